Source: an optimization exercise on an open RTL-to-GDS flow (aim: small area and a short achievable clock period). Production flows keep margins and buffers that such runs may drop. Only simulation tests tie the RTL to the original design; equivalence was not proved. Order is by start time. A run may have started before the one above it ended, and the first run may already hold edits. Not every run is shown, and edits may drop behaviour that the tests do not exercise. Power figures rest on the tool's default switching activity, not on a simulated workload.

==> design.v <==
module FullAdder( a, b, cin, sum, cout ) ;
  input a, b, cin ;
  output sum, cout ;
  assign sum =  a ^ b ^ cin ;
  assign cout = a & b | a & cin | b & cin ;
endmodule 
module Mux5( addout, subout, sltout, andout, orout, s, y ) ;
  input addout, subout, sltout, andout, orout ;
  input [2:0] s ;
  output y ;
  parameter AND = 3'b000;
  parameter OR  = 3'b001;
  parameter ADD = 3'b010;
  parameter SUB = 3'b110;
  parameter SLT = 3'b111;
  wire  a,b,c,d,e ;
  assign a = s == AND ? 1 : 0 ;
  assign b = s == OR ? 1 : 0 ;
  assign c = s == ADD ? 1 : 0 ;
  assign d = s == SUB ? 1 : 0 ;
  assign e = s == SLT ? 1 : 0 ;
  assign y = a ? andout : b ? orout : c ? addout : d ? subout : e ? sltout : 1'b0 ;
endmodule 
module ALUbit( ai, bi, ci, Signal, bitOut, cout, less, set );
input less ;
input ai, bi, ci ;
input [2:0] Signal ;
output bitOut, cout ;
output set ;
parameter AND = 3'b000;
parameter OR  = 3'b001;
parameter ADD = 3'b010;
parameter SUB = 3'b110;
parameter SLT = 3'b111;
wire addsubout, andout, orout, sltout ;
wire temp ;
assign sltout = less ;
assign andout = ai & bi ;
assign orout = ai | bi ;
assign set = addsubout ;
wire binvert = Signal == ADD ? 0 : 1 ;
wire binvertB = bi ^ binvert ;
FullAdder a1( ai, binvertB, ci, addsubout, cout ) ;
Mux5 m5( addsubout, addsubout, sltout, andout, orout, Signal, temp ) ;
assign bitOut = temp ;
endmodule
module alu(ctl, a, b, result, zero) ;
input [31:0] a ;
input [31:0] b ;
input [2:0] ctl ;
output [31:0] result ;
output zero ;
wire [31:0] temp ;
parameter AND = 3'b000;
parameter OR  = 3'b001;
parameter ADD = 3'b010;
parameter SUB = 3'b110;
parameter SLT = 3'b111;
wire [31:0] c ;  
assign c[0] = ctl == ADD ? 1'b0 : 1'b1 ; 
wire cout ;      
wire set  ;      
ALUbit f0( a[0], b[0],  c[0], ctl, temp[0], c[1], set, ) ;
ALUbit f1( a[1], b[1],  c[1], ctl, temp[1], c[2], 1'b0, ) ;
ALUbit f2( a[2], b[2],  c[2], ctl, temp[2], c[3], 1'b0, ) ;
ALUbit f3( a[3], b[3],  c[3], ctl, temp[3], c[4], 1'b0, ) ;
ALUbit f4( a[4], b[4],  c[4], ctl, temp[4], c[5], 1'b0, ) ;
ALUbit f5( a[5], b[5],  c[5], ctl, temp[5], c[6], 1'b0, ) ;
ALUbit f6( a[6], b[6],  c[6], ctl, temp[6], c[7], 1'b0, ) ;
ALUbit f7( a[7], b[7],  c[7], ctl, temp[7], c[8], 1'b0, ) ;
ALUbit f8( a[8], b[8],  c[8], ctl, temp[8], c[9], 1'b0, ) ;
ALUbit f9( a[9], b[9],  c[9], ctl, temp[9], c[10], 1'b0, ) ;
ALUbit f10( a[10], b[10],  c[10], ctl, temp[10], c[11], 1'b0, ) ;
ALUbit f11( a[11], b[11],  c[11], ctl, temp[11], c[12], 1'b0, ) ;
ALUbit f12( a[12], b[12],  c[12], ctl, temp[12], c[13], 1'b0, ) ;
ALUbit f13( a[13], b[13],  c[13], ctl, temp[13], c[14], 1'b0, ) ;
ALUbit f14( a[14], b[14],  c[14], ctl, temp[14], c[15], 1'b0, ) ;
ALUbit f15( a[15], b[15],  c[15], ctl, temp[15], c[16], 1'b0, ) ;
ALUbit f16( a[16], b[16],  c[16], ctl, temp[16], c[17], 1'b0, ) ;
ALUbit f17( a[17], b[17],  c[17], ctl, temp[17], c[18], 1'b0, ) ;
ALUbit f18( a[18], b[18],  c[18], ctl, temp[18], c[19], 1'b0, ) ;
ALUbit f19( a[19], b[19],  c[19], ctl, temp[19], c[20], 1'b0, ) ;
ALUbit f20( a[20], b[20],  c[20], ctl, temp[20], c[21], 1'b0, ) ;
ALUbit f21( a[21], b[21],  c[21], ctl, temp[21], c[22], 1'b0, ) ;
ALUbit f22( a[22], b[22],  c[22], ctl, temp[22], c[23], 1'b0, ) ;
ALUbit f23( a[23], b[23],  c[23], ctl, temp[23], c[24], 1'b0, ) ;
ALUbit f24( a[24], b[24],  c[24], ctl, temp[24], c[25], 1'b0, ) ;
ALUbit f25( a[25], b[25],  c[25], ctl, temp[25], c[26], 1'b0, ) ;
ALUbit f26( a[26], b[26],  c[26], ctl, temp[26], c[27], 1'b0, ) ;
ALUbit f27( a[27], b[27],  c[27], ctl, temp[27], c[28], 1'b0, ) ;
ALUbit f28( a[28], b[28],  c[28], ctl, temp[28], c[29], 1'b0, ) ;
ALUbit f29( a[29], b[29],  c[29], ctl, temp[29], c[30], 1'b0, ) ;
ALUbit f30( a[30], b[30],  c[30], ctl, temp[30], c[31], 1'b0, ) ;
ALUbit f31( a[31], b[31],  c[31], ctl, temp[31], cout, 1'b0, set ) ;
assign zero = ctl == SUB ? ( temp == 32'd0 ? 1'b1 : 1'b0 ) : 1'b0 ;  
assign result = ctl == SLT ? ( temp[0] ? 32'd1 : 32'd0 ) : temp ;
endmodule
module alu_ctl( ALUOp, Funct, ALUOperation, sllMuxDst );
    input [1:0] ALUOp;
    input [5:0] Funct;
    output [2:0] ALUOperation;
    reg    [2:0] ALUOperation;
	output sllMuxDst ;
    parameter F_add = 6'd32;
    parameter F_sub = 6'd34;
    parameter F_and = 6'd36;
    parameter F_or  = 6'd37;
    parameter F_slt = 6'd42;
    parameter F_sll = 6'd00 ;
    parameter ALU_add = 3'b010;
    parameter ALU_sub = 3'b110;
    parameter ALU_and = 3'b000;
    parameter ALU_or  = 3'b001;
    parameter ALU_slt = 3'b111;
    always @(ALUOp or Funct)
    begin
        case (ALUOp)
            2'b00 : ALUOperation = ALU_add;
            2'b01 : ALUOperation = ALU_sub;
			2'b11 : ALUOperation = ALU_or;   
            2'b10 : case (Funct)
                        F_add : ALUOperation = ALU_add;
                        F_sub : ALUOperation = ALU_sub;
                        F_and : ALUOperation = ALU_and;
                        F_or  : ALUOperation = ALU_or;
                        F_slt : ALUOperation = ALU_slt;
                        default ALUOperation = ALU_and;
                    endcase
            default ALUOperation = ALU_and;
        endcase
    end
	assign sllMuxDst = ( ALUOp == 2'b10 && Funct == F_sll ) ? 1'b1 : 1'b0 ;
endmodule
module control_single( opcode, RegDst, ALUSrc, MemtoReg, RegWrite,
					   MemRead, MemWrite, Branch, Jump, ALUOp, BneDst, ExtndDst);
    input[5:0] opcode;
    output RegDst, ALUSrc, MemtoReg, RegWrite, MemRead, MemWrite, Branch, Jump, BneDst, ExtndDst;
   output[1:0] ALUOp;
    reg RegDst, ALUSrc, MemtoReg, RegWrite, MemRead, MemWrite, Branch, Jump, BneDst, ExtndDst;
    reg[1:0] ALUOp;
    parameter R_FORMAT = 6'd0;
    parameter LW = 6'd35;
    parameter SW = 6'd43;
    parameter BEQ = 6'd4;
	parameter J = 6'd2;
    parameter BNE = 6'd5 ;
	parameter ORI = 6'd13 ;
    always @( opcode ) begin
        case ( opcode )
          R_FORMAT :
          begin
				RegDst = 1'b1; ALUSrc = 1'b0; MemtoReg = 1'b0; RegWrite = 1'b1; MemRead = 1'b0;
				MemWrite = 1'b0; Branch = 1'b0; Jump = 1'b0; ALUOp = 2'b10; BneDst = 1'b0 ; ExtndDst = 1'b0 ;
          end
          LW :
          begin
				RegDst = 1'b0; ALUSrc = 1'b1; MemtoReg = 1'b1; RegWrite = 1'b1; MemRead = 1'b1;
				MemWrite = 1'b0; Branch = 1'b0; Jump = 1'b0; ALUOp = 2'b00; BneDst = 1'b0 ; ExtndDst = 1'b0 ;
          end
          SW :
          begin
				RegDst = 1'b0; ALUSrc = 1'b1; MemtoReg = 1'b0; RegWrite = 1'b0; MemRead = 1'b0;
				MemWrite = 1'b1; Branch = 1'b0; Jump = 1'b0; ALUOp = 2'b00; BneDst = 1'b0 ; ExtndDst = 1'b0 ;
          end
          BEQ :
          begin
				RegDst = 1'b0; ALUSrc = 1'b0; MemtoReg = 1'b0; RegWrite = 1'b0; MemRead = 1'b0;
				MemWrite = 1'b0; Branch = 1'b1; Jump = 1'b0; ALUOp = 2'b01; BneDst = 1'b0 ; ExtndDst = 1'b0 ;
          end
		  J :
		  begin
				RegDst = 1'b0; ALUSrc = 1'b0; MemtoReg = 1'b0; RegWrite = 1'b0; MemRead = 1'b0;
				MemWrite = 1'b0; Branch = 1'b1; Jump = 1'b1; ALUOp = 2'b01; BneDst = 1'b0 ; ExtndDst = 1'b0 ;
		  end
		  BNE :
		  begin
				RegDst = 1'b0; ALUSrc = 1'b0; MemtoReg = 1'b0; RegWrite = 1'b0; MemRead = 1'b0;
				MemWrite = 1'b0; Branch = 1'b1; Jump = 1'b0; ALUOp = 2'b01; BneDst = 1'b1 ; ExtndDst = 1'b0 ;
		  end
		  ORI :
		  begin
				RegDst = 1'b0; ALUSrc = 1'b1; MemtoReg = 1'b0; RegWrite = 1'b1; MemRead = 1'b0;
				MemWrite = 1'b0; Branch = 1'b0; Jump = 1'b0; ALUOp = 2'b11 ; BneDst = 1'b0 ; ExtndDst = 1'b1 ;
		  end
          default
          begin
				RegDst=1'b0; ALUSrc=1'b0; MemtoReg=1'b0; RegWrite=1'b0; MemRead=1'b0;
				MemWrite=1'b0; Branch=1'b0; Jump = 1'b0; ALUOp = 2'b00; BneDst = 1'b0 ; ExtndDst = 1'b0 ;
          end
        endcase
    end
endmodule
module Shifter( in, shamt, Signal, out, reset );
input reset ;
input [31:0] in ;
input [31:0] shamt ;
input [5:0] Signal ;
output [31:0] out ;
wire [31:0] outLeft ;
wire [31:0] temp ;
parameter SLL = 6'b000000;
wire s0, s1, s2, s3, s4, s5 ;
wire [25:0] s6 ;
wire [31:0] tempOutLeft0, tempOutLeft1, tempOutLeft2, tempOutLeft3, tempOutLeft4 ;
assign s0 = shamt[0] ;
assign s1 = shamt[1] ;
assign s2 = shamt[2] ;
assign s3 = shamt[3] ;
assign s4 = shamt[4] ;
assign s5 = shamt[5] ;
assign tempOutLeft0 = s0 ? { in[30:0], 1'b0 } : in;
assign tempOutLeft1 = s1 ? { tempOutLeft0[29:0], 2'b0 } : tempOutLeft0 ;
assign tempOutLeft2 = s2 ? { tempOutLeft1[27:0], 4'b0 } : tempOutLeft1 ;
assign tempOutLeft3 = s3 ? { tempOutLeft2[23:0], 8'b0 } : tempOutLeft2 ;
assign tempOutLeft4 = s4 ? { tempOutLeft3[15:0], 16'b0 } : tempOutLeft3 ;
assign outLeft = s5 ? 32'b0 : tempOutLeft4 ;
assign temp = ( Signal == SLL ) ? outLeft : 32'b0 ;
assign out = temp ;
endmodule
module add32(a, b, result);
  input [31:0] a, b;
  output [31:0] result;
  assign result = a + b;
endmodule
module mux2( sel, a, b, y );
    parameter bitwidth=32;
    input sel;
    input  [bitwidth-1:0] a, b;
    output [bitwidth-1:0] y;
    assign y = sel ? b : a;
endmodule
module reg32 ( clk, rst, en_reg, d_in, d_out );
    input clk, rst, en_reg;
    input[31:0]	d_in;
    output[31:0] d_out;
    reg [31:0] d_out;
    always @( posedge clk ) begin
        if ( rst )
			d_out <= 32'b0;
        else if ( en_reg )
			d_out <= d_in;
    end
endmodule
module sign_extend( immed_in, ext_immed_out, extndDecide );
	input[15:0] immed_in;
	input extndDecide ;  
	output[31:0] ext_immed_out;
	assign ext_immed_out = extndDecide ? { {16{1'b0}}, immed_in } : { {16{immed_in[15]}}, immed_in };
endmodule
module reg_file( clk, RegWrite, RN1, RN2, WN, WD, RD1, RD2 );
	input clk;
	input RegWrite;
	input[4:0] RN1, RN2, WN;
	input[31:0] WD;
	output[31:0] RD1, RD2;
	reg[31:0] RD1, RD2;
	reg[31:0] file_array[31:1];
	always @( RN1 or file_array[RN1] ) begin
		if ( RN1 == 0 )
			RD1 = 32'd0;
		else
			RD1 = file_array[RN1];
	end
	always @( RN2 or file_array[RN2] ) begin
		if ( RN2 == 0 )
			RD2 = 32'd0;
		else
			RD2 = file_array[RN2];
	end
	always @( posedge clk ) begin
		if ( RegWrite && (WN != 0) ) begin
			file_array[WN] <= WD;
		end
	end
endmodule
module if_id (  clk, rst, en_reg, add32_in, add32_out, insmem_in, insmem_out, jmpaddr_in, jmpaddr_out );
    input clk, rst, en_reg;
    input[31:0]	insmem_in, add32_in;
	input[25:0] jmpaddr_in ;
	output[25:0] jmpaddr_out ;
	reg[25:0] jmpaddr_out ;
    output[31:0] insmem_out, add32_out;
    reg [31:0] insmem_out, add32_out;
    always @( posedge clk ) begin
        if ( rst )
			jmpaddr_out <= 26'b0;
        else if ( en_reg )
			jmpaddr_out <= jmpaddr_in;
    end
    always @( posedge clk ) begin
        if ( rst )
			insmem_out <= 32'b0;
        else if ( en_reg )
			insmem_out <= insmem_in;
    end
    always @( posedge clk ) begin
        if ( rst )
			add32_out <= 32'b0;
	else if ( en_reg )
			add32_out <= add32_in;
    end
endmodule 
module id_ex (  clk, rst, en_reg, add32_tin, add32_tout, rfrd_out1, rfrd_out2, rfrd_in1, rfrd_in2, 
			    extnd_out, extnd_in, rt_in, rd_in, rt_out, rd_out,
				RegDst_in, ALUSrc_in, MemtoReg_in, RegWrite_in,
				MemRead_in, MemWrite_in, Branch_in, BneDst_in, ALUOp_in, funct_in,
				RegDst_out, ALUSrc_out, MemtoReg_out, RegWrite_out, MemRead_out, MemWrite_out,
				Branch_out, BneDst_out, ALUOp_out, funct_out, Jump_in, Jump_out, jmpaddr_in, jmpaddr_out, shamt_32bits_in, shamt_32bits_out );
    input clk, rst, en_reg ;
    input[31:0]	 add32_tin ;
    output[31:0]  add32_tout ;
    output[31:0] rfrd_out1, rfrd_out2, extnd_out;
    reg [31:0] rfrd_out1, rfrd_out2, add32_tout, extnd_out;
	input[1:0] ALUOp_in;
    input RegDst_in, ALUSrc_in, MemtoReg_in, RegWrite_in, MemRead_in, MemWrite_in, Branch_in, BneDst_in, Jump_in ;
	input [5:0]funct_in;
	output[1:0] ALUOp_out;
	output RegDst_out, ALUSrc_out, MemtoReg_out, RegWrite_out, MemRead_out, MemWrite_out, Branch_out, BneDst_out, Jump_out;
    input [31:0] rfrd_in1, rfrd_in2, extnd_in;
	input [4:0] rt_in, rd_in ;
	output[4:0] rt_out, rd_out ;
	output [5:0]funct_out;
	reg[4:0] rt_out, rd_out ;
	reg RegDst_out, ALUSrc_out, MemtoReg_out, RegWrite_out, MemRead_out, MemWrite_out, Branch_out, BneDst_out, Jump_out ;
	reg[1:0] ALUOp_out;
	reg[5:0]funct_out;
	input[31:0] jmpaddr_in ;
	output[31:0] jmpaddr_out ;
	reg[31:0] jmpaddr_out ;
	input[31:0] shamt_32bits_in ;
	output[31:0] shamt_32bits_out ;
	reg[31:0] shamt_32bits_out ;
	always @( posedge clk ) begin
        if ( rst )
			shamt_32bits_out <= 31'd0;
        else if ( en_reg )
			shamt_32bits_out <= shamt_32bits_in;
    end
    always @( posedge clk ) begin
        if ( rst )
			jmpaddr_out <= 31'd0;
        else if ( en_reg )
			jmpaddr_out <= jmpaddr_in;
    end
   always @( posedge clk ) begin
        if ( rst )
			rt_out <= 32'b0;
        else if ( en_reg )
			rt_out <= rt_in;
    end
	always @( posedge clk ) begin
        if ( rst )
			rd_out <= 32'b0;
        else if ( en_reg )
			rd_out <= rd_in;
    end
    always @( posedge clk ) begin
        if ( rst )
			rfrd_out1 <= 32'b0;
        else if ( en_reg )
			rfrd_out1 <= rfrd_in1;
    end
    always @( posedge clk ) begin
        if ( rst )
			rfrd_out2 <= 32'b0;
        else if ( en_reg )
			rfrd_out2 <= rfrd_in2;
    end
    always @( posedge clk ) begin
        if ( rst )
			add32_tout <= 32'b0;
	else if ( en_reg )
			add32_tout <= add32_tin;
    end
    always @( posedge clk ) begin
        if ( rst )
			extnd_out <= 32'b0;
	else if ( en_reg )
			extnd_out <= extnd_in;
    end	
    always @( posedge clk ) begin
        if ( rst )
		    RegDst_out <= 1'd0;
		else if ( en_reg )
			RegDst_out <= RegDst_in;
    end
	always @( posedge clk ) begin
        if ( rst )
		    ALUSrc_out <= 1'd0;
		else if ( en_reg )
			ALUSrc_out <= ALUSrc_in;
    end
	always @( posedge clk ) begin
        if ( rst )
		    MemtoReg_out <= 1'd0;
		else if ( en_reg )
			MemtoReg_out <= MemtoReg_in;
    end
	always @( posedge clk ) begin
        if ( rst )
		    RegWrite_out <= 1'd0;
		else if ( en_reg )
			RegWrite_out <= RegWrite_in;
    end
	always @( posedge clk ) begin
        if ( rst )
		    MemRead_out <= 1'd0;
		else if ( en_reg )
			MemRead_out <= MemRead_in;
    end
	always @( posedge clk ) begin
        if ( rst )
		    MemWrite_out <= 1'd0;
		else if ( en_reg )
			MemWrite_out <= MemWrite_in;
    end
	always @( posedge clk ) begin
        if ( rst )
		    Branch_out <= 1'd0;
		else if ( en_reg )
			Branch_out <= Branch_in;
    end 
	always @( posedge clk ) begin
        if ( rst )
		    BneDst_out <= 1'd0;
		else if ( en_reg )
			BneDst_out <= BneDst_in;
    end
	always @( posedge clk ) begin
        if ( rst )
		    ALUOp_out <= 2'd0;
		else if ( en_reg )
			ALUOp_out <= ALUOp_in;
    end
	always @( posedge clk ) begin
        if ( rst )
		    funct_out <= 5'd0;
		else if ( en_reg )
			funct_out <= funct_in;
    end
	always @( posedge clk ) begin
        if ( rst )
		    Jump_out <= 1'd0;
		else if ( en_reg )
			Jump_out <= Jump_in;
    end
endmodule  
module ex_mem (  clk, rst, en_reg, add32three_in, add32three_out, zero_in, zero_out, alu_in, alu_out,EMrd_out2, EMrd_in2, rfile_wn_in, rfile_wn_out, 
                 in_shiftCtl, out_shiftCtl, 
                 in_wb_regwrite, in_wb_memtoreg, in_m_branch, in_m_memread, in_m_mem,
                 out_wb_regwrite, out_wb_memtoreg, out_m_branch, Jump_in, Jump_out, out_m_memread, out_m_mem, jmpaddr_in, jmpaddr_out,
                 shifter_dataout_in, shifter_dataout_out );
    input clk, rst, en_reg, zero_in;
	input[4:0] rfile_wn_in ;
    input[31:0] add32three_in, alu_in, EMrd_in2;
    output[31:0] alu_out, add32three_out , EMrd_out2;
	output[4:0]  rfile_wn_out ;
	output zero_out ;
    reg [31:0] alu_out, add32three_out, EMrd_out2;
    reg[4:0]  rfile_wn_out ;
	reg zero_out ;
	input[31:0] jmpaddr_in ;
	output[31:0] jmpaddr_out ;
	reg[31:0] jmpaddr_out ;
	input[31:0] shifter_dataout_in ;
	output[31:0] shifter_dataout_out ;
	reg[31:0] shifter_dataout_out ;
	input in_wb_regwrite, in_wb_memtoreg, in_m_branch, in_m_memread, in_m_mem, Jump_in, in_shiftCtl ;
	output out_wb_regwrite, out_wb_memtoreg, out_m_branch, out_m_memread, out_m_mem, Jump_out, out_shiftCtl;
	reg out_wb_regwrite, out_wb_memtoreg, out_m_branch, out_m_memread, out_m_mem, Jump_out, out_shiftCtl ;
	always @( posedge clk ) begin
        if ( rst )
			shifter_dataout_out <= 32'b0;
        else if ( en_reg )
			shifter_dataout_out <= shifter_dataout_in;
    end
	always @( posedge clk ) begin
        if ( rst )
			jmpaddr_out <= 31'b0;
        else if ( en_reg )
			jmpaddr_out <= jmpaddr_in;
    end
    always @( posedge clk ) begin
        if ( rst )
			zero_out <= 32'b0;
        else if ( en_reg )
			zero_out <= zero_in;
    end
	always @( posedge clk ) begin
        if ( rst )
			rfile_wn_out <= 32'b0;
        else if ( en_reg )
			rfile_wn_out <= rfile_wn_in;
    end
    always @( posedge clk ) begin
        if ( rst )
			alu_out <= 32'b0;
        else if ( en_reg )
			alu_out <= alu_in;
    end
    always @( posedge clk ) begin
        if ( rst )
			add32three_out <= 32'b0;
	else if ( en_reg )
			add32three_out <= add32three_in;
    end
    always @( posedge clk ) begin
        if ( rst )
			EMrd_out2 <= 32'b0;
        else if ( en_reg )
			EMrd_out2 <= EMrd_in2;
    end
	always @( posedge clk ) begin
        if ( rst )
			out_wb_regwrite <= 1'b0;
        else if ( en_reg )
			out_wb_regwrite <= in_wb_regwrite;
    end
	always @( posedge clk ) begin
        if ( rst )
			out_wb_memtoreg <= 1'b0;
        else if ( en_reg )
			out_wb_memtoreg <= in_wb_memtoreg;
    end
	always @( posedge clk ) begin
        if ( rst )
			out_m_branch <= 1'b0;
        else if ( en_reg )
			out_m_branch <= in_m_branch;
    end
	always @( posedge clk ) begin
        if ( rst )
			out_m_memread <= 1'b0;
        else if ( en_reg )
			out_m_memread <= in_m_memread;
    end
	always @( posedge clk ) begin
        if ( rst )
			out_m_mem <= 1'b0;
        else if ( en_reg )
			out_m_mem <= in_m_mem;
    end	
	always @( posedge clk ) begin
        if ( rst )
			Jump_out <= 1'b0;
        else if ( en_reg )
			Jump_out <= Jump_in;
    end	
	always @( posedge clk ) begin
        if ( rst )
			out_shiftCtl <= 1'b0;
        else if ( en_reg )
			out_shiftCtl <= in_shiftCtl;
    end	
endmodule  
module mem_wb (  clk, rst, en_reg, alutwo_in, alutwo_out,DataMemoryRd_out, DataMemoryRd_in, rfile_wn_in, rfile_wn_out, in_shiftCtl, out_shiftCtl, 
                 MW_MemtoReg_in, MW_RegWrite_in, MW_MemtoReg_out, MW_RegWrite_out, shifter_dataout_in, shifter_dataout_out );
    input clk, rst, en_reg;
	input[4:0] rfile_wn_in ;
    input[31:0]	alutwo_in, DataMemoryRd_in;
    output[31:0] alutwo_out, DataMemoryRd_out;
	output[4:0]  rfile_wn_out ;
    reg [31:0] alutwo_out, DataMemoryRd_out;
	reg[4:0]  rfile_wn_out ;
    input MW_MemtoReg_in, MW_RegWrite_in, in_shiftCtl;
	output MW_MemtoReg_out, MW_RegWrite_out, out_shiftCtl;
	reg MW_MemtoReg_out, MW_RegWrite_out, out_shiftCtl;
	input[31:0] shifter_dataout_in ;
	output[31:0] shifter_dataout_out ;
	reg[31:0] shifter_dataout_out ;
	always @( posedge clk ) begin
        if ( rst )
			shifter_dataout_out <= 32'b0;
        else if ( en_reg )
			shifter_dataout_out <= shifter_dataout_in;
    end
    always @( posedge clk ) begin
        if ( rst )
			rfile_wn_out <= 32'b0;
        else if ( en_reg )
			rfile_wn_out <= rfile_wn_in;
    end
    always @( posedge clk ) begin
        if ( rst )
			alutwo_out <= 32'b0;
        else if ( en_reg )
			alutwo_out <= alutwo_in;
    end
    always @( posedge clk ) begin
        if ( rst )
			DataMemoryRd_out <= 32'b0;
        else if ( en_reg )
			DataMemoryRd_out <= DataMemoryRd_in;
    end
	always @( posedge clk ) begin
        if ( rst )
		    MW_MemtoReg_out <= 1'd0;
		else if ( en_reg )
		    MW_MemtoReg_out <= MW_MemtoReg_in;
    end
	always @( posedge clk ) begin
        if ( rst )
		    MW_RegWrite_out <= 1'd0;
		else if ( en_reg )
			MW_RegWrite_out <= MW_RegWrite_in;
    end
	always @( posedge clk ) begin
        if ( rst )
		    out_shiftCtl <= 1'd0;
		else if ( en_reg )
			out_shiftCtl <= in_shiftCtl;
    end
endmodule  
module mips_single( clk, rst, imem_addr, imem_rdata, dmem_addr, dmem_wdata, dmem_re, dmem_we, dmem_rdata,
                    rf_we, rf_waddr, rf_wdata );
	input clk, rst;
	output [31:0] imem_addr;
	input  [31:0] imem_rdata;
	output [31:0] dmem_addr, dmem_wdata;
	output dmem_re, dmem_we;
	input  [31:0] dmem_rdata;
	output rf_we;
	output [4:0] rf_waddr;
	output [31:0] rf_wdata;
	wire[31:0] right_instr_from_IFID_to_IDEX, right_instr_from_IFID_to_IDEX_to_IFID;
	wire [5:0] opcode, funct;
    wire [4:0] rs, rt, rt_from_IDEX_to_EXMEM, rd, rd_from_IDEX_to_EXMEM, shamt;
    wire [15:0] immed;
    wire [31:0] extend_immed, extend_immed_from_IDEX_to_EXMEM, b_offset;
    wire [25:0] jumpoffset, jumpoffset_to_IFID;
    wire [4:0] rfile_wn, rfile_wn_from_EXMEM_to_MEMWB, rfile_wn_from_MEMWB ;
    wire [31:0] rfile_rd1, rfile_rd1_from_IDEX_to_EXMEM, rfile_rd2, rfile_rd2_from_IDEX_to_EXMEM, rfile_rd2_from_EXMEM_to_MEMWB, WRMUX_out, rfile_wd, alu_b, alu_out, alu_out_from_EXMEM_to_MEMWB, alu_out_from_MEMWB, b_tgt, b_tgt_from_EXMEM_to_MEMWB, pc_next,
                pc, pc_incr_to_IFID, pc_incr_form_IFID_to_IDEX, pc_incr_form_IDEX_to_EXMEM, dmem_rdata_from_MEMWB, jump_addr, jump_addr_from_IDEX_to_EXMEM, jump_addr_from_EXMEM_to_MEMWB, branch_addr;
    wire RegWrite, Branch, PCSrc, RegDst, MemtoReg, MemRead, MemWrite, ALUSrc, Zero, zero_from_EXMEM_to_MEMWB, Jump;
    wire [1:0] ALUOp;
    wire [2:0] Operation;
	wire ControlToIDEX_RegWrite, ControlToIDEX_MemtoReg, ControlToIDEX_MemRead, ControlToIDEX_MemWrite, ControlToIDEX_Branch, ControlToIDEX_Jump ;
    wire ControlToIDEX_RegDst  ;
    wire [1:0]ControlToIDEX_ALUOp;
	wire ControlToIDEX_ALUSrc, ControlToIDEX_BneDst ;
    wire IDEXtoEXMEM_RegWrite, 	IDEXtoEXMEM_MemtoReg, IDEXtoEXMEM_MemRead, IDEXtoEXMEM_MemWrite, IDEXtoEXMEM_Branch;
	wire IDEXtoEXMEM_Jump ;
	wire EXMEMtoMEMWB_RegWrite, EXMEMtoMEMWB_MemtoReg ;
	wire [31:0] shamt_32bits, shamt_32bits_from_IDEX_to_EXMEM , shifter_dataout, shifter_dataout_from_EXMEM_to_MEMWB, shifter_dataout_from_MEMWB ;
	wire srlDst_toEXMEM, EXMEMtoMEMWB_srlDst, shiftDst ;
	wire ExtndDst, BneDst, ZeroSrc ;
    assign opcode = right_instr_from_IFID_to_IDEX[31:26];
    assign rs = right_instr_from_IFID_to_IDEX[25:21];
    assign rt = right_instr_from_IFID_to_IDEX[20:16];
    assign rd = right_instr_from_IFID_to_IDEX[15:11];
    assign shamt = right_instr_from_IFID_to_IDEX[10:6];
	assign shamt_32bits = { 27'b000_0000_0000_0000_0000_0000_0000, shamt } ;
    assign immed = right_instr_from_IFID_to_IDEX[15:0];
    assign jumpoffset = right_instr_from_IFID_to_IDEX_to_IFID[25:0];
    assign b_offset = extend_immed_from_IDEX_to_EXMEM << 2;
	assign jump_addr = { pc_incr_form_IFID_to_IDEX[31:28], jumpoffset_to_IFID, 2'b00 };
	assign imem_addr = pc;
	assign right_instr_from_IFID_to_IDEX_to_IFID = imem_rdata;
	assign dmem_addr = alu_out_from_EXMEM_to_MEMWB;
	assign dmem_wdata = rfile_rd2_from_EXMEM_to_MEMWB;
	assign dmem_re = MemRead;
	assign dmem_we = MemWrite;
	assign rf_we = RegWrite && ( rfile_wn_from_MEMWB != 5'd0 );
	assign rf_waddr = rfile_wn_from_MEMWB;
	assign rf_wdata = rfile_wd;
	reg32 PC( .clk(clk), .rst(rst), .en_reg(1'b1), .d_in(pc_next), .d_out(pc) );
	sign_extend SignExt( .immed_in(immed), .ext_immed_out(extend_immed), .extndDecide(ExtndDst)  );
	add32 PCADD( .a(pc), .b(32'd4), .result(pc_incr_to_IFID) );
	if_id if_id_complement(  .clk(clk), .rst(rst), .en_reg(1'b1), .add32_in(pc_incr_to_IFID), .add32_out(pc_incr_form_IFID_to_IDEX),
	                         .insmem_in(right_instr_from_IFID_to_IDEX_to_IFID), .insmem_out(right_instr_from_IFID_to_IDEX) , .jmpaddr_in(jumpoffset), .jmpaddr_out(jumpoffset_to_IFID));
	id_ex id_ex_complement(  .clk(clk), .rst(rst), .en_reg(1'b1), .add32_tin(pc_incr_form_IFID_to_IDEX), .add32_tout(pc_incr_form_IDEX_to_EXMEM),
	                         .rfrd_out1( rfile_rd1_from_IDEX_to_EXMEM ), .rfrd_out2( rfile_rd2_from_IDEX_to_EXMEM ), .rfrd_in1(rfile_rd1),
							 .rfrd_in2(rfile_rd2), .extnd_out( extend_immed_from_IDEX_to_EXMEM ), .extnd_in(extend_immed), .rt_in(rt), .rd_in(rd),
							 .rt_out(rt_from_IDEX_to_EXMEM), .rd_out(rd_from_IDEX_to_EXMEM ),
							 .RegDst_in(ControlToIDEX_RegDst), .ALUSrc_in(ControlToIDEX_ALUSrc), .MemtoReg_in(ControlToIDEX_MemtoReg),
							 .RegWrite_in(ControlToIDEX_RegWrite), .MemRead_in(ControlToIDEX_MemRead), .MemWrite_in(ControlToIDEX_MemWrite),
							 .Branch_in(ControlToIDEX_Branch), .BneDst_in(ControlToIDEX_BneDst), .ALUOp_in(ControlToIDEX_ALUOp), .funct_in(right_instr_from_IFID_to_IDEX[5:0]),
							 .RegDst_out(RegDst), .ALUSrc_out(ALUSrc), .MemtoReg_out(IDEXtoEXMEM_MemtoReg),
							 .RegWrite_out(IDEXtoEXMEM_RegWrite), .MemRead_out(IDEXtoEXMEM_MemRead), .MemWrite_out(IDEXtoEXMEM_MemWrite),
							 .Branch_out(IDEXtoEXMEM_Branch), .BneDst_out(BneDst), .ALUOp_out(ALUOp), .funct_out(funct), .Jump_in(ControlToIDEX_Jump), .Jump_out( IDEXtoEXMEM_Jump ),
							 .jmpaddr_in(jump_addr), .jmpaddr_out(jump_addr_from_IDEX_to_EXMEM) , .shamt_32bits_in(shamt_32bits), .shamt_32bits_out(shamt_32bits_from_IDEX_to_EXMEM) );
	ex_mem ex_mem_complement(  .clk(clk), .rst(rst), .en_reg(1'b1), .add32three_in(b_tgt), .add32three_out( b_tgt_from_EXMEM_to_MEMWB ),
							   .zero_in(ZeroSrc), .zero_out(zero_from_EXMEM_to_MEMWB), .alu_in(alu_out),
							   .alu_out( alu_out_from_EXMEM_to_MEMWB ), .EMrd_out2( rfile_rd2_from_EXMEM_to_MEMWB ),
							   .EMrd_in2( rfile_rd2_from_IDEX_to_EXMEM ), .rfile_wn_in( rfile_wn), .rfile_wn_out( rfile_wn_from_EXMEM_to_MEMWB),
							   .in_shiftCtl(srlDst_toEXMEM), .out_shiftCtl(EXMEMtoMEMWB_srlDst),
							   .in_wb_regwrite(IDEXtoEXMEM_RegWrite), .in_wb_memtoreg(IDEXtoEXMEM_MemtoReg), .in_m_branch(IDEXtoEXMEM_Branch),
							   .in_m_memread(IDEXtoEXMEM_MemRead), .in_m_mem(IDEXtoEXMEM_MemWrite),
							   .out_wb_regwrite(EXMEMtoMEMWB_RegWrite), .out_wb_memtoreg(EXMEMtoMEMWB_MemtoReg), .out_m_branch(Branch), .Jump_in( IDEXtoEXMEM_Jump ), .Jump_out( Jump ),
							   .out_m_memread(MemRead), .out_m_mem(MemWrite), .jmpaddr_in(jump_addr_from_IDEX_to_EXMEM), .jmpaddr_out(jump_addr_from_EXMEM_to_MEMWB),
                               .shifter_dataout_in(shifter_dataout), .shifter_dataout_out(shifter_dataout_from_EXMEM_to_MEMWB)  );
	mem_wb mem_wb_complement(  .clk(clk), .rst(rst), .en_reg(1'b1), .alutwo_in( alu_out_from_EXMEM_to_MEMWB ),
							  .alutwo_out( alu_out_from_MEMWB ) , .DataMemoryRd_out( dmem_rdata_from_MEMWB ),
							  .DataMemoryRd_in( dmem_rdata ),.rfile_wn_in( rfile_wn_from_EXMEM_to_MEMWB),
							  .rfile_wn_out( rfile_wn_from_MEMWB ) ,
                              .in_shiftCtl(EXMEMtoMEMWB_srlDst), .out_shiftCtl(shiftDst),
							  .MW_MemtoReg_in(EXMEMtoMEMWB_MemtoReg), .MW_RegWrite_in(EXMEMtoMEMWB_RegWrite),
	                          .MW_MemtoReg_out(MemtoReg), .MW_RegWrite_out(RegWrite), .shifter_dataout_in(shifter_dataout_from_EXMEM_to_MEMWB), .shifter_dataout_out(shifter_dataout_from_MEMWB) );
    add32 BRADD( .a(pc_incr_form_IDEX_to_EXMEM), .b(b_offset), .result(b_tgt) );
    alu ALU( .ctl(Operation), .a(rfile_rd1_from_IDEX_to_EXMEM), .b(alu_b), .result(alu_out), .zero(Zero) );
    and BR_AND(PCSrc, Branch, zero_from_EXMEM_to_MEMWB);
    mux2 #(32) SHIFTER_MUX( .sel(shiftDst), .a(WRMUX_out), .b(shifter_dataout_from_MEMWB), .y(rfile_wd) ) ;
	mux2 #(1) BENMUX( .sel(BneDst), .a(Zero), .b(~Zero), .y(ZeroSrc) ) ;
    mux2 #(5) RFMUX( .sel(RegDst), .a(rt_from_IDEX_to_EXMEM), .b(rd_from_IDEX_to_EXMEM), .y(rfile_wn) );
    mux2 #(32) PCMUX( .sel(PCSrc), .a(pc_incr_to_IFID), .b(b_tgt_from_EXMEM_to_MEMWB), .y(branch_addr) );
	mux2 #(32) JMUX( .sel(Jump), .a(branch_addr), .b(jump_addr_from_EXMEM_to_MEMWB), .y(pc_next) );
    mux2 #(32) ALUMUX( .sel(ALUSrc), .a(rfile_rd2_from_IDEX_to_EXMEM), .b(extend_immed_from_IDEX_to_EXMEM), .y(alu_b) );
    mux2 #(32) WRMUX( .sel(MemtoReg), .a(alu_out_from_MEMWB), .b(dmem_rdata_from_MEMWB), .y(WRMUX_out) );
    control_single CTL(.opcode(opcode), .RegDst(ControlToIDEX_RegDst), .ALUSrc(ControlToIDEX_ALUSrc), .MemtoReg(ControlToIDEX_MemtoReg),
                       .RegWrite(ControlToIDEX_RegWrite), .MemRead(ControlToIDEX_MemRead), .MemWrite(ControlToIDEX_MemWrite), .Branch(ControlToIDEX_Branch),
                       .Jump(ControlToIDEX_Jump), .ALUOp(ControlToIDEX_ALUOp), .BneDst(ControlToIDEX_BneDst), .ExtndDst(ExtndDst) );
    alu_ctl ALUCTL( .ALUOp(ALUOp), .Funct(funct), .ALUOperation(Operation), .sllMuxDst(srlDst_toEXMEM));
	reg_file RegFile( .clk(clk), .RegWrite(RegWrite), .RN1(rs), .RN2(rt), .WN(rfile_wn_from_MEMWB),
					  .WD(rfile_wd), .RD1(rfile_rd1), .RD2(rfile_rd2) );
    Shifter shifter_complement( .in(rfile_rd2_from_IDEX_to_EXMEM), .shamt(shamt_32bits_from_IDEX_to_EXMEM), .Signal(funct), .out(shifter_dataout), .reset(rst) ) ;
endmodule
==> run.sh <==
#!/bin/bash
# synth_recipe.tcl (not shown) runs the flow's synth.tcl, then flattens the netlist and writes it again
# the make line also repeats each setting of config.mk as NAME=value (left out here)
make -C /OpenROAD-flow-scripts/flow DESIGN_CONFIG=/design/flow/config.mk WORK_HOME=/design/flow/orfs CLKGATE_MAP_FILE= SYNTH_SCRIPT=/design/flow/synth_recipe.tcl finish
==> config.mk <==
export PLATFORM = sky130hd
export DESIGN_NAME = mips_single
export DESIGN_NICKNAME = mips_single
export VERILOG_FILES = /design/flow/design.v
export SDC_FILE = /design/flow/constraint.sdc
export NUM_CORES = 4
export LEC_CHECK = 0
export CAP_MARGIN = 20
export CORE_MARGIN = 2
export CORE_UTILIZATION = 40
export PLACE_DENSITY = 0.6
export SLEW_MARGIN = 20
==> constraint.sdc <==
create_clock -name core_clock -period 15.0 [get_ports {clk}]
set_input_delay 3.0000 -clock core_clock [delete_from_list [all_inputs] [get_ports {clk}]]
set_output_delay 3.0000 -clock core_clock [all_outputs]
set_load 0.01 [all_outputs]
==> results of run 1 <==
-- synthesized netlist by cell type, types with 30 or more instances --
library cell                 n
sky130_fd_sc_hd__dfxtp_1   503
sky130_fd_sc_hd__edfxtp_1  992
sky130_fd_sc_hd__o21ai_0   143
sky130_fd_sc_hd__mux2i_1   396
sky130_fd_sc_hd__buf_1      79
sky130_fd_sc_hd__ha_1       30
sky130_fd_sc_hd__a22oi_1    64
sky130_fd_sc_hd__a221oi_1   64
sky130_fd_sc_hd__nor2b_1   287
sky130_fd_sc_hd__a21oi_1   307
sky130_fd_sc_hd__mux4_2    403
sky130_fd_sc_hd__nor2_1    421
sky130_fd_sc_hd__xor2_1     58
sky130_fd_sc_hd__o211ai_1   70
sky130_fd_sc_hd__nand2_1   286
sky130_fd_sc_hd__fa_1       31
sky130_fd_sc_hd__a211oi_1   35
sky130_fd_sc_hd__clkbuf_1  236
-- power groups by stage --
| stage | clock [mW] | combinational [mW] | sequential, mW |
|---|---|---|---|
| after global placement | 0 | 0.990 | 4.68 |
| after detailed placement | 0 | 1.00 | 4.68 |
| after floorplan | 0 | 0.613 | 4.64 |
| after CTS | 3.96 | 1.01 | 4.60 |
| after global routing | 4.11 | 1.09 | 4.60 |
| final | 3.90 | 1.02 | 4.60 |
-- cell families (layout without fill, tap and decap cells) --
kind of cell | Yosys count | count (layout)
adder cells (fa/ha/maj) | 61 | 61
multiplexers | 807 | 807
AO/OA/AOI/OAI | 771 | 771
buffers and inverters | 350 | 655
AND/OR/NAND/NOR | 1124 | 1124
XOR/XNOR | 76 | 76
flip-flops | 1495 | 1495
-- stage by stage --
step                      setup TNS [ns]  utilization (%)  worst slack (ns)
after global routing                   0             46.5            0.0443
after CTS                              0             46.4            0.0271
after global placement            -0.178             43.2            -0.178
final                                  0             46.5             0.402
after detailed placement          -0.272             43.3            -0.272
after floorplan                        0                -           0.00805
-- final cells by class --
class	count	area, µm²	area share [%]
clock buffer	209	4400	5.75
clock inverter	82	774	1.01
inverter	22	82.6	0.108
multi-input combinational	2839	25400	33.2
sequential	1495	39900	52.2
tap	2189	2740	3.59
timing repair buffer	342	3110	4.07
-- state kept, by name, summed over array words and instances (netlist names), 2 cells and up, named ones only --
name and cells:
PC.d_out 30, RegFile.file_array 992, ex_mem_complement.EMrd_out2 32, ex_mem_complement.add32three_out 32, ex_mem_complement.alu_out 32, ex_mem_complement.jmpaddr_out 30
ex_mem_complement.rfile_wn_out 5, ex_mem_complement.shifter_dataout_out 32, id_ex_complement.ALUOp_out 2, id_ex_complement.add32_tout 28, id_ex_complement.jmpaddr_out 26, id_ex_complement.rfrd_out1 32
id_ex_complement.rfrd_out2 32, id_ex_complement.shamt_32bits_out 4, if_id_complement.add32_out 32, if_id_complement.insmem_out 7, if_id_complement.jmpaddr_out 25, mem_wb_complement.DataMemoryRd_out 32
mem_wb_complement.alutwo_out 32, mem_wb_complement.rfile_wn_out 5, mem_wb_complement.shifter_dataout_out 32
-- repair_timing --
item,in CTS,in global routing
setup endpoints to repair,1,1
buffers inserted,0,0
gates resized for setup,7,10
pin swaps,3,3
-- worst min-delay path by stage --
stage / to / slack [ns] / depth (start not counted) / startpoint
after global placement: mem_wb_complement.out_shiftCtl / 0.42 / 1 / ex_mem_complement.out_shiftCtl
after CTS: id_ex_complement.add32_tout[2] / 0.44 / 1 / if_id_complement.add32_out[2]
final: ex_mem_complement.jmpaddr_out[25] / 0.43 / 1 / id_ex_complement.jmpaddr_out[25]
after global routing: mem_wb_complement.shifter_dataout_out[27] / 0.45 / 1 / ex_mem_complement.shifter_dataout_out[27]
after detailed placement: mem_wb_complement.out_shiftCtl / 0.42 / 1 / ex_mem_complement.out_shiftCtl
after floorplan: ex_mem_complement.Jump_out / 0.41 / 1 / id_ex_complement.Jump_out
-- metal layers --
layer  wire length (µm)  share of wire [%]
met2              95900                 47
met3              16800                8.3
met5                 41              0.020
met1              82100                 41
met4               7580                3.7
-- cells in the final DEF (no fill, tap or decap), types with 20 or more instances in the layout --
| master | n |
|---|---|
| sky130_fd_sc_hd__and3_1 | 28 |
| sky130_fd_sc_hd__o211ai_1 | 70 |
| sky130_fd_sc_hd__o21ai_0 | 106 |
| sky130_fd_sc_hd__clkinv_1 | 32 |
| sky130_fd_sc_hd__mux2i_1 | 396 |
| sky130_fd_sc_hd__clkbuf_16 | 166 |
| sky130_fd_sc_hd__clkbuf_1 | 35 |
| sky130_fd_sc_hd__o21ai_2 | 31 |
| sky130_fd_sc_hd__a21o_1 | 20 |
| sky130_fd_sc_hd__a211oi_1 | 35 |
| sky130_fd_sc_hd__nand2_1 | 284 |
| sky130_fd_sc_hd__nand3_1 | 22 |
| sky130_fd_sc_hd__nor3_1 | 24 |
| sky130_fd_sc_hd__buf_4 | 138 |
| sky130_fd_sc_hd__clkdlybuf4s50_1 | 200 |
| sky130_fd_sc_hd__clkinv_2 | 26 |
| sky130_fd_sc_hd__edfxtp_1 | 992 |
| sky130_fd_sc_hd__a21oi_1 | 306 |
| sky130_fd_sc_hd__nor2b_1 | 284 |
| sky130_fd_sc_hd__mux4_2 | 403 |
| sky130_fd_sc_hd__nor2_4 | 33 |
| sky130_fd_sc_hd__inv_1 | 21 |
| sky130_fd_sc_hd__dfxtp_1 | 489 |
| sky130_fd_sc_hd__ha_1 | 30 |
| sky130_fd_sc_hd__fa_2 | 28 |
| sky130_fd_sc_hd__nor2_1 | 388 |
| sky130_fd_sc_hd__a221oi_1 | 64 |
| sky130_fd_sc_hd__xor2_1 | 58 |
| sky130_fd_sc_hd__a22oi_1 | 64 |
==> results.json, run 1 <==
{
  "crit_type": "flip-flop to flip-flop",
  "r2r-end": "ex_mem_complement.zero_out",
  "ctsHoldBuffers": 0,
  "dp_cells": 6886,
  "yosysSeqAreaShare_pct": 60.4,
  "comb_power_share_pct": 10.7,
  "finish.cell_count_without_fillers": 7178,
  "cap_viol_max_count": 0,
  "worst_skew_pair.late_latency_ns": 0.80,
  "use_met1_pct": 31.7,
  "start_kind": "flip-flop",
  "drt-vias-per-instance": 5.88,
  "cts_buffers": 159,
  "route.antenna.remaining_nets": 0,
  "synthSimpleGateAreaFrac_pct": 7.98,
  "remaining_drc_errors": 0,
  "multiplexer_share_of_the_synthesized_area_pct": 19.9,
  "timing_hold_violations_final": 0,
  "critPathRequiredTime_ns": 15.68,
  "r2r_worst_path_depth": 39,
  "floorplan.initialDensity_pct": 40.2,
  "hold_slack_ns": 0.434,
  "timing.critical_path.mode_cell": "sky130_fd_sc_hd__fa_2",
  "gp_routability_congestion": 0.922,
  "path_buf_inv": 0,
  "nNetsFinal": 4986,
  "min_period_ns": 14.60,
  "groute.layer.met2.usage_pct": 38.4,
  "drive_above_1_share_pct": 18.1,
  "ff2ff_setup_slack_ns": 0.40,
  "largest_stage_delay_worst_path_ns": 0.55,
  "timing.clock.skew_ns": 0.0311,
  "net-switching-power_mw": 2.38,
  "synth_top_area_share_pct": 45.1,
  "ys_dominant_reg_cell": "sky130_fd_sc_hd__edfxtp_1",
  "report.final.setup_viol": 0,
  "status": "finished clean",
  "adder_cell_share_of_the_synthesized_area_pct": 1.51,
  "syn_to_final_growth_pct": 15.7,
  "grt_pass1_wl_um": 292000,
  "xor_xnor_cell_area_share_of_the_yosys_netlist_pct": 1.01,
  "critical_path.startpoint": "id_ex_complement.jmpaddr_out[2]",
  "yosys.cell_types.count": 70,
  "grt_pass1_vias": 42200,
  "synth_enable_flop_cells": 992,
  "ys_warn_count": 8,
  "cts_max_level": 4,
  "synth_area_mm2": 0.0660,
  "layout.cell_area.non_filler_mm2": 0.0764,
  "internal_power_mw": 7.14,
  "timing.critical_path.depth": 39,
  "antenna_cells": 0,
  "total_power_mw": 9.52,
  "top_level_ports": 202,
  "die_area_mm2": 0.168,
  "clk_transition_reported_paths_ns": 0.06,
  "timing.rr.start": "id_ex_complement.jmpaddr_out[2]",
  "crit_fanout": 3,
  "tritoncts": "done",
  "p_seq_share_pct": 48.3,
  "post-dp-hpwl_um": 122000,
  "routed_wire_length_per_instance_um": 28.2,
  "synth-seq-cells": 1495,
  "timing.critical_path.arrival_ns": 15.28,
  "critical-path-slowest-cell": "sky130_fd_sc_hd__or4b_4",
  "maximum_number_of_pins_on_one_net_before_global_route_repair": 123,
  "postPlaceCellArea_mm2": 0.0711,
  "portBuffers": 201,
  "maxClockFrequency_mhz": 68.5,
  "antenna_found_initial": 12,
  "clock_path_buffers": 3,
  "die-height_um": 410,
  "drt-total-wl_um": 202000,
  "irDropWorstVdd_mv": 0.0976,
  "pwr_density_cell_mw_per_mm2": 125,
  "slew_at_the_pin_closest_to_its_max_slew_limit_ns": 1.33,
  "p_clk_share_pct": 41.0,
  "crit_family": "adder cells",
  "cts_root_buf": "sky130_fd_sc_hd__clkbuf_16",
  "grt_use_met3_pct": 4.66,
  "max_slew_margin_pct": 10.1,
  "postSynthCellCount": 4684,
  "leakagePower_nw": 25.4,
  "numClockSinks": 1495,
  "hp-class": "flip-flop to flip-flop",
  "grt_overflow_total": 0,
  "detail_route.first_pass.iterations": 7,
  "report.final.slew_viol_count": 0,
  "die_w_um": 410,
  "setup.worst_path.end_class": "flip-flop",
  "rsz0062_at_grt": "no",
  "synth_area_leaders": "sky130_fd_sc_hd__edfxtp_1 45%, sky130_fd_sc_hd__dfxtp_1 15%, sky130_fd_sc_hd__mux4_2 14%",
  "share_of_the_synthesized_area_in_compound_gates_ao_oa_aoi_oai_pct": 7.23,
  "main_combinational_cell_family_by_area_after_synthesis": "multiplexers",
  "drtIter0Drc": 4733,
  "filler_cell_count": 14300,
  "dr_total_vias": 42200,
  "async_flop_share_pct": 0,
  "switching_power_as_a_share_of_total_power_pct": 25.0,
  "coreArea_mm2": 0.164,
  "postSynthAreaPerCell_um2": 14.1,
  "period_share_pct": 97.3,
  "yosysTopAreaCell": "sky130_fd_sc_hd__edfxtp_1",
  "core.rowCount": 149,
  "track_usage_pct": 23.8,
  "setup.worst_path.end": "ex_mem_complement.zero_out",
  "global_route.peak_usage_layer": "met2"
}
==> run 2: changes to the inputs <==
==> design.v (replaced) <==
module rf_2r1w( clk, we, wn, wd, rn1, rn2, rd1, rd2 );
	input clk, we;
	input [4:0] wn, rn1, rn2;
	input [31:0] wd;
	output [31:0] rd1, rd2;
	reg [31:0] r [31:1];
	always @( posedge clk ) begin
		if ( we )
			r[wn] <= wd;
	end
	reg [31:0] a1, a2;
	integer i;
	always @* begin
		a1 = 32'd0;
		a2 = 32'd0;
		for ( i = 1; i < 32; i = i + 1 ) begin
			a1 = a1 | ( r[i] & {32{rn1 == i}} );
			a2 = a2 | ( r[i] & {32{rn2 == i}} );
		end
	end
	assign rd1 = a1;
	assign rd2 = a2;
endmodule
module mips_single( clk, rst, imem_addr, imem_rdata, dmem_addr, dmem_wdata, dmem_re, dmem_we, dmem_rdata,
                    rf_we, rf_waddr, rf_wdata );
	input clk, rst;
	output [31:0] imem_addr;
	input  [31:0] imem_rdata;
	output [31:0] dmem_addr, dmem_wdata;
	output dmem_re, dmem_we;
	input  [31:0] dmem_rdata;
	output rf_we;
	output [4:0] rf_waddr;
	output [31:0] rf_wdata;
	reg  [31:2] pc;
	wire [31:2] pc4 = pc + 30'd1;
	wire        m_taken;
	reg  [31:2] m_target;
	always @( posedge clk ) begin
		if ( rst )
			pc <= 30'd0;
		else
			pc <= m_taken ? m_target : pc4;
	end
	assign imem_addr = { pc, 2'b00 };
	reg [31:0] d_ins;
	reg [31:2] d_pc4;
	reg        d_v;
	always @( posedge clk ) begin
		d_ins <= imem_rdata;
		d_pc4 <= pc4;
		d_v   <= ~rst;
	end
	wire [5:0]  op  = d_ins[31:26];
	wire [4:0]  rs  = d_ins[25:21];
	wire [4:0]  rt  = d_ins[20:16];
	wire [4:0]  rd  = d_ins[15:11];
	wire [15:0] imm = d_ins[15:0];
	wire [5:0]  fn  = d_ins[5:0];
	wire i_r   = ~( op[5] | op[3] | op[2] | op[1] );   
	wire i_lw  = op[5] & ~op[3];                       
	wire i_sw  = op[5] &  op[3];                       
	wire i_ori = op[3] & ~op[5];                       
	wire i_br  = op[2] & ~op[3];                       
	wire i_j   = op[1] & ~op[5];                       
	wire [4:0] wn   = i_r ? rd : rt;
	wire       wr   = d_v & ( i_r | i_ori | i_lw ) & ( wn != 5'd0 );
	wire c_sll = i_r & ~fn[5];
	wire c_log = ( i_r & fn[2] ) | i_ori;
	wire c_or  = fn[0] | i_ori;
	wire c_slt = i_r & fn[3];
	wire c_sub = ( i_r & fn[1] ) | i_br;
	wire c_imm = i_ori | op[5];
	wire c_ext = imm[15] & ~i_ori;
	wire k1 = d_v & i_br;
	wire k0 = d_v & ( i_j | ( i_br & op[0] ) );
	wire [31:2] b_tgt  = d_pc4 + { {14{imm[15]}}, imm };
	wire [31:2] target = i_j ? { d_pc4[31:28], d_ins[25:0] } : b_tgt;
	wire [31:0] rd1, rd2;
	reg         w_we;
	reg  [4:0]  w_n;
	reg  [31:0] w_data;
	rf_2r1w RF( .clk(clk), .we(w_we), .wn(w_n), .wd(w_data), .rn1(rs), .rn2(rt), .rd1(rd1), .rd2(rd2) );
	reg [31:0] e_a, e_b;
	reg [15:0] e_imm;
	reg        e_ext, e_sll, e_log, e_or, e_slt, e_sub, e_imsel;
	reg [31:2] e_target;
	reg [4:0]  e_wn;
	reg        e_we, e_lw, e_sw, e_k1, e_k0;
	always @( posedge clk ) begin
		e_a <= rd1;
		e_b <= rd2;
		e_imm <= imm;
		e_ext <= c_ext;
		e_sll <= c_sll;
		e_log <= c_log;
		e_or  <= c_or;
		e_slt <= c_slt;
		e_sub <= c_sub;
		e_imsel <= c_imm;
		e_target <= target;
		e_wn <= wn;
		if ( rst ) begin
			e_we <= 1'b0; e_lw <= 1'b0; e_sw <= 1'b0; e_k1 <= 1'b0; e_k0 <= 1'b0;
		end else begin
			e_we <= wr; e_lw <= d_v & i_lw; e_sw <= d_v & i_sw; e_k1 <= k1; e_k0 <= k0;
		end
	end
	wire [31:0] bop  = e_imsel ? { {16{e_ext}}, e_imm } : e_b;
	wire [31:0] sum  = e_sub ? ( e_a - bop ) : ( e_a + bop );
	wire [31:0] shl  = e_b << e_imm[10:6];
	wire [31:0] logv = e_or ? ( e_a | bop ) : ( e_a & bop );
	wire [31:0] res  = e_sll ? shl : e_log ? logv : e_slt ? { 31'd0, sum[31] } : sum;
	reg [31:0] m_alu, m_sd;
	reg [4:0]  m_wn;
	reg        m_we, m_lw, m_sw, m_k1, m_k0;
	always @( posedge clk ) begin
		m_alu <= res;
		m_sd  <= e_b;
		m_target <= e_target;
		m_wn <= e_wn;
		if ( rst ) begin
			m_we <= 1'b0; m_lw <= 1'b0; m_sw <= 1'b0; m_k1 <= 1'b0; m_k0 <= 1'b0;
		end else begin
			m_we <= e_we; m_lw <= e_lw; m_sw <= e_sw; m_k1 <= e_k1; m_k0 <= e_k0;
		end
	end
	assign dmem_addr  = m_alu;
	assign dmem_wdata = m_sd;
	assign dmem_re    = m_lw;
	assign dmem_we    = m_sw;
	wire m_zero = ( m_alu == 32'd0 );
	assign m_taken = m_k1 ? ( m_k0 ^ m_zero ) : m_k0;
	always @( posedge clk ) begin
		w_data <= m_lw ? dmem_rdata : m_alu;
		w_n <= m_wn;
		if ( rst )
			w_we <= 1'b0;
		else
			w_we <= m_we;
	end
	assign rf_we    = w_we;
	assign rf_waddr = w_n;
	assign rf_wdata = w_data;
endmodule
==> results.json, run 2 <==
{
  "timing.clock.skew_ns": 0.0356,
  "core.rowCount": 138,
  "largest_stage_delay_worst_path_ns": 0.72,
  "p_seq_share_pct": 50.3,
  "track_usage_pct": 33.9,
  "period_share_pct": 44.4,
  "post-dp-hpwl_um": 132000,
  "maximum_number_of_pins_on_one_net_before_global_route_repair": 79,
  "async_flop_share_pct": 0,
  "portBuffers": 198,
  "postSynthCellCount": 4197,
  "pwr_density_cell_mw_per_mm2": 149,
  "ctsHoldBuffers": 0,
  "die_area_mm2": 0.145,
  "die_w_um": 381,
  "maxClockFrequency_mhz": 150,
  "timing.critical_path.arrival_ns": 7.29,
  "rsz0062_at_grt": "no",
  "min_from": "e_target[18]",
  "tritoncts": "done",
  "synth_area_mm2": 0.0567,
  "max_flop_register": "RF.r",
  "route.antenna.remaining_nets": 0,
  "synth.top_cells.by_count": "992 x sky130_fd_sc_hd__edfxtp_1, 569 x sky130_fd_sc_hd__a22oi_1, 361 x sky130_fd_sc_hd__dfxtp_1, 236 x sky130_fd_sc_hd__clkbuf_1, 232 x sky130_fd_sc_hd__nor2_1",
  "gp_routability_congestion": 0.923,
  "grt_pass1_wl_um": 343000,
  "dr_total_vias": 45900,
  "drt-vias-per-instance": 7.15,
  "start_kind": "flip-flop",
  "drtIter0Drc": 8708,
  "status": "finished clean",
  "max_slew_margin_pct": 22.8,
  "r2r_worst_path_depth": 18,
  "leakagePower_nw": 22.3,
  "coreArea_mm2": 0.141,
  "hold_end": "m_target[18]",
  "use_met1_pct": 41.2,
  "drive_above_1_share_pct": 12.0,
  "comb_power_share_pct": 13.7,
  "cp_cell_sequence": "buf_4 > mux2i_1 > ha_1 > o221ai_1 > nor4_1 > and3_1 > nor3_1 > o21ai_1 > o21a_1 > ha_1 > a21oi_1 > nor2_1 > a2111o_1 > nor3b_1 > a2bb2oi_1 > a31o_1 > xnor2_1 > o21ai_1",
  "report.final.setup_viol": 0,
  "antenna_found_initial": 20,
  "synth_most_common_cell": "sky130_fd_sc_hd__edfxtp_1",
  "ff2ff_setup_slack_ns": 8.34,
  "timing_hold_violations_final": 0,
  "switching_power_as_a_share_of_total_power_pct": 28.1,
  "cts_setup_buffers": 0,
  "grt_overflow_total": 0,
  "crit_fanout": 78,
  "timing.rr.start": "e_imsel",
  "cap_viol_max_count": 0,
  "detail_route.first_pass.iterations": 9,
  "crit_family": "compound AO/OA/AOI/OAI gates",
  "grt_use_met3_pct": 14.8,
  "report.final.slew_viol_count": 0,
  "routed_wire_length_per_instance_um": 39.7,
  "min_period_ns": 6.66,
  "yosys.cell_types.count": 88,
  "timing.setup.tns_ns": 0,
  "synth_area_leaders": "sky130_fd_sc_hd__edfxtp_1 53%, sky130_fd_sc_hd__dfxtp_1 13%, sky130_fd_sc_hd__a22oi_1 7.5%",
  "commonest_non_fill_non_tap_cells_in_the_layout": "992 x sky130_fd_sc_hd__edfxtp_1, 569 x sky130_fd_sc_hd__a22oi_1, 350 x sky130_fd_sc_hd__dfxtp_1",
  "cts_buffers": 138,
  "postSynthAreaPerCell_um2": 13.5,
  "nNetsFinal": 4520,
  "global_route.peak_usage_layer": "met2",
  "clk_transition_reported_paths_ns": 0.06,
  "syn_to_final_growth_pct": 17.0,
  "postCtsResizedCells": 0,
  "critical-path-slowest-cell": "sky130_fd_sc_hd__nor4_1",
  "synth_top_area_share_pct": 52.5,
  "total_power_mw": 9.86,
  "cts_max_level": 4,
  "crit_type": "flip-flop to flip-flop",
  "die-height_um": 381,
  "drt-total-wl_um": 255000,
  "path_buf_inv": 1,
  "floorplan.initialDensity_pct": 40.2,
  "largest_reg_flops": 992,
  "clock_path_buffers": 3,
  "internal_power_mw": 7.09,
  "worstHoldPathCells": 0,
  "worst_skew_pair.late_latency_ns": 0.81,
  "net-switching-power_mw": 2.78,
  "synth-seq-cells": 1353,
  "irDropWorstVdd_mv": 0.119,
  "synth_enable_flop_cells": 992,
  "ys_dominant_reg_cell": "sky130_fd_sc_hd__edfxtp_1",
  "numClockSinks": 1353,
  "hp-class": "flip-flop to flip-flop",
  "p_clk_share_pct": 36.1,
  "cts_root_buf": "sky130_fd_sc_hd__clkbuf_16",
  "setup.worst_path.end_class": "flip-flop",
  "slew_at_the_pin_closest_to_its_max_slew_limit_ns": 1.16,
  "grt_pass1_vias": 42500,
  "remaining_drc_errors": 0,
  "yosysSeqAreaShare_pct": 65.3,
  "yosysTopAreaCell": "sky130_fd_sc_hd__edfxtp_1",
  "layout.cells.most_common": "sky130_fd_sc_hd__edfxtp_1",
  "r2r-end": "m_alu[0]",
  "top_level_ports": 202,
  "ys_warn_count": 2,
  "critPathRequiredTime_ns": 15.63,
  "groute.layer.met2.usage_pct": 49.4
}
==> run 2: cell types whose count changed after synthesis, moves of 142 or more <==
cell	before	now
sky130_fd_sc_hd__a21oi_1	307	104
sky130_fd_sc_hd__a22o_1	1	171
sky130_fd_sc_hd__a22oi_1	64	569
sky130_fd_sc_hd__dfxtp_1	503	361
sky130_fd_sc_hd__mux2i_1	396	81
sky130_fd_sc_hd__mux4_2	403	24
sky130_fd_sc_hd__nand2_1	286	95
sky130_fd_sc_hd__nor2_1	421	232
sky130_fd_sc_hd__nor2b_1	287	28
==> run 2: final cells by class <==
| cell class | instances | area, µm² |
|---|---|---|
| fill | 12300 | 74700 |
| sequential | 1353 | 37000 |
| multi-input combinational | 2526 | 19200 |
| clock buffer | 190 | 3890 |
| timing repair buffer | 323 | 2920 |
| tap | 1890 | 2360 |
| clock inverter | 67 | 758 |
| inverter | 46 | 173 |
| antenna | 19 | 47.5 |
==> run 2: worst max-delay path by stage <==
| stage | startpoint | to | slack (ns) | depth (start not counted) |
|---|---|---|---|---|
| after floorplan | e_imsel | m_alu[27] | 9.53 | 24 |
| final | e_imsel | m_alu[0] | 8.34 | 18 |
| after detailed placement | e_imsel | m_alu[0] | 8.50 | 18 |
| after global placement | e_imsel | m_alu[0] | 8.57 | 18 |
| after CTS | e_imsel | m_alu[0] | 8.47 | 18 |
| after global routing | e_imsel | m_alu[0] | 8.14 | 18 |
==> run 2: power groups by stage <==
stage	combinational [mW]	clock, mW	sequential [mW]
2_1_floorplan	0.527	0	4.95
3_3_place_gp	1.29	0	5.03
3_5_place_dp	1.29	0	5.04
4_1_cts	1.29	3.57	4.96
5_1_grt	1.40	3.71	4.99
6_report	1.35	3.56	4.96
==> run 2: per-layer routing <==
metal	wire, µm	vias up
li1	-	17600
met3	42200	1400
met2	106000	4741
met4	20500	26
met5	360	-
met1	85800	22100
==> run 2: kinds of logic after synthesis <==
family                   Yosys count  share of synthesized area (%)
adder cells (fa/ha/maj)           81                           1.75
XOR/XNOR                          96                           1.48
AO/OA/AOI/OAI                   1341                           18.0
flip-flops                      1353                           65.3
AND/OR/NAND/NOR                  850                           7.88
buffers and inverters            319                           2.18
other                              1                        0.00661
multiplexers                     156                           3.40
==> run 2: worst register-to-register path, delay by kind of cell (launching register included) <==
family          cells  cell delay, ns
compound gates      8            2.46
simple gates        5            1.56
buf+inv             1            0.64
fa+ha+maj           2            0.55
xor+xnor            1            0.55
mux                 1            0.44
flops               1            0.33
==> run 2: per-stage QoR <==
stage / hold WS (ns) / setup slack [ns] / std cells / utilization, % / area, µm²
final: 0.315 / 8.34 / 6414 / 47.0 / 66400
after global routing: 0.319 / 8.14 / 6396 / 47.0 / 66300
after CTS: 0.307 / 8.47 / 6395 / 47.0 / 66300
after detailed placement: 0.312 / 8.50 / 6138 / 43.7 / 61600
after global placement: 0.310 / 8.57 / 6138 / 43.7 / 61600
after floorplan: 0.310 / 9.53 / 4198 / - / 56700
==> run 3: changes to the inputs <==
--- a/design.v
+++ b/design.v
@@ -81,23 +81,24 @@
 	reg  [4:0]  w_n;
 	reg  [31:0] w_data;
 	rf_2r1w RF( .clk(clk), .we(w_we), .wn(w_n), .wd(w_data), .rn1(rs), .rn2(rt), .rd1(rd1), .rd2(rd2) );
-	reg [31:0] e_a, e_b;
-	reg [15:0] e_imm;
-	reg        e_ext, e_sll, e_log, e_or, e_slt, e_sub, e_imsel;
+	wire [31:0] bsel = c_imm ? { {16{c_ext}}, imm } : rd2;
+	wire [31:0] bop  = bsel ^ {32{c_sub}};
+	reg [31:0] e_a, e_b, e_bop;
+	reg [4:0]  e_sh;
+	reg        e_cin, e_sll, e_or, e_arith, e_slt;
 	reg [31:2] e_target;
 	reg [4:0]  e_wn;
 	reg        e_we, e_lw, e_sw, e_k1, e_k0;
 	always @( posedge clk ) begin
 		e_a <= rd1;
 		e_b <= rd2;
-		e_imm <= imm;
-		e_ext <= c_ext;
+		e_bop <= bop;
+		e_sh <= imm[10:6];
+		e_cin <= c_sub;
 		e_sll <= c_sll;
-		e_log <= c_log;
 		e_or  <= c_or;
+		e_arith <= ~( c_sll | c_log | c_slt );
 		e_slt <= c_slt;
-		e_sub <= c_sub;
-		e_imsel <= c_imm;
 		e_target <= target;
 		e_wn <= wn;
 		if ( rst ) begin
@@ -106,11 +107,12 @@
 			e_we <= wr; e_lw <= d_v & i_lw; e_sw <= d_v & i_sw; e_k1 <= k1; e_k0 <= k0;
 		end
 	end
-	wire [31:0] bop  = e_imsel ? { {16{e_ext}}, e_imm } : e_b;
-	wire [31:0] sum  = e_sub ? ( e_a - bop ) : ( e_a + bop );
-	wire [31:0] shl  = e_b << e_imm[10:6];
-	wire [31:0] logv = e_or ? ( e_a | bop ) : ( e_a & bop );
-	wire [31:0] res  = e_sll ? shl : e_log ? logv : e_slt ? { 31'd0, sum[31] } : sum;
+	wire [32:0] sum33 = { e_a, 1'b1 } + { e_bop, e_cin };
+	wire [31:0] sum   = sum33[32:1];
+	wire [31:0] shl   = e_b << e_sh;
+	wire [31:0] logv  = e_or ? ( e_a | e_bop ) : ( e_a & e_bop );
+	wire [31:0] other = e_sll ? shl : e_slt ? 32'd0 : logv;
+	wire [31:0] res   = e_arith ? sum : { other[31:1], other[0] | ( e_slt & sum[31] ) };
 	reg [31:0] m_alu, m_sd;
 	reg [4:0]  m_wn;
 	reg        m_we, m_lw, m_sw, m_k1, m_k0;
==> results.json, run 3 <==
{
  "status": "finished clean",
  "setup_ws_ns": 9.29,
  "hp-class": "flip-flop to flip-flop",
  "worstHoldPathCells": 0,
  "internal_power_mw": 7.19,
  "maximum_number_of_pins_on_one_net_before_global_route_repair": 68,
  "critical-path-slowest-cell": "sky130_fd_sc_hd__dfxtp_1",
  "cts_buffers": 140,
  "synth_enable_flop_cells": 992,
  "cts_setup_buffers": 0,
  "yosys.cell_types.count": 71,
  "r2r-end": "e_bop[8]",
  "crit_family": "flip-flops",
  "grt_pass1_vias": 42600,
  "gp_routability_congestion": 0.942,
  "comb_power_share_pct": 12.6,
  "core.rowCount": 138,
  "synth_most_common_cell": "sky130_fd_sc_hd__edfxtp_1",
  "dr_total_vias": 45300,
  "report.final.slew_viol_count": 0,
  "top_level_ports": 202,
  "synth_area_leaders": "sky130_fd_sc_hd__edfxtp_1 53%, sky130_fd_sc_hd__dfxtp_1 13%, sky130_fd_sc_hd__a22oi_1 8.1%",
  "postSynthAreaPerCell_um2": 13.5,
  "irDropWorstVdd_mv": 0.105,
  "setup.worst_path.end_class": "output pin",
  "min_from": "e_target[7]",
  "path_buf_inv": 1,
  "timing.setup.tns_ns": 0,
  "period_share_pct": 38.1,
  "nNetsFinal": 4573,
  "antenna_found_initial": 7,
  "numClockSinks": 1372,
  "crit_fanout": 32,
  "max_flop_register": "RF.r",
  "floorplan.initialDensity_pct": 40.2,
  "leakagePower_nw": 22.6,
  "detail_route.first_pass.iterations": 10,
  "largest_stage_delay_worst_path_ns": 1.03,
  "p_seq_share_pct": 50.4,
  "routed_wire_length_per_instance_um": 39.0,
  "tritoncts": "done",
  "min_period_ns": 5.71,
  "die_area_mm2": 0.145,
  "crit_type": "flip-flop to output pin",
  "synth.top_cells.by_count": "992 x sky130_fd_sc_hd__edfxtp_1, 614 x sky130_fd_sc_hd__a22oi_1, 380 x sky130_fd_sc_hd__dfxtp_1, 222 x sky130_fd_sc_hd__nor2_1, 207 x sky130_fd_sc_hd__clkbuf_1",
  "preCtsSetupSlack_ns": 10.12,
  "hold_end": "m_target[7]",
  "ys_dominant_reg_cell": "sky130_fd_sc_hd__edfxtp_1",
  "r2r_worst_path_depth": 9,
  "synth_area_mm2": 0.0567,
  "ctsHoldBuffers": 0,
  "timing.critical_path.arrival_ns": 2.71,
  "coreArea_mm2": 0.141,
  "postSynthCellCount": 4213,
  "rsz0062_at_grt": "no",
  "cts_root_buf": "sky130_fd_sc_hd__clkbuf_16",
  "net-switching-power_mw": 2.70,
  "yosysSeqAreaShare_pct": 65.9,
  "cts_max_level": 4,
  "drive_above_1_share_pct": 11.7,
  "start_kind": "flip-flop",
  "maxClockFrequency_mhz": 175,
  "portBuffers": 198,
  "drtIter0Drc": 8656,
  "p_clk_share_pct": 37.0,
  "pwr_density_cell_mw_per_mm2": 149,
  "grt_pass1_wl_um": 339000,
  "drt-total-wl_um": 250000,
  "timing.critical_path.depth": 1,
  "route.antenna.remaining_nets": 0,
  "drt-vias-per-instance": 7.05,
  "cap_viol_max_count": 0,
  "commonest_non_fill_non_tap_cells_in_the_layout": "992 x sky130_fd_sc_hd__edfxtp_1, 614 x sky130_fd_sc_hd__a22oi_1, 367 x sky130_fd_sc_hd__dfxtp_1",
  "ys_warn_count": 2,
  "timing_hold_violations_final": 0,
  "largest_reg_flops": 992,
  "timing.rr.start": "d_ins[17]",
  "die-height_um": 381,
  "slew_at_the_pin_closest_to_its_max_slew_limit_ns": 1.23,
  "clk_transition_reported_paths_ns": 0.06,
  "layout.cells.most_common": "sky130_fd_sc_hd__edfxtp_1",
  "critPathRequiredTime_ns": 12.00,
  "timing.clock.skew_ns": 0.0330,
  "yosysTopAreaCell": "sky130_fd_sc_hd__edfxtp_1",
  "synth-seq-cells": 1372,
  "switching_power_as_a_share_of_total_power_pct": 27.3,
  "cp_cell_sequence": "clkdlybuf4s50_1",
  "die_w_um": 381,
  "ff2ff_setup_slack_ns": 10.83,
  "synth_top_area_share_pct": 52.5,
  "postCtsResizedCells": 0,
  "report.final.setup_viol": 0,
  "syn_to_final_growth_pct": 17.2,
  "track_usage_pct": 33.5,
  "max_slew_margin_pct": 17.6,
  "remaining_drc_errors": 0,
  "async_flop_share_pct": 0,
  "grt_overflow_total": 0,
  "post-dp-hpwl_um": 131000,
  "clock_path_buffers": 3,
  "worst_skew_pair.late_latency_ns": 0.81
}
==> run 3: changes by cell type in the layout (fill, tap and decap cells not counted), moves of 24 or more <==
| cell | before | now |
|---|---|---|
| sky130_fd_sc_hd__nand3_1 | 160 | 206 |
| sky130_fd_sc_hd__a22oi_1 | 569 | 614 |
| sky130_fd_sc_hd__inv_1 | 45 | 90 |
| sky130_fd_sc_hd__a21oi_1 | 104 | 146 |
| sky130_fd_sc_hd__ha_1 | 64 | 94 |
| sky130_fd_sc_hd__a22o_1 | 171 | 142 |
| sky130_fd_sc_hd__nand4_1 | 106 | 82 |
==> run 3: how the worst max path moves through the flow <==
stage | startpoint | endpoint | slack [ns]
after detailed placement | w_data[11] | rf_wdata[11] | 10.12
after CTS | w_data[11] | rf_wdata[11] | 9.31
final | w_data[6] | rf_wdata[6] | 9.29
after global routing | w_data[11] | rf_wdata[11] | 9.19
after global placement | w_data[11] | rf_wdata[11] | 10.18
after floorplan | rst | pc[10] | 11.27
==> run 3: final cells by class <==
| type | count | area (µm²) |
|---|---|---|
| Fill cell | 12400 | 74700 |
| Clock buffer | 196 | 4050 |
| Tap cell | 1890 | 2360 |
| Inverter | 94 | 353 |
| Timing Repair Buffer | 323 | 2920 |
| Multi-Input combinational cell | 2480 | 18700 |
| Sequential cell | 1372 | 37400 |
| Antenna cell | 13 | 32.5 |
| Clock inverter | 58 | 718 |
==> run 3: metrics by stage <==
stage	util, %	instances	instance area, µm²	hold WS (ns)	power, mW
finish	47.1	6426	66500	0.325	9.89
global route	47.1	6414	66500	0.329	10.1
CTS	47.1	6413	66500	0.317	9.85
detailed placement	43.7	6159	61700	0.312	6.26
global placement	43.7	6159	61700	0.310	6.24
floorplan	-	4214	56700	0.310	5.48
==> run 3: kinds of logic (layout without fill, tap and decap cells) <==
| kind of cell | Yosys count | count (layout) | synth area share [%] |
|---|---|---|---|
| buf+inv | 362 | 671 | 2.47 |
| flops | 1372 | 1372 | 65.9 |
| fa+ha+maj | 96 | 96 | 2.14 |
| mux | 138 | 138 | 2.97 |
| other cells | 1 | 15 | 0.00661 |
| simple gates | 814 | 814 | 7.23 |
| compound gates | 1317 | 1317 | 17.5 |
| xor+xnor | 113 | 113 | 1.74 |
==> run 3: metal layers <==
layer  up-vias  share of wire, %  GRT usage (%)
met2      4527                41           48.6
met3      1392                17           16.2
li1      17400                 -              -
met1     21900                34           40.3
met4        14               7.8           19.7
met5         -             0.063          0.331
==> run 3: power by group through the flow <==
| stage | logic [mW] | clock network (mW) | registers [mW] |
|---|---|---|---|
| 5_1_grt | 1.31 | 3.81 | 5.02 |
| 6_report | 1.24 | 3.66 | 4.98 |
| 3_3_place_gp | 1.20 | 0 | 5.04 |
| 2_1_floorplan | 0.492 | 0 | 4.99 |
| 4_1_cts | 1.21 | 3.66 | 4.98 |
| 3_5_place_dp | 1.20 | 0 | 5.06 |
==> run 4: changes to the inputs <==
==> flow/run.sh (new file) <==
#!/bin/bash
# Standard ORFS layout (standard.sh, synthesis unchanged), with:
#  - timing repair aimed below the 15 ns clock (setup margin), so the achieved
#    period is pushed towards what the design's IO paths allow;
#  - port buffers made from buf_2 cells instead of the default choice.
# Each make step's full output is in orfs/logs; the make output is in flow_make.log.
set -euo pipefail
bash standard.sh \
  SETUP_SLACK_MARGIN=10.7 \
  "BUFFER_PORTS_ARGS=-buffer_cell sky130_fd_sc_hd__buf_2" \
  finish > flow_make.log 2>&1
==> standard.sh (new file) <==
#!/bin/bash
# synth_recipe.tcl (not shown) runs the flow's synth.tcl, then flattens the netlist and writes it again
# the make line also repeats each setting of config.mk as NAME=value (left out here)
make -C /OpenROAD-flow-scripts/flow DESIGN_CONFIG=/design/flow/config.mk WORK_HOME=/design/flow/orfs CLKGATE_MAP_FILE= SYNTH_SCRIPT=/design/flow/synth_recipe.tcl "${@:-finish}"
removed: run.sh
==> results.json, run 4 <==
{
  "finish.cell_count_without_fillers": 6552,
  "remaining_drc_errors": 0,
  "dr_total_vias": 46300,
  "drtIter0Drc": 9467,
  "yosysSeqAreaShare_pct": 65.9,
  "pwr_density_cell_mw_per_mm2": 153,
  "coreArea_mm2": 0.141,
  "synth-seq-cells": 1372,
  "tritoncts": "done",
  "yosys.cell_types.count": 71,
  "portBuffers": 198,
  "route.antenna.remaining_nets": 0,
  "routed_wire_length_per_instance_um": 39.3,
  "rsz0062_at_grt": "yes",
  "grt_overflow_total": 0,
  "leakagePower_nw": 23.7,
  "cp_cell_sequence": "buf_12 > buf_8",
  "dp_cells": 6158,
  "antenna_found_initial": 16,
  "die-height_um": 381,
  "start_kind": "flip-flop",
  "synth_area_mm2": 0.0567,
  "critical-path-slowest-cell": "sky130_fd_sc_hd__dfxtp_4",
  "max_slew_margin_pct": 9.67,
  "max_flop_register": "RF.r",
  "period_share_pct": 29.6,
  "largest_stage_delay_worst_path_ns": 0.35,
  "drive_above_1_share_pct": 20.5,
  "timing.setup.tns_ns": 0,
  "drt-vias-per-instance": 7.06,
  "synth_enable_flop_cells": 992,
  "min_period_ns": 4.43,
  "seqCellArea_mm2": 0.0377,
  "grt_pass1_wl_um": 348000,
  "crit_type": "flip-flop to output pin",
  "synth_area_leaders": "sky130_fd_sc_hd__edfxtp_1 53%, sky130_fd_sc_hd__dfxtp_1 13%, sky130_fd_sc_hd__a22oi_1 8.1%",
  "syn_to_final_growth_pct": 19.3,
  "core.rowCount": 138,
  "worst_skew_pair.late_latency_ns": 0.82,
  "postSynthAreaPerCell_um2": 13.5,
  "timing.clock.skew_ns": 0.0378,
  "hp-class": "flip-flop to flip-flop",
  "critPathRequiredTime_ns": 12.00,
  "numClockSinks": 1372,
  "crit_family": "flip-flops",
  "async_flop_share_pct": 0,
  "slew_at_the_pin_closest_to_its_max_slew_limit_ns": 1.35,
  "path_buf_inv": 2,
  "filler_cell_count": 12200,
  "ys_warn_count": 2,
  "die_area_mm2": 0.145,
  "yosysTopAreaCell": "sky130_fd_sc_hd__edfxtp_1",
  "detail_route.first_pass.iterations": 11,
  "cts_root_buf": "sky130_fd_sc_hd__clkbuf_16",
  "grt_pass1_vias": 43300,
  "clock_path_buffers": 3,
  "cap_viol_max_count": 0,
  "report.final.setup_viol": 0,
  "timing_hold_violations_final": 0,
  "combined_area_of_the_multi_input_logic_cells_mm2": 0.0187,
  "cts_buffers": 139,
  "status": "finished clean",
  "ff2ff_setup_slack_ns": 10.95,
  "cts_max_level": 4,
  "report.final.slew_viol_count": 0,
  "postSynthCellCount": 4213,
  "gp_routability_congestion": 0.929,
  "synth_top_area_share_pct": 52.5,
  "floorplan.initialDensity_pct": 40.2,
  "maxClockFrequency_mhz": 226,
  "nNetsFinal": 4700,
  "layout.cells.most_common": "sky130_fd_sc_hd__edfxtp_1",
  "synth.top_cells.by_count": "992 x sky130_fd_sc_hd__edfxtp_1, 614 x sky130_fd_sc_hd__a22oi_1, 380 x sky130_fd_sc_hd__dfxtp_1, 222 x sky130_fd_sc_hd__nor2_1, 207 x sky130_fd_sc_hd__clkbuf_1",
  "largest_reg_flops": 992,
  "timing.critical_path.arrival_ns": 1.43,
  "synth_most_common_cell": "sky130_fd_sc_hd__edfxtp_1",
  "crit_fanout": 5,
  "irDropWorstVdd_mv": 0.129,
  "drt-total-wl_um": 258000,
  "clk_transition_reported_paths_ns": 0.07,
  "post-dp-hpwl_um": 130000,
  "top_level_ports": 202,
  "die_w_um": 381,
  "track_usage_pct": 34.4,
  "commonest_non_fill_non_tap_cells_in_the_layout": "992 x sky130_fd_sc_hd__edfxtp_1, 614 x sky130_fd_sc_hd__a22oi_1, 276 x sky130_fd_sc_hd__dfxtp_1",
  "ys_dominant_reg_cell": "sky130_fd_sc_hd__edfxtp_1",
  "setup.worst_path.end_class": "output pin",
  "maximum_number_of_pins_on_one_net_before_global_route_repair": 68
}
-- run 4: cell counts after synthesis --
No cell type changed its count.
-- run 4: path summary, 6_finish.rpt --
check / startpoint / to / cells past startpoint
setup / recovery: w_data[14] / rf_wdata[14] / 2
hold / removal: e_target[18] / m_target[18] / 0
setup reg to reg: d_ins[16] / e_bop[29] / 9
hold reg to reg: e_target[18] / m_target[18] / 0
-- run 4: repair_timing --
action                     4_1_cts  5_1_grt
hold buffers                     0        0
gates resized for setup        297        9
setup buffers                  113        2
setup endpoints to repair       99       36
cloned                          14        0
-- run 4: area by class of cell --
class / instances / share of cell area [%]
Sequential cell: 1372 / 55.7
Multi-Input combinational cell: 2480 / 27.5
Timing Repair Buffer: 451 / 5.76
Clock buffer: 177 / 5.70
Tap cell: 1890 / 3.49
Clock inverter: 77 / 1.26
Inverter: 94 / 0.521
Antenna cell: 11 / 0.0407
-- run 4: cells by family (layout without fill, tap and decap cells) --
group / after synthesis / count (layout) / synth area share (%)
AO/OA/AOI/OAI: 1317 / 1317 / 17.5
multiplexers: 138 / 138 / 2.97
buffers and inverters: 362 / 799 / 2.47
flip-flops: 1372 / 1372 / 65.9
adder cells (fa/ha/maj): 96 / 96 / 2.14
other: 1 / 13 / 0.00661
AND/OR/NAND/NOR: 814 / 814 / 7.23
XOR/XNOR: 113 / 113 / 1.74
-- run 4: stage by stage --
stage | area, µm² | utilization, % | hold slack (ns) | worst slack [ns] | power, mW
floorplan | 56700 | - | 0.310 | 11.27 | 5.48
global placement | 60700 | 43.0 | 0.310 | 10.65 | 6.14
detailed placement | 60700 | 43.0 | 0.312 | 10.58 | 6.15
CTS | 67600 | 47.9 | 0.321 | 10.54 | 10.3
global route | 67700 | 47.9 | 0.323 | 10.55 | 10.6
finish | 67700 | 47.9 | 0.323 | 10.57 | 10.4
-- run 4: worst register-to-register path: stages (launching register included) --
cell and delay, ns:
sky130_fd_sc_hd__dfxtp_1 0.36, sky130_fd_sc_hd__nand2b_1 0.58, sky130_fd_sc_hd__nor2_4 1.23, sky130_fd_sc_hd__buf_4 0.59, sky130_fd_sc_hd__a22o_1 0.20, sky130_fd_sc_hd__a221oi_1 0.05, sky130_fd_sc_hd__nand3_1 0.15, sky130_fd_sc_hd__or4_1 0.40
sky130_fd_sc_hd__a21oi_1 0.15, sky130_fd_sc_hd__xnor2_1 0.18
-- run 4: metal layers --
layer | wire length, µm | track usage (%) | share of wire (%)
met5 | 432 | 1.55 | 0.17
met4 | 20700 | 21.2 | 8.0
met3 | 45200 | 16.7 | 18
met2 | 106000 | 49.8 | 41
met1 | 85100 | 40.9 | 33
-- run 4: power by group --
part | internal [mW] | total [mW] | switching (mW)
Sequential | 4.64 | 4.82 | 0.184
Combinational | 0.771 | 1.92 | 1.15
Clock | 2.06 | 3.62 | 1.56
==> run 5: changes to the inputs <==
--- a/design.v
+++ b/design.v
@@ -1,3 +1,21 @@
+module rf_aoi3( a1, a2, b1, b2, c1, c2, y );
+	input a1, a2, b1, b2, c1, c2;
+	output y;
+	assign y = ~( ( a1 & a2 ) | ( b1 & b2 ) | ( c1 & c2 ) );
+endmodule
+module rf_rdbit( d, s, y );
+	input [31:1] d, s;
+	output y;
+	wire [10:0] t;
+	genvar k;
+	generate
+		for ( k = 0; k < 10; k = k + 1 ) begin : g
+			rf_aoi3 u( .a1(d[3*k+1]), .a2(s[3*k+1]), .b1(d[3*k+2]), .b2(s[3*k+2]), .c1(d[3*k+3]), .c2(s[3*k+3]), .y(t[k]) );
+		end
+	endgenerate
+	assign t[10] = ~( d[31] & s[31] );
+	assign y = ~&t;
+endmodule
 module rf_2r1w( clk, we, wn, wd, rn1, rn2, rd1, rd2 );
 	input clk, we;
 	input [4:0] wn, rn1, rn2;
@@ -8,18 +26,25 @@
 		if ( we )
 			r[wn] <= wd;
 	end
-	reg [31:0] a1, a2;
+	reg [31:1] s1, s2;
 	integer i;
 	always @* begin
-		a1 = 32'd0;
-		a2 = 32'd0;
 		for ( i = 1; i < 32; i = i + 1 ) begin
-			a1 = a1 | ( r[i] & {32{rn1 == i}} );
-			a2 = a2 | ( r[i] & {32{rn2 == i}} );
+			s1[i] = ( rn1 == i );
+			s2[i] = ( rn2 == i );
 		end
 	end
-	assign rd1 = a1;
-	assign rd2 = a2;
+	genvar b, j;
+	generate
+		for ( b = 0; b < 32; b = b + 1 ) begin : gb
+			wire [31:1] col;
+			for ( j = 1; j < 32; j = j + 1 ) begin : c
+				assign col[j] = r[j][b];
+			end
+			rf_rdbit p1( .d(col), .s(s1), .y(rd1[b]) );
+			rf_rdbit p2( .d(col), .s(s2), .y(rd2[b]) );
+		end
+	endgenerate
 endmodule
 module mips_single( clk, rst, imem_addr, imem_rdata, dmem_addr, dmem_wdata, dmem_re, dmem_we, dmem_rdata,
                     rf_we, rf_waddr, rf_wdata );
@@ -34,13 +59,13 @@
 	output [31:0] rf_wdata;
 	reg  [31:2] pc;
 	wire [31:2] pc4 = pc + 30'd1;
-	wire        m_taken;
-	reg  [31:2] m_target;
+	reg         m_taken;
+	reg  [31:0] m_alu;
 	always @( posedge clk ) begin
 		if ( rst )
 			pc <= 30'd0;
 		else
-			pc <= m_taken ? m_target : pc4;
+			pc <= m_taken ? m_alu[31:2] : pc4;
 	end
 	assign imem_addr = { pc, 2'b00 };
 	reg [31:0] d_ins;
@@ -72,8 +97,7 @@
 	wire c_sub = ( i_r & fn[1] ) | i_br;
 	wire c_imm = i_ori | op[5];
 	wire c_ext = imm[15] & ~i_ori;
-	wire k1 = d_v & i_br;
-	wire k0 = d_v & ( i_j | ( i_br & op[0] ) );
+	wire c_jb  = i_br | i_j;
 	wire [31:2] b_tgt  = d_pc4 + { {14{imm[15]}}, imm };
 	wire [31:2] target = i_j ? { d_pc4[31:28], d_ins[25:0] } : b_tgt;
 	wire [31:0] rd1, rd2;
@@ -85,10 +109,10 @@
 	wire [31:0] bop  = bsel ^ {32{c_sub}};
 	reg [31:0] e_a, e_b, e_bop;
 	reg [4:0]  e_sh;
-	reg        e_cin, e_sll, e_or, e_arith, e_slt;
+	reg        e_cin, e_sll, e_or, e_arith, e_slt, e_jb, e_bne;
 	reg [31:2] e_target;
 	reg [4:0]  e_wn;
-	reg        e_we, e_lw, e_sw, e_k1, e_k0;
+	reg        e_we, e_lw, e_sw, e_br, e_j;
 	always @( posedge clk ) begin
 		e_a <= rd1;
 		e_b <= rd2;
@@ -97,42 +121,43 @@
 		e_cin <= c_sub;
 		e_sll <= c_sll;
 		e_or  <= c_or;
-		e_arith <= ~( c_sll | c_log | c_slt );
+		e_arith <= ~( c_sll | c_log | c_slt | c_jb );
 		e_slt <= c_slt;
+		e_jb  <= c_jb;
+		e_bne <= op[0];
 		e_target <= target;
 		e_wn <= wn;
 		if ( rst ) begin
-			e_we <= 1'b0; e_lw <= 1'b0; e_sw <= 1'b0; e_k1 <= 1'b0; e_k0 <= 1'b0;
+			e_we <= 1'b0; e_lw <= 1'b0; e_sw <= 1'b0; e_br <= 1'b0; e_j <= 1'b0;
 		end else begin
-			e_we <= wr; e_lw <= d_v & i_lw; e_sw <= d_v & i_sw; e_k1 <= k1; e_k0 <= k0;
+			e_we <= wr; e_lw <= d_v & i_lw; e_sw <= d_v & i_sw; e_br <= d_v & i_br; e_j <= d_v & i_j;
 		end
 	end
 	wire [32:0] sum33 = { e_a, 1'b1 } + { e_bop, e_cin };
 	wire [31:0] sum   = sum33[32:1];
 	wire [31:0] shl   = e_b << e_sh;
 	wire [31:0] logv  = e_or ? ( e_a | e_bop ) : ( e_a & e_bop );
-	wire [31:0] other = e_sll ? shl : e_slt ? 32'd0 : logv;
+	wire [31:0] other = e_jb ? { e_target, 2'b00 } : e_sll ? shl : e_slt ? 32'd0 : logv;
+	wire        eq    = &( e_a ^ e_bop );
+	wire        taken = e_j | ( e_br & ( eq ^ e_bne ) );
 	wire [31:0] res   = e_arith ? sum : { other[31:1], other[0] | ( e_slt & sum[31] ) };
-	reg [31:0] m_alu, m_sd;
+	reg [31:0] m_sd;
 	reg [4:0]  m_wn;
-	reg        m_we, m_lw, m_sw, m_k1, m_k0;
+	reg        m_we, m_lw, m_sw;
 	always @( posedge clk ) begin
 		m_alu <= res;
 		m_sd  <= e_b;
-		m_target <= e_target;
 		m_wn <= e_wn;
 		if ( rst ) begin
-			m_we <= 1'b0; m_lw <= 1'b0; m_sw <= 1'b0; m_k1 <= 1'b0; m_k0 <= 1'b0;
+			m_we <= 1'b0; m_lw <= 1'b0; m_sw <= 1'b0; m_taken <= 1'b0;
 		end else begin
-			m_we <= e_we; m_lw <= e_lw; m_sw <= e_sw; m_k1 <= e_k1; m_k0 <= e_k0;
+			m_we <= e_we; m_lw <= e_lw; m_sw <= e_sw; m_taken <= taken;
 		end
 	end
 	assign dmem_addr  = m_alu;
 	assign dmem_wdata = m_sd;
 	assign dmem_re    = m_lw;
 	assign dmem_we    = m_sw;
-	wire m_zero = ( m_alu == 32'd0 );
-	assign m_taken = m_k1 ? ( m_k0 ^ m_zero ) : m_k0;
 	always @( posedge clk ) begin
 		w_data <= m_lw ? dmem_rdata : m_alu;
 		w_n <= m_wn;
--- a/flow/run.sh
+++ b/flow/run.sh
@@ -6,6 +6,6 @@
 # Each make step's full output is in orfs/logs; the make output is in flow_make.log.
 set -euo pipefail
 bash standard.sh \
-  SETUP_SLACK_MARGIN=10.7 \
+  SETUP_SLACK_MARGIN=10.85 \
   "BUFFER_PORTS_ARGS=-buffer_cell sky130_fd_sc_hd__buf_2" \
   finish > flow_make.log 2>&1
--- a/config.mk
+++ b/config.mk
@@ -7,6 +7,10 @@
 export LEC_CHECK = 0
 export CAP_MARGIN = 20
 export CORE_MARGIN = 2
-export CORE_UTILIZATION = 40
+export CORE_UTILIZATION = 50
+export CTS_CLUSTER_DIAMETER = 80
+export CTS_CLUSTER_SIZE = 20
 export PLACE_DENSITY = 0.6
 export SLEW_MARGIN = 20
+export SYNTH_HIERARCHICAL = 1
+export SYNTH_MINIMUM_KEEP_SIZE = 0
==> results.json, run 5 <==
{
  "portBuffers": 198,
  "cts_max_level": 3,
  "net-switching-power_mw": 2.49,
  "grt_overflow_total": 0,
  "ys_dominant_reg_cell": "sky130_fd_sc_hd__edfxtp_1",
  "max_flop_register": "RF.r",
  "setup.worst_path.end_class": "output pin",
  "track_usage_pct": 38.5,
  "tritoncts": "done",
  "cts_buffers": 80,
  "postPlaceCellArea_mm2": 0.0586,
  "comb_power_share_pct": 21.3,
  "dp_cells": 5358,
  "die-height_um": 335,
  "final_util_pct": 59.1,
  "detail_route.first_pass.iterations": 14,
  "ys_warn_count": 8,
  "report.final.slew_viol_count": 0,
  "leakagePower_nw": 22.6,
  "critical-path-slowest-cell": "sky130_fd_sc_hd__dfxtp_4",
  "postSynthCellCount": 3706,
  "die_area_mm2": 0.112,
  "max_slew_margin_pct": 28.2,
  "p_clk_share_pct": 26.4,
  "synth_area_mm2": 0.0547,
  "synth.top_cells.by_count": "992 x sky130_fd_sc_hd__edfxtp_1, 640 x sky130_fd_sc_hd__a222oi_1, 351 x sky130_fd_sc_hd__dfxtp_1, 220 x sky130_fd_sc_hd__nor2_1, 191 x sky130_fd_sc_hd__nand2_1",
  "largest_reg_flops": 992,
  "post-dp-hpwl_um": 128000,
  "yosys.cell_types.count": 79,
  "dr_total_vias": 41800,
  "min_period_ns": 4.34,
  "internal_power_mw": 6.17,
  "critical_path.startpoint": "w_data[23]",
  "remaining_drc_errors": 0,
  "worst_skew_pair.late_latency_ns": 0.71,
  "hp-class": "flip-flop to flip-flop",
  "status": "finished clean",
  "report.final.setup_viol": 0,
  "maxClockFrequency_mhz": 230,
  "synth_top_area_share_pct": 54.5,
  "start_kind": "flip-flop",
  "core.rowCount": 121,
  "syn_to_final_growth_pct": 17.5,
  "rsz0062_at_grt": "yes",
  "path_buf_inv": 2,
  "finish.cell_count_without_fillers": 5661,
  "nNetsFinal": 4352,
  "layout.cells.most_common": "sky130_fd_sc_hd__edfxtp_1",
  "total_power_mw": 8.67,
  "maximum_number_of_pins_on_one_net_before_global_route_repair": 61,
  "p_seq_share_pct": 52.3,
  "largest_stage_delay_worst_path_ns": 0.36,
  "pwr_density_cell_mw_per_mm2": 135,
  "yosysTopAreaCell": "sky130_fd_sc_hd__edfxtp_1",
  "floorplan.initialDensity_pct": 50.3,
  "r2r_worst_path_depth": 8,
  "grt_pass1_vias": 39400,
  "antenna_found_initial": 17,
  "drt-vias-per-instance": 7.39,
  "cap_viol_max_count": 0,
  "synth_enable_flop_cells": 992,
  "clock_path_buffers": 3,
  "async_flop_share_pct": 0,
  "crit_type": "flip-flop to output pin",
  "coreArea_mm2": 0.109,
  "timing.clock.skew_ns": 0.0324,
  "route.antenna.remaining_nets": 0,
  "grt_pass1_wl_um": 301000,
  "die_w_um": 335,
  "clk_transition_reported_paths_ns": 0.09,
  "synth_area_leaders": "sky130_fd_sc_hd__edfxtp_1 54%, sky130_fd_sc_hd__dfxtp_1 13%, sky130_fd_sc_hd__a222oi_1 12%",
  "yosysSeqAreaShare_pct": 67.3,
  "crit_fanout": 2,
  "slew_at_the_pin_closest_to_its_max_slew_limit_ns": 1.07,
  "drt-total-wl_um": 220000,
  "switching_power_as_a_share_of_total_power_pct": 28.8,
  "synth_most_common_cell": "sky130_fd_sc_hd__edfxtp_1",
  "irDropWorstVdd_mv": 0.111,
  "gp_routability_congestion": 0.955,
  "ctsHoldBuffers": 0,
  "timing_hold_violations_final": 0,
  "layout.cell_area.non_filler_mm2": 0.0643,
  "timing.critical_path.depth": 2,
  "met1_length_um": 75200,
  "timing.setup.tns_ns": 0,
  "timing.critical_path.arrival_ns": 1.34,
  "drtIter0Drc": 8749,
  "drive_above_1_share_pct": 21.6,
  "commonest_non_fill_non_tap_cells_in_the_layout": "992 x sky130_fd_sc_hd__edfxtp_1, 640 x sky130_fd_sc_hd__a222oi_1, 240 x sky130_fd_sc_hd__buf_4",
  "wl_met2_um": 97900,
  "crit_family": "flip-flops",
  "r2r-end": "e_bop[8]",
  "synth-seq-cells": 1343,
  "ff2ff_setup_slack_ns": 11.28,
  "routed_wire_length_per_instance_um": 38.9,
  "critPathRequiredTime_ns": 12.00,
  "numClockSinks": 1343,
  "cp_cell_sequence": "buf_12 > buf_6",
  "postSynthAreaPerCell_um2": 14.8,
  "maxUsedRoutingLayer": "met5",
  "timing.rr.start": "d_ins[17]",
  "wl_met3_um": 30600,
  "cts_root_buf": "sky130_fd_sc_hd__clkbuf_16",
  "top_level_ports": 202,
  "setup.worst_path.end": "rf_wdata[23]",
  "period_share_pct": 29.0,
  "filler_cell_count": 8546
}
[run 5: per-stage QoR]
step / setup WS (ns) / hold WS (ns)
2_1_floorplan: 11.26 / 0.310
6_report: 10.66 / 0.328
3_5_place_dp: 10.59 / 0.313
5_1_grt: 10.64 / 0.333
4_1_cts: 10.65 / 0.332
3_3_place_gp: 10.62 / 0.313
[run 5: repair_timing]
item,4_1_cts,5_1_grt
gates resized for setup,387,11
cloned,25,0
buffers inserted,128,10
setup endpoints to repair,119,124
pin swaps,0,0
[run 5: worst min-delay path by stage]
stage / to / cells after the start / start
after floorplan: e_bne / 0 / d_ins[26]
after global placement: w_n[4] / 0 / m_wn[4]
after detailed placement: w_n[4] / 0 / m_wn[4]
after CTS: w_n[0] / 0 / m_wn[0]
after global routing: w_n[0] / 0 / m_wn[0]
final: w_n[0] / 0 / m_wn[0]
[run 5: cell families after synthesis]
family | after synthesis | share of synthesized area, %
XOR/XNOR | 108 | 1.73
flip-flops | 1343 | 67.3
multiplexers | 144 | 3.36
other | 1 | 0.00686
adder cells (fa/ha/maj) | 96 | 2.22
AND/OR/NAND/NOR | 745 | 6.68
AO/OA/AOI/OAI | 1074 | 17.3
buffers and inverters | 195 | 1.37
[run 5: final cells by class]
cell class / instances / area, µm² / area share [%]
Sequential cell: 1343 / 37200 / 57.8
Inverter: 102 / 383 / 0.596
Antenna cell: 9 / 22.5 / 0.0350
Clock buffer: 118 / 2230 / 3.47
Tap cell: 1414 / 1770 / 2.75
Multi-Input combinational cell: 2169 / 17600 / 27.5
Timing Repair Buffer: 494 / 4940 / 7.68
Clock inverter: 12 / 124 / 0.193
[run 5: modules after synthesis (local to each module, per instance)]
module / times used / cell area (µm²) / cells inside
rf_aoi3: 640 / 10.0 / 1
mips_single: 1 / 16100 / 1680
rf_rdbit: 64 / 27.5 / 4
rf_2r1w: 1 / 30400 / 1130
[run 5: layer usage]
| layer | global-route usage, % | up-vias |
|---|---|---|
| met4 | 24.0 | 18 |
| met1 | 47.6 | 20800 |
| met2 | 58.9 | 3294 |
| met5 | 0 | - |
| met3 | 12.3 | 723 |
| li1 | - | 17000 |
[run 5: power groups by stage]
stage | logic, mW | registers, mW | clock network, mW
finish | 1.85 | 4.53 | 2.29
global route | 1.89 | 4.54 | 2.43
CTS | 1.78 | 4.53 | 2.29
detailed placement | 1.20 | 4.65 | 0
global placement | 1.20 | 4.64 | 0
floorplan | 0.507 | 4.66 | 0
==> run 6: changes to the inputs <==
==> flow/run.sh (replaced) <==
#!/bin/bash
# Standard ORFS layout (standard.sh, synthesis unchanged), with:
#  - timing repair aimed below the 15 ns clock (setup margin), so the achieved
#    period is pushed towards what the design's IO paths allow;
#  - port buffers made from buf_2 cells instead of the default choice;
#  - clock tree with larger sink clusters and no dummy balancing loads.
# Each make step's full output is in orfs/logs; the make output is in flow_make.log.
set -euo pipefail
bash standard.sh \
  SETUP_SLACK_MARGIN=10.85 \
  "BUFFER_PORTS_ARGS=-buffer_cell sky130_fd_sc_hd__buf_2" \
  "CTS_ARGS=-sink_clustering_enable -repair_clock_nets -sink_clustering_size 20 -sink_clustering_max_diameter 80 -dont_use_dummy_load" \
  finish > flow_make.log 2>&1
--- a/config.mk
+++ b/config.mk
@@ -7,10 +7,8 @@
 export LEC_CHECK = 0
 export CAP_MARGIN = 20
 export CORE_MARGIN = 2
-export CORE_UTILIZATION = 50
-export CTS_CLUSTER_DIAMETER = 80
-export CTS_CLUSTER_SIZE = 20
-export PLACE_DENSITY = 0.6
+export CORE_UTILIZATION = 60
+export PLACE_DENSITY = 0.65
 export SLEW_MARGIN = 20
 export SYNTH_HIERARCHICAL = 1
 export SYNTH_MINIMUM_KEEP_SIZE = 0
==> results.json, run 6 <==
{
  "grt_overflow_total": 0,
  "synth_enable_flop_cells": 992,
  "layout.cell_area.non_filler_mm2": 0.0629,
  "combined_area_of_the_multi_input_logic_cells_mm2": 0.0175,
  "status": "finished clean",
  "maxClockFrequency_mhz": 231,
  "max_slew_margin_pct": 11.7,
  "rsz0062_at_grt": "yes",
  "leakagePower_nw": 22.2,
  "die-height_um": 306,
  "report.final.slew_viol_count": 0,
  "synth_area_mm2": 0.0547,
  "setup.worst_path.end": "rf_wdata[26]",
  "filler_cell_count": 6035,
  "groute.layer.met2.usage_pct": 69.1,
  "die_area_mm2": 0.0936,
  "cts_max_level": 3,
  "timing_hold_violations_final": 0,
  "net-switching-power_mw": 2.41,
  "seqCellArea_mm2": 0.0371,
  "r2r-end": "m_alu[6]",
  "tritoncts": "done",
  "async_flop_share_pct": 0,
  "yosys.cell_types.count": 79,
  "timing.setup.tns_ns": 0,
  "postSynthCellCount": 3706,
  "ys_warn_count": 8,
  "route.antenna.remaining_nets": 0,
  "slew_at_the_pin_closest_to_its_max_slew_limit_ns": 1.31,
  "grt_pass1_vias": 40600,
  "p_clk_share_pct": 24.9,
  "internal_power_mw": 6.00,
  "max_flop_register": "RF.r",
  "layout.cells.most_common": "sky130_fd_sc_hd__edfxtp_1",
  "timing.clock.skew_ns": 0.0988,
  "gp_routability_congestion": 0.955,
  "setup.worst_path.end_class": "output pin",
  "track_usage_pct": 45.3,
  "detail_route.first_pass.iterations": 17,
  "coreArea_mm2": 0.0901,
  "worst_skew_pair.late_latency_ns": 0.71,
  "min_period_ns": 4.32,
  "start_kind": "flip-flop",
  "core.rowCount": 110,
  "crit_fanout": 2,
  "report.final.setup_viol": 0,
  "die_w_um": 306,
  "yosysSeqAreaShare_pct": 67.3,
  "drt-vias-per-instance": 8.02,
  "r2r_worst_path_depth": 6,
  "cts_buffers": 79,
  "ff2ff_setup_slack_ns": 11.11,
  "ys_dominant_reg_cell": "sky130_fd_sc_hd__edfxtp_1",
  "largest_reg_flops": 992,
  "antenna_found_initial": 27,
  "post-dp-hpwl_um": 126000,
  "synth_area_leaders": "sky130_fd_sc_hd__edfxtp_1 54%, sky130_fd_sc_hd__dfxtp_1 13%, sky130_fd_sc_hd__a222oi_1 12%",
  "critical_path.startpoint": "w_data[26]",
  "pwr_density_cell_mw_per_mm2": 134,
  "crit_type": "flip-flop to output pin",
  "synth-seq-cells": 1343,
  "maximum_number_of_pins_on_one_net_before_global_route_repair": 61,
  "postPlaceCellArea_mm2": 0.0581,
  "yosysTopAreaCell": "sky130_fd_sc_hd__edfxtp_1",
  "comb_power_share_pct": 21.1,
  "global_route.peak_usage_layer": "met2",
  "use_met1_pct": 53.8,
  "grt_use_met3_pct": 17.6,
  "drtIter0Drc": 11100,
  "nNetsFinal": 4329,
  "critPathRequiredTime_ns": 12.00,
  "timing.rr.start": "e_sh[1]",
  "timing.critical_path.arrival_ns": 1.32,
  "clk_transition_reported_paths_ns": 0.08,
  "top_level_ports": 202,
  "commonest_non_fill_non_tap_cells_in_the_layout": "992 x sky130_fd_sc_hd__edfxtp_1, 640 x sky130_fd_sc_hd__a222oi_1, 244 x sky130_fd_sc_hd__dfxtp_1",
  "grt_pass1_wl_um": 298000,
  "drt-total-wl_um": 217000,
  "numClockSinks": 1343,
  "dr_total_vias": 42900,
  "period_share_pct": 28.8,
  "p_seq_share_pct": 54.0,
  "switching_power_as_a_share_of_total_power_pct": 28.6,
  "synth_most_common_cell": "sky130_fd_sc_hd__edfxtp_1",
  "clock_path_buffers": 3,
  "synth_top_area_share_pct": 54.5,
  "routed_wire_length_per_instance_um": 40.6,
  "syn_to_final_growth_pct": 15.0,
  "cts_root_buf": "sky130_fd_sc_hd__clkbuf_16",
  "irDropWorstVdd_mv": 0.105,
  "remaining_drc_errors": 0,
  "postSynthAreaPerCell_um2": 14.8,
  "cap_viol_max_count": 0,
  "drive_above_1_share_pct": 20.6,
  "synth.top_cells.by_count": "992 x sky130_fd_sc_hd__edfxtp_1, 640 x sky130_fd_sc_hd__a222oi_1, 351 x sky130_fd_sc_hd__dfxtp_1, 220 x sky130_fd_sc_hd__nor2_1, 191 x sky130_fd_sc_hd__nand2_1",
  "hp-class": "flip-flop to flip-flop",
  "portBuffers": 198,
  "floorplan.initialDensity_pct": 60.7
}
## run 6: cell count changes in the layout (fill, tap and decap cells not counted), sizes merged
cell	before	now
clkbuf	118	79
buf	469	452
inv	108	102
bufbuf	25	20
diode	9	8
clkinv	6	0
## run 6: stage by stage
stage | hold WS (ns) | worst slack (ns) | total power, mW | util, % | instances
6_report | 0.329 | 10.68 | 8.41 | 69.7 | 5349
5_1_grt | 0.336 | 10.66 | 8.56 | 69.7 | 5341
4_1_cts | 0.330 | 10.62 | 8.28 | 69.5 | 5332
3_5_place_dp | 0.313 | 10.54 | 5.82 | 64.5 | 5112
3_3_place_gp | 0.314 | 10.59 | 5.79 | 64.5 | 5112
2_1_floorplan | 0.310 | 11.26 | 5.17 | - | 3707
## run 6: logic make-up (layout without fill, tap and decap cells)
family	count (synthesis)	count (layout)	share of synthesized area, %
adders and majority gates	96	96	2.22
and+or+nand+nor	745	745	6.68
muxes	144	144	3.36
DFF	1343	1343	67.3
AOI/OAI and AO/OA	1074	1074	17.3
other	1	10	0.00686
xor gates and xnor gates	108	108	1.73
buffers and inverters	195	653	1.37
## run 6: how the worst min path moves through the flow
stage	slack, ns	end	cells past startpoint	from
final	0.33	w_n[0]	0	m_wn[0]
after global routing	0.34	w_n[0]	0	m_wn[0]
after CTS	0.33	w_n[0]	0	m_wn[0]
after detailed placement	0.31	m_wn[0]	0	e_wn[0]
after global placement	0.31	w_n[1]	0	m_wn[1]
after floorplan	0.31	e_bne	0	d_ins[26]
## run 6: per-module statistics from Yosys (local to each module, per instance)
| module | cells | cell area [µm²] | times used |
|---|---|---|---|
| rf_rdbit | 4 | 27.5 | 64 |
| mips_single | 1680 | 16100 | 1 |
| rf_2r1w | 1130 | 30400 | 1 |
| rf_aoi3 | 1 | 10.0 | 640 |
## run 6: area by class of cell
cell class / count / area share, %
antenna: 8 / 0.0318
clock buffer: 79 / 3.15
inverter: 102 / 0.609
multi-input combinational: 2169 / 27.9
sequential: 1343 / 59.0
tap: 1176 / 2.34
timing repair buffer: 472 / 6.96
## run 6: critical path, cell delays in order (launching register included)
cell	delay, ns
sky130_fd_sc_hd__dfxtp_4	0.37
sky130_fd_sc_hd__buf_12	0.13
sky130_fd_sc_hd__buf_6	0.11
## run 6: power groups by stage
stage	clock network (mW)	logic (mW)	registers, mW
2_1_floorplan	0	0.507	4.66
3_3_place_gp	0	1.12	4.67
3_5_place_dp	0	1.14	4.68
4_1_cts	2.08	1.67	4.53
5_1_grt	2.21	1.81	4.55
6_report	2.09	1.77	4.54
## run 6: layer usage
metal	vias up	wire, µm
li1	16900	-
met1	20600	66300
met2	4313	95300
met3	1029	36300
met4	24	19100
met5	-	272
## run 6: what timing repair did
| item | 4_1_cts | 5_1_grt |
|---|---|---|
| setup endpoints to repair | 98 | 82 |
| resized for setup | 296 | 22 |
| hold buffers | 0 | 0 |
| cloned | 20 | 0 |
| buffers inserted | 121 | 8 |
==> run 7: changes to the inputs <==
--- a/design.v
+++ b/design.v
@@ -1,3 +1,9 @@
+module rf_cell( clk, d, s, h, q );
+	input clk, d, s, h;
+	output reg q;
+	always @( posedge clk )
+		q <= ( d & s ) | ( q & h );
+endmodule
 module rf_aoi3( a1, a2, b1, b2, c1, c2, y );
 	input a1, a2, b1, b2, c1, c2;
 	output y;
@@ -21,15 +27,12 @@
 	input [4:0] wn, rn1, rn2;
 	input [31:0] wd;
 	output [31:0] rd1, rd2;
-	reg [31:0] r [31:1];
-	always @( posedge clk ) begin
-		if ( we )
-			r[wn] <= wd;
-	end
-	reg [31:1] s1, s2;
+	reg [31:1] ws, wh, s1, s2;
 	integer i;
 	always @* begin
 		for ( i = 1; i < 32; i = i + 1 ) begin
+			ws[i] = we & ( wn == i );
+			wh[i] = ~ws[i];
 			s1[i] = ( rn1 == i );
 			s2[i] = ( rn2 == i );
 		end
@@ -38,8 +41,8 @@
 	generate
 		for ( b = 0; b < 32; b = b + 1 ) begin : gb
 			wire [31:1] col;
-			for ( j = 1; j < 32; j = j + 1 ) begin : c
-				assign col[j] = r[j][b];
+			for ( j = 1; j < 32; j = j + 1 ) begin : r
+				rf_cell u( .clk(clk), .d(wd[b]), .s(ws[j]), .h(wh[j]), .q(col[j]) );
 			end
 			rf_rdbit p1( .d(col), .s(s1), .y(rd1[b]) );
 			rf_rdbit p2( .d(col), .s(s2), .y(rd2[b]) );
@@ -94,38 +97,38 @@
 	wire c_log = ( i_r & fn[2] ) | i_ori;
 	wire c_or  = fn[0] | i_ori;
 	wire c_slt = i_r & fn[3];
-	wire c_sub = ( i_r & fn[1] ) | i_br;
-	wire c_imm = i_ori | op[5];
+	wire c_sub = i_r & fn[1];
+	wire c_imm = i_ori | op[5] | i_br | i_j;
 	wire c_ext = imm[15] & ~i_ori;
 	wire c_jb  = i_br | i_j;
-	wire [31:2] b_tgt  = d_pc4 + { {14{imm[15]}}, imm };
-	wire [31:2] target = i_j ? { d_pc4[31:28], d_ins[25:0] } : b_tgt;
+	wire [31:0] a_pc = { d_pc4[31:28], i_j ? 26'd0 : d_pc4[27:2], 2'b00 };
+	wire [31:0] immv = i_j ? { 4'd0, d_ins[25:0], 2'b00 } :
+	                   i_br ? { {14{imm[15]}}, imm, 2'b00 } : { {16{c_ext}}, imm };
 	wire [31:0] rd1, rd2;
 	reg         w_we;
 	reg  [4:0]  w_n;
-	reg  [31:0] w_data;
-	rf_2r1w RF( .clk(clk), .we(w_we), .wn(w_n), .wd(w_data), .rn1(rs), .rn2(rt), .rd1(rd1), .rd2(rd2) );
-	wire [31:0] bsel = c_imm ? { {16{c_ext}}, imm } : rd2;
+	reg  [31:0] w_data, rw_data_n;
+	rf_2r1w RF( .clk(clk), .we(w_we), .wn(w_n), .wd(~rw_data_n), .rn1(rs), .rn2(rt), .rd1(rd1), .rd2(rd2) );
+	wire [31:0] bsel = c_imm ? immv : rd2;
+	wire        eq   = ( rd1 == rd2 );
 	wire [31:0] bop  = bsel ^ {32{c_sub}};
 	reg [31:0] e_a, e_b, e_bop;
 	reg [4:0]  e_sh;
-	reg        e_cin, e_sll, e_or, e_arith, e_slt, e_jb, e_bne;
-	reg [31:2] e_target;
+	reg        e_cin, e_sll, e_or, e_arith, e_slt, e_eq, e_bne;
 	reg [4:0]  e_wn;
 	reg        e_we, e_lw, e_sw, e_br, e_j;
 	always @( posedge clk ) begin
-		e_a <= rd1;
+		e_a <= c_jb ? a_pc : rd1;
 		e_b <= rd2;
 		e_bop <= bop;
 		e_sh <= imm[10:6];
 		e_cin <= c_sub;
 		e_sll <= c_sll;
 		e_or  <= c_or;
-		e_arith <= ~( c_sll | c_log | c_slt | c_jb );
+		e_arith <= ~( c_sll | c_log | c_slt );
 		e_slt <= c_slt;
-		e_jb  <= c_jb;
+		e_eq  <= eq;
 		e_bne <= op[0];
-		e_target <= target;
 		e_wn <= wn;
 		if ( rst ) begin
 			e_we <= 1'b0; e_lw <= 1'b0; e_sw <= 1'b0; e_br <= 1'b0; e_j <= 1'b0;
@@ -137,29 +140,32 @@
 	wire [31:0] sum   = sum33[32:1];
 	wire [31:0] shl   = e_b << e_sh;
 	wire [31:0] logv  = e_or ? ( e_a | e_bop ) : ( e_a & e_bop );
-	wire [31:0] other = e_jb ? { e_target, 2'b00 } : e_sll ? shl : e_slt ? 32'd0 : logv;
-	wire        eq    = &( e_a ^ e_bop );
-	wire        taken = e_j | ( e_br & ( eq ^ e_bne ) );
+	wire [31:0] other = e_sll ? shl : e_slt ? 32'd0 : logv;
+	wire        taken = e_j | ( e_br & ( e_eq ^ e_bne ) );
 	wire [31:0] res   = e_arith ? sum : { other[31:1], other[0] | ( e_slt & sum[31] ) };
 	reg [31:0] m_sd;
 	reg [4:0]  m_wn;
 	reg        m_we, m_lw, m_sw;
+	reg        m_ld_n;   
+	wire       m_ld = ~m_ld_n;
 	always @( posedge clk ) begin
 		m_alu <= res;
 		m_sd  <= e_b;
 		m_wn <= e_wn;
 		if ( rst ) begin
-			m_we <= 1'b0; m_lw <= 1'b0; m_sw <= 1'b0; m_taken <= 1'b0;
+			m_we <= 1'b0; m_lw <= 1'b0; m_sw <= 1'b0; m_taken <= 1'b0; m_ld_n <= 1'b1;
 		end else begin
-			m_we <= e_we; m_lw <= e_lw; m_sw <= e_sw; m_taken <= taken;
+			m_we <= e_we; m_lw <= e_lw; m_sw <= e_sw; m_taken <= taken; m_ld_n <= ~e_lw;
 		end
 	end
 	assign dmem_addr  = m_alu;
 	assign dmem_wdata = m_sd;
 	assign dmem_re    = m_lw;
 	assign dmem_we    = m_sw;
+	wire [31:0] wdata = m_ld ? dmem_rdata : m_alu;
 	always @( posedge clk ) begin
-		w_data <= m_lw ? dmem_rdata : m_alu;
+		w_data <= wdata;
+		rw_data_n <= ~wdata;
 		w_n <= m_wn;
 		if ( rst )
 			w_we <= 1'b0;
==> flow/run.sh (replaced) <==
#!/bin/bash
# Standard ORFS layout (standard.sh, synthesis unchanged), with:
#  - timing repair aimed below the 15 ns clock (setup margin), so the achieved
#    period is pushed towards what the design's IO paths allow;
#  - port buffers made from buf_2 cells instead of the default choice.
# Each make step's full output is in orfs/logs; the make output is in flow_make.log.
set -euo pipefail
bash standard.sh \
  SETUP_SLACK_MARGIN=10.7 \
  "BUFFER_PORTS_ARGS=-buffer_cell sky130_fd_sc_hd__buf_2" \
  finish > flow_make.log 2>&1
--- a/config.mk
+++ b/config.mk
@@ -7,8 +7,10 @@
 export LEC_CHECK = 0
 export CAP_MARGIN = 20
 export CORE_MARGIN = 2
-export CORE_UTILIZATION = 60
-export PLACE_DENSITY = 0.65
+export CORE_UTILIZATION = 50
+export CTS_CLUSTER_DIAMETER = 80
+export CTS_CLUSTER_SIZE = 20
+export PLACE_DENSITY = 0.6
 export SLEW_MARGIN = 20
 export SYNTH_HIERARCHICAL = 1
 export SYNTH_MINIMUM_KEEP_SIZE = 0
==> results.json, run 7 <==
{
  "crit_type": "flip-flop to flip-flop",
  "hp-class": "flip-flop to flip-flop",
  "synth_most_common_cell": "sky130_fd_sc_hd__dfxtp_1",
  "routed_wire_length_per_instance_um": 37.0,
  "detail_route.first_pass.iterations": 14,
  "postSynthCellCount": 4753,
  "drt-vias-per-instance": 7.64,
  "p_seq_share_pct": 57.0,
  "grt_overflow_total": 0,
  "finish.cell_count_without_fillers": 6496,
  "ctsHoldBuffers": 0,
  "total_power_mw": 6.86,
  "die-height_um": 330,
  "grt_pass1_wl_um": 337000,
  "largest_reg_flops": 992,
  "postSynthAreaPerCell_um2": 11.2,
  "cts_buffers": 77,
  "rsz0062_at_grt": "yes",
  "maxClockFrequency_mhz": 219,
  "drtIter0Drc": 9970,
  "top_level_ports": 202,
  "groute.layer.met2.usage_pct": 60.1,
  "antenna_found_initial": 18,
  "period_share_pct": 30.4,
  "remaining_drc_errors": 0,
  "critical_path.startpoint": "d_ins[22]",
  "dp_cells": 6389,
  "ys_warn_count": 9,
  "start_kind": "flip-flop",
  "hold_slack_ns": 0.327,
  "yosysSeqAreaShare_pct": 50.8,
  "timing.rr.start": "d_ins[22]",
  "yosys.cell_types.count": 74,
  "synth_area_mm2": 0.0530,
  "setup.worst_path.end_class": "flip-flop",
  "cp_cell_sequence": "nand2b_4 > nor2_2 > buf_4 > a222oi_1 > nand4_1 > a2111o_1 > xor2_1 > nor4_1 > nand4_1 > nor2_1",
  "filler_cell_count": 9094,
  "clock_path_buffers": 3,
  "switching_power_as_a_share_of_total_power_pct": 28.0,
  "tritoncts": "done",
  "max_slew_margin_pct": 9.92,
  "ys_dominant_reg_cell": "sky130_fd_sc_hd__dfxtp_1",
  "min_period_ns": 4.57,
  "global_route.peak_usage_layer": "met2",
  "report.final.setup_viol": 0,
  "die_w_um": 330,
  "async_flop_share_pct": 0,
  "largest_stage_delay_worst_path_ns": 0.74,
  "drive_above_1_share_pct": 12.7,
  "post-dp-hpwl_um": 143000,
  "path_buf_inv": 1,
  "internal_power_mw": 4.94,
  "worst_skew_pair.late_latency_ns": 0.71,
  "ff2ff_setup_slack_ns": 10.43,
  "dr_total_vias": 49600,
  "synth.top_cells.by_count": "1,346 x sky130_fd_sc_hd__dfxtp_1, 992 x sky130_fd_sc_hd__a22o_1, 640 x sky130_fd_sc_hd__a222oi_1, 280 x sky130_fd_sc_hd__nand2_1, 224 x sky130_fd_sc_hd__nor2_1",
  "irDropWorstVdd_mv": 0.142,
  "commonest_non_fill_non_tap_cells_in_the_layout": "1,302 x sky130_fd_sc_hd__dfxtp_1, 992 x sky130_fd_sc_hd__a22o_1, 640 x sky130_fd_sc_hd__a222oi_1",
  "slew_at_the_pin_closest_to_its_max_slew_limit_ns": 1.35,
  "min_from": "m_wn[3]",
  "grt_pass1_vias": 45900,
  "report.final.slew_viol_count": 0,
  "synth-seq-cells": 1346,
  "p_clk_share_pct": 32.1,
  "track_usage_pct": 42.5,
  "route.antenna.remaining_nets": 0,
  "net-switching-power_mw": 1.92,
  "syn_to_final_growth_pct": 12.3,
  "yosysTopAreaCell": "sky130_fd_sc_hd__dfxtp_1",
  "cap_viol_max_count": 0,
  "portBuffers": 198,
  "pwr_density_cell_mw_per_mm2": 115,
  "cts_root_buf": "sky130_fd_sc_hd__clkbuf_16",
  "numClockSinks": 1346,
  "timing.critical_path.arrival_ns": 5.14,
  "timing.clock.skew_ns": 0.0412,
  "cts_max_level": 3,
  "core.rowCount": 119,
  "status": "finished clean",
  "critical-path-slowest-cell": "sky130_fd_sc_hd__a2111o_1",
  "leakagePower_nw": 23.5,
  "synth_top_area_share_pct": 50.8,
  "timing_hold_violations_final": 0,
  "floorplan.initialDensity_pct": 50.4,
  "timing.setup.tns_ns": 0,
  "crit_family": "simple AND/OR/NAND/NOR gates",
  "comb_power_share_pct": 10.9,
  "nNetsFinal": 5225,
  "synth_area_leaders": "sky130_fd_sc_hd__dfxtp_1 51%, sky130_fd_sc_hd__a22o_1 16%, sky130_fd_sc_hd__a222oi_1 12%",
  "max_flop_register": "RF.gb.r.u.q",
  "timing.critical_path.mode_cell": "sky130_fd_sc_hd__nand4_1",
  "gp_routability_congestion": 0.983,
  "layout.cells.most_common": "sky130_fd_sc_hd__dfxtp_1",
  "grt_use_met3_pct": 15.2,
  "clk_transition_reported_paths_ns": 0.09,
  "use_met1_pct": 55.3,
  "crit_fanout": 32,
  "maximum_number_of_pins_on_one_net_before_global_route_repair": 68,
  "drt-total-wl_um": 240000,
  "die_area_mm2": 0.109,
  "critPathRequiredTime_ns": 15.57,
  "synth_enable_flop_cells": 0,
  "coreArea_mm2": 0.105
}
==> run 7: timing repair <==
action,CTS,global route
gates cloned,5,0
pin swaps,6,5
setup endpoints to repair,22,10
gates resized for setup,40,20
setup buffers,4,0
==> run 7: final cells by class <==
type / instances / area [µm²] / area share [%]
multi-input combinational: 3153 / 25700 / 43.2
tap: 1391 / 1740 / 2.92
clock buffer: 82 / 2010 / 3.37
clock inverter: 5 / 66.3 / 0.111
timing repair buffer: 363 / 2420 / 4.07
sequential: 1346 / 27000 / 45.4
inverter: 152 / 571 / 0.958
antenna: 4 / 10.0 / 0.0168
==> run 7: cells by family after synthesis <==
kind of cell / after synthesis / synth area share (%)
compound gates: 2049 / 34.0
other cells: 1 / 0.00707
fa+ha+maj: 66 / 1.57
flops: 1346 / 50.8
buf+inv: 260 / 1.91
xor+xnor: 119 / 1.97
mux: 115 / 2.52
simple gates: 797 / 7.17
==> run 7: stage by stage <==
step | setup slack, ns | area, µm² | util [%]
finish | 10.43 | 59500 | 56.6
detailed placement | 10.46 | 57100 | 54.2
CTS | 10.70 | 59300 | 56.3
floorplan | 11.23 | 53000 | -
global route | 10.69 | 59500 | 56.6
global placement | 10.38 | 57000 | 54.1
==> run 7: Yosys stat by module, one instance, submodules excluded <==
module / times used / cells inside / area (µm²) / flops+latches
mips_single: 1 / 1685 / 15400 / 354
rf_2r1w: 1 / 188 / 912 / 0
rf_aoi3: 640 / 1 / 10.0 / 0
rf_cell: 992 / 2 / 28.8 / 1
rf_rdbit: 64 / 4 / 27.5 / 0
==> run 7: power groups by stage <==
stage / registers, mW / clock network, mW / logic (mW)
after floorplan: 3.94 / 0 / 0.387
after global placement: 3.98 / 0 / 0.701
after detailed placement: 3.98 / 0 / 0.706
after CTS: 3.90 / 2.21 / 0.715
after global routing: 3.93 / 2.32 / 0.776
final: 3.91 / 2.20 / 0.747
==> run 7: worst paths after layout <==
kind | endpoint | cells past startpoint
max | e_eq | 10
min | w_n[3] | 0
max reg2reg | e_eq | 10
min reg2reg | w_n[3] | 0
==> run 7: routing by layer <==
| metal | up-vias | routed length [µm] |
|---|---|---|
| met5 | - | 135 |
| met4 | 18 | 17000 |
| met2 | 3918 | 97600 |
| met3 | 827 | 34700 |
| li1 | 20700 | - |
| met1 | 24200 | 90700 |
==> run 8: changes to the inputs <==
==> flow/run.sh (replaced) <==
#!/bin/bash
# Standard ORFS layout (standard.sh, synthesis unchanged), with:
#  - timing repair aimed below the 15 ns clock (setup margin), so the achieved
#    period is pushed towards what the design's IO paths allow;
#  - port buffers made from buf_1 cells instead of the default choice;
#  - clock tree with larger sink clusters and no dummy balancing loads.
# Each make step's full output is in orfs/logs; the make output is in flow_make.log.
set -euo pipefail
bash standard.sh \
  SETUP_SLACK_MARGIN=10.7 \
  "BUFFER_PORTS_ARGS=-buffer_cell sky130_fd_sc_hd__buf_1" \
  "CTS_ARGS=-sink_clustering_enable -repair_clock_nets -sink_clustering_size 20 -sink_clustering_max_diameter 80 -dont_use_dummy_load" \
  finish > flow_make.log 2>&1
--- a/config.mk
+++ b/config.mk
@@ -7,10 +7,8 @@
 export LEC_CHECK = 0
 export CAP_MARGIN = 20
 export CORE_MARGIN = 2
-export CORE_UTILIZATION = 50
-export CTS_CLUSTER_DIAMETER = 80
-export CTS_CLUSTER_SIZE = 20
-export PLACE_DENSITY = 0.6
+export CORE_UTILIZATION = 60
+export PLACE_DENSITY = 0.65
 export SLEW_MARGIN = 20
 export SYNTH_HIERARCHICAL = 1
 export SYNTH_MINIMUM_KEEP_SIZE = 0
==> results.json, run 8 <==
{
  "status": "finished clean",
  "commonest_non_fill_non_tap_cells_in_the_layout": "1,321 x sky130_fd_sc_hd__dfxtp_1, 992 x sky130_fd_sc_hd__a22o_1, 640 x sky130_fd_sc_hd__a222oi_1",
  "synth-seq-cells": 1346,
  "postSynthAreaPerCell_um2": 11.2,
  "worstHoldPathCells": 0,
  "worst_skew_pair.late_latency_ns": 0.68,
  "timing.clock.skew_ns": 0.0495,
  "ys_warn_count": 9,
  "max_flop_register": "RF.gb.r.u.q",
  "cts_root_buf": "sky130_fd_sc_hd__clkbuf_16",
  "synth.top_cells.by_count": "1,346 x sky130_fd_sc_hd__dfxtp_1, 992 x sky130_fd_sc_hd__a22o_1, 640 x sky130_fd_sc_hd__a222oi_1, 280 x sky130_fd_sc_hd__nand2_1, 224 x sky130_fd_sc_hd__nor2_1",
  "setup_ws_ns": 10.52,
  "gp_routability_congestion": 0.987,
  "crit_type": "flip-flop to flip-flop",
  "report.final.setup_viol": 0,
  "grt_pass1_vias": 46100,
  "async_flop_share_pct": 0,
  "nNetsFinal": 5225,
  "core.rowCount": 109,
  "die-height_um": 301,
  "hold_slack_ns": 0.331,
  "timing.setup.tns_ns": 0,
  "postSynthCellCount": 4753,
  "synth_area_leaders": "sky130_fd_sc_hd__dfxtp_1 51%, sky130_fd_sc_hd__a22o_1 16%, sky130_fd_sc_hd__a222oi_1 12%",
  "drtIter0Drc": 11400,
  "period_share_pct": 29.9,
  "syn_to_final_growth_pct": 10.9,
  "preCtsSetupSlack_ns": 10.65,
  "synth_top_area_share_pct": 50.8,
  "antenna_found_initial": 17,
  "detail_route.first_pass.iterations": 14,
  "yosys.cell_types.count": 74,
  "maxClockFrequency_mhz": 223,
  "leakagePower_nw": 22.8,
  "track_usage_pct": 47.8,
  "grt_pass1_wl_um": 321000,
  "numClockSinks": 1346,
  "timing.critical_path.arrival_ns": 5.04,
  "yosysTopAreaCell": "sky130_fd_sc_hd__dfxtp_1",
  "top_level_ports": 202,
  "dr_total_vias": 50200,
  "yosysSeqAreaShare_pct": 50.8,
  "maximum_number_of_pins_on_one_net_before_global_route_repair": 68,
  "grt_overflow_total": 0,
  "portBuffers": 198,
  "tritoncts": "done",
  "setup.worst_path.end_class": "flip-flop",
  "hp-class": "flip-flop to flip-flop",
  "report.final.slew_viol_count": 0,
  "drt-total-wl_um": 227000,
  "coreArea_mm2": 0.0880,
  "irDropWorstVdd_mv": 0.119,
  "largest_reg_flops": 992,
  "die_area_mm2": 0.0908,
  "floorplan.initialDensity_pct": 60.3,
  "ff2ff_setup_slack_ns": 10.52,
  "route.antenna.remaining_nets": 0,
  "critPathRequiredTime_ns": 15.56,
  "post-dp-hpwl_um": 137000,
  "drt-vias-per-instance": 8.02,
  "routed_wire_length_per_instance_um": 36.3,
  "crit_fanout": 32,
  "ys_dominant_reg_cell": "sky130_fd_sc_hd__dfxtp_1",
  "cts_max_level": 3,
  "cap_viol_max_count": 0,
  "clock_path_buffers": 3,
  "synth_most_common_cell": "sky130_fd_sc_hd__dfxtp_1",
  "layout.cells.most_common": "sky130_fd_sc_hd__dfxtp_1",
  "cts_buffers": 77,
  "max_slew_margin_pct": 16.2,
  "remaining_drc_errors": 0,
  "synth_area_mm2": 0.0530,
  "start_kind": "flip-flop",
  "synth_enable_flop_cells": 0,
  "min_period_ns": 4.48,
  "timing_hold_violations_final": 0,
  "rsz0062_at_grt": "yes",
  "r2r_worst_path_depth": 10,
  "die_w_um": 301,
  "slew_at_the_pin_closest_to_its_max_slew_limit_ns": 1.25,
  "pwr_density_cell_mw_per_mm2": 115,
  "drive_above_1_share_pct": 8.43,
  "clk_transition_reported_paths_ns": 0.08
}
==> run 8: cell families after synthesis <==
kind of cell	after synthesis	synth area share, %
flip-flops	1346	50.8
other	1	0.00707
multiplexers	115	2.52
AND/OR/NAND/NOR	797	7.17
adder cells (fa/ha/maj)	66	1.57
AO/OA/AOI/OAI	2049	34.0
buffers and inverters	260	1.91
XOR/XNOR	119	1.97
==> run 8: through the flow <==
stage	area, µm²	util [%]	power, mW	cells
final	58800	66.8	6.74	6262
after detailed placement	56500	64.2	4.66	6160
after floorplan	53000	-	4.33	4754
after CTS	58500	66.5	6.67	6240
after global routing	58800	66.8	6.89	6258
after global placement	56400	64.1	4.65	6157
==> run 8: layout make-up <==
| cell class | instances | area (µm²) |
|---|---|---|
| fillers | 7014 | 29200 |
| flip-flops and latches | 1346 | 27000 |
| multi-input cells | 3148 | 25600 |
| repair buffers | 368 | 2250 |
| clock buffers | 77 | 1930 |
| well taps | 1165 | 1460 |
| inverters | 152 | 571 |
| diodes | 6 | 15.0 |
==> run 8: Yosys stat by module (local to each module, per instance) <==
module | cells | copies in the design
rf_cell | 2 | 992
rf_2r1w | 188 | 1
rf_aoi3 | 1 | 640
rf_rdbit | 4 | 64
mips_single | 1685 | 1
==> run 8: critical path, cell delays in order, from the launching register on <==
cell	delay, ns
sky130_fd_sc_hd__dfxtp_1	0.70
sky130_fd_sc_hd__or3b_1	0.40
sky130_fd_sc_hd__nor2_4	0.04
sky130_fd_sc_hd__buf_4	0.33
sky130_fd_sc_hd__a222oi_1	0.56
sky130_fd_sc_hd__nand4_1	0.49
sky130_fd_sc_hd__a2111o_1	0.61
sky130_fd_sc_hd__xor2_1	0.28
sky130_fd_sc_hd__nor4_1	0.51
sky130_fd_sc_hd__nand4_1	0.15
sky130_fd_sc_hd__nor2_1	0.27
==> run 8: what timing repair did <==
action                                  in CTS  in global routing
pin swaps                                    0                  6
hold buffers                                 0                  0
gates resized for setup                     28                 14
endpoints found under the setup margin      12                  7
buffers inserted                             3                  5
==> run 8: final timing paths <==
| check | from | to |
|---|---|---|
| worst max-delay path | d_ins[23] | e_eq |
| worst min-delay path | e_wn[2] | m_wn[2] |
| worst max register to register | d_ins[23] | e_eq |
| worst min register to register | e_wn[2] | m_wn[2] |
==> run 8: routing by layer <==
layer	vias up	GRT usage [%]	share of wire [%]	routed length (µm)
met5	-	1.38	0.091	207
met3	1001	18.7	17	38100
met2	4506	67.0	40	91400
met1	24000	61.5	35	80300
met4	24	29.1	7.6	17400
li1	20700	-	-	-
==> run 8: report_power, final <==
part	internal [mW]	leakage, nW	switching [mW]	total, mW
clock	0.916	0.949	1.19	2.11
combinational	0.215	10.9	0.515	0.730
sequential	3.75	10.9	0.152	3.90
total	4.88	22.8	1.86	6.74
==> run 9: changes to the inputs <==
--- a/design.v
+++ b/design.v
@@ -1,3 +1,23 @@
+module add32_sk( a, b, cin, sum );
+	input  [31:0] a, b;
+	input         cin;
+	output [31:0] sum;
+	reg [31:0] g, p, c;
+	integer l, i;
+	always @* begin
+		g = a & b;
+		p = a ^ b;
+		g[0] = g[0] | ( p[0] & cin );
+		for ( l = 1; l < 32; l = l * 2 )
+			for ( i = 0; i < 32; i = i + 1 )
+				if ( ( i / l ) % 2 == 1 ) begin
+					g[i] = g[i] | ( p[i] & g[( i / l ) * l - 1] );
+					p[i] = p[i] & p[( i / l ) * l - 1];
+				end
+		c = { g[30:0], cin };
+	end
+	assign sum = a ^ b ^ c;
+endmodule
 module rf_cell( clk, d, s, h, q );
 	input clk, d, s, h;
 	output reg q;
@@ -110,11 +130,17 @@
 	reg  [31:0] w_data, rw_data_n;
 	rf_2r1w RF( .clk(clk), .we(w_we), .wn(w_n), .wd(~rw_data_n), .rn1(rs), .rn2(rt), .rd1(rd1), .rd2(rd2) );
 	wire [31:0] bsel = c_imm ? immv : rd2;
-	wire        eq   = ( rd1 == rd2 );
+	reg  [7:0]  eqp;
+	integer q;
+	always @* begin
+		for ( q = 0; q < 8; q = q + 1 )
+			eqp[q] = ( rd1[4*q +: 4] == rd2[4*q +: 4] );
+	end
 	wire [31:0] bop  = bsel ^ {32{c_sub}};
 	reg [31:0] e_a, e_b, e_bop;
 	reg [4:0]  e_sh;
-	reg        e_cin, e_sll, e_or, e_arith, e_slt, e_eq, e_bne;
+	reg        e_cin, e_sll, e_or, e_arith, e_slt, e_bne;
+	reg [7:0]  e_eqp;
 	reg [4:0]  e_wn;
 	reg        e_we, e_lw, e_sw, e_br, e_j;
 	always @( posedge clk ) begin
@@ -127,7 +153,7 @@
 		e_or  <= c_or;
 		e_arith <= ~( c_sll | c_log | c_slt );
 		e_slt <= c_slt;
-		e_eq  <= eq;
+		e_eqp <= eqp;
 		e_bne <= op[0];
 		e_wn <= wn;
 		if ( rst ) begin
@@ -136,12 +162,12 @@
 			e_we <= wr; e_lw <= d_v & i_lw; e_sw <= d_v & i_sw; e_br <= d_v & i_br; e_j <= d_v & i_j;
 		end
 	end
-	wire [32:0] sum33 = { e_a, 1'b1 } + { e_bop, e_cin };
-	wire [31:0] sum   = sum33[32:1];
+	wire [31:0] sum;
+	add32_sk ADD( .a(e_a), .b(e_bop), .cin(e_cin), .sum(sum) );
 	wire [31:0] shl   = e_b << e_sh;
 	wire [31:0] logv  = e_or ? ( e_a | e_bop ) : ( e_a & e_bop );
 	wire [31:0] other = e_sll ? shl : e_slt ? 32'd0 : logv;
-	wire        taken = e_j | ( e_br & ( e_eq ^ e_bne ) );
+	wire        taken = e_j | ( e_br & ( ( &e_eqp ) ^ e_bne ) );
 	wire [31:0] res   = e_arith ? sum : { other[31:1], other[0] | ( e_slt & sum[31] ) };
 	reg [31:0] m_sd;
 	reg [4:0]  m_wn;
--- a/flow/run.sh
+++ b/flow/run.sh
@@ -7,7 +7,7 @@
 # Each make step's full output is in orfs/logs; the make output is in flow_make.log.
 set -euo pipefail
 bash standard.sh \
-  SETUP_SLACK_MARGIN=10.7 \
+  SETUP_SLACK_MARGIN=10.8 \
   "BUFFER_PORTS_ARGS=-buffer_cell sky130_fd_sc_hd__buf_1" \
   "CTS_ARGS=-sink_clustering_enable -repair_clock_nets -sink_clustering_size 20 -sink_clustering_max_diameter 80 -dont_use_dummy_load" \
   finish > flow_make.log 2>&1
==> results.json, run 9 <==
{
  "crit_family": "simple AND/OR/NAND/NOR gates",
  "die_w_um": 299,
  "setup.worst_path.end_class": "flip-flop",
  "synth_area_mm2": 0.0521,
  "detail_route.first_pass.iterations": 15,
  "maximum_number_of_pins_on_one_net_before_global_route_repair": 61,
  "timing.setup.tns_ns": 0,
  "period_share_pct": 29.1,
  "start_kind": "flip-flop",
  "crit_type": "flip-flop to flip-flop",
  "coreArea_mm2": 0.0863,
  "hold_end": "e_bne",
  "timing.rr.start": "d_ins[20]",
  "drt-total-wl_um": 221000,
  "max_slew_margin_pct": 16.8,
  "rsz0062_at_grt": "yes",
  "synth_enable_flop_cells": 0,
  "clk_transition_reported_paths_ns": 0.08,
  "tritoncts": "done",
  "cts_max_level": 3,
  "groute.layer.met2.usage_pct": 67.4,
  "report.final.slew_viol_count": 0,
  "grt_overflow_total": 0,
  "antenna_found_initial": 15,
  "async_flop_share_pct": 0,
  "critPathRequiredTime_ns": 15.50,
  "route.antenna.remaining_nets": 0,
  "die_area_mm2": 0.0891,
  "synth_area_leaders": "sky130_fd_sc_hd__dfxtp_1 52%, sky130_fd_sc_hd__a22o_1 17%, sky130_fd_sc_hd__a222oi_1 12%",
  "largest_stage_delay_worst_path_ns": 0.83,
  "grt_pass1_wl_um": 314000,
  "ys_warn_count": 10,
  "path_buf_inv": 1,
  "postSynthCellCount": 4485,
  "clock_path_buffers": 3,
  "maxClockFrequency_mhz": 229,
  "filler_cell_count": 6710,
  "grt_use_met3_pct": 18.3,
  "yosysTopAreaCell": "sky130_fd_sc_hd__dfxtp_1",
  "numClockSinks": 1353,
  "drt-vias-per-instance": 8.07,
  "top_level_ports": 202,
  "grt_pass1_vias": 45700,
  "yosys.cell_types.count": 83,
  "drive_above_1_share_pct": 11.1,
  "track_usage_pct": 47.4,
  "hp-class": "flip-flop to flip-flop",
  "portBuffers": 198,
  "dr_total_vias": 48500,
  "global_route.peak_usage_layer": "met2",
  "ys_dominant_reg_cell": "sky130_fd_sc_hd__dfxtp_1",
  "post-dp-hpwl_um": 132000,
  "max_flop_register": "RF.gb.r.u.q",
  "report.final.setup_viol": 0,
  "cts_root_buf": "sky130_fd_sc_hd__clkbuf_16",
  "irDropWorstVdd_mv": 0.116,
  "floorplan.initialDensity_pct": 60.3,
  "min_period_ns": 4.37,
  "critical-path-slowest-cell": "sky130_fd_sc_hd__dfxtp_1",
  "timing.clock.skew_ns": 0.0603,
  "postSynthAreaPerCell_um2": 11.6,
  "syn_to_final_growth_pct": 11.5,
  "yosysSeqAreaShare_pct": 52.0,
  "cp_cell_sequence": "nand2b_1 > nor2_2 > buf_4 > a222oi_1 > nand4_1 > a2111o_1 > xor2_1 > nor4_1",
  "cap_viol_max_count": 0,
  "hold_slack_ns": 0.335,
  "pwr_density_cell_mw_per_mm2": 115,
  "status": "finished clean",
  "leakagePower_nw": 22.6,
  "slew_at_the_pin_closest_to_its_max_slew_limit_ns": 1.25,
  "timing_hold_violations_final": 0,
  "min_from": "d_ins[26]",
  "ff2ff_setup_slack_ns": 10.63,
  "r2r-end": "e_eqp[3]",
  "commonest_non_fill_non_tap_cells_in_the_layout": "1,293 x sky130_fd_sc_hd__dfxtp_1, 993 x sky130_fd_sc_hd__a22o_1, 641 x sky130_fd_sc_hd__a222oi_1",
  "layout.cells.most_common": "sky130_fd_sc_hd__dfxtp_1",
  "crit_fanout": 32,
  "r2r_worst_path_depth": 8,
  "largest_reg_flops": 992,
  "remaining_drc_errors": 0,
  "timing.critical_path.arrival_ns": 4.86,
  "gp_routability_congestion": 0.999,
  "drtIter0Drc": 10100,
  "cts_buffers": 77,
  "die-height_um": 299,
  "synth_most_common_cell": "sky130_fd_sc_hd__dfxtp_1",
  "synth-seq-cells": 1353,
  "synth_top_area_share_pct": 52.0,
  "synth.top_cells.by_count": "1,353 x sky130_fd_sc_hd__dfxtp_1, 993 x sky130_fd_sc_hd__a22o_1, 641 x sky130_fd_sc_hd__a222oi_1, 265 x sky130_fd_sc_hd__nand2_1, 146 x sky130_fd_sc_hd__nor2_1",
  "nNetsFinal": 4953,
  "worstHoldPathCells": 0,
  "core.rowCount": 108,
  "worst_skew_pair.late_latency_ns": 0.68,
  "use_met1_pct": 59.9,
  "routed_wire_length_per_instance_um": 36.8
}
[run 9: cell count changes in the layout (fill, tap and decap cells not counted), sizes merged, moves of 18 or more]
cell,previous run,this run
maj3,0,32
o21a,11,36
o21ai,43,19
clkbuf,78,96
nor2,224,146
inv,152,106
mux2i,86,47
ha,65,30
a21oi,158,97
[run 9: cells by family after synthesis]
logic type | after synthesis | synth area share [%]
compound gates | 1959 | 33.9
flops | 1353 | 52.0
simple gates | 701 | 6.63
buf+inv | 197 | 1.52
xor+xnor | 116 | 1.95
mux | 90 | 2.44
fa+ha+maj | 68 | 1.57
other cells | 1 | 0.00720
[run 9: final cells by class]
class	instances	area [µm²]	area share (%)
Antenna cell	5	12.5	0.0216
Clock buffer	77	1930	3.32
Inverter	108	407	0.701
Multi-Input combinational cell	2936	24600	42.4
Sequential cell	1353	27200	46.9
Tap cell	1155	1450	2.49
Timing Repair Buffer	375	2400	4.14
[run 9: per-layer routing]
| metal | share of wire (%) | vias up | routed length (µm) |
|---|---|---|---|
| met3 | 16 | 978 | 35300 |
| met2 | 41 | 4197 | 91000 |
| li1 | - | 19900 | - |
| met4 | 7.4 | 22 | 16400 |
| met5 | 0.14 | - | 317 |
| met1 | 35 | 23400 | 78100 |
[run 9: where the power goes]
group	switching [mW]	internal (mW)
sequential	0.149	3.77
combinational	0.469	0.207
clock	1.19	0.916
[run 9: worst max path at each step]
stage	cells past startpoint	from	end
after global placement	3	rst	e_sw
after CTS	1	w_n[3]	rf_waddr[3]
after floorplan	4	rst	pc[18]
after global routing	1	w_n[3]	rf_waddr[3]
final	8	d_ins[20]	e_eqp[3]
after detailed placement	3	rst	e_sw
[run 9: worst reg2reg max path, delay by kind of cell (launching register included)]
family / cells / cell delay, ns
flip-flops: 1 / 0.83
XOR/XNOR: 1 / 0.19
AO/OA/AOI/OAI: 2 / 1.10
buffers and inverters: 1 / 0.33
AND/OR/NAND/NOR: 4 / 1.76
[run 9: Yosys stat by module, one instance, submodules excluded]
module       cells inside  flip-flops and latches  times used  area (µm²)
rf_aoi3                 1                       0         640        10.0
add32_sk              155                       0           1        1280
rf_2r1w               188                       0           1         912
rf_cell                 2                       1         992        28.8
mips_single          1262                     361           1       13200
rf_rdbit                4                       0          64        27.5
[run 9: repair_timing]
item,4_1_cts,5_1_grt
pin swaps,0,1
gates cloned,0,0
buffers inserted,6,8
setup endpoints to repair,82,45
gates resized for setup,91,46
hold buffers,0,0
[run 9: per-stage QoR]
| step | instance area, µm² | total power [mW] | setup slack, ns | cells | util [%] |
|---|---|---|---|---|---|
| 2_1_floorplan | 52100 | 4.31 | 11.33 | 4486 | - |
| 3_3_place_gp | 55400 | 4.61 | 9.87 | 5899 | 64.2 |
| 3_5_place_dp | 55500 | 4.62 | 9.81 | 5903 | 64.3 |
| 4_1_cts | 57600 | 6.64 | 10.52 | 5986 | 66.7 |
| 5_1_grt | 58000 | 6.84 | 10.79 | 6004 | 67.2 |
| 6_report | 58000 | 6.70 | 10.63 | 6009 | 67.2 |
==> run 10: changes to the inputs <==
--- a/design.v
+++ b/design.v
@@ -125,10 +125,10 @@
 	wire [31:0] immv = i_j ? { 4'd0, d_ins[25:0], 2'b00 } :
 	                   i_br ? { {14{imm[15]}}, imm, 2'b00 } : { {16{c_ext}}, imm };
 	wire [31:0] rd1, rd2;
-	reg         w_we;
-	reg  [4:0]  w_n;
+	reg         w_we, rw_we_n;
+	reg  [4:0]  w_n, rw_n_n;
 	reg  [31:0] w_data, rw_data_n;
-	rf_2r1w RF( .clk(clk), .we(w_we), .wn(w_n), .wd(~rw_data_n), .rn1(rs), .rn2(rt), .rd1(rd1), .rd2(rd2) );
+	rf_2r1w RF( .clk(clk), .we(~rw_we_n), .wn(~rw_n_n), .wd(~rw_data_n), .rn1(rs), .rn2(rt), .rd1(rd1), .rd2(rd2) );
 	wire [31:0] bsel = c_imm ? immv : rd2;
 	reg  [7:0]  eqp;
 	integer q;
@@ -193,10 +193,14 @@
 		w_data <= wdata;
 		rw_data_n <= ~wdata;
 		w_n <= m_wn;
-		if ( rst )
+		rw_n_n <= ~m_wn;
+		if ( rst ) begin
 			w_we <= 1'b0;
-		else
+			rw_we_n <= 1'b1;
+		end else begin
 			w_we <= m_we;
+			rw_we_n <= ~m_we;
+		end
 	end
 	assign rf_we    = w_we;
 	assign rf_waddr = w_n;
==> results.json, run 10 <==
{
  "crit_type": "flip-flop to flip-flop",
  "ys_warn_count": 10,
  "setup_ws_ns": 10.79,
  "yosysSeqAreaShare_pct": 51.9,
  "remaining_drc_errors": 0,
  "status": "finished clean",
  "drtIter0Drc": 10800,
  "min_period_ns": 4.21,
  "gp_routability_congestion": 0.973,
  "layout.cells.most_common": "sky130_fd_sc_hd__dfxtp_1",
  "use_met1_pct": 60.8,
  "critPathRequiredTime_ns": 15.54,
  "crit_fanout": 32,
  "drt-total-wl_um": 225000,
  "synth-seq-cells": 1359,
  "postSynthCellCount": 4540,
  "die_w_um": 300,
  "grt_use_met3_pct": 19.0,
  "grt_overflow_total": 0,
  "numClockSinks": 1359,
  "min_from": "d_ins[26]",
  "dr_total_vias": 49300,
  "max_flop_register": "RF.gb.r.u.q",
  "clk_transition_reported_paths_ns": 0.08,
  "groute.layer.met2.usage_pct": 68.1,
  "global_route.peak_usage_layer": "met2",
  "coreArea_mm2": 0.0868,
  "synth_top_area_share_pct": 51.9,
  "postSynthAreaPerCell_um2": 11.6,
  "report.final.slew_viol_count": 0,
  "maximum_number_of_pins_on_one_net_before_global_route_repair": 59,
  "setup.worst_path.end_class": "flip-flop",
  "drive_above_1_share_pct": 11.0,
  "max_slew_margin_pct": 15.6,
  "core.rowCount": 108,
  "report.final.setup_viol": 0,
  "largest_reg_flops": 992,
  "drt-vias-per-instance": 8.14,
  "die-height_um": 300,
  "hold_slack_ns": 0.331,
  "pwr_density_cell_mw_per_mm2": 116,
  "cts_root_buf": "sky130_fd_sc_hd__clkbuf_16",
  "ys_dominant_reg_cell": "sky130_fd_sc_hd__dfxtp_1",
  "period_share_pct": 28.0,
  "slew_at_the_pin_closest_to_its_max_slew_limit_ns": 1.26,
  "synth_most_common_cell": "sky130_fd_sc_hd__dfxtp_1",
  "routed_wire_length_per_instance_um": 37.2,
  "leakagePower_nw": 22.8,
  "irDropWorstVdd_mv": 0.111,
  "die_area_mm2": 0.0898,
  "synth.top_cells.by_count": "1,359 x sky130_fd_sc_hd__dfxtp_1, 992 x sky130_fd_sc_hd__a22o_1, 641 x sky130_fd_sc_hd__a222oi_1, 254 x sky130_fd_sc_hd__nand2_1, 164 x sky130_fd_sc_hd__nor2_1",
  "total_power_mw": 6.75,
  "post-dp-hpwl_um": 131000,
  "worstHoldPathCells": 0,
  "clock_path_buffers": 3,
  "cts_buffers": 78,
  "floorplan.initialDensity_pct": 60.5,
  "cap_viol_max_count": 0,
  "nNetsFinal": 5001,
  "syn_to_final_growth_pct": 11.2,
  "grt_pass1_vias": 45900,
  "yosysTopAreaCell": "sky130_fd_sc_hd__dfxtp_1",
  "rsz0062_at_grt": "yes",
  "synth_enable_flop_cells": 0,
  "critical_path.startpoint": "d_ins[17]",
  "maxClockFrequency_mhz": 238,
  "top_level_ports": 202,
  "track_usage_pct": 48.0,
  "grt_pass1_wl_um": 319000,
  "async_flop_share_pct": 0,
  "portBuffers": 198,
  "timing.rr.start": "d_ins[17]",
  "timing.critical_path.arrival_ns": 4.75,
  "synth_area_leaders": "sky130_fd_sc_hd__dfxtp_1 52%, sky130_fd_sc_hd__a22o_1 17%, sky130_fd_sc_hd__a222oi_1 12%",
  "commonest_non_fill_non_tap_cells_in_the_layout": "1,300 x sky130_fd_sc_hd__dfxtp_1, 992 x sky130_fd_sc_hd__a22o_1, 641 x sky130_fd_sc_hd__a222oi_1",
  "synth_area_mm2": 0.0524,
  "worst_skew_pair.late_latency_ns": 0.69,
  "start_kind": "flip-flop",
  "finish.cell_count_without_fillers": 6056,
  "yosys.cell_types.count": 83,
  "tritoncts": "done",
  "r2r_worst_path_depth": 8,
  "cts_max_level": 3,
  "route.antenna.remaining_nets": 0,
  "hp-class": "flip-flop to flip-flop",
  "detail_route.first_pass.iterations": 13,
  "timing.clock.skew_ns": 0.0670,
  "timing_hold_violations_final": 0,
  "preCtsSetupSlack_ns": 9.82,
  "antenna_found_initial": 16,
  "timing.setup.tns_ns": 0,
  "dp_cells": 5953
}
## run 10: worst paths after layout
kind                                  to  slack (ns)
worst max register to register  e_eqp[3]       10.79
worst min-delay path               e_bne        0.33
worst max-delay path            e_eqp[3]       10.79
worst min register to register     e_bne        0.33
## run 10: area by class of cell
type | instances | area, µm²
clock buffer | 78 | 1950
antenna | 4 | 10.0
timing repair buffer | 370 | 2330
inverter | 118 | 445
sequential | 1359 | 27300
fill | 6800 | 28400
tap | 1155 | 1450
multi-input combinational | 2972 | 24800
## run 10: per-layer routing
metal | vias up | share of wire (%) | routed length [µm]
met1 | 23600 | 35 | 78900
met3 | 1113 | 16 | 36600
met4 | 24 | 8.0 | 18000
met5 | - | 0.13 | 299
met2 | 4537 | 41 | 91600
li1 | 20000 | - | -
## run 10: repair_timing
action                     in CTS  in global routing
setup endpoints to repair      88                 35
resized for setup             121                 29
hold buffers                    0                  0
buffers inserted               11                  6
pin swaps                       0                  0
## run 10: cells by family after synthesis
group / after synthesis / synth area share, %
muxes: 107 / 2.75
buffers and inverters: 210 / 1.62
and+or+nand+nor: 708 / 6.66
adders and majority gates: 67 / 1.54
AOI/OAI and AO/OA: 1972 / 33.6
xor gates and xnor gates: 116 / 1.94
other: 1 / 0.00715
DFF: 1359 / 51.9
## run 10: power by group
part / internal, mW / switching, mW
clock: 0.927 / 1.19
combinational: 0.218 / 0.478
sequential: 3.79 / 0.147
total: 4.93 / 1.82
## run 10: modules after synthesis (local to each module, per instance)
module / cell area, µm² / cells inside
rf_aoi3: 10.0 / 1
add32_sk: 1280 / 155
mips_single: 13500 / 1317
rf_cell: 28.8 / 2
rf_rdbit: 27.5 / 4
rf_2r1w: 912 / 188
## run 10: stage by stage
stage	utilization (%)	cell area (µm²)
3_3_place_gp	64.3	55800
5_1_grt	67.2	58300
3_5_place_dp	64.4	55900
6_report	67.2	58300
2_1_floorplan	-	52500
4_1_cts	67.0	58100
## run 10: worst max-delay path: stages (launching register included)
cell	delay, ns
sky130_fd_sc_hd__dfxtp_1	0.69
sky130_fd_sc_hd__nand2b_1	0.60
sky130_fd_sc_hd__nor2_2	0.05
sky130_fd_sc_hd__buf_4	0.32
sky130_fd_sc_hd__a222oi_1	0.61
sky130_fd_sc_hd__nand4_1	0.58
sky130_fd_sc_hd__a2111o_1	0.59
sky130_fd_sc_hd__xor2_1	0.18
sky130_fd_sc_hd__nor4_1	0.39
==> run 11: changes to the inputs <==
--- a/flow/run.sh
+++ b/flow/run.sh
@@ -7,7 +7,7 @@
 # Each make step's full output is in orfs/logs; the make output is in flow_make.log.
 set -euo pipefail
 bash standard.sh \
-  SETUP_SLACK_MARGIN=10.8 \
+  SETUP_SLACK_MARGIN=11.05 \
   "BUFFER_PORTS_ARGS=-buffer_cell sky130_fd_sc_hd__buf_1" \
   "CTS_ARGS=-sink_clustering_enable -repair_clock_nets -sink_clustering_size 20 -sink_clustering_max_diameter 80 -dont_use_dummy_load" \
   finish > flow_make.log 2>&1
==> results.json, run 11 <==
{
  "nNetsFinal": 5045,
  "drt-total-wl_um": 227000,
  "die_area_mm2": 0.0898,
  "ys_dominant_reg_cell": "sky130_fd_sc_hd__dfxtp_1",
  "cp_cell_sequence": "buf_6",
  "setup_ws_ns": 10.80,
  "finish.cell_count_without_fillers": 6102,
  "drtIter0Drc": 10900,
  "synth_most_common_cell": "sky130_fd_sc_hd__dfxtp_1",
  "setup.worst_path.end_class": "output pin",
  "cts_buffers": 78,
  "crit_type": "flip-flop to output pin",
  "seqCellArea_mm2": 0.0274,
  "commonest_non_fill_non_tap_cells_in_the_layout": "1,269 x sky130_fd_sc_hd__dfxtp_1, 992 x sky130_fd_sc_hd__a22o_1, 641 x sky130_fd_sc_hd__a222oi_1",
  "r2r-end": "e_eqp[3]",
  "combined_area_of_the_multi_input_logic_cells_mm2": 0.0248,
  "r2r_worst_path_depth": 8,
  "report.final.slew_viol_count": 0,
  "critPathRequiredTime_ns": 12.00,
  "yosysTopAreaCell": "sky130_fd_sc_hd__dfxtp_1",
  "dp_cells": 5953,
  "period_share_pct": 28.0,
  "clk_transition_reported_paths_ns": 0.09,
  "timing.clock.skew_ns": 0.0721,
  "grt_pass1_wl_um": 321000,
  "synth_enable_flop_cells": 0,
  "pwr_density_cell_mw_per_mm2": 115,
  "numClockSinks": 1359,
  "synth_area_mm2": 0.0524,
  "die_w_um": 300,
  "max_slew_margin_pct": 16.0,
  "ff2ff_setup_slack_ns": 10.93,
  "postSynthAreaPerCell_um2": 11.6,
  "timing_hold_violations_final": 0,
  "synth_area_leaders": "sky130_fd_sc_hd__dfxtp_1 52%, sky130_fd_sc_hd__a22o_1 17%, sky130_fd_sc_hd__a222oi_1 12%",
  "dr_total_vias": 49600,
  "irDropWorstVdd_mv": 0.111,
  "crit_fanout": 3,
  "syn_to_final_growth_pct": 13.0,
  "largest_reg_flops": 992,
  "grt_pass1_vias": 46300,
  "yosys.cell_types.count": 83,
  "status": "finished clean",
  "path_buf_inv": 1,
  "cts_max_level": 3,
  "hold_end": "e_bne",
  "route.antenna.remaining_nets": 0,
  "filler_cell_count": 6602,
  "max_flop_register": "RF.gb.r.u.q",
  "timing.critical_path.arrival_ns": 1.20,
  "layout.cells.most_common": "sky130_fd_sc_hd__dfxtp_1",
  "gp_routability_congestion": 0.973,
  "main_combinational_cell_family_by_area_after_synthesis": "compound AO/OA/AOI/OAI gates",
  "async_flop_share_pct": 0,
  "multiplexer_share_of_the_synthesized_area_pct": 2.75,
  "timing.setup.tns_ns": 0,
  "track_usage_pct": 48.4,
  "floorplan.initialDensity_pct": 60.5,
  "leakagePower_nw": 23.3,
  "total_power_mw": 6.80,
  "adder_cell_share_of_the_synthesized_area_pct": 1.54,
  "worstHoldPathCells": 0,
  "slew_at_the_pin_closest_to_its_max_slew_limit_ns": 1.26,
  "synth_top_area_share_pct": 51.9,
  "synth-seq-cells": 1359,
  "top_level_ports": 202,
  "antenna_found_initial": 17,
  "synth.top_cells.by_count": "1,359 x sky130_fd_sc_hd__dfxtp_1, 992 x sky130_fd_sc_hd__a22o_1, 641 x sky130_fd_sc_hd__a222oi_1, 254 x sky130_fd_sc_hd__nand2_1, 164 x sky130_fd_sc_hd__nor2_1",
  "drt-vias-per-instance": 8.12,
  "remaining_drc_errors": 0,
  "post-dp-hpwl_um": 131000,
  "timing.rr.start": "d_ins[17]",
  "preCtsSetupSlack_ns": 9.82,
  "start_kind": "flip-flop",
  "xor_xnor_cell_area_share_of_the_yosys_netlist_pct": 1.94,
  "rsz0062_at_grt": "yes",
  "report.final.setup_viol": 0,
  "detail_route.first_pass.iterations": 15,
  "maximum_number_of_pins_on_one_net_before_global_route_repair": 59,
  "share_of_the_synthesized_area_in_compound_gates_ao_oa_aoi_oai_pct": 33.6,
  "min_period_ns": 4.20,
  "worst_skew_pair.late_latency_ns": 0.70,
  "die-height_um": 300,
  "synthSimpleGateAreaFrac_pct": 6.66,
  "yosysSeqAreaShare_pct": 51.9,
  "critical-path-slowest-cell": "sky130_fd_sc_hd__dfxtp_4",
  "core.rowCount": 108,
  "routed_wire_length_per_instance_um": 37.3,
  "tritoncts": "done",
  "grt_overflow_total": 0,
  "cap_viol_max_count": 0,
  "portBuffers": 198,
  "postSynthCellCount": 4540,
  "drive_above_1_share_pct": 13.9,
  "hp-class": "flip-flop to flip-flop",
  "min_from": "d_ins[26]",
  "largest_stage_delay_worst_path_ns": 0.39,
  "ys_warn_count": 10,
  "cts_root_buf": "sky130_fd_sc_hd__clkbuf_16",
  "maxClockFrequency_mhz": 238,
  "coreArea_mm2": 0.0868,
  "crit_family": "flip-flops",
  "clock_path_buffers": 3
}
run 11: cell count changes in the layout (fill, tap and decap cells not counted), moves of 3 or more:
cell,change
sky130_fd_sc_hd__nand2b_2,+3
sky130_fd_sc_hd__clkbuf_2,-10
sky130_fd_sc_hd__buf_4,+43
sky130_fd_sc_hd__dfxtp_2,+26
sky130_fd_sc_hd__dfxtp_4,+5
sky130_fd_sc_hd__nand2b_1,-3
sky130_fd_sc_hd__buf_2,+10
sky130_fd_sc_hd__buf_6,+73
sky130_fd_sc_hd__buf_1,-72
sky130_fd_sc_hd__dfxtp_1,-31
run 11: report_power, final:
group	switching, mW	total [mW]	internal (mW)
clock network	1.19	2.12	0.927
registers	0.147	3.93	3.79
logic	0.491	0.745	0.254
run 11: routing by layer:
layer	vias to the layer above	share of wire [%]	global-route usage [%]
li1	20100	-	-
met1	23700	35	61.4
met2	4622	41	68.8
met3	1128	16	18.6
met4	26	7.9	30.4
met5	-	0.15	1.32
run 11: cell families (layout without fill, tap and decap cells):
| family | count (synthesis) | count (layout) |
|---|---|---|
| AO/OA/AOI/OAI | 1972 | 1972 |
| flip-flops | 1359 | 1359 |
| AND/OR/NAND/NOR | 708 | 708 |
| buffers and inverters | 210 | 610 |
| XOR/XNOR | 116 | 116 |
| multiplexers | 107 | 107 |
| adder cells (fa/ha/maj) | 67 | 67 |
| other | 1 | 8 |
run 11: timing repair:
item / CTS / global route
setup buffers: 52 / 9
hold buffers: 0 / 0
endpoints found under the setup margin: 164 / 161
pin swaps: 0 / 1
gates resized for setup: 307 / 29
run 11: cell type report:
class | count | area share, %
sequential | 1359 | 46.2
multi-input combinational | 2972 | 41.9
timing repair buffer | 414 | 5.41
clock buffer | 78 | 3.29
tap | 1155 | 2.44
inverter | 118 | 0.756
antenna | 6 | 0.0253
run 11: through the flow:
step                      util [%]  hold WS (ns)  cell area (µm²)
final                         68.3         0.331            59300
after global routing          68.3         0.336            59300
after CTS                     68.0         0.330            59000
after detailed placement      64.4         0.313            55900
after global placement        64.3         0.312            55800
after floorplan                  -         0.310            52500
run 11: how the worst max path moves through the flow:
stage          startpoint      endpoint  depth (start not counted)
6_report         m_alu[4]  dmem_addr[4]                          1
5_1_grt          m_alu[4]  dmem_addr[4]                          1
4_1_cts          m_alu[4]  dmem_addr[4]                          1
3_3_place_gp          rst          e_sw                          3
3_5_place_dp          rst          e_sw                          3
2_1_floorplan         rst        pc[17]                          4
run 11: modules after synthesis (local to each module, per instance):
module / area (µm²) / flip-flops and latches / cells / copies in the design
mips_single: 13500 / 367 / 1317 / 1
rf_2r1w: 912 / 0 / 188 / 1
rf_cell: 28.8 / 1 / 2 / 992
rf_rdbit: 27.5 / 0 / 4 / 64
rf_aoi3: 10.0 / 0 / 1 / 640
add32_sk: 1280 / 0 / 155 / 1
==> run 12: changes to the inputs <==
--- a/design.v
+++ b/design.v
@@ -42,9 +42,11 @@
 	assign t[10] = ~( d[31] & s[31] );
 	assign y = ~&t;
 endmodule
-module rf_2r1w( clk, we, wn, wd, rn1, rn2, rd1, rd2 );
+module rf_2r1w( clk, we, wn, wd, rs_l, rs_h, rt_l, rt_h, rd1, rd2 );
 	input clk, we;
-	input [4:0] wn, rn1, rn2;
+	input [4:0] wn;
+	input [3:0] rs_l, rt_l;    
+	input [7:0] rs_h, rt_h;    
 	input [31:0] wd;
 	output [31:0] rd1, rd2;
 	reg [31:1] ws, wh, s1, s2;
@@ -53,8 +55,8 @@
 		for ( i = 1; i < 32; i = i + 1 ) begin
 			ws[i] = we & ( wn == i );
 			wh[i] = ~ws[i];
-			s1[i] = ( rn1 == i );
-			s2[i] = ( rn2 == i );
+			s1[i] = rs_l[i%4] & rs_h[i/4];
+			s2[i] = rt_l[i%4] & rt_h[i/4];
 		end
 	end
 	genvar b, j;
@@ -91,17 +93,28 @@
 			pc <= m_taken ? m_alu[31:2] : pc4;
 	end
 	assign imem_addr = { pc, 2'b00 };
-	reg [31:0] d_ins;
+	reg [31:26] d_op;
+	reg [15:0]  d_lo;
+	reg [3:0]   d_rs_l, d_rt_l;
+	reg [7:0]   d_rs_h, d_rt_h;
 	reg [31:2] d_pc4;
 	reg        d_v;
 	always @( posedge clk ) begin
-		d_ins <= imem_rdata;
+		d_op <= imem_rdata[31:26];
+		d_lo <= imem_rdata[15:0];
+		d_rs_l <= 4'd1 << imem_rdata[22:21];
+		d_rs_h <= 8'd1 << imem_rdata[25:23];
+		d_rt_l <= 4'd1 << imem_rdata[17:16];
+		d_rt_h <= 8'd1 << imem_rdata[20:18];
 		d_pc4 <= pc4;
 		d_v   <= ~rst;
 	end
+	wire [4:0]  rs  = { d_rs_h[4] | d_rs_h[5] | d_rs_h[6] | d_rs_h[7], d_rs_h[2] | d_rs_h[3] | d_rs_h[6] | d_rs_h[7],
+	                    d_rs_h[1] | d_rs_h[3] | d_rs_h[5] | d_rs_h[7], d_rs_l[2] | d_rs_l[3], d_rs_l[1] | d_rs_l[3] };
+	wire [4:0]  rt  = { d_rt_h[4] | d_rt_h[5] | d_rt_h[6] | d_rt_h[7], d_rt_h[2] | d_rt_h[3] | d_rt_h[6] | d_rt_h[7],
+	                    d_rt_h[1] | d_rt_h[3] | d_rt_h[5] | d_rt_h[7], d_rt_l[2] | d_rt_l[3], d_rt_l[1] | d_rt_l[3] };
+	wire [31:0] d_ins = { d_op, rs, rt, d_lo };
 	wire [5:0]  op  = d_ins[31:26];
-	wire [4:0]  rs  = d_ins[25:21];
-	wire [4:0]  rt  = d_ins[20:16];
 	wire [4:0]  rd  = d_ins[15:11];
 	wire [15:0] imm = d_ins[15:0];
 	wire [5:0]  fn  = d_ins[5:0];
@@ -128,7 +141,7 @@
 	reg         w_we, rw_we_n;
 	reg  [4:0]  w_n, rw_n_n;
 	reg  [31:0] w_data, rw_data_n;
-	rf_2r1w RF( .clk(clk), .we(~rw_we_n), .wn(~rw_n_n), .wd(~rw_data_n), .rn1(rs), .rn2(rt), .rd1(rd1), .rd2(rd2) );
+	rf_2r1w RF( .clk(clk), .we(~rw_we_n), .wn(~rw_n_n), .wd(~rw_data_n), .rs_l(d_rs_l), .rs_h(d_rs_h), .rt_l(d_rt_l), .rt_h(d_rt_h), .rd1(rd1), .rd2(rd2) );
 	wire [31:0] bsel = c_imm ? immv : rd2;
 	reg  [7:0]  eqp;
 	integer q;
--- a/flow/run.sh
+++ b/flow/run.sh
@@ -7,7 +7,7 @@
 # Each make step's full output is in orfs/logs; the make output is in flow_make.log.
 set -euo pipefail
 bash standard.sh \
-  SETUP_SLACK_MARGIN=11.05 \
+  SETUP_SLACK_MARGIN=10.8 \
   "BUFFER_PORTS_ARGS=-buffer_cell sky130_fd_sc_hd__buf_1" \
   "CTS_ARGS=-sink_clustering_enable -repair_clock_nets -sink_clustering_size 20 -sink_clustering_max_diameter 80 -dont_use_dummy_load" \
   finish > flow_make.log 2>&1
--- a/config.mk
+++ b/config.mk
@@ -7,8 +7,8 @@
 export LEC_CHECK = 0
 export CAP_MARGIN = 20
 export CORE_MARGIN = 2
-export CORE_UTILIZATION = 60
-export PLACE_DENSITY = 0.65
+export CORE_UTILIZATION = 65
+export PLACE_DENSITY = 0.7
 export SLEW_MARGIN = 20
 export SYNTH_HIERARCHICAL = 1
 export SYNTH_MINIMUM_KEEP_SIZE = 0
==> results.json, run 12 <==
{
  "drive_above_1_share_pct": 9.62,
  "drtIter0Drc": 11300,
  "top_level_ports": 202,
  "tritoncts": "done",
  "postSynthCellCount": 4511,
  "track_usage_pct": 50.1,
  "die-height_um": 289,
  "slew_at_the_pin_closest_to_its_max_slew_limit_ns": 1.38,
  "coreArea_mm2": 0.0803,
  "antenna_found_initial": 27,
  "timing.clock.skew_ns": 0.0569,
  "largest_reg_flops": 992,
  "clk_transition_reported_paths_ns": 0.09,
  "synth_enable_flop_cells": 0,
  "drt-total-wl_um": 220000,
  "grt_overflow_total": 0,
  "r2r_worst_path_depth": 7,
  "post-dp-hpwl_um": 130000,
  "met1_length_um": 75900,
  "synth_area_leaders": "sky130_fd_sc_hd__dfxtp_1 52%, sky130_fd_sc_hd__a22o_1 17%, sky130_fd_sc_hd__a222oi_1 12%",
  "crit_type": "flip-flop to output pin",
  "grt_pass1_wl_um": 308000,
  "status": "finished clean",
  "report.final.slew_viol_count": 0,
  "timing.setup.tns_ns": 0,
  "maxClockFrequency_mhz": 238,
  "hold_slack_ns": 0.332,
  "cts_max_level": 3,
  "switching_power_as_a_share_of_total_power_pct": 27.1,
  "syn_to_final_growth_pct": 10.3,
  "rsz0062_at_grt": "no",
  "synth_area_mm2": 0.0526,
  "max_slew_margin_pct": 7.02,
  "cp_cell_sequence": "buf_2",
  "multiplexer_share_of_the_synthesized_area_pct": 2.51,
  "hp-class": "flip-flop to flip-flop",
  "ctsHoldBuffers": 0,
  "pwr_density_cell_mw_per_mm2": 119,
  "async_flop_share_pct": 0,
  "floorplan.initialDensity_pct": 65.5,
  "commonest_non_fill_non_tap_cells_in_the_layout": "1,321 x sky130_fd_sc_hd__dfxtp_1, 992 x sky130_fd_sc_hd__a22o_1, 640 x sky130_fd_sc_hd__a222oi_1",
  "synth_most_common_cell": "sky130_fd_sc_hd__dfxtp_1",
  "wl_met2_um": 87900,
  "net-switching-power_mw": 1.86,
  "report.final.setup_viol": 0,
  "die_area_mm2": 0.0832,
  "adder_cell_share_of_the_synthesized_area_pct": 1.55,
  "clock_path_buffers": 3,
  "yosys.cell_types.count": 84,
  "route.antenna.remaining_nets": 0,
  "dr_total_vias": 49600,
  "synth_top_area_share_pct": 52.2,
  "wl_met3_um": 37000,
  "internal_power_mw": 5.02,
  "max_flop_register": "RF.gb.r.u.q",
  "crit_fanout": 3,
  "period_share_pct": 28.0,
  "start_kind": "flip-flop",
  "preCtsSetupSlack_ns": 10.18,
  "detail_route.first_pass.iterations": 14,
  "setup.worst_path.end_class": "output pin",
  "min_period_ns": 4.20,
  "largest_stage_delay_worst_path_ns": 0.39,
  "remaining_drc_errors": 0,
  "postSynthAreaPerCell_um2": 11.7,
  "drt-vias-per-instance": 8.34,
  "leakagePower_nw": 22.8,
  "synthSimpleGateAreaFrac_pct": 6.94,
  "cts_buffers": 79,
  "path_buf_inv": 1,
  "maximum_number_of_pins_on_one_net_before_global_route_repair": 59,
  "synth-seq-cells": 1373,
  "p_clk_share_pct": 31.1,
  "grt_pass1_vias": 45200,
  "core.rowCount": 104,
  "p_seq_share_pct": 58.5,
  "worstHoldPathCells": 0,
  "timing.critical_path.depth": 1,
  "share_of_the_synthesized_area_in_compound_gates_ao_oa_aoi_oai_pct": 33.3,
  "ys_warn_count": 10,
  "timing_hold_violations_final": 0,
  "yosysTopAreaCell": "sky130_fd_sc_hd__dfxtp_1",
  "ff2ff_setup_slack_ns": 11.15,
  "finish.cell_count_without_fillers": 5938,
  "ys_dominant_reg_cell": "sky130_fd_sc_hd__dfxtp_1",
  "maxUsedRoutingLayer": "met5",
  "critical-path-slowest-cell": "sky130_fd_sc_hd__dfxtp_2",
  "comb_power_share_pct": 10.4,
  "numClockSinks": 1373,
  "portBuffers": 198,
  "routed_wire_length_per_instance_um": 37.0,
  "timing.critical_path.arrival_ns": 1.20,
  "main_combinational_cell_family_by_area_after_synthesis": "compound AO/OA/AOI/OAI gates",
  "xor_xnor_cell_area_share_of_the_yosys_netlist_pct": 1.93,
  "die_w_um": 289,
  "worst_skew_pair.late_latency_ns": 0.68,
  "nNetsFinal": 4969,
  "synth.top_cells.by_count": "1,373 x sky130_fd_sc_hd__dfxtp_1, 992 x sky130_fd_sc_hd__a22o_1, 640 x sky130_fd_sc_hd__a222oi_1, 262 x sky130_fd_sc_hd__nand2_1, 136 x sky130_fd_sc_hd__nand4_1",
  "cap_viol_max_count": 0,
  "crit_family": "flip-flops",
  "setup_ws_ns": 10.80,
  "layout.cells.most_common": "sky130_fd_sc_hd__dfxtp_1",
  "yosysSeqAreaShare_pct": 52.2,
  "critPathRequiredTime_ns": 12.00,
  "gp_routability_congestion": 1.03,
  "cts_root_buf": "sky130_fd_sc_hd__clkbuf_16",
  "irDropWorstVdd_mv": 0.113,
  "dp_cells": 5834,
  "final_util_pct": 72.3
}
==> run 12: stage by stage <==
| step | power, mW | area (µm²) |
|---|---|---|
| global route | 7.01 | 58000 |
| global placement | 4.74 | 55600 |
| finish | 6.88 | 58000 |
| detailed placement | 4.76 | 55600 |
| floorplan | 4.44 | 52600 |
| CTS | 6.81 | 57700 |
==> run 12: cell families (layout without fill, tap and decap cells) <==
kind of cell	after synthesis	in the layout
muxes	90	90
DFF	1373	1373
and+or+nand+nor	715	715
adders and majority gates	68	68
buffers and inverters	197	550
AOI/OAI and AO/OA	1951	1951
xor gates and xnor gates	116	116
other	1	15
==> run 12: power groups by stage <==
| stage | clock network, mW | logic (mW) | registers [mW] |
|---|---|---|---|
| 2_1_floorplan | 0 | 0.385 | 4.05 |
| 3_3_place_gp | 0 | 0.652 | 4.09 |
| 3_5_place_dp | 0 | 0.667 | 4.10 |
| 4_1_cts | 2.12 | 0.673 | 4.02 |
| 5_1_grt | 2.23 | 0.735 | 4.05 |
| 6_report | 2.14 | 0.717 | 4.03 |
==> run 12: layer usage <==
layer  track usage [%]  up-vias
met5              2.61        -
met3              20.3     1202
met2              69.7     4712
met1              63.8    23700
met4              32.6       26
li1                  -    19900
==> run 12: path summary, 6_finish.rpt <==
check / from / endpoint
worst max-delay path: m_alu[5] / dmem_addr[5]
worst min-delay path: e_wn[1] / m_wn[1]
worst max register to register: d_rt_l[1] / e_eqp[1]
worst min register to register: e_wn[1] / m_wn[1]
==> run 12: what timing repair did <==
action / in CTS / in global routing
gates resized for setup: 81 / 34
setup endpoints to repair: 51 / 48
setup buffers: 1 / 2
gates cloned: 0 / 1
==> run 12: per-module statistics from Yosys (local to each module, per instance) <==
module       cells  cell area (µm²)
mips_single   1318            13800
rf_2r1w        158              880
rf_rdbit         4             27.5
add32_sk       155             1280
rf_aoi3          1             10.0
rf_cell          2             28.8
==> run 12: area by class of cell <==
type / count / area, µm²
Antenna cell: 13 / 32.5
Clock buffer: 79 / 1980
Fill cell: 5993 / 22300
Inverter: 115 / 435
Multi-Input combinational cell: 2942 / 24500
Sequential cell: 1373 / 27600
Tap cell: 1060 / 1330
Timing Repair Buffer: 355 / 2160
Timing Repair inverter: 1 / 7.51
==> run 13: changes to the inputs <==
==> config.mk (replaced) <==
export PLATFORM = sky130hd
export DESIGN_NAME = mips_single
export DESIGN_NICKNAME = mips_single
export VERILOG_FILES = /design/flow/design.v
export SDC_FILE = /design/flow/constraint.sdc
export NUM_CORES = 4
export LEC_CHECK = 0
export CAP_MARGIN = 30
export CORE_MARGIN = 2
export CORE_UTILIZATION = 70
export PLACE_DENSITY = 0.75
export SLEW_MARGIN = 30
export SYNTH_HIERARCHICAL = 1
export SYNTH_MINIMUM_KEEP_SIZE = 0
==> results.json, run 13 <==
{
  "die-height_um": 278,
  "r2r-end": "m_alu[0]",
  "portBuffers": 198,
  "gp_routability_congestion": 1.02,
  "period_share_pct": 28.0,
  "synth.top_cells.by_count": "1,373 x sky130_fd_sc_hd__dfxtp_1, 992 x sky130_fd_sc_hd__a22o_1, 640 x sky130_fd_sc_hd__a222oi_1, 262 x sky130_fd_sc_hd__nand2_1, 136 x sky130_fd_sc_hd__nand4_1",
  "cts_buffers": 78,
  "die_w_um": 278,
  "top_level_ports": 202,
  "min_period_ns": 4.19,
  "postSynthAreaPerCell_um2": 11.7,
  "drt-vias-per-instance": 8.61,
  "start_kind": "flip-flop",
  "crit_fanout": 3,
  "critPathRequiredTime_ns": 12.00,
  "synth_area_mm2": 0.0526,
  "drive_above_1_share_pct": 9.45,
  "core.rowCount": 100,
  "timing.critical_path.arrival_ns": 1.19,
  "ys_dominant_reg_cell": "sky130_fd_sc_hd__dfxtp_1",
  "routed_wire_length_per_instance_um": 37.2,
  "filler_cell_count": 4895,
  "max_slew_margin_pct": 25.9,
  "final_util_pct": 77.9,
  "numClockSinks": 1373,
  "syn_to_final_growth_pct": 10.2,
  "status": "finished clean",
  "timing.critical_path.depth": 1,
  "cap_viol_max_count": 0,
  "irDropWorstVdd_mv": 0.0908,
  "comb_power_share_pct": 10.4,
  "nNetsFinal": 4971,
  "ctsHoldBuffers": 0,
  "yosysSeqAreaShare_pct": 52.2,
  "maxClockFrequency_mhz": 238,
  "rsz0062_at_grt": "no",
  "maximum_number_of_pins_on_one_net_before_global_route_repair": 62,
  "clk_transition_reported_paths_ns": 0.09,
  "remaining_drc_errors": 0,
  "critical-path-slowest-cell": "sky130_fd_sc_hd__dfxtp_2",
  "leakagePower_nw": 22.8,
  "report.final.setup_viol": 0,
  "post-dp-hpwl_um": 131000,
  "worst_skew_pair.late_latency_ns": 0.68,
  "report.final.slew_viol_count": 0,
  "cts_root_buf": "sky130_fd_sc_hd__clkbuf_16",
  "r2r_worst_path_depth": 15,
  "crit_type": "flip-flop to output pin",
  "p_seq_share_pct": 58.7,
  "largest_reg_flops": 992,
  "critical_path.startpoint": "m_alu[4]",
  "crit_family": "flip-flops",
  "timing.clock.skew_ns": 0.0430,
  "timing_hold_violations_final": 0,
  "clock_path_buffers": 3,
  "cp_cell_sequence": "buf_2",
  "commonest_non_fill_non_tap_cells_in_the_layout": "1,324 x sky130_fd_sc_hd__dfxtp_1, 992 x sky130_fd_sc_hd__a22o_1, 640 x sky130_fd_sc_hd__a222oi_1",
  "worstHoldPathCells": 0,
  "setup.worst_path.end": "dmem_addr[4]",
  "coreArea_mm2": 0.0744,
  "hp-class": "flip-flop to flip-flop",
  "synth_enable_flop_cells": 0,
  "grt_pass1_vias": 47900,
  "max_flop_register": "RF.gb.r.u.q",
  "largest_stage_delay_worst_path_ns": 0.39,
  "synth_most_common_cell": "sky130_fd_sc_hd__dfxtp_1",
  "synth_area_leaders": "sky130_fd_sc_hd__dfxtp_1 52%, sky130_fd_sc_hd__a22o_1 17%, sky130_fd_sc_hd__a222oi_1 12%",
  "synth_top_area_share_pct": 52.2,
  "setup.worst_path.end_class": "output pin",
  "layout.cells.most_common": "sky130_fd_sc_hd__dfxtp_1",
  "p_clk_share_pct": 30.9,
  "die_area_mm2": 0.0774,
  "postSynthCellCount": 4511,
  "drtIter0Drc": 12700,
  "grt_overflow_total": 0,
  "antenna_found_initial": 21,
  "timing.rr.start": "e_a[0]",
  "synth-seq-cells": 1373,
  "timing.setup.tns_ns": 0,
  "grt_pass1_wl_um": 311000,
  "ys_warn_count": 10,
  "yosysTopAreaCell": "sky130_fd_sc_hd__dfxtp_1",
  "pwr_density_cell_mw_per_mm2": 118,
  "dr_total_vias": 50300,
  "drt-total-wl_um": 217000,
  "path_buf_inv": 1,
  "net-switching-power_mw": 1.86,
  "slew_at_the_pin_closest_to_its_max_slew_limit_ns": 1.09,
  "yosys.cell_types.count": 84,
  "track_usage_pct": 53.6,
  "internal_power_mw": 5.00,
  "async_flop_share_pct": 0,
  "tritoncts": "done",
  "switching_power_as_a_share_of_total_power_pct": 27.1,
  "detail_route.first_pass.iterations": 17,
  "ff2ff_setup_slack_ns": 11.22,
  "route.antenna.remaining_nets": 0,
  "floorplan.initialDensity_pct": 70.7,
  "cts_max_level": 3
}
## run 13: cell counts after synthesis
No cell type changed its count.
## run 13: final cells by class
class	instances	area [µm²]	share of cell area, %
antenna	10	25.0	0.0431
clock buffer	78	1950	3.37
inverter	115	435	0.751
multi-input combinational	2942	24500	42.2
sequential	1373	27600	47.5
tap	969	1210	2.09
timing repair buffer	358	2290	3.95
timing repair inverter	1	7.51	0.0129
## run 13: power by group through the flow
stage	Sequential, mW	Clock (mW)	Combinational [mW]
final	4.03	2.12	0.715
after detailed placement	4.09	0	0.663
after global placement	4.09	0	0.644
after global routing	4.04	2.21	0.729
after floorplan	4.05	0	0.385
after CTS	4.01	2.09	0.668
## run 13: routing by layer
| layer | vias up | GRT usage, % | wire length (µm) |
|---|---|---|---|
| li1 | 19900 | - | - |
| met1 | 23600 | 65.0 | 70600 |
| met2 | 5202 | 73.7 | 85200 |
| met3 | 1523 | 25.7 | 40300 |
| met4 | 22 | 38.7 | 21100 |
| met5 | - | 0.438 | 148 |
## run 13: modules after synthesis, one instance, submodules excluded
module | flops+latches | copies in the design | cell area (µm²) | cells inside
rf_aoi3 | 0 | 640 | 10.0 | 1
add32_sk | 0 | 1 | 1280 | 155
rf_rdbit | 0 | 64 | 27.5 | 4
rf_cell | 1 | 992 | 28.8 | 2
rf_2r1w | 0 | 1 | 880 | 158
mips_single | 381 | 1 | 13800 | 1318
## run 13: how the worst min path moves through the flow
stage | startpoint | endpoint
global route | e_wn[4] | m_wn[4]
global placement | e_wn[4] | m_wn[4]
floorplan | d_op[26] | e_bne
detailed placement | e_wn[4] | m_wn[4]
CTS | e_wn[2] | m_wn[2]
finish | e_wn[4] | m_wn[4]
## run 13: per-stage QoR
stage	hold WS, ns	setup slack (ns)	std cells	total power [mW]	instance area, µm²
floorplan	0.310	11.16	4512	4.44	52600
global placement	0.315	10.17	5738	4.73	55400
detailed placement	0.317	10.15	5755	4.76	55900
CTS	0.335	10.78	5833	6.77	57900
global route	0.338	10.78	5838	6.98	58000
finish	0.332	10.81	5846	6.86	58000
## run 13: repair_timing
| action | in CTS | in global routing |
|---|---|---|
| gates cloned | 0 | 1 |
| gates resized for setup | 71 | 34 |
| buffers inserted | 0 | 2 |
| endpoints found under the hold margin | 0 | 0 |
| setup endpoints to repair | 46 | 49 |
## run 13: cell families after synthesis
group / after synthesis / share of synthesized area (%)
compound gates: 1951 / 33.3
xor+xnor: 116 / 1.93
fa+ha+maj: 68 / 1.55
buf+inv: 197 / 1.53
flops: 1373 / 52.2
mux: 90 / 2.51
other cells: 1 / 0.00713
simple gates: 715 / 6.94
## run 13: worst register-to-register path: cells and delay by family, from the launching register on
kind | cells | cell delay (ns)
AO/OA/AOI/OAI | 9 | 2.03
adder cells (fa/ha/maj) | 2 | 0.61
XOR/XNOR | 1 | 0.26
flip-flops | 1 | 0.33
multiplexers | 1 | 0.33
buffers and inverters | 2 | 0.15
==> run 14: changes to the inputs <==
--- a/flow/run.sh
+++ b/flow/run.sh
@@ -9,5 +9,5 @@
 bash standard.sh \
   SETUP_SLACK_MARGIN=10.8 \
   "BUFFER_PORTS_ARGS=-buffer_cell sky130_fd_sc_hd__buf_1" \
-  "CTS_ARGS=-sink_clustering_enable -repair_clock_nets -sink_clustering_size 20 -sink_clustering_max_diameter 80 -dont_use_dummy_load" \
+  "CTS_ARGS=-sink_clustering_enable -repair_clock_nets -sink_clustering_size 24 -sink_clustering_max_diameter 70 -dont_use_dummy_load" \
   finish > flow_make.log 2>&1
==> config.mk (replaced) <==
export PLATFORM = sky130hd
export DESIGN_NAME = mips_single
export DESIGN_NICKNAME = mips_single
export VERILOG_FILES = /design/flow/design.v
export SDC_FILE = /design/flow/constraint.sdc
export NUM_CORES = 4
export LEC_CHECK = 0
export CAP_MARGIN = 20
export CORE_MARGIN = 2
export CORE_UTILIZATION = 65
export PLACE_DENSITY = 0.7
export SLEW_MARGIN = 20
export SYNTH_HIERARCHICAL = 1
export SYNTH_MINIMUM_KEEP_SIZE = 0
==> results.json, run 14 <==
{
  "cts_root_buf": "sky130_fd_sc_hd__clkbuf_16",
  "nNetsFinal": 4955,
  "drtIter0Drc": 11800,
  "multiplexer_share_of_the_synthesized_area_pct": 2.51,
  "maximum_number_of_pins_on_one_net_before_global_route_repair": 59,
  "adder_cell_share_of_the_synthesized_area_pct": 1.55,
  "detail_route.first_pass.iterations": 15,
  "final_util_pct": 71.9,
  "status": "finished clean",
  "synth_area_mm2": 0.0526,
  "layout.cells.most_common": "sky130_fd_sc_hd__dfxtp_1",
  "max_slew_margin_pct": 11.8,
  "p_clk_share_pct": 29.7,
  "synth_top_area_share_pct": 52.2,
  "internal_power_mw": 4.91,
  "start_kind": "flip-flop",
  "net-switching-power_mw": 1.84,
  "floorplan.initialDensity_pct": 65.5,
  "grt_pass1_wl_um": 307000,
  "main_combinational_cell_family_by_area_after_synthesis": "compound AO/OA/AOI/OAI gates",
  "routed_wire_length_per_instance_um": 36.8,
  "critical-path-slowest-cell": "sky130_fd_sc_hd__dfxtp_2",
  "core.rowCount": 104,
  "largest_reg_flops": 992,
  "timing_hold_violations_final": 0,
  "syn_to_final_growth_pct": 9.66,
  "min_period_ns": 4.18,
  "commonest_non_fill_non_tap_cells_in_the_layout": "1,321 x sky130_fd_sc_hd__dfxtp_1, 992 x sky130_fd_sc_hd__a22o_1, 640 x sky130_fd_sc_hd__a222oi_1",
  "period_share_pct": 27.9,
  "clk_transition_reported_paths_ns": 0.10,
  "xor_xnor_cell_area_share_of_the_yosys_netlist_pct": 1.93,
  "rsz0062_at_grt": "no",
  "synth_most_common_cell": "sky130_fd_sc_hd__dfxtp_1",
  "async_flop_share_pct": 0,
  "critPathRequiredTime_ns": 12.00,
  "grt_pass1_vias": 45000,
  "portBuffers": 198,
  "pwr_density_cell_mw_per_mm2": 117,
  "maxClockFrequency_mhz": 239,
  "hold_slack_ns": 0.315,
  "remaining_drc_errors": 0,
  "synthSimpleGateAreaFrac_pct": 6.94,
  "ys_warn_count": 10,
  "synth_enable_flop_cells": 0,
  "timing.critical_path.arrival_ns": 1.18,
  "crit_family": "flip-flops",
  "synth_area_leaders": "sky130_fd_sc_hd__dfxtp_1 52%, sky130_fd_sc_hd__a22o_1 17%, sky130_fd_sc_hd__a222oi_1 12%",
  "clock_path_buffers": 3,
  "hp-class": "flip-flop to flip-flop",
  "gp_routability_congestion": 1.03,
  "cts_buffers": 69,
  "worst_skew_pair.late_latency_ns": 0.67,
  "synth.top_cells.by_count": "1,373 x sky130_fd_sc_hd__dfxtp_1, 992 x sky130_fd_sc_hd__a22o_1, 640 x sky130_fd_sc_hd__a222oi_1, 262 x sky130_fd_sc_hd__nand2_1, 136 x sky130_fd_sc_hd__nand4_1",
  "die_w_um": 289,
  "cp_cell_sequence": "buf_2",
  "crit_type": "flip-flop to output pin",
  "dr_total_vias": 49300,
  "post-dp-hpwl_um": 130000,
  "report.final.slew_viol_count": 0,
  "timing.clock.skew_ns": 0.0610,
  "path_buf_inv": 1,
  "leakagePower_nw": 22.6,
  "grt_overflow_total": 0,
  "p_seq_share_pct": 59.7,
  "slew_at_the_pin_closest_to_its_max_slew_limit_ns": 1.31,
  "die_area_mm2": 0.0832,
  "cap_viol_max_count": 0,
  "drt-vias-per-instance": 8.31,
  "yosysSeqAreaShare_pct": 52.2,
  "max_flop_register": "RF.gb.r.u.q",
  "route.antenna.remaining_nets": 0,
  "drt-total-wl_um": 218000,
  "crit_fanout": 6,
  "timing.setup.tns_ns": 0,
  "postSynthAreaPerCell_um2": 11.7,
  "cts_max_level": 3,
  "die-height_um": 289,
  "antenna_found_initial": 29,
  "track_usage_pct": 50.1,
  "synth-seq-cells": 1373,
  "setup.worst_path.end_class": "output pin",
  "yosysTopAreaCell": "sky130_fd_sc_hd__dfxtp_1",
  "largest_stage_delay_worst_path_ns": 0.39,
  "comb_power_share_pct": 10.6,
  "irDropWorstVdd_mv": 0.110,
  "tritoncts": "done",
  "yosys.cell_types.count": 84,
  "postSynthCellCount": 4511,
  "report.final.setup_viol": 0,
  "top_level_ports": 202,
  "switching_power_as_a_share_of_total_power_pct": 27.3,
  "coreArea_mm2": 0.0803,
  "share_of_the_synthesized_area_in_compound_gates_ao_oa_aoi_oai_pct": 33.3,
  "ctsHoldBuffers": 0,
  "drive_above_1_share_pct": 9.13,
  "ys_dominant_reg_cell": "sky130_fd_sc_hd__dfxtp_1",
  "numClockSinks": 1373
}
run 14: cell count changes in the layout (fill, tap and decap cells not counted), moves of 5 or more:
cell,delta
sky130_fd_sc_hd__buf_2,-12
sky130_fd_sc_hd__clkbuf_16,-9
sky130_fd_sc_hd__diode_2,+8
sky130_fd_sc_hd__buf_1,+7
sky130_fd_sc_hd__and2_1,-6
sky130_fd_sc_hd__and2_2,+6
sky130_fd_sc_hd__clkbuf_2,+6
sky130_fd_sc_hd__inv_1,+6
sky130_fd_sc_hd__inv_2,-6
sky130_fd_sc_hd__buf_16,-5
sky130_fd_sc_hd__dfxtp_2,+5
run 14: power groups by stage:
stage	registers (mW)	logic, mW	clock network [mW]
after floorplan	4.05	0.385	0
after global placement	4.09	0.652	0
after detailed placement	4.10	0.667	0
after CTS	4.02	0.670	1.98
after global routing	4.05	0.733	2.10
final	4.03	0.712	2.00
run 14: final cells by class:
class	instances	area [µm²]
clock buffer	69	1730
antenna	18	45.0
sequential	1373	27600
inverter	115	435
fill	6039	22600
tap	1060	1330
timing repair buffer	351	2090
multi-input combinational	2942	24500
timing repair inverter	1	7.51
run 14: what timing repair did:
item / in CTS / in global routing
resized for setup: 57 / 43
endpoints found under the setup margin: 43 / 57
cloned: 0 / 1
buffers inserted: 0 / 1
run 14: through the flow:
step	cells	power (mW)	worst slack, ns	area, µm²
after floorplan	4512	4.44	11.16	52600
after global placement	5833	4.74	10.17	55600
after detailed placement	5834	4.76	10.18	55600
after CTS	5903	6.67	10.76	57400
after global routing	5919	6.88	10.80	57700
final	5929	6.75	10.82	57700
run 14: per-module statistics from Yosys (local to each module, per instance):
module	cell area (µm²)	times used	cells inside	flops+latches
mips_single	13800	1	1318	381
add32_sk	1280	1	155	0
rf_aoi3	10.0	640	1	0
rf_2r1w	880	1	158	0
rf_rdbit	27.5	64	4	0
rf_cell	28.8	992	2	1
run 14: path summary, 6_finish.rpt:
check / from / to / slack (ns) / depth (start not counted)
worst max register to register: e_a[0] / m_alu[0] / 11.21 / 15
worst max-delay path: pc[2] / imem_addr[2] / 10.82 / 1
worst min register to register: e_wn[0] / m_wn[0] / 0.32 / 0
worst min-delay path: e_wn[0] / m_wn[0] / 0.32 / 0
run 14: cells by family (layout without fill, tap and decap cells):
kind of cell,after synthesis,after routing
mux,90,90
flops,1373,1373
compound gates,1951,1951
simple gates,715,715
xor+xnor,116,116
fa+ha+maj,68,68
other cells,1,20
buf+inv,197,536
run 14: per-layer routing:
layer	part of all wire, %	wire length [µm]	vias to the layer above	GRT usage, %
li1	-	-	19900	-
met2	40	87000	4683	69.0
met4	8.5	18600	28	33.3
met1	34	74800	23500	63.4
met5	0.19	406	-	2.39
met3	17	37600	1178	21.5

==> separate check: timing with driven ports <==
In the flow no input, the clock included, has a driving cell. The finished layouts below were timed again as built, in two steps. Step 1: set_driving_cell puts a clkbuf_16 on clk and a buf_2 on each other input, an assumption about the parent block. Step 2 moves the port delays by t, midway between the first and last clock arrival at a register: inputs arrive t later, outputs are due t later. That takes back most of the time a late clock gives input paths. Slacks: no drivers / after step 1 / after step 2; pairs: no drivers / after step 1.
run	t, ns	setup WS [ns]	hold slack, ns
run 1	0.875	0.402 / 0.402 / 0.402	0.434 / 0.434 / 0.434
run 2	0.866	8.340 / 8.340 / 8.340	0.315 / 0.315 / 0.315
run 3	0.866	9.289 / 9.209 / 10.075	0.325 / 0.325 / 0.325
run 4	0.881	10.566 / 10.485 / 10.749	0.323 / 0.323 / 0.323
run 5	0.776	10.658 / 10.578 / 10.840	0.328 / 0.328 / 0.328
run 6	0.740	10.678 / 10.601 / 10.695	0.329 / 0.329 / 0.329
run 7	0.774	10.434 / 10.434 / 10.434	0.327 / 0.327 / 0.327
run 8	0.730	10.518 / 10.518 / 10.518	0.331 / 0.331 / 0.331
run 9	0.726	10.635 / 10.635 / 10.212	0.335 / 0.335 / 0.335
run 10	0.730	10.794 / 10.739 / 10.599	0.331 / 0.331 / 0.331
run 11	0.736	10.802 / 10.725 / 10.809	0.331 / 0.331 / 0.331
run 12	0.730	10.800 / 10.723 / 10.577	0.332 / 0.332 / 0.332
run 13	0.728	10.806 / 10.732 / 10.555	0.332 / 0.332 / 0.332
run 14	0.717	10.816 / 10.739 / 10.603	0.315 / 0.315 / 0.315
After both steps every run listed still meets setup and hold. The setup slack of run 9, which loses most, moves by 0.000 ns with the drivers and by -0.423 ns with both steps.
